This is an optimization exercise on Yosys and OpenROAD, whose aim is small area, not a production implementation. RTL that was checked went through simulation tests only; none was proved equivalent to the original. The runs stand in the order in which they began. Some may have run side by side, so a run need not build on the results above it, and the first need not be the original design. Not every run is shown, and edits may drop behaviour that the tests do not exercise. No functional check of the RTL was part of runs 5 to 7. The clock cells of runs 9 to 15 come from the design's own scripts or RTL, not from TritonCTS. The flow treats the clock pin as an ideal source. Dropping or thinning the clock tree relies on that and would not hold on a real chip.

==> flow/design.v <==
module CRC_chk (
    input wire reset
    ,input wire clk
    ,input wire [7:0] CRC_data_in
    ,input wire CRC_init
    ,input wire CRC_en
    ,output reg [31:0] CRC_data_out
    ,output wire CRC_ok
);
function[31:0]  NextCRC;
    input[7:0]      D;
    input[31:0]     C;
    reg[31:0]       NewCRC;
    begin
    NewCRC[0]=C[24]^C[30]^D[1]^D[7];
    NewCRC[1]=C[25]^C[31]^D[0]^D[6]^C[24]^C[30]^D[1]^D[7];
    NewCRC[2]=C[26]^D[5]^C[25]^C[31]^D[0]^D[6]^C[24]^C[30]^D[1]^D[7];
    NewCRC[3]=C[27]^D[4]^C[26]^D[5]^C[25]^C[31]^D[0]^D[6];
    NewCRC[4]=C[28]^D[3]^C[27]^D[4]^C[26]^D[5]^C[24]^C[30]^D[1]^D[7];
    NewCRC[5]=C[29]^D[2]^C[28]^D[3]^C[27]^D[4]^C[25]^C[31]^D[0]^D[6]^C[24]^C[30]^D[1]^D[7];
    NewCRC[6]=C[30]^D[1]^C[29]^D[2]^C[28]^D[3]^C[26]^D[5]^C[25]^C[31]^D[0]^D[6];
    NewCRC[7]=C[31]^D[0]^C[29]^D[2]^C[27]^D[4]^C[26]^D[5]^C[24]^D[7];
    NewCRC[8]=C[0]^C[28]^D[3]^C[27]^D[4]^C[25]^D[6]^C[24]^D[7];
    NewCRC[9]=C[1]^C[29]^D[2]^C[28]^D[3]^C[26]^D[5]^C[25]^D[6];
    NewCRC[10]=C[2]^C[29]^D[2]^C[27]^D[4]^C[26]^D[5]^C[24]^D[7];
    NewCRC[11]=C[3]^C[28]^D[3]^C[27]^D[4]^C[25]^D[6]^C[24]^D[7];
    NewCRC[12]=C[4]^C[29]^D[2]^C[28]^D[3]^C[26]^D[5]^C[25]^D[6]^C[24]^C[30]^D[1]^D[7];
    NewCRC[13]=C[5]^C[30]^D[1]^C[29]^D[2]^C[27]^D[4]^C[26]^D[5]^C[25]^C[31]^D[0]^D[6];
    NewCRC[14]=C[6]^C[31]^D[0]^C[30]^D[1]^C[28]^D[3]^C[27]^D[4]^C[26]^D[5];
    NewCRC[15]=C[7]^C[31]^D[0]^C[29]^D[2]^C[28]^D[3]^C[27]^D[4];
    NewCRC[16]=C[8]^C[29]^D[2]^C[28]^D[3]^C[24]^D[7];
    NewCRC[17]=C[9]^C[30]^D[1]^C[29]^D[2]^C[25]^D[6];
    NewCRC[18]=C[10]^C[31]^D[0]^C[30]^D[1]^C[26]^D[5];
    NewCRC[19]=C[11]^C[31]^D[0]^C[27]^D[4];
    NewCRC[20]=C[12]^C[28]^D[3];
    NewCRC[21]=C[13]^C[29]^D[2];
    NewCRC[22]=C[14]^C[24]^D[7];
    NewCRC[23]=C[15]^C[25]^D[6]^C[24]^C[30]^D[1]^D[7];
    NewCRC[24]=C[16]^C[26]^D[5]^C[25]^C[31]^D[0]^D[6];
    NewCRC[25]=C[17]^C[27]^D[4]^C[26]^D[5];
    NewCRC[26]=C[18]^C[28]^D[3]^C[27]^D[4]^C[24]^C[30]^D[1]^D[7];
    NewCRC[27]=C[19]^C[29]^D[2]^C[28]^D[3]^C[25]^C[31]^D[0]^D[6];
    NewCRC[28]=C[20]^C[30]^D[1]^C[29]^D[2]^C[26]^D[5];
    NewCRC[29]=C[21]^C[31]^D[0]^C[30]^D[1]^C[27]^D[4];
    NewCRC[30]=C[22]^C[31]^D[0]^C[28]^D[3];
    NewCRC[31]=C[23]^C[29]^D[2];
    NextCRC=NewCRC;
    end
endfunction
always @ (posedge clk)
    if (reset)
        CRC_data_out <=32'hffffffff;
    else if (CRC_init)
        CRC_data_out <=32'hffffffff;
    else if (CRC_en)
        CRC_data_out <=NextCRC(CRC_data_in, CRC_data_out);
assign CRC_ok = &(CRC_data_out[31:0] == 32'hc704dd7b);
endmodule
module GMII_MAC_RX #
(    
    parameter [31:0] ip1 = {8'd192, 8'd168, 8'd0, 8'd1},
    parameter [31:0] ip2 = {8'd192, 8'd168, 8'd0, 8'd2},
    parameter [31:0] ip3 = {8'd192, 8'd168, 8'd0, 8'd3},
    parameter [31:0] ip4 = {8'd192, 8'd168, 8'd1, 8'd102},
    parameter [31:0] ip5 = {8'd192, 8'd168, 8'd0, 8'd5}
) (
    input wire reset
    ,input wire rx_clk          
    ,input wire [7:0] rxd      
    ,input wire rxdv           
    ,input wire rxer           
    ,output wire [7:0] data_out
    ,output wire IP_is_matched
    ,output reg error
    ,output reg CRC_ok
);
localparam [47:0] MAC_DST = 48'h38_6b_1c_1d_f5_65;
localparam [47:0] MAC_SRC = 48'hFF_FF_FF_11_11_11;
localparam [3:0]   
    SM_IDLE      = 4'd0,
    SM_PRMBL_RDY = 4'd1,
    SM_SFD       = 4'd2,
    SM_HEAD_MAC  = 4'd3,
    SM_FR_TYPE   = 4'd4,
    SM_PAYLOAD   = 4'd5,
    SM_CRC       = 4'd6,
    SM_IPG       = 4'd7,
    SM_ERROR     = 4'd8,
    SM_FR_VLAN   = 4'd9,
    SM_IP_DEST   = 4'd10
;
localparam [7:0]
    PREAMBLE = 8'h55,
    START_FRAME_DELIMITER = 8'h5d
;
localparam [15:0]
    IPV4 = 16'h08_00,
    VLAN_TAG = 16'h81_00
;
assign data_out = rxd;
reg [3:0] fsm_rcvr, fsm_rcvr_next;
reg [3:0] preamble_cntr;     
reg [3:0] header_cntr;       
reg [3:0] vlan_tags_cntr;    
reg [10:0] payload_cntr;
reg [95:0] mac_src_dst;      
reg [15:0] frame_type;
reg frame_start, frame_end;
reg [63:0] ip_src_dst_r;     
wire MAC_is_correct;
wire [47:0] MAC_src_w, MAC_dst_w;
assign MAC_src_w = mac_src_dst[95:48];
assign MAC_dst_w = mac_src_dst[47:0];
assign MAC_is_correct = (MAC_DST == MAC_dst_w) ? 1'b1 : 1'b0;
wire [31:0] ip_dest, ip_src;
assign ip_src = ip_src_dst_r[63:32];
assign ip_dest = ip_src_dst_r[31:0];
wire ip1_match, ip2_match, ip3_match, ip4_match, ip5_match;
assign ip1_match = (ip1 == ip_dest) ? 1'b1: 1'b0;
assign ip2_match = (ip2 == ip_dest) ? 1'b1: 1'b0;
assign ip3_match = (ip3 == ip_dest) ? 1'b1: 1'b0;
assign ip4_match = (ip4 == ip_dest) ? 1'b1: 1'b0;
assign ip5_match = (ip5 == ip_dest) ? 1'b1: 1'b0;
assign IP_is_matched = ip1_match || ip2_match || ip3_match || ip4_match || ip5_match;
localparam PAYLOAD_MAX = 1500;
wire [5:0] Payload_min;
assign Payload_min = (vlan_tags_cntr == 0) ? 46 :
                     (vlan_tags_cntr == 1) ? 42 :
                     (vlan_tags_cntr == 2) ? 38 :
                     34;        
reg [31:0] CRC_received_r;
reg rCRC_init, rCRC_en;
wire [31:0] wCRC_32;
wire wCRC_ok;
wire wCRC_shift_ok;
reg [2:0] wCRC_ok_shift;
always @(posedge rx_clk) begin
    if (reset)
        wCRC_ok_shift <= 0;
    else begin
        wCRC_ok_shift[0] <= wCRC_ok;
        wCRC_ok_shift[1] <= wCRC_ok_shift[0];
        wCRC_ok_shift[2] <= wCRC_ok_shift[1];
    end
end
assign  wCRC_shift_ok = |wCRC_ok_shift;
always @(posedge rx_clk) begin : Reseiver_FSM_first
    if (reset)
        fsm_rcvr <= SM_IDLE;
    else
        fsm_rcvr <= fsm_rcvr_next;
end  
always @(*) begin : Reseiver_FSM_second
    fsm_rcvr_next = SM_IDLE;
    case (fsm_rcvr)
        SM_IDLE :
            if (rxer) fsm_rcvr_next = SM_ERROR;
            else if (preamble_cntr >= 7) fsm_rcvr_next = SM_PRMBL_RDY;
            else fsm_rcvr_next = SM_IDLE;
        SM_PRMBL_RDY :
            if (rxer) fsm_rcvr_next = SM_ERROR;
            else if (rxd != PREAMBLE) fsm_rcvr_next = SM_IDLE;
            else if (rxdv) fsm_rcvr_next = SM_SFD;
            else fsm_rcvr_next = SM_PRMBL_RDY;
        SM_SFD :
            if (rxer) fsm_rcvr_next = SM_ERROR;
            else if (!rxdv) fsm_rcvr_next = SM_ERROR;
            else if (rxd == PREAMBLE) fsm_rcvr_next = SM_SFD;
            else if (rxd == START_FRAME_DELIMITER) fsm_rcvr_next = SM_HEAD_MAC;
            else fsm_rcvr_next = SM_IDLE;
        SM_HEAD_MAC :
            if (rxer) fsm_rcvr_next = SM_ERROR;
            else if (!rxdv) fsm_rcvr_next = SM_ERROR;
            else if (header_cntr >= 13) fsm_rcvr_next = SM_FR_TYPE;
            else fsm_rcvr_next = SM_HEAD_MAC;
        SM_FR_TYPE :
            if (rxer) fsm_rcvr_next = SM_ERROR;
            else if (!rxdv) fsm_rcvr_next = SM_ERROR;
            else if (preamble_cntr >= 2)  begin
                if (frame_type == VLAN_TAG) fsm_rcvr_next = SM_FR_VLAN;
                else fsm_rcvr_next = SM_PAYLOAD;  
            end
            else fsm_rcvr_next = SM_FR_TYPE;
        SM_FR_VLAN :
            if (rxer) fsm_rcvr_next = SM_ERROR;
            else if (!rxdv) fsm_rcvr_next = SM_ERROR;
            else if (header_cntr >= 2) fsm_rcvr_next = SM_FR_TYPE;
            else fsm_rcvr_next = SM_FR_VLAN;
        SM_PAYLOAD :
            if (rxer) fsm_rcvr_next = SM_ERROR;
            else if (payload_cntr == 12) fsm_rcvr_next = SM_IP_DEST;
            else if (payload_cntr >= PAYLOAD_MAX) fsm_rcvr_next = SM_ERROR;
            else if (!rxdv)
                if (payload_cntr <= Payload_min)
                    fsm_rcvr_next = SM_ERROR;
                else fsm_rcvr_next = SM_CRC;
            else fsm_rcvr_next = SM_PAYLOAD;
        SM_IP_DEST :
            if (rxer) fsm_rcvr_next = SM_ERROR;
            else if (!rxdv) fsm_rcvr_next = SM_ERROR;
            else if (payload_cntr == 20) fsm_rcvr_next = SM_PAYLOAD;
            else fsm_rcvr_next = SM_IP_DEST;
        SM_CRC :
            if (rxer) fsm_rcvr_next = SM_ERROR;
            else if (!wCRC_shift_ok) fsm_rcvr_next = SM_ERROR;
            else fsm_rcvr_next = SM_IPG;
        SM_ERROR :
            fsm_rcvr_next = SM_IPG;
        SM_IPG :
            fsm_rcvr_next = SM_IDLE;
        default :
            fsm_rcvr_next = SM_IDLE;
    endcase
end  
always @(posedge rx_clk) begin : Reseiver_FSM_third
    if (reset) begin
        CRC_received_r <= 32'hFFFFFFFF;
        preamble_cntr <= 4'h0;
        payload_cntr <= 11'b0;
        header_cntr <= 4'h0;
        frame_start <= 1'b0;
        frame_end <= 1'b0;
        frame_type <= 16'h0;
        mac_src_dst <= 96'h0;
        ip_src_dst_r <= 64'b0;
        vlan_tags_cntr <= 4'b0;
        error <= 1'b0;
        rCRC_init <= 1'b1;
        rCRC_en <= 1'b0;
        CRC_ok <= 1'b0;
    end
    else begin
        CRC_received_r <= { CRC_received_r[23:0], rxd };
        preamble_cntr <= 4'h0;
        payload_cntr <= 11'b0;
        header_cntr <= 4'h0;
        frame_start <= 1'b0;
        frame_end <= 1'b0;
        rCRC_init <= 1'b0;
        rCRC_en <= 1'b0;
        case (fsm_rcvr_next)     
            SM_IDLE : begin
                rCRC_init <= 1'b1;
                vlan_tags_cntr <= 4'b0;
                if (rxd == PREAMBLE) preamble_cntr <= preamble_cntr + 1'b1;
                else preamble_cntr <= 4'b0;
            end
            SM_PRMBL_RDY : begin
                CRC_ok <= 1'b0;
                error <= 0;
                if (rxd == PREAMBLE) preamble_cntr <= preamble_cntr;
                else preamble_cntr <= 4'b0;
            end
            SM_SFD : begin
                if (rxd == START_FRAME_DELIMITER) begin
                    frame_start <= 1'b1;
                    rCRC_en <= 1'b1;
                end
            end
            SM_HEAD_MAC : begin
                rCRC_en <= 1'b1;
                header_cntr <= header_cntr + 1'b1;
                mac_src_dst <= {mac_src_dst[88:0], rxd};
            end
            SM_FR_TYPE : begin
                rCRC_en <= 1'b1;
                preamble_cntr <= preamble_cntr + 1'b1;
                frame_type <= {frame_type[7:0], rxd};
            end
            SM_FR_VLAN : begin
                rCRC_en <= 1'b1;
                header_cntr <= header_cntr + 1'b1;
                if (header_cntr == 1)
                    vlan_tags_cntr <= vlan_tags_cntr +1'b1;
            end
            SM_PAYLOAD : begin
                rCRC_en <= 1'b1;
                payload_cntr <= payload_cntr + 1'b1;
            end
            SM_IP_DEST : begin
                rCRC_en <= 1'b1;
                payload_cntr <= payload_cntr + 1'b1;
                ip_src_dst_r <= {ip_src_dst_r[55:0], rxd};
            end
            SM_CRC : begin
                rCRC_en <= 1'b0;
                frame_end <= 1'b1;
            end
            SM_IPG : begin
                if (wCRC_shift_ok == 1'b1) CRC_ok <= 1'b1;
            end
            SM_ERROR : begin
                frame_end <= 1'b1;
                error <= 1'b1;
            end
        endcase
    end
end  
CRC_chk CRC_chk_inst (
    .reset          (reset),
    .clk            (rx_clk),
    .CRC_data_in    (rxd),
    .CRC_init       (rCRC_init),
    .CRC_en         (rCRC_en),
    .CRC_data_out   (wCRC_32),
    .CRC_ok        (wCRC_ok)
);
endmodule
==> flow/run.sh <==
#!/bin/bash
# synth_recipe.tcl (not shown) runs the flow's synth.tcl, then flattens the netlist and writes it again
# the make line also repeats each setting of config.mk as NAME=value (left out here)
make -C /OpenROAD-flow-scripts/flow DESIGN_CONFIG=/design/flow/config.mk WORK_HOME=/design/flow/orfs CLKGATE_MAP_FILE= SYNTH_SCRIPT=/design/flow/synth_recipe.tcl finish
==> flow/config.mk <==
export PLATFORM = sky130hd
export DESIGN_NAME = GMII_MAC_RX
export DESIGN_NICKNAME = GMII_MAC_RX
export VERILOG_FILES = /design/flow/design.v
export SDC_FILE = /design/flow/constraint.sdc
export NUM_CORES = 4
export LEC_CHECK = 0
export CAP_MARGIN = 20
export CORE_MARGIN = 2
export CORE_UTILIZATION = 40
export SLEW_MARGIN = 20
==> flow/constraint.sdc <==
create_clock -name core_clock -period 8.0 [get_ports {rx_clk}]
set_input_delay 1.6000 -clock core_clock [delete_from_list [all_inputs] [get_ports {rx_clk}]]
set_output_delay 1.6000 -clock core_clock [all_outputs]
set_load 0.01 [all_outputs]
==> flow_summary.json, run 1 <==
{
  "cp_data_required_time_ps": 8260,
  "clock_path_buffers": 2,
  "core_area_sq_um": 14400,
  "path_clk_slew_ps": 50,
  "fillCellCount": 1401,
  "vias_per_cell": 5.31,
  "final-setup-viol-count": 0,
  "synthToLayoutAreaGrowth_pct": 14.9,
  "cts_root_buf": "clkbuf_16",
  "grt_max_degree": 83,
  "tns_ps": 0,
  "grt_use_total": 0.176,
  "slew_headroom": 0.330,
  "die_area_sq_um": 15700,
  "setup_ws_ps": 3430,
  "grt_pass1_wl_mm": 22.4,
  "r2r-start": "payload_cntr[0]",
  "start_util": 0.407,
  "rsz0062_at_grt": "false",
  "async_reset_ff_frac": 0,
  "wl_mm": 13.3,
  "ctsHoldBuffers": 0,
  "fmax_mhz": 219,
  "status": "complete, no violations",
  "drtPass1Iterations": 5,
  "worstSetupPathType": "input port to flop",
  "wire_per_inst_microns": 15.3,
  "final-hold-violation-count": 0,
  "drv_cap": 0,
  "synth_cell_types": 61,
  "hold_class": "flop to flop",
  "drt_iter0_drc": 365,
  "antenna_found_initial": 0,
  "post-place-ws_ps": 3010,
  "fp.dieH_microns": 125,
  "hp-start": "error",
  "final_common_cell": "dfxtp_1",
  "synth_flop_cell": "dfxtp_1",
  "period_share": 0.571,
  "cts_resized": 0,
  "synth_edf_count": 0,
  "synth_warnings": 2,
  "dp_cells": 838,
  "die_w_microns": 125,
  "gp_congestion": 0.919,
  "syn_area_per_cell_sq_um": 8.84,
  "vias": 4621,
  "tritoncts": "built",
  "io_buffers": 22,
  "whs_ps": 457,
  "cts_setup_buffers": 0,
  "skew_ps": 11.1,
  "ys_seq_elements": 114,
  "path_max_fanout": 33,
  "cts_buffers": 17,
  "worstSetupEndpointType": "flop",
  "ys_seq_area_frac": 0.388,
  "nets": 699,
  "syn_area_sq_um": 5880,
  "drive_gt1_frac": 0.0700,
  "startpoint_type": "input port",
  "final_cells": 870,
  "most-common-layout-cells": "dfxtp_1, nand2_1, nor2_1, xnor2_1, mux2i_1",
  "synth_nets": 691,
  "synthCells": 665,
  "postRouteAntennaNets": 0,
  "fp-row-count": 44,
  "report.final.slew_viol_count": 0,
  "min_period_ps": 4570,
  "overflow": 0,
  "arrival_ps": 4830,
  "tightest_slew_ps": 998,
  "dp_hpwl_mm": 9.20,
  "numClockSinks": 114,
  "antenna_cells": 0,
  "io_pins": 23,
  "worstSetupStartpoint": "rxer",
  "drc_errors": 0,
  "grt_pass1_vias": 4387,
  "clk-insertion-delay-late_ps": 420,
  "cts_max_level": 4
}
==> critical path: stages <==
cell             delay, ps
clkdlybuf4s50_1        680
nand2b_1               280
nor3_1                 110
a222oi_1               450
o211a_1                260
a21o_1                 100
buf_4                  450
a21boi_1               770
nor3_1                 120
==> cell type report <==
type	count	area [sq um]	share of cell area
clock buffers	20	467	0.0692
clock inverters	12	108	0.0159
inverters	11	41.3	0.00612
multi-input cells	503	3370	0.500
well taps	184	230	0.0341
repair buffers	26	245	0.0363
flip-flops and latches	114	2280	0.338
==> routing by layer <==
metal	global-route usage	wire length, microns
met1	0.238	6460
met2	0.275	6150
met3	0.0479	545
met4	0.0588	177
met5	0	0
==> cell families after synthesis <==
family / after synthesis / synth area share
and+or+nand+nor: 258 / 0.221
DFF: 114 / 0.388
AOI/OAI and AO/OA: 92 / 0.105
xor gates and xnor gates: 87 / 0.130
muxes: 52 / 0.0886
buffers and inverters: 48 / 0.0377
adders and majority gates: 14 / 0.0298
==> synthesized netlist by cell type (11+ instances only) <==
master    instances  area [sq um]
dfxtp_1         114          2280
nand2_1          74           278
nor2_1           70           263
xnor2_1          63           552
mux2i_1          52           521
nor3_1           24           120
xor2_1           24           210
o21ai_0          23           115
clkbuf_1         19          71.3
nand3_1          17          85.1
a21oi_1          15          75.1
ha_1             14           175
o21ai_1          14          70.1
inv_1            11          41.3
nor2b_1          11          68.8
==> registers in the layout, indices dropped and copies added (netlist names) <==
signal and cells:
CRC_ok 1, frame_type 16, wCRC_ok_shift 3, rCRC_init 1, rCRC_en 1, fsm_rcvr 4
CRC_chk_inst.CRC_data_out 32, vlan_tags_cntr 4, preamble_cntr 4, header_cntr 4, error 1, ip_src_dst_r 32
payload_cntr 11
==> final timing paths <==
check	to	slack (ps)	cells past startpoint
max	payload_cntr[2]	3430	9
min	error	460	2
max reg2reg	payload_cntr[2]	4370	10
min reg2reg	error	460	2
==> metrics by stage <==
step | utilization | instance area (sq um)
after floorplan | - | 5880
after detailed placement | 0.428 | 6170
final | 0.468 | 6750
after global routing | 0.468 | 6750
after CTS | 0.468 | 6750
after global placement | 0.428 | 6170
Power of run 1 is not shown: the default activity estimate is doubtful for this run.
==> run 2, diff against run 1 <==
==> flow/design.v (replaced) <==
module CRC_chk (
    input wire clk
    ,input wire [7:0] CRC_data_in
    ,input wire CRC_en           
    ,output wire CRC_match       
);
reg [31:0] F;
wire [7:0] D = CRC_data_in;
wire [7:0] nb;
assign nb[0] = F[1] ^ F[2] ^ F[4] ^ F[7] ^ F[12] ^ F[13] ^ F[16] ^ F[17] ^ F[18] ^ F[24] ^ F[25] ^ F[26] ^ F[28] ^ F[29] ^ F[30] ^ D[1] ^ D[7];
assign nb[1] = F[2] ^ F[3] ^ F[5] ^ F[8] ^ F[13] ^ F[14] ^ F[17] ^ F[18] ^ F[19] ^ F[25] ^ F[26] ^ F[27] ^ F[29] ^ F[30] ^ F[31] ^ D[0] ^ D[6];
assign nb[2] = F[0] ^ F[3] ^ F[4] ^ F[10] ^ F[14] ^ F[15] ^ F[16] ^ F[18] ^ F[19] ^ F[21] ^ F[22] ^ F[24] ^ F[25] ^ F[26] ^ D[5];
assign nb[3] = F[1] ^ F[4] ^ F[5] ^ F[11] ^ F[15] ^ F[16] ^ F[17] ^ F[19] ^ F[20] ^ F[22] ^ F[23] ^ F[25] ^ F[26] ^ F[27] ^ D[4];
assign nb[4] = F[2] ^ F[5] ^ F[6] ^ F[12] ^ F[16] ^ F[17] ^ F[18] ^ F[20] ^ F[21] ^ F[23] ^ F[24] ^ F[26] ^ F[27] ^ F[28] ^ D[3];
assign nb[5] = F[3] ^ F[6] ^ F[7] ^ F[13] ^ F[17] ^ F[18] ^ F[19] ^ F[21] ^ F[22] ^ F[24] ^ F[25] ^ F[27] ^ F[28] ^ F[29] ^ D[2];
assign nb[6] = F[4] ^ F[7] ^ F[8] ^ F[14] ^ F[18] ^ F[19] ^ F[20] ^ F[22] ^ F[23] ^ F[25] ^ F[26] ^ F[28] ^ F[29] ^ F[30] ^ D[1];
assign nb[7] = F[5] ^ F[8] ^ F[9] ^ F[15] ^ F[19] ^ F[20] ^ F[21] ^ F[23] ^ F[24] ^ F[26] ^ F[27] ^ F[29] ^ F[30] ^ F[31] ^ D[0];
wire [31:0] Fn = {F[23:0], nb};
always @(posedge clk)
    F <= CRC_en ? Fn : 32'h47830999;
assign CRC_match = CRC_en & (Fn == 32'hfc4f00b5);
endmodule
module GMII_MAC_RX #
(    
    parameter [31:0] ip1 = {8'd192, 8'd168, 8'd0, 8'd1},
    parameter [31:0] ip2 = {8'd192, 8'd168, 8'd0, 8'd2},
    parameter [31:0] ip3 = {8'd192, 8'd168, 8'd0, 8'd3},
    parameter [31:0] ip4 = {8'd192, 8'd168, 8'd1, 8'd102},
    parameter [31:0] ip5 = {8'd192, 8'd168, 8'd0, 8'd5}
) (
    input wire reset
    ,input wire rx_clk
    ,input wire [7:0] rxd
    ,input wire rxdv
    ,input wire rxer
    ,output wire [7:0] data_out
    ,output wire IP_is_matched
    ,output reg error
    ,output reg CRC_ok
);
localparam [3:0]
    SM_IDLE      = 4'd0,
    SM_PRMBL_RDY = 4'd1,
    SM_SFD       = 4'd2,
    SM_HEAD_MAC  = 4'd3,
    SM_FR_TYPE   = 4'd4,
    SM_PAYLOAD   = 4'd5,
    SM_CRC       = 4'd6,
    SM_IPG       = 4'd7,
    SM_ERROR     = 4'd8,
    SM_FR_VLAN   = 4'd9,
    SM_IP_DEST   = 4'd10;
localparam [7:0]
    PREAMBLE = 8'h55,
    START_FRAME_DELIMITER = 8'h5d;
assign data_out = rxd;
reg [3:0] st, nx;
reg [10:0] cnt;
reg [3:0] vlan_tags_cntr;
reg type_vlan;               
reg [2:0] ip_st;             
reg crc_ok_r;                
reg [2:0] crc_ok_shift;
wire crc_shift_ok = |crc_ok_shift;
wire rx55 = (rxd == PREAMBLE);
wire cnt_idle_full = cnt[2] & cnt[1] & cnt[0];               
wire cnt_head_full = cnt[3] & cnt[2] & cnt[0];               
wire cnt_two       = cnt[1];                                 
wire cnt_low       = (cnt[10:6] == 5'd0);
wire cnt_is12      = cnt_low & (cnt[5:0] == 6'd12);
wire cnt_is20      = cnt[4] & cnt[2];                        
wire cnt_max       = cnt[10] & cnt[8] & cnt[7] & cnt[6] & cnt[4] & cnt[3] & cnt[2];  
wire [5:0] payload_min = (vlan_tags_cntr == 4'd0) ? 6'd46 :
                         (vlan_tags_cntr == 4'd1) ? 6'd42 :
                         (vlan_tags_cntr == 4'd2) ? 6'd38 : 6'd34;
wire cnt_le_min = cnt_low & (cnt[5:0] <= payload_min);
always @(*) begin
    nx = SM_IDLE;
    case (st)
        SM_IDLE :
            if (rxer) nx = SM_ERROR;
            else if (cnt_idle_full) nx = SM_PRMBL_RDY;
            else nx = SM_IDLE;
        SM_PRMBL_RDY :
            if (rxer) nx = SM_ERROR;
            else if (!rx55) nx = SM_IDLE;
            else if (rxdv) nx = SM_SFD;
            else nx = SM_PRMBL_RDY;
        SM_SFD :
            if (rxer || !rxdv) nx = SM_ERROR;
            else if (rx55) nx = SM_SFD;
            else if (rxd == START_FRAME_DELIMITER) nx = SM_HEAD_MAC;
            else nx = SM_IDLE;
        SM_HEAD_MAC :
            if (rxer || !rxdv) nx = SM_ERROR;
            else if (cnt_head_full) nx = SM_FR_TYPE;
            else nx = SM_HEAD_MAC;
        SM_FR_TYPE :
            if (rxer || !rxdv) nx = SM_ERROR;
            else if (cnt_two) nx = type_vlan ? SM_FR_VLAN : SM_PAYLOAD;
            else nx = SM_FR_TYPE;
        SM_FR_VLAN :
            if (rxer || !rxdv) nx = SM_ERROR;
            else if (cnt_two) nx = SM_FR_TYPE;
            else nx = SM_FR_VLAN;
        SM_PAYLOAD :
            if (rxer) nx = SM_ERROR;
            else if (cnt_is12) nx = SM_IP_DEST;
            else if (cnt_max) nx = SM_ERROR;
            else if (!rxdv) nx = cnt_le_min ? SM_ERROR : SM_CRC;
            else nx = SM_PAYLOAD;
        SM_IP_DEST :
            if (rxer || !rxdv) nx = SM_ERROR;
            else if (cnt_is20) nx = SM_PAYLOAD;
            else nx = SM_IP_DEST;
        SM_CRC :
            if (rxer || !crc_shift_ok) nx = SM_ERROR;
            else nx = SM_IPG;
        SM_ERROR :
            nx = SM_IPG;
        default :
            nx = SM_IDLE;
    endcase
end
wire crc_en = (st == SM_HEAD_MAC) || (st == SM_FR_TYPE) || (st == SM_FR_VLAN) ||
              (st == SM_PAYLOAD) || (st == SM_IP_DEST);
wire crc_match;
CRC_chk CRC_chk_inst (
    .clk         (rx_clk),
    .CRC_data_in (rxd),
    .CRC_en      (crc_en),
    .CRC_match   (crc_match)
);
wire cnt_inc = (nx == SM_HEAD_MAC) || (nx == SM_FR_TYPE) || (nx == SM_FR_VLAN) ||
               (nx == SM_PAYLOAD) || (nx == SM_IP_DEST) || ((nx == SM_IDLE) && rx55);
wire cnt_restart = ((st == SM_HEAD_MAC) && cnt_head_full) ||
                   (((st == SM_FR_TYPE) || (st == SM_FR_VLAN)) && cnt_two);
always @(posedge rx_clk) begin
    if (reset) begin
        st <= SM_IDLE;
        cnt <= 11'd0;
        ip_st <= 3'd0;
        error <= 1'b0;
        CRC_ok <= 1'b0;
        crc_ok_r <= 1'b0;
        crc_ok_shift <= 3'd0;
    end else begin
        st <= nx;
        cnt <= cnt_inc ? (cnt_restart ? 11'd1 : cnt + 11'd1) : 11'd0;
        crc_ok_shift <= {crc_ok_shift[1:0], crc_ok_r};
        if (crc_en) crc_ok_r <= crc_match;
        else if (st == SM_IDLE) crc_ok_r <= 1'b0;
        if (nx == SM_IP_DEST) begin
            if (rxd == ip1[31:24]) ip_st <= 3'd1;
            else case (ip_st)
                3'd1: ip_st <= (rxd == ip1[23:16]) ? 3'd2 : 3'd0;
                3'd2: ip_st <= (rxd == 8'd0) ? 3'd3 : (rxd == 8'd1) ? 3'd6 : 3'd0;
                3'd3: ip_st <= (rxd == 8'd1 || rxd == 8'd2 || rxd == 8'd3 || rxd == 8'd5) ? 3'd4 : 3'd0;
                3'd6: ip_st <= (rxd == 8'd102) ? 3'd4 : 3'd0;
                default: ip_st <= 3'd0;
            endcase
        end
        if (nx == SM_PRMBL_RDY) begin
            CRC_ok <= 1'b0;
            error <= 1'b0;
        end
        if (nx == SM_IPG && crc_shift_ok) CRC_ok <= 1'b1;
        if (nx == SM_ERROR) error <= 1'b1;
    end
end
assign IP_is_matched = (ip_st == 3'd4);
always @(posedge rx_clk) begin
    if (nx == SM_IDLE) vlan_tags_cntr <= 4'd0;
    else if ((st == SM_FR_VLAN) && (nx == SM_FR_VLAN) && cnt[0])
        vlan_tags_cntr <= vlan_tags_cntr + 1'b1;
    if (nx == SM_FR_TYPE)
        type_vlan <= (st == SM_FR_TYPE) ? (type_vlan & (rxd == 8'h00)) : (rxd == 8'h81);
end
endmodule
==> run 2 against run 1 <==
Against the previous run: still clean on timing, DRC and antenna; worst setup slack improved by 100 ps; final area fell by 37%; synthesized area fell by 34%; die area fell by 33%; utilization fell by 0.89 points; hold slack got worse by 3.3 ps; clock-buffer cell count fell by 11; largest cell class unchanged.
==> flow_summary.json, run 2 <==
{
  "fp-row-count": 35,
  "tritoncts": "built",
  "synth_area_leader_cell": "dfxtp_1",
  "hold_class": "flop to flop",
  "cts_root_buf": "clkbuf_8",
  "crit_path_cell_trace": "clkdlybuf4s50_1 > clkdlybuf4s50_1",
  "ctsHoldBuffers": 0,
  "critical-path-max-stage-delay_ps": 660,
  "worstSetupPathType": "input port to primary output",
  "critPathSlowestCell": "clkdlybuf4s50_1",
  "synth_top_area_share": 0.309,
  "drv_cap": 0,
  "die_area_sq_um": 10500,
  "stdcell_area_sq_um": 4280,
  "synthToLayoutAreaGrowth_pct": 10.1,
  "synthTopCellsByArea": "dfxtp_1, xnor2_1, nor2_1",
  "syn_area_per_cell_sq_um": 8.96,
  "ys_seq_area_frac": 0.317,
  "report.final.slew_viol_count": 0,
  "cts_max_level": 3,
  "status": "complete, no violations",
  "largest_reg_flops": 32,
  "cp_data_required_time_ps": 6400,
  "nets": 463,
  "worstSetupEndpointType": "primary output",
  "min_period_ps": 4470,
  "overflow": 0,
  "rsz0062_at_grt": "false",
  "most-common-layout-cells": "xnor2_1, dfxtp_1, nor2_1, clkdlybuf4s50_1, nand2_1",
  "cts_buffers": 9,
  "drt_iter0_drc": 129,
  "path_max_fanout": 8,
  "die_w_microns": 103,
  "clock_path_buffers": 2,
  "drive_gt1_frac": 0.112,
  "cts_resized": 0,
  "synth_flop_cell": "dfxtp_1",
  "final-setup-viol-count": 0,
  "cp.depth": 2,
  "final-hold-violation-count": 0,
  "postRouteAntennaNets": 0,
  "wire_per_inst_microns": 15.0,
  "reg_top3": "CRC_chk_inst.F (32), cnt (11)",
  "synth_nets": 456,
  "vias": 2971,
  "grt_pass1_vias": 2884,
  "regArea_sq_um": 1230,
  "fp.dieH_microns": 103,
  "fillCellCount": 904,
  "grt_use_total": 0.174,
  "fmax_mhz": 224,
  "startpoint_type": "input port",
  "hold_depth": 1,
  "setup_ws_ps": 3530,
  "synth.most_common_cell": "xnor2_1",
  "grt_max_degree": 34,
  "placed_area_sq_um": 4080,
  "synth_top_cells_by_count": "xnor2_1, dfxtp_1, nor2_1",
  "slew_headroom": 0.357,
  "skew_ps": 16.7,
  "io_pins": 23,
  "numClockSinks": 61,
  "post-place-ws_ps": 3530,
  "synth_cell_types": 71,
  "tns_ps": 0,
  "path_clk_slew_ps": 80,
  "async_reset_ff_frac": 0,
  "core_area_sq_um": 9330,
  "tightest_slew_ps": 956,
  "worstRegToRegCells": 11,
  "cts_setup_buffers": 0,
  "period_share": 0.558,
  "vias_per_cell": 5.17,
  "grt_pass1_wl_mm": 14.3,
  "wl_mm": 8.61,
  "final_common_cell": "xnor2_1",
  "multi_input_area_sq_um": 2410,
  "antenna_found_initial": 0,
  "drc_errors": 0,
  "syn_area_sq_um": 3890,
  "whs_ps": 453,
  "crit_top_cell": "clkdlybuf4s50_1",
  "synth_edf_count": 1,
  "critPathBufInv": 2,
  "synthCells": 434,
  "critPathTopFamily": "buffers and inverters",
  "drtPass1Iterations": 4,
  "antenna_cells": 0,
  "clk-insertion-delay-late_ps": 350,
  "io_buffers": 22,
  "regMostFlops": "CRC_chk_inst.F",
  "start_util": 0.417,
  "gp_congestion": 0.907,
  "synth_warnings": 2,
  "arrival_ps": 2870,
  "dp_hpwl_mm": 6.44,
  "ys_seq_elements": 61
}
-- run 2: cell types whose count changed after synthesis, sizes merged, moves of 7 or more --
cell	previous run	this run
dfxtp	114	60
nand2	74	20
mux2i	52	4
nor2	70	35
o21ai	37	12
nor3	24	10
xor2	24	12
or2	1	10
nor2b	11	19
xnor2	63	70
-- run 2: cell type report --
type	instances	area share
Clock buffer	9	0.0289
Multi-Input combinational cell	332	0.563
Tap cell	129	0.0377
Clock inverter	7	0.0172
Timing Repair Buffer	23	0.0532
Sequential cell	61	0.288
Inverter	14	0.0123
-- run 2: cell families (layout without fill, tap and decap cells) --
logic type      count (synthesis)  in the layout  synth area share
mux                             5              5            0.0132
fa+ha+maj                      10             10            0.0322
compound gates                 67             67             0.127
flops                          61             61             0.317
buf+inv                        41             53            0.0646
xor+xnor                       84             84             0.198
simple gates                  166            166             0.248
-- run 2: final timing paths --
check,from,endpoint,slack (ps)
setup / recovery,rxd[6],data_out[6],3530
hold reg to reg,crc_ok_shift[0],crc_ok_shift[1],450
setup reg to reg,vlan_tags_cntr[0],cnt[1],4670
hold / removal,crc_ok_shift[0],crc_ok_shift[1],450
-- run 2: worst register-to-register path: stages, from the launching register on --
cell	delay (ps)
dfxtp_1	430
inv_1	90
ha_1	210
o21ai_0	190
ha_1	270
a211o_1	300
a22oi_1	230
o21ai_1	150
a211oi_2	500
a21oi_4	100
o21ai_2	560
a2111oi_2	150
-- run 2: per-layer routing --
layer  part of all wire  global-route usage
met1               0.47               0.232
met2               0.46               0.282
met3              0.044              0.0332
met4              0.017              0.0595
met5                  0                   0
-- run 2: stage by stage --
| stage | util | instances |
|---|---|---|
| floorplan | - | 434 |
| global placement | 0.438 | 559 |
| global route | 0.459 | 575 |
| detailed placement | 0.438 | 559 |
| finish | 0.459 | 575 |
| CTS | 0.459 | 575 |
Power of run 2 is not shown: the default activity estimate is doubtful for this run.
==> run 3, diff against run 2 <==
--- a/flow/config.mk
+++ b/flow/config.mk
@@ -7,5 +7,7 @@
 export LEC_CHECK = 0
 export CAP_MARGIN = 20
 export CORE_MARGIN = 2
-export CORE_UTILIZATION = 40
+export CORE_UTILIZATION = 65
+export CTS_CLUSTER_DIAMETER = 100
+export CTS_CLUSTER_SIZE = 30
 export SLEW_MARGIN = 20
==> run 3 against run 2 <==
Against the previous run: clock-buffer cell count is 1 higher; final cell count is 9.6% lower; hold slack better by 16 ps; routed wire length grew 4.3%; still clean on timing, DRC and antenna; clock skew is 6.4 ps lower; synthesized cell count is the same; synthesized area stayed put; sequential share of layout area increased by 0.38 points; worst setup slack better by 6.2 ps; sequential cell count did not move.
==> flow_summary.json, run 3 <==
{
  "synthTopCellsByArea": "dfxtp_1, xnor2_1, nor2_1",
  "postRouteAntennaNets": 0,
  "cts_setup_buffers": 0,
  "die_area_sq_um": 6620,
  "drt_iter0_drc": 246,
  "fp.dieH_microns": 81.4,
  "final_common_cell": "xnor2_1",
  "synth_compound_area_frac": 0.127,
  "synth_cell_types": 71,
  "critPathTopFamily": "buffers and inverters",
  "grt_pass1_wl_mm": 14.3,
  "worstSetupPathType": "input port to primary output",
  "final-hold-violation-count": 0,
  "wl_mm": 8.98,
  "async_reset_ff_frac": 0,
  "tritoncts": "built",
  "tightest_slew_ps": 998,
  "period_share": 0.558,
  "critPathBufInv": 2,
  "synthCells": 434,
  "slew_headroom": 0.335,
  "synth.most_common_cell": "xnor2_1",
  "clk-insertion-delay-late_ps": 350,
  "arrival_ps": 2860,
  "rsz0062_at_grt": "false",
  "fmax_mhz": 224,
  "crit_top_cell": "clkdlybuf4s50_1",
  "reg_top3": "CRC_chk_inst.F (32), cnt (11)",
  "largest_reg_flops": 32,
  "die_w_microns": 81.4,
  "crit_path_cell_trace": "clkdlybuf4s50_1 > clkdlybuf4s50_1",
  "gp_congestion": 0.898,
  "tns_ps": 0,
  "cp.depth": 2,
  "ys_seq_elements": 61,
  "worstRegToRegCells": 11,
  "synth_edf_count": 1,
  "drv_cap": 0,
  "path_max_fanout": 9,
  "synth_flop_cell": "dfxtp_1",
  "fp-row-count": 28,
  "synth_simple_gate_area_share": 0.248,
  "cts_root_buf": "clkbuf_8",
  "antenna_cells": 0,
  "vias": 3083,
  "drc_errors": 0,
  "final-setup-viol-count": 0,
  "synth_mux_area_frac": 0.0132,
  "worstSetupEndpointType": "primary output",
  "hold_depth": 1,
  "report.final.slew_viol_count": 0,
  "synth_nets": 456,
  "cts_resized": 0,
  "synth_top_family_by_area": "simple AND/OR/NAND/NOR gates",
  "drive_gt1_frac": 0.110,
  "min_period_ps": 4460,
  "clock_path_buffers": 2,
  "status": "complete, no violations",
  "cts_buffers": 9,
  "core_area_sq_um": 5850,
  "cp_data_required_time_ps": 6400,
  "regMostFlops": "CRC_chk_inst.F",
  "dp_hpwl_mm": 6.45,
  "synth_top_cells_by_count": "xnor2_1, dfxtp_1, nor2_1",
  "cts_max_level": 3,
  "startpoint_type": "input port",
  "io_pins": 23,
  "syn_area_per_cell_sq_um": 8.96,
  "synth_warnings": 2,
  "synth_top_area_share": 0.309,
  "most-common-layout-cells": "xnor2_1, dfxtp_1, nor2_1, clkdlybuf4s50_1, nand2_1",
  "overflow": 0,
  "antenna_found_initial": 0,
  "hold_class": "flop to flop",
  "ctsHoldBuffers": 0,
  "grt_max_degree": 34,
  "start_util": 0.665,
  "synth_xor_area_frac": 0.198,
  "drtPass1Iterations": 6,
  "grt_pass1_vias": 2928,
  "synth_fa_ha_area_frac": 0.0322,
  "synthToLayoutAreaGrowth_pct": 8.62,
  "skew_ps": 10.4,
  "path_clk_slew_ps": 80,
  "synth_area_leader_cell": "dfxtp_1",
  "wire_per_inst_microns": 17.3,
  "critical-path-max-stage-delay_ps": 660,
  "syn_area_sq_um": 3890,
  "nets": 462,
  "numClockSinks": 61,
  "ys_seq_area_frac": 0.317,
  "vias_per_cell": 5.93,
  "io_buffers": 22,
  "critPathSlowestCell": "clkdlybuf4s50_1",
  "grt_use_total": 0.291
}
## run 3: cell counts after synthesis
Identical to the previous run, type by type.
## run 3: through the flow
stage               instances  utilization  area [sq um]  setup slack (ps)  hold WS (ps)
finish                    520        0.722          4230              3540           469
global route              520        0.722          4230              3510           479
CTS                       520        0.722          4230              3550           475
detailed placement        504        0.686          4020              3560           461
global placement          504        0.685          4010              3570           452
floorplan                 434            -          3890              4670           439
## run 3: layout make-up
type,instances,area [sq um]
inverters,14,52.6
multi-input cells,332,2420
fillers,461,1630
well taps,75,93.8
clock buffers,10,138
clock inverters,6,71.3
repair buffers,22,220
flip-flops and latches,61,1230
## run 3: routing by layer
layer  global-route usage  vias to the layer above  routed length, microns
met3               0.0756                       24                     396
met5                    0                        -                       0
li1                     -                     1514                       -
met2                0.489                       82                    4420
met1                0.356                     1463                    3940
met4                0.108                        0                     216
## run 3: logic make-up after synthesis
logic type,count (synthesis)
DFF,61
and+or+nand+nor,166
buffers and inverters,41
adders and majority gates,10
xor gates and xnor gates,84
AOI/OAI and AO/OA,67
muxes,5
## run 3: path summary, 6_finish.rpt
path	start	slack [ps]	endpoint
worst max-delay path	rxd[7]	3540	data_out[7]
worst min-delay path	crc_ok_shift[0]	470	crc_ok_shift[1]
worst max register to register	vlan_tags_cntr[0]	4640	cnt[1]
worst min register to register	crc_ok_shift[0]	470	crc_ok_shift[1]
Power of run 3 is not shown: the default activity estimate is doubtful for this run.
==> run 4, diff against run 3 <==
--- a/flow/config.mk
+++ b/flow/config.mk
@@ -7,7 +7,8 @@
 export LEC_CHECK = 0
 export CAP_MARGIN = 20
 export CORE_MARGIN = 2
-export CORE_UTILIZATION = 65
-export CTS_CLUSTER_DIAMETER = 100
-export CTS_CLUSTER_SIZE = 30
+export CORE_UTILIZATION = 40
+export CTS_BUF_LIST = sky130_fd_sc_hd__clkbuf_8
+export CTS_CLUSTER_DIAMETER = 500
+export CTS_CLUSTER_SIZE = 100
 export SLEW_MARGIN = 20
==> run 4 against run 3 <==
Against the previous run: worst setup slack lost 6.2 ps; synthesized cell count is the same; final cell count grew 11%; via count shrank 3.6%; maximum frequency shrank 0.14%; utilization shrank 26 points; sequential share of layout area shrank 0.38 points; critical path depth is the same; clock-buffer cell count shrank 1; routed wire length shrank 4.1%; final area grew 1.3%.
==> flow_summary.json, run 4 <==
{
  "status": "complete, no violations",
  "grt_use_total": 0.174,
  "largest_reg_flops": 32,
  "wire_per_inst_microns": 15.0,
  "die_area_sq_um": 10500,
  "final-hold-violation-count": 0,
  "crit_top_cell": "clkdlybuf4s50_1",
  "rsz0062_at_grt": "false",
  "dp_hpwl_mm": 6.44,
  "synth_top_cells_by_count": "xnor2_1, dfxtp_1, nor2_1",
  "path_max_fanout": 8,
  "startpoint_type": "input port",
  "synth_warnings": 2,
  "async_reset_ff_frac": 0,
  "syn_area_per_cell_sq_um": 8.96,
  "clk-insertion-delay-late_ps": 350,
  "drv_cap": 0,
  "synth_area_leader_cell": "dfxtp_1",
  "worstSetupPathType": "input port to primary output",
  "reg_top3": "CRC_chk_inst.F (32), cnt (11)",
  "period_share": 0.558,
  "wl_mm": 8.61,
  "cp_data_required_time_ps": 6400,
  "clock_path_buffers": 2,
  "tightest_slew_ps": 956,
  "most-common-layout-cells": "xnor2_1, dfxtp_1, nor2_1, clkdlybuf4s50_1, nand2_1",
  "vias_per_cell": 5.17,
  "crit_path_cell_trace": "clkdlybuf4s50_1 > clkdlybuf4s50_1",
  "synth_edf_count": 1,
  "slew_headroom": 0.357,
  "grt_pass1_vias": 2884,
  "placed_area_sq_um": 4080,
  "ctsHoldBuffers": 0,
  "antenna_found_initial": 0,
  "final-setup-viol-count": 0,
  "postRouteAntennaNets": 0,
  "skew_ps": 16.7,
  "antenna_cells": 0,
  "cts_resized": 0,
  "drc_errors": 0,
  "regArea_sq_um": 1230,
  "core_area_sq_um": 9330,
  "io_pins": 23,
  "final_common_cell": "xnor2_1",
  "syn_area_sq_um": 3890,
  "cts_setup_buffers": 0,
  "critical-path-max-stage-delay_ps": 660,
  "start_util": 0.417,
  "critPathSlowestCell": "clkdlybuf4s50_1",
  "ys_seq_area_frac": 0.317,
  "vias": 2971,
  "r2r_slack_ps": 4670,
  "die_w_microns": 103,
  "grt_max_degree": 34,
  "cts_root_buf": "clkbuf_8",
  "drtPass1Iterations": 4,
  "drt_iter0_drc": 129,
  "tns_ps": 0,
  "synth_top_area_share": 0.309,
  "overflow": 0,
  "report.final.slew_viol_count": 0,
  "regMostFlops": "CRC_chk_inst.F",
  "cts_buffers": 9,
  "synth_flop_cell": "dfxtp_1",
  "synthToLayoutAreaGrowth_pct": 10.1,
  "fmax_mhz": 224,
  "nets": 463,
  "critPathTopFamily": "buffers and inverters",
  "synth_cell_types": 71,
  "tritoncts": "built",
  "fp.dieH_microns": 103,
  "arrival_ps": 2870,
  "ys_seq_elements": 61,
  "numClockSinks": 61,
  "synthTopCellsByArea": "dfxtp_1, xnor2_1, nor2_1",
  "drive_gt1_frac": 0.112,
  "multi_input_area_sq_um": 2410,
  "critPathBufInv": 2,
  "stdcell_area_sq_um": 4280,
  "grt_pass1_wl_mm": 14.3,
  "synthCells": 434,
  "hold_class": "flop to flop",
  "cts_max_level": 3,
  "fillCellCount": 904,
  "io_buffers": 22,
  "synth_nets": 456,
  "fin_util": 0.459,
  "gp_congestion": 0.907,
  "fp-row-count": 35,
  "worstSetupEndpointType": "primary output",
  "min_period_ps": 4470,
  "synth.most_common_cell": "xnor2_1",
  "path_clk_slew_ps": 80
}
run 4: cell counts after synthesis:
No cell type changed its count.
run 4: final timing paths:
check             depth (start not counted)               from              end
setup / recovery                          2             rxd[6]      data_out[6]
hold reg to reg                           1    crc_ok_shift[0]  crc_ok_shift[1]
setup reg to reg                         11  vlan_tags_cntr[0]           cnt[1]
hold / removal                            1    crc_ok_shift[0]  crc_ok_shift[1]
run 4: cells by family (layout without fill, tap and decap cells):
kind of cell	after synthesis	in the layout	synth area share
AND/OR/NAND/NOR	166	166	0.248
XOR/XNOR	84	84	0.198
buffers and inverters	41	53	0.0646
AO/OA/AOI/OAI	67	67	0.127
flip-flops	61	61	0.317
multiplexers	5	5	0.0132
adder cells (fa/ha/maj)	10	10	0.0322
run 4: final cells by class:
class / count / share of cell area
multi-input cells: 332 / 0.563
flip-flops and latches: 61 / 0.288
repair buffers: 23 / 0.0532
well taps: 129 / 0.0377
clock buffers: 9 / 0.0289
clock inverters: 7 / 0.0172
inverters: 14 / 0.0123
run 4: stage by stage:
step | instances | hold slack [ps] | setup slack [ps]
2_1_floorplan | 434 | 439 | 4670
3_3_place_gp | 559 | 455 | 3560
3_5_place_dp | 559 | 458 | 3530
4_1_cts | 575 | 458 | 3530
5_1_grt | 575 | 461 | 3490
6_report | 575 | 453 | 3530
run 4: per-layer routing:
metal / track usage / wire [microns] / up-vias
met1: 0.232 / 4080 / 1384
met5: 0 / 0 / -
met2: 0.282 / 4000 / 68
met4: 0.0595 / 149 / 0
met3: 0.0332 / 375 / 13
li1: - / - / 1506
Power of run 4 is not shown: the default activity estimate is doubtful for this run.
==> run 5, diff against run 4 <==
--- a/flow/design.v
+++ b/flow/design.v
@@ -2,23 +2,25 @@
     input wire clk
     ,input wire [7:0] CRC_data_in
     ,input wire CRC_en           
+    ,input wire CRC_first        
     ,output wire CRC_match       
 );
 reg [31:0] F;
 wire [7:0] D = CRC_data_in;
+wire first = CRC_first;
 wire [7:0] nb;
 assign nb[0] = F[1] ^ F[2] ^ F[4] ^ F[7] ^ F[12] ^ F[13] ^ F[16] ^ F[17] ^ F[18] ^ F[24] ^ F[25] ^ F[26] ^ F[28] ^ F[29] ^ F[30] ^ D[1] ^ D[7];
 assign nb[1] = F[2] ^ F[3] ^ F[5] ^ F[8] ^ F[13] ^ F[14] ^ F[17] ^ F[18] ^ F[19] ^ F[25] ^ F[26] ^ F[27] ^ F[29] ^ F[30] ^ F[31] ^ D[0] ^ D[6];
-assign nb[2] = F[0] ^ F[3] ^ F[4] ^ F[10] ^ F[14] ^ F[15] ^ F[16] ^ F[18] ^ F[19] ^ F[21] ^ F[22] ^ F[24] ^ F[25] ^ F[26] ^ D[5];
-assign nb[3] = F[1] ^ F[4] ^ F[5] ^ F[11] ^ F[15] ^ F[16] ^ F[17] ^ F[19] ^ F[20] ^ F[22] ^ F[23] ^ F[25] ^ F[26] ^ F[27] ^ D[4];
-assign nb[4] = F[2] ^ F[5] ^ F[6] ^ F[12] ^ F[16] ^ F[17] ^ F[18] ^ F[20] ^ F[21] ^ F[23] ^ F[24] ^ F[26] ^ F[27] ^ F[28] ^ D[3];
-assign nb[5] = F[3] ^ F[6] ^ F[7] ^ F[13] ^ F[17] ^ F[18] ^ F[19] ^ F[21] ^ F[22] ^ F[24] ^ F[25] ^ F[27] ^ F[28] ^ F[29] ^ D[2];
-assign nb[6] = F[4] ^ F[7] ^ F[8] ^ F[14] ^ F[18] ^ F[19] ^ F[20] ^ F[22] ^ F[23] ^ F[25] ^ F[26] ^ F[28] ^ F[29] ^ F[30] ^ D[1];
-assign nb[7] = F[5] ^ F[8] ^ F[9] ^ F[15] ^ F[19] ^ F[20] ^ F[21] ^ F[23] ^ F[24] ^ F[26] ^ F[27] ^ F[29] ^ F[30] ^ F[31] ^ D[0];
+assign nb[2] = F[0] ^ F[3] ^ F[4] ^ F[10] ^ F[14] ^ F[15] ^ F[16] ^ F[18] ^ F[19] ^ F[21] ^ F[22] ^ F[24] ^ F[25] ^ F[26] ^ D[5] ^ first;
+assign nb[3] = F[1] ^ F[4] ^ F[5] ^ F[11] ^ F[15] ^ F[16] ^ F[17] ^ F[19] ^ F[20] ^ F[22] ^ F[23] ^ F[25] ^ F[26] ^ F[27] ^ D[4] ^ first;
+assign nb[4] = F[2] ^ F[5] ^ F[6] ^ F[12] ^ F[16] ^ F[17] ^ F[18] ^ F[20] ^ F[21] ^ F[23] ^ F[24] ^ F[26] ^ F[27] ^ F[28] ^ D[3] ^ first;
+assign nb[5] = F[3] ^ F[6] ^ F[7] ^ F[13] ^ F[17] ^ F[18] ^ F[19] ^ F[21] ^ F[22] ^ F[24] ^ F[25] ^ F[27] ^ F[28] ^ F[29] ^ D[2] ^ first;
+assign nb[6] = F[4] ^ F[7] ^ F[8] ^ F[14] ^ F[18] ^ F[19] ^ F[20] ^ F[22] ^ F[23] ^ F[25] ^ F[26] ^ F[28] ^ F[29] ^ F[30] ^ D[1] ^ first;
+assign nb[7] = F[5] ^ F[8] ^ F[9] ^ F[15] ^ F[19] ^ F[20] ^ F[21] ^ F[23] ^ F[24] ^ F[26] ^ F[27] ^ F[29] ^ F[30] ^ F[31] ^ D[0] ^ first;
 wire [31:0] Fn = {F[23:0], nb};
 always @(posedge clk)
-    F <= CRC_en ? Fn : 32'h47830999;
-assign CRC_match = CRC_en & (Fn == 32'hfc4f00b5);
+    F <= {F[23:0], CRC_en ? nb : 8'h00};
+assign CRC_match = (Fn == 32'hfc4f00b5);
 endmodule
 module GMII_MAC_RX #
 (    
@@ -129,6 +131,7 @@
     .clk         (rx_clk),
     .CRC_data_in (rxd),
     .CRC_en      (crc_en),
+    .CRC_first   ((st == SM_HEAD_MAC) && !cnt[3] && !(cnt[2] && (cnt[1] || cnt[0]))),
     .CRC_match   (crc_match)
 );
 wire cnt_inc = (nx == SM_HEAD_MAC) || (nx == SM_FR_TYPE) || (nx == SM_FR_VLAN) ||
==> flow/flow/run.sh (new file) <==
#!/bin/bash
# Standard layout, unchanged (used to look at the flow's inputs).
set -e
bash standard.sh > standard.log 2>&1
==> flow/standard.sh (new file) <==
#!/bin/bash
# synth_recipe.tcl (not shown) runs the flow's synth.tcl, then flattens the netlist and writes it again
# the make line also repeats each setting of config.mk as NAME=value (left out here)
make -C /OpenROAD-flow-scripts/flow DESIGN_CONFIG=/design/flow/config.mk WORK_HOME=/design/flow/orfs CLKGATE_MAP_FILE= SYNTH_SCRIPT=/design/flow/synth_recipe.tcl "${@:-finish}"
--- a/flow/config.mk
+++ b/flow/config.mk
@@ -8,7 +8,4 @@
 export CAP_MARGIN = 20
 export CORE_MARGIN = 2
 export CORE_UTILIZATION = 40
-export CTS_BUF_LIST = sky130_fd_sc_hd__clkbuf_8
-export CTS_CLUSTER_DIAMETER = 500
-export CTS_CLUSTER_SIZE = 100
 export SLEW_MARGIN = 20
removed: flow/run.sh
==> run 5 against run 4 <==
Against the previous run: still clean on timing, DRC and antenna; utilization increased by 0.46 points; final cell count decreased by 5.7%; maximum frequency decreased by 0.42%; worst setup slack got worse by 19 ps; die area decreased by 5.4%; first-iteration DRC count increased by 29%; non-clock buffer count unchanged; register-to-register slack got worse by 100 ps; via count decreased by 2.3%; sequential cell count unchanged; highest routed layer unchanged.
==> flow_summary.json, run 5 <==
{
  "synth_top_area_share": 0.327,
  "grt_pass1_wl_mm": 14.5,
  "grt_use_total": 0.185,
  "synth_mux_area_frac": 0.0112,
  "io_buffers": 22,
  "grt_max_degree": 26,
  "min_period_ps": 4490,
  "crit_path_cell_trace": "clkdlybuf4s50_1 > clkdlybuf4s50_1",
  "arrival_ps": 2890,
  "core_area_sq_um": 8810,
  "clock_path_buffers": 2,
  "clk-insertion-delay-late_ps": 340,
  "r2r-start": "vlan_tags_cntr[0]",
  "reg_top3": "CRC_chk_inst.F (32), cnt (11)",
  "cts_buffers": 9,
  "startpoint_type": "input port",
  "skew_ps": 10.2,
  "synthToLayoutAreaGrowth_pct": 11.1,
  "synth_flop_cell": "dfxtp_1",
  "synth_edf_count": 1,
  "numClockSinks": 61,
  "path_clk_slew_ps": 80,
  "tritoncts": "built",
  "critPathBufInv": 2,
  "final-hold-violation-count": 0,
  "synth_cell_types": 58,
  "worstSetupStartpoint": "rxd[6]",
  "syn_area_sq_um": 3670,
  "period_share": 0.561,
  "synthTopCellsByArea": "dfxtp_1, xnor2_1, nor2_1",
  "ys_seq_area_frac": 0.335,
  "vias_per_cell": 5.36,
  "fp-row-count": 34,
  "synth_compound_area_frac": 0.113,
  "critical-path-max-stage-delay_ps": 680,
  "worstSetupEndpointType": "primary output",
  "wire_per_inst_microns": 15.9,
  "critPathTopFamily": "buffers and inverters",
  "critPathSlowestCell": "clkdlybuf4s50_1",
  "rsz0062_at_grt": "false",
  "cts_max_level": 3,
  "die_w_microns": 99.8,
  "drv_cap": 0,
  "drc_errors": 0,
  "synth_fa_ha_area_frac": 0.0341,
  "synth_top_cells_by_count": "xnor2_1, dfxtp_1, nor2_1",
  "start_util": 0.417,
  "hp-start": "CRC_chk_inst.F[12]",
  "synth_area_leader_cell": "dfxtp_1",
  "slew_headroom": 0.372,
  "crit_top_cell": "clkdlybuf4s50_1",
  "fillCellCount": 855,
  "tns_ps": 0,
  "synth_top_family_by_area": "simple AND/OR/NAND/NOR gates",
  "die_area_sq_um": 9970,
  "wl_mm": 8.61,
  "drtPass1Iterations": 4,
  "dp_hpwl_mm": 6.49,
  "cp_data_required_time_ps": 6400,
  "io_pins": 23,
  "cts_root_buf": "clkbuf_8",
  "synth_nets": 442,
  "vias": 2903,
  "synth_simple_gate_area_share": 0.257,
  "grt_pass1_vias": 2850,
  "regMostFlops": "CRC_chk_inst.F",
  "cts_resized": 0,
  "drive_gt1_frac": 0.0876,
  "largest_reg_flops": 32,
  "ys_seq_elements": 61,
  "fp.dieH_microns": 99.8,
  "synthCells": 420,
  "path_max_fanout": 9,
  "nets": 451,
  "syn_area_per_cell_sq_um": 8.75,
  "gp_congestion": 0.871,
  "synth.most_common_cell": "xnor2_1",
  "report.final.slew_viol_count": 0,
  "worstSetupPathType": "input port to primary output",
  "antenna_found_initial": 0,
  "synth_xor_area_frac": 0.202,
  "final-setup-viol-count": 0,
  "postRouteAntennaNets": 0,
  "async_reset_ff_frac": 0,
  "status": "complete, no violations",
  "tightest_slew_ps": 940,
  "ctsHoldBuffers": 0,
  "drt_iter0_drc": 167,
  "antenna_cells": 0,
  "final_common_cell": "xnor2_1",
  "hold_class": "flop to flop",
  "overflow": 0,
  "cts_setup_buffers": 0,
  "fmax_mhz": 223,
  "most-common-layout-cells": "xnor2_1, dfxtp_1, nor2_1, clkdlybuf4s50_1, o21ai_0",
  "synth_warnings": 2
}
## run 5: logic make-up after synthesis
logic type | count (synthesis)
simple gates | 166
buf+inv | 37
fa+ha+maj | 10
mux | 4
compound gates | 62
xor+xnor | 80
flops | 61
## run 5: worst paths after layout
path                        endpoint  slack (ps)  cells after the start
setup / recovery         data_out[6]        3510                      2
hold / removal    CRC_chk_inst.F[20]         380                      0
setup reg to reg              cnt[0]        4570                     11
hold reg to reg   CRC_chk_inst.F[20]         380                      0
## run 5: area by class of cell
class	instances	area, sq um	share of cell area
clock buffers	9	124	0.0303
clock inverters	7	51.3	0.0126
inverters	12	45.0	0.0110
multi-input cells	322	2270	0.556
flip-flops and latches	61	1230	0.302
well taps	108	135	0.0331
repair buffers	23	228	0.0558
## run 5: through the flow
| step | std cells | setup WS (ps) | hold slack, ps | util | instance area (sq um) |
|---|---|---|---|---|---|
| after floorplan | 420 | 4460 | 351 | - | 3670 |
| after global placement | 526 | 3520 | 370 | 0.444 | 3910 |
| after detailed placement | 526 | 3480 | 370 | 0.444 | 3910 |
| after CTS | 542 | 3510 | 382 | 0.464 | 4080 |
| after global routing | 542 | 3480 | 394 | 0.464 | 4080 |
| final | 542 | 3510 | 380 | 0.464 | 4080 |
## run 5: metal layers
metal  up-vias  share of wire  global-route usage
li1       1474              -                   -
met1      1366           0.50               0.260
met2        46           0.45               0.285
met3        17          0.029              0.0299
met4         0          0.021              0.0717
met5         -              0                   0
Power of run 5 is not shown: the default activity estimate is doubtful for this run.
==> run 6, diff against run 5 <==
--- a/flow/design.v
+++ b/flow/design.v
@@ -9,18 +9,18 @@
 wire [7:0] D = CRC_data_in;
 wire first = CRC_first;
 wire [7:0] nb;
-assign nb[0] = F[1] ^ F[2] ^ F[4] ^ F[7] ^ F[12] ^ F[13] ^ F[16] ^ F[17] ^ F[18] ^ F[24] ^ F[25] ^ F[26] ^ F[28] ^ F[29] ^ F[30] ^ D[1] ^ D[7];
-assign nb[1] = F[2] ^ F[3] ^ F[5] ^ F[8] ^ F[13] ^ F[14] ^ F[17] ^ F[18] ^ F[19] ^ F[25] ^ F[26] ^ F[27] ^ F[29] ^ F[30] ^ F[31] ^ D[0] ^ D[6];
-assign nb[2] = F[0] ^ F[3] ^ F[4] ^ F[10] ^ F[14] ^ F[15] ^ F[16] ^ F[18] ^ F[19] ^ F[21] ^ F[22] ^ F[24] ^ F[25] ^ F[26] ^ D[5] ^ first;
-assign nb[3] = F[1] ^ F[4] ^ F[5] ^ F[11] ^ F[15] ^ F[16] ^ F[17] ^ F[19] ^ F[20] ^ F[22] ^ F[23] ^ F[25] ^ F[26] ^ F[27] ^ D[4] ^ first;
-assign nb[4] = F[2] ^ F[5] ^ F[6] ^ F[12] ^ F[16] ^ F[17] ^ F[18] ^ F[20] ^ F[21] ^ F[23] ^ F[24] ^ F[26] ^ F[27] ^ F[28] ^ D[3] ^ first;
-assign nb[5] = F[3] ^ F[6] ^ F[7] ^ F[13] ^ F[17] ^ F[18] ^ F[19] ^ F[21] ^ F[22] ^ F[24] ^ F[25] ^ F[27] ^ F[28] ^ F[29] ^ D[2] ^ first;
-assign nb[6] = F[4] ^ F[7] ^ F[8] ^ F[14] ^ F[18] ^ F[19] ^ F[20] ^ F[22] ^ F[23] ^ F[25] ^ F[26] ^ F[28] ^ F[29] ^ F[30] ^ D[1] ^ first;
-assign nb[7] = F[5] ^ F[8] ^ F[9] ^ F[15] ^ F[19] ^ F[20] ^ F[21] ^ F[23] ^ F[24] ^ F[26] ^ F[27] ^ F[29] ^ F[30] ^ F[31] ^ D[0] ^ first;
+assign nb[0] = F[0] ^ F[7] ^ F[12] ^ F[14] ^ F[17] ^ F[21] ^ F[26] ^ F[28] ^ F[29] ^ F[31] ^ D[2] ^ D[4] ^ D[5] ^ D[7];
+assign nb[1] = F[0] ^ F[2] ^ F[7] ^ F[11] ^ F[12] ^ F[15] ^ F[16] ^ F[17] ^ F[18] ^ F[19] ^ F[21] ^ F[23] ^ F[25] ^ F[28] ^ F[30] ^ D[0] ^ D[1] ^ D[4] ^ D[7];
+assign nb[2] = F[1] ^ F[2] ^ F[3] ^ F[6] ^ F[7] ^ F[9] ^ F[12] ^ F[15] ^ F[16] ^ F[20] ^ F[23] ^ F[25] ^ F[27] ^ F[28] ^ D[2] ^ D[7];
+assign nb[3] = F[0] ^ F[1] ^ F[3] ^ F[6] ^ F[7] ^ F[11] ^ F[12] ^ F[17] ^ F[21] ^ F[27] ^ F[28] ^ F[29] ^ D[2] ^ D[6] ^ D[7] ^ first;
+assign nb[4] = F[2] ^ F[4] ^ F[6] ^ F[7] ^ F[9] ^ F[12] ^ F[15] ^ F[19] ^ F[23] ^ F[27] ^ F[31] ^ D[1] ^ D[3];
+assign nb[5] = F[0] ^ F[1] ^ F[4] ^ F[5] ^ F[9] ^ F[11] ^ F[16] ^ F[24] ^ F[25] ^ F[26] ^ F[31] ^ D[4] ^ D[6];
+assign nb[6] = F[1] ^ F[2] ^ F[6] ^ F[7] ^ F[8] ^ F[12] ^ F[16] ^ F[26] ^ F[27] ^ F[29] ^ D[4] ^ D[5] ^ D[7] ^ first;
+assign nb[7] = F[0] ^ F[1] ^ F[2] ^ F[4] ^ F[5] ^ F[6] ^ F[9] ^ F[10] ^ F[11] ^ F[18] ^ F[21] ^ F[23] ^ F[27] ^ D[0] ^ D[4];
 wire [31:0] Fn = {F[23:0], nb};
 always @(posedge clk)
     F <= {F[23:0], CRC_en ? nb : 8'h00};
-assign CRC_match = (Fn == 32'hfc4f00b5);
+assign CRC_match = (Fn == 32'h489800b9);
 endmodule
 module GMII_MAC_RX #
 (    
==> flow/flow/run.sh (replaced) <==
#!/bin/bash
# The standard layout, with two changes: the port buffers are the
# smallest buffer cell, and the clock tree is built from few clock buffers
# without dummy loads.
set -euo pipefail
bash standard.sh \
  BUFFER_PORTS_ARGS="-buffer_cell sky130_fd_sc_hd__buf_1" \
  CTS_ARGS="-sink_clustering_enable -repair_clock_nets -sink_clustering_size 40 -sink_clustering_max_diameter 500 -buf_list sky130_fd_sc_hd__clkbuf_8 -dont_use_dummy_load" \
  finish > standard.log 2>&1
==> run 6 against run 5 <==
Against the previous run: critical path depth rose by 7; clock skew grew 18 ps; via count decreased by 7.5%; synthesized cell count shrank 6.4%; routed wire length shrank 9.7%; critical endpoint is now cnt[7].
==> flow_summary.json, run 6 <==
{
  "critPathBufInv": 1,
  "most-common-layout-cells": "dfxtp_1, xnor2_1, nor2_1, buf_1, nand3_1",
  "largest_reg_flops": 32,
  "wire_per_inst_microns": 15.3,
  "antenna_cells": 0,
  "synth_area_leader_cell": "dfxtp_1",
  "clock_path_buffers": 2,
  "synth_top_family_by_area": "simple AND/OR/NAND/NOR gates",
  "synth_top_area_share": 0.340,
  "min_period_ps": 4040,
  "die_w_microns": 98.0,
  "status": "complete, no violations",
  "hold_class": "flop to flop",
  "fmax_mhz": 247,
  "worstSetupPathType": "input port to flop",
  "synth_top_cells_by_count": "dfxtp_1, xnor2_1, nor2_1",
  "fp.dieH_microns": 98.0,
  "vias": 2684,
  "synth_simple_gate_area_share": 0.257,
  "reg_top3": "CRC_chk_inst.F (32), cnt (11)",
  "synth_compound_area_frac": 0.0989,
  "cts_resized": 0,
  "wl_mm": 7.78,
  "core_area_sq_um": 8640,
  "cts_buffers": 9,
  "synth_fa_ha_area_frac": 0.0354,
  "drive_gt1_frac": 0.0627,
  "regMostFlops": "CRC_chk_inst.F",
  "grt_pass1_vias": 2665,
  "io_pins": 23,
  "cts_setup_buffers": 0,
  "syn_area_sq_um": 3530,
  "ctsHoldBuffers": 0,
  "period_share": 0.505,
  "synth_flop_cell": "dfxtp_1",
  "syn_area_per_cell_sq_um": 8.98,
  "tightest_slew_ps": 847,
  "ys_seq_elements": 61,
  "synth_cell_types": 67,
  "cp_data_required_time_ps": 8190,
  "synth_mux_area_frac": 0.00850,
  "path_clk_slew_ps": 80,
  "tns_ps": 0,
  "report.final.slew_viol_count": 0,
  "rsz0062_at_grt": "false",
  "tritoncts": "built",
  "synth_nets": 415,
  "clk-insertion-delay-late_ps": 350,
  "arrival_ps": 4230,
  "drt_iter0_drc": 104,
  "overflow": 0,
  "drtPass1Iterations": 4,
  "route.met2.wl_mm": 3.43,
  "fillCellCount": 877,
  "dp_hpwl_mm": 5.90,
  "cts_max_level": 3,
  "drc_errors": 0,
  "wl_met3_microns": 327,
  "grt_pass1_wl_mm": 13.1,
  "synth.most_common_cell": "dfxtp_1",
  "crit_path_cell_trace": "buf_1 > nor4bb_1 > and4_1 > nand3_1 > o211a_1 > and2_1 > nor2b_1 > a2111oi_4 > nor3_1",
  "fp-row-count": 34,
  "synthCells": 393,
  "synth_xor_area_frac": 0.197,
  "critical-path-max-stage-delay_ps": 790,
  "vias_per_cell": 5.29,
  "drv_cap": 0,
  "postRouteAntennaNets": 0,
  "numClockSinks": 61,
  "io_buffers": 22,
  "worstSetupEndpointType": "flop",
  "final_common_cell": "dfxtp_1",
  "grt_use_total": 0.172,
  "wl_met1_mm": 3.83,
  "critPathSlowestCell": "a2111oi_4",
  "antenna_found_initial": 0,
  "skew_ps": 27.9,
  "grt_max_degree": 22,
  "gp_congestion": 0.940,
  "final-hold-violation-count": 0,
  "die_area_sq_um": 9600,
  "synth_edf_count": 1,
  "final-setup-viol-count": 0,
  "path_max_fanout": 11,
  "start_util": 0.409,
  "synth_warnings": 2,
  "async_reset_ff_frac": 0,
  "ys_seq_area_frac": 0.349,
  "nets": 423,
  "synthToLayoutAreaGrowth_pct": 5.81,
  "cts_root_buf": "clkbuf_8",
  "slew_headroom": 0.435,
  "routed.top_layer": "met4",
  "critPathTopFamily": "simple AND/OR/NAND/NOR gates",
  "synthTopCellsByArea": "dfxtp_1, xnor2_1, nor2_1",
  "startpoint_type": "input port"
}
run 6: metrics by stage:
stage	util	cell area, sq um	std cells	hold slack (ps)	setup slack, ps
finish	0.433	3740	507	353	3960
detailed placement	0.418	3610	498	337	3610
floorplan	-	3530	393	331	4380
global route	0.433	3740	507	361	3770
global placement	0.418	3610	498	335	3760
CTS	0.433	3740	507	354	3980
run 6: path summary, 6_finish.rpt:
kind	from	to	slack, ps	cells after the start
worst min register to register	CRC_chk_inst.F[22]	CRC_chk_inst.F[30]	350	0
worst max-delay path	rxd[6]	cnt[7]	3960	9
worst min-delay path	CRC_chk_inst.F[22]	CRC_chk_inst.F[30]	350	0
worst max register to register	vlan_tags_cntr[0]	cnt[7]	4470	12
run 6: area by class of cell:
cell class | instances | area, sq um | area share
Inverter | 13 | 48.8 | 0.0131
Timing Repair Buffer | 23 | 90.1 | 0.0241
Sequential cell | 61 | 1230 | 0.330
Tap cell | 108 | 135 | 0.0362
Clock buffer | 9 | 124 | 0.0332
Multi-Input combinational cell | 293 | 2110 | 0.564
run 6: per-layer routing:
metal | up-vias | GRT usage
li1 | 1368 | -
met1 | 1246 | 0.230
met2 | 52 | 0.258
met3 | 18 | 0.0508
met4 | 0 | 0.0705
met5 | - | 0
run 6: worst reg2reg max path, delay by kind of cell, from the launching register on:
kind | cells | cell delay (ps)
buf+inv | 1 | 100
simple gates | 1 | 140
flops | 1 | 380
compound gates | 8 | 2300
fa+ha+maj | 2 | 480
run 6: kinds of logic after synthesis:
logic type	Yosys count
adders and majority gates	10
xor gates and xnor gates	78
and+or+nand+nor	157
DFF	61
AOI/OAI and AO/OA	45
buffers and inverters	39
muxes	3
Power of run 6 is not shown: the default activity estimate is doubtful for this run.
==> run 7, diff against run 6 <==
==> flow/run.sh (new file) <==
#!/bin/bash
# synth_recipe.tcl (not shown) runs the flow's synth.tcl, then flattens the netlist and writes it again
# the make line also repeats each setting of config.mk as NAME=value (left out here)
make -C /OpenROAD-flow-scripts/flow DESIGN_CONFIG=/design/flow/config.mk WORK_HOME=/design/flow/orfs CLKGATE_MAP_FILE= SYNTH_SCRIPT=/design/flow/synth_recipe.tcl finish
removed: flow/flow/run.sh
removed: flow/standard.sh
==> run 7 against run 6 <==
Against the previous run: via count increased by 3.0%; synthesized cell count unchanged; clock skew decreased by 17 ps; utilization increased by 2.3 points; sequential cell count unchanged; first-iteration DRC count increased by 5.8%; maximum frequency decreased by 11%; sequential share of layout area decreased by 1.6 points; routed wire length increased by 4.3%; still clean; global-route usage increased by 0.23 points; largest cell class unchanged; final cell count increased by 1.2%; worst setup slack got worse by 520 ps.
==> flow_summary.json, run 7 <==
{
  "status": "complete, no violations",
  "dp_cells": 497,
  "clock_path_buffers": 2,
  "post-place-ws_ps": 3260,
  "startpoint_type": "input port",
  "critical-path-max-stage-delay_ps": 730,
  "drtPass1Iterations": 4,
  "overflow": 0,
  "io_pins": 23,
  "cp.depth": 2,
  "worstSetupPathType": "input port to primary output",
  "grt_use_total": 0.174,
  "fp.dieH_microns": 98.0,
  "worstSetupEndpointType": "primary output",
  "final_cells": 513,
  "die_w_microns": 98.0,
  "drc_errors": 0,
  "core_area_sq_um": 8640,
  "cts_resized": 0,
  "final_common_cell": "dfxtp_1",
  "cts_buffers": 9,
  "reg2reg_to": "cnt[9]",
  "synth_top_cells_by_count": "dfxtp_1, xnor2_1, nor2_1",
  "tns_ps": 0,
  "drt_iter0_drc": 110,
  "final-setup-viol-count": 0,
  "tightest_slew_ps": 963,
  "vias": 2764,
  "nets": 422,
  "grt_max_degree": 22,
  "io_buffers": 22,
  "synth_nets": 415,
  "r2r-start": "vlan_tags_cntr[0]",
  "wl_mm": 8.11,
  "synthCells": 393,
  "period_share": 0.570,
  "tritoncts": "built",
  "gr-usage-met3": 0.0394,
  "grt_pass1_wl_mm": 13.5,
  "fillCellCount": 847,
  "ctsHoldBuffers": 0,
  "met1_usage": 0.239,
  "synth_top_area_share": 0.340,
  "drive_gt1_frac": 0.0765,
  "setup.worst_path.end": "data_out[3]",
  "hp-start": "CRC_chk_inst.F[22]",
  "synth.most_common_cell": "dfxtp_1",
  "use_met2": 0.266,
  "fin_util": 0.455,
  "crit_top_cell": "clkdlybuf4s50_1",
  "synth_area_leader_cell": "dfxtp_1",
  "die_area_sq_um": 9600,
  "slew_headroom": 0.356,
  "cts_max_level": 3,
  "busiest_layer": "met2",
  "synth_edf_count": 1,
  "most-common-layout-cells": "dfxtp_1, xnor2_1, nor2_1, clkdlybuf4s50_1, nand3_1",
  "grt_pass1_vias": 2737,
  "ys_seq_elements": 61,
  "synth_flop_cell": "dfxtp_1",
  "regMostFlops": "CRC_chk_inst.F",
  "setup_ws_ps": 3440,
  "cp_data_required_time_ps": 6400,
  "critPathTopFamily": "buffers and inverters",
  "r2r_slack_ps": 4440,
  "syn_area_sq_um": 3530,
  "synthTopCellsByArea": "dfxtp_1, xnor2_1, nor2_1",
  "path_clk_slew_ps": 90,
  "synth_warnings": 2,
  "cts_setup_buffers": 0,
  "rsz0062_at_grt": "false",
  "reg_top3": "CRC_chk_inst.F (32), cnt (11)",
  "arrival_ps": 2960,
  "numClockSinks": 61,
  "ys_seq_area_frac": 0.349,
  "critPathSlowestCell": "clkdlybuf4s50_1",
  "postRouteAntennaNets": 0,
  "min_period_ps": 4560,
  "cts_root_buf": "clkbuf_8",
  "worstSetupStartpoint": "rxd[3]",
  "worstRegToRegCells": 12,
  "path_max_fanout": 10,
  "start_util": 0.409,
  "hold_class": "flop to flop",
  "async_reset_ff_frac": 0,
  "final-hold-violation-count": 0,
  "largest_reg_flops": 32,
  "clk-insertion-delay-late_ps": 350,
  "dp_hpwl_mm": 6.03,
  "antenna_found_initial": 0,
  "gp_congestion": 0.895,
  "critPathBufInv": 2,
  "fmax_mhz": 219,
  "wire_per_inst_microns": 15.8,
  "syn_area_per_cell_sq_um": 8.98,
  "antenna_cells": 0,
  "crit_path_cell_trace": "clkdlybuf4s50_1 > clkdlybuf4s50_1",
  "synth_cell_types": 67,
  "fp-row-count": 34,
  "drv_cap": 0,
  "skew_ps": 11.1,
  "vias_per_cell": 5.39,
  "synthToLayoutAreaGrowth_pct": 11.3,
  "report.final.slew_viol_count": 0
}
==> run 7: area by class of cell <==
class | instances | area [sq um] | share of cell area
Tap cell | 108 | 135 | 0.0344
Clock buffer | 9 | 124 | 0.0315
Timing Repair Buffer | 22 | 220 | 0.0560
Multi-Input combinational cell | 293 | 2110 | 0.536
Sequential cell | 61 | 1230 | 0.313
Inverter | 13 | 48.8 | 0.0124
Clock inverter | 7 | 65.1 | 0.0165
==> run 7: stage by stage <==
step | area, sq um | hold WS [ps]
CTS | 3930 | 355
global route | 3930 | 358
global placement | 3740 | 334
floorplan | 3530 | 331
detailed placement | 3740 | 337
finish | 3930 | 355
==> run 7: how the worst min path moves through the flow <==
stage                                     to  slack [ps]  cells past startpoint
after detailed placement  CRC_chk_inst.F[30]         340                      0
final                     CRC_chk_inst.F[30]         350                      0
after floorplan           CRC_chk_inst.F[30]         330                      0
after CTS                 CRC_chk_inst.F[30]         360                      0
after global routing      CRC_chk_inst.F[30]         360                      0
after global placement    CRC_chk_inst.F[21]         330                      0
==> run 7: kinds of logic after synthesis <==
group | synth area share
buffers and inverters | 0.0546
flip-flops | 0.349
adder cells (fa/ha/maj) | 0.0354
AO/OA/AOI/OAI | 0.0989
XOR/XNOR | 0.197
AND/OR/NAND/NOR | 0.257
multiplexers | 0.00850
==> run 7: routing by layer <==
layer / wire, microns / vias up
met1: 3930 / 1300
met2: 3600 / 72
met4: 219 / 0
li1: - / 1374
met3: 362 / 18
met5: 0 / -
==> run 7: worst reg2reg max path, cell delays in order, from the launching register on <==
cell       delay [ps]
dfxtp_1           380
inv_1             100
ha_1              210
o21ai_0           170
ha_1              260
a211o_1           320
a22oi_1           250
o21ai_0           140
o211ai_1          310
a22o_4            250
o21ai_2            80
a2111oi_4         820
nor3_1            140
Power of run 7 is not shown: the default activity estimate is doubtful for this run.
==> run 8, diff against run 7 <==
--- a/flow/design.v
+++ b/flow/design.v
@@ -44,17 +44,14 @@
     SM_IDLE      = 4'd0,
     SM_PRMBL_RDY = 4'd1,
     SM_SFD       = 4'd2,
-    SM_HEAD_MAC  = 4'd3,
-    SM_FR_TYPE   = 4'd4,
-    SM_PAYLOAD   = 4'd5,
-    SM_CRC       = 4'd6,
-    SM_IPG       = 4'd7,
-    SM_ERROR     = 4'd8,
-    SM_FR_VLAN   = 4'd9,
-    SM_IP_DEST   = 4'd10;
-localparam [7:0]
-    PREAMBLE = 8'h55,
-    START_FRAME_DELIMITER = 8'h5d;
+    SM_CRC       = 4'd3,
+    SM_ERROR     = 4'd4,
+    SM_IPG       = 4'd5,
+    SM_HEAD_MAC  = 4'd8,
+    SM_FR_TYPE   = 4'd9,
+    SM_FR_VLAN   = 4'd10,
+    SM_PAYLOAD   = 4'd11,
+    SM_IP_DEST   = 4'd12;
 assign data_out = rxd;
 reg [3:0] st, nx;
 reg [10:0] cnt;
@@ -64,18 +61,33 @@
 reg crc_ok_r;                
 reg [2:0] crc_ok_shift;
 wire crc_shift_ok = |crc_ok_shift;
-wire rx55 = (rxd == PREAMBLE);
+wire s_idle  = (st == SM_IDLE);
+wire s_prmbl = (st == SM_PRMBL_RDY);
+wire s_sfd   = (st == SM_SFD);
+wire s_head  = (st == SM_HEAD_MAC);
+wire s_type  = (st == SM_FR_TYPE);
+wire s_vlan  = (st == SM_FR_VLAN);
+wire s_pay   = (st == SM_PAYLOAD);
+wire s_ipd   = (st == SM_IP_DEST);
+wire s_crc   = (st == SM_CRC);
+wire s_err   = (st == SM_ERROR);
+wire s_ipg   = (st == SM_IPG);
+wire crc_en  = st[3];
+wire rx55 = (rxd == 8'h55);
+wire rx5d = (rxd == 8'h5d);
+wire dv_ok = rxdv & !rxer;
 wire cnt_idle_full = cnt[2] & cnt[1] & cnt[0];               
 wire cnt_head_full = cnt[3] & cnt[2] & cnt[0];               
 wire cnt_two       = cnt[1];                                 
 wire cnt_low       = (cnt[10:6] == 5'd0);
-wire cnt_is12      = cnt_low & (cnt[5:0] == 6'd12);
+wire cnt_is12      = cnt_low & !cnt[5] & !cnt[4] & cnt[3] & cnt[2] & !cnt[1] & !cnt[0];
 wire cnt_is20      = cnt[4] & cnt[2];                        
 wire cnt_max       = cnt[10] & cnt[8] & cnt[7] & cnt[6] & cnt[4] & cnt[3] & cnt[2];  
-wire [5:0] payload_min = (vlan_tags_cntr == 4'd0) ? 6'd46 :
-                         (vlan_tags_cntr == 4'd1) ? 6'd42 :
-                         (vlan_tags_cntr == 4'd2) ? 6'd38 : 6'd34;
-wire cnt_le_min = cnt_low & (cnt[5:0] <= payload_min);
+wire x1 = (vlan_tags_cntr[3:1] == 3'd0);
+wire x0 = (vlan_tags_cntr[3:2] == 2'd0) & !vlan_tags_cntr[0];
+wire c_lt = (!cnt[3] & (x1 | (!cnt[2] & x0))) | (!cnt[2] & x1 & x0);
+wire c_eq = (cnt[3] == x1) & (cnt[2] == x0);
+wire cnt_le_min = cnt_low & (!cnt[5] | (!cnt[4] & (c_lt | (c_eq & !(cnt[1] & cnt[0])))));
 always @(*) begin
     nx = SM_IDLE;
     case (st)
@@ -89,20 +101,20 @@
             else if (rxdv) nx = SM_SFD;
             else nx = SM_PRMBL_RDY;
         SM_SFD :
-            if (rxer || !rxdv) nx = SM_ERROR;
+            if (!dv_ok) nx = SM_ERROR;
             else if (rx55) nx = SM_SFD;
-            else if (rxd == START_FRAME_DELIMITER) nx = SM_HEAD_MAC;
+            else if (rx5d) nx = SM_HEAD_MAC;
             else nx = SM_IDLE;
         SM_HEAD_MAC :
-            if (rxer || !rxdv) nx = SM_ERROR;
+            if (!dv_ok) nx = SM_ERROR;
             else if (cnt_head_full) nx = SM_FR_TYPE;
             else nx = SM_HEAD_MAC;
         SM_FR_TYPE :
-            if (rxer || !rxdv) nx = SM_ERROR;
+            if (!dv_ok) nx = SM_ERROR;
             else if (cnt_two) nx = type_vlan ? SM_FR_VLAN : SM_PAYLOAD;
             else nx = SM_FR_TYPE;
         SM_FR_VLAN :
-            if (rxer || !rxdv) nx = SM_ERROR;
+            if (!dv_ok) nx = SM_ERROR;
             else if (cnt_two) nx = SM_FR_TYPE;
             else nx = SM_FR_VLAN;
         SM_PAYLOAD :
@@ -112,7 +124,7 @@
             else if (!rxdv) nx = cnt_le_min ? SM_ERROR : SM_CRC;
             else nx = SM_PAYLOAD;
         SM_IP_DEST :
-            if (rxer || !rxdv) nx = SM_ERROR;
+            if (!dv_ok) nx = SM_ERROR;
             else if (cnt_is20) nx = SM_PAYLOAD;
             else nx = SM_IP_DEST;
         SM_CRC :
@@ -124,20 +136,27 @@
             nx = SM_IDLE;
     endcase
 end
-wire crc_en = (st == SM_HEAD_MAC) || (st == SM_FR_TYPE) || (st == SM_FR_VLAN) ||
-              (st == SM_PAYLOAD) || (st == SM_IP_DEST);
 wire crc_match;
 CRC_chk CRC_chk_inst (
     .clk         (rx_clk),
     .CRC_data_in (rxd),
     .CRC_en      (crc_en),
-    .CRC_first   ((st == SM_HEAD_MAC) && !cnt[3] && !(cnt[2] && (cnt[1] || cnt[0]))),
+    .CRC_first   (s_head && !cnt[3] && !(cnt[2] && (cnt[1] || cnt[0]))),
     .CRC_match   (crc_match)
 );
-wire cnt_inc = (nx == SM_HEAD_MAC) || (nx == SM_FR_TYPE) || (nx == SM_FR_VLAN) ||
-               (nx == SM_PAYLOAD) || (nx == SM_IP_DEST) || ((nx == SM_IDLE) && rx55);
-wire cnt_restart = ((st == SM_HEAD_MAC) && cnt_head_full) ||
-                   (((st == SM_FR_TYPE) || (st == SM_FR_VLAN)) && cnt_two);
+wire cnt_inc = (s_idle & !rxer & !cnt_idle_full & rx55) |
+               (s_sfd & dv_ok & rx5d) |
+               ((s_head | s_type | s_vlan | s_ipd) & dv_ok) |
+               (s_pay & !rxer & (cnt_is12 | (!cnt_max & rxdv))) |
+               (s_ipg & rx55);
+wire cnt_restart = (s_head & cnt_head_full) | ((s_type | s_vlan) & cnt_two);
+wire ip_shift = (s_pay & !rxer & cnt_is12) | (s_ipd & dv_ok & !cnt_is20);
+wire to_prmbl = s_idle & !rxer & cnt_idle_full;
+wire to_error = (rxer & !s_ipg) |
+                ((s_sfd | s_head | s_type | s_vlan | s_ipd) & !rxdv) |
+                (s_pay & !cnt_is12 & (cnt_max | (!rxdv & cnt_le_min))) |
+                (s_crc & !crc_shift_ok);
+wire set_ok = (s_crc & !rxer | s_err) & crc_shift_ok;
 always @(posedge rx_clk) begin
     if (reset) begin
         st <= SM_IDLE;
@@ -152,8 +171,8 @@
         cnt <= cnt_inc ? (cnt_restart ? 11'd1 : cnt + 11'd1) : 11'd0;
         crc_ok_shift <= {crc_ok_shift[1:0], crc_ok_r};
         if (crc_en) crc_ok_r <= crc_match;
-        else if (st == SM_IDLE) crc_ok_r <= 1'b0;
-        if (nx == SM_IP_DEST) begin
+        else if (s_idle) crc_ok_r <= 1'b0;
+        if (ip_shift) begin
             if (rxd == ip1[31:24]) ip_st <= 3'd1;
             else case (ip_st)
                 3'd1: ip_st <= (rxd == ip1[23:16]) ? 3'd2 : 3'd0;
@@ -163,20 +182,17 @@
                 default: ip_st <= 3'd0;
             endcase
         end
-        if (nx == SM_PRMBL_RDY) begin
-            CRC_ok <= 1'b0;
-            error <= 1'b0;
-        end
-        if (nx == SM_IPG && crc_shift_ok) CRC_ok <= 1'b1;
-        if (nx == SM_ERROR) error <= 1'b1;
+        if (to_prmbl) error <= 1'b0;
+        else if (to_error) error <= 1'b1;
+        if (to_prmbl) CRC_ok <= 1'b0;
+        else if (set_ok) CRC_ok <= 1'b1;
     end
 end
 assign IP_is_matched = (ip_st == 3'd4);
 always @(posedge rx_clk) begin
-    if (nx == SM_IDLE) vlan_tags_cntr <= 4'd0;
-    else if ((st == SM_FR_VLAN) && (nx == SM_FR_VLAN) && cnt[0])
+    if (!crc_en) vlan_tags_cntr <= 4'd0;
+    else if (s_vlan & dv_ok & cnt[0])
         vlan_tags_cntr <= vlan_tags_cntr + 1'b1;
-    if (nx == SM_FR_TYPE)
-        type_vlan <= (st == SM_FR_TYPE) ? (type_vlan & (rxd == 8'h00)) : (rxd == 8'h81);
+    type_vlan <= s_type ? (type_vlan & (rxd == 8'h00)) : (rxd == 8'h81);
 end
 endmodule
==> flow/flow/run.sh (new file) <==
#!/bin/bash
# The standard layout (standard.sh) with three changes:
#  - synthesis maps the logic with an area-oriented ABC script (synth.tcl);
#  - the port buffers are the smallest buffer cell;
#  - the clock tree has no dummy loads.
set -euo pipefail
FD=$(cd "$(dirname "$0")" && pwd)
bash standard.sh \
  SYNTH_SCRIPT="$FD/synth.tcl" \
  BUFFER_PORTS_ARGS="-buffer_cell sky130_fd_sc_hd__buf_1" \
  CTS_ARGS="-sink_clustering_enable -repair_clock_nets -buf_list sky130_fd_sc_hd__clkbuf_8 -dont_use_dummy_load" \
  finish > standard.log 2>&1
==> flow/flow/abc_area.script (new file) <==
strash
&get -n
&st
&syn2
&if -g -K 6
&synch2
&st
&syn2
&if -g -K 6
&synch2
&put
strash
dch -f
amap
==> flow/flow/synth.tcl (new file) <==
# The standard flow's synthesis script (synth_recipe.tcl) with one change: ABC maps the
# logic with an area-oriented script (abc_area.script beside this file)
# instead of ORFS's speed script. Registers are mapped before ABC runs, so
# they are the same as in the standard synthesis.
set my_abc_script [file join [file dirname [file normalize [info script]]] abc_area.script]
proc synth {args} { yosys synth -nofsm -noshare {*}$args }
proc abc {args} {
  set i [lsearch $args -script]
  if {$i >= 0} { lset args [expr {$i+1}] $::my_abc_script }
  yosys abc {*}$args
}
source $::env(SCRIPTS_DIR)/synth.tcl
# left out here: clear keep_hierarchy, flatten, clean up, hide names made inside functions, write 1_2_yosys.v
==> flow/standard.sh (new file) <==
#!/bin/bash
# synth_recipe.tcl (not shown) runs the flow's synth.tcl, then flattens the netlist and writes it again
# the make line also repeats each setting of config.mk as NAME=value (left out here)
make -C /OpenROAD-flow-scripts/flow DESIGN_CONFIG=/design/flow/config.mk WORK_HOME=/design/flow/orfs CLKGATE_MAP_FILE= SYNTH_SCRIPT=/design/flow/synth_recipe.tcl "${@:-finish}"
removed: flow/run.sh
==> run 8 against run 7 <==
Against the previous run: final cell count grew 11%; first-iteration DRC count is 31% higher; clock skew up 20 ps; synthesized area fell by 12%; clock-buffer cell count unchanged; sequential cell count did not move; die area fell by 11%; global-route usage up 2.9 points; critical path depth up 8; maximum frequency grew 16%; worst setup slack improved by 630 ps; critical endpoint is now cnt[2].
==> flow_summary.json, run 8 <==
{
  "antenna_cells": 0,
  "cts_root_buf": "clkbuf_8",
  "path_clk_slew_ps": 70,
  "nets": 485,
  "regMostFlops": "CRC_chk_inst.F",
  "wire_per_inst_microns": 14.1,
  "final-setup-viol-count": 0,
  "gp_congestion": 0.926,
  "startpoint_type": "input port",
  "tns_ps": 0,
  "rsz0062_at_grt": "false",
  "final-hold-violation-count": 0,
  "grt_max_degree": 20,
  "postRouteAntennaNets": 0,
  "worstSetupEndpointType": "flop",
  "synth.most_common_cell": "nor2_1",
  "cts_setup_buffers": 0,
  "start_util": 0.408,
  "clock_path_buffers": 2,
  "report.final.slew_viol_count": 0,
  "reg_top3": "CRC_chk_inst.F (32), cnt (11)",
  "path_max_fanout": 10,
  "clk-insertion-delay-late_ps": 340,
  "synth_fa_ha_area_frac": 0.0200,
  "use_met2": 0.308,
  "drtPass1Iterations": 4,
  "arrival_ps": 4160,
  "largest_reg_flops": 32,
  "gr-usage-met3": 0.0391,
  "min_period_ps": 3920,
  "synth_compound_area_frac": 0.220,
  "fin_util": 0.444,
  "period_share": 0.491,
  "synth_nets": 460,
  "cts_resized": 0,
  "synth_simple_gate_area_share": 0.263,
  "vias_per_cell": 5.27,
  "tritoncts": "built",
  "synth_top_area_share": 0.391,
  "worstSetupPathType": "input port to flop",
  "synth_edf_count": 0,
  "slew_headroom": 0.546,
  "fp-row-count": 32,
  "crit_path_cell_trace": "buf_1 > nand2_1 > or4_1 > or4_1 > o21ai_0 > nor3_1 > clkinv_1 > o21ai_0 > or2_0 > a221oi_1",
  "synthCells": 443,
  "fp.dieH_microns": 92.3,
  "hold_class": "flop to flop",
  "critical-path-max-stage-delay_ps": 580,
  "synth_top_cells_by_count": "nor2_1, dfxtp_1, clkinv_1",
  "synth_xor_area_frac": 0.0140,
  "cts_max_level": 3,
  "async_reset_ff_frac": 0,
  "synth_cell_types": 35,
  "final_common_cell": "nor2_1",
  "core_area_sq_um": 7650,
  "status": "complete, no violations",
  "ctsHoldBuffers": 0,
  "synth_warnings": 2,
  "met1_usage": 0.281,
  "drc_errors": 0,
  "antenna_found_initial": 0,
  "synthToLayoutAreaGrowth_pct": 8.78,
  "synthTopCellsByArea": "dfxtp_1, nor2_1, clkinv_1",
  "ys_seq_elements": 61,
  "cp_data_required_time_ps": 8230,
  "r2r_slack_ps": 4910,
  "ys_seq_area_frac": 0.391,
  "skew_ps": 31.3,
  "overflow": 0,
  "dp_hpwl_mm": 6.32,
  "grt_pass1_vias": 2835,
  "syn_area_sq_um": 3120,
  "io_buffers": 22,
  "grt_pass1_wl_mm": 13.5,
  "synth_area_leader_cell": "dfxtp_1",
  "grt_use_total": 0.202,
  "syn_area_per_cell_sq_um": 7.04,
  "fillCellCount": 798,
  "synth_top_family_by_area": "simple AND/OR/NAND/NOR gates",
  "synth_mux_area_frac": 0,
  "critPathSlowestCell": "or4_1",
  "vias": 2992,
  "drv_cap": 0,
  "busiest_layer": "met2",
  "synth_flop_cell": "dfxtp_1",
  "drt_iter0_drc": 144,
  "tightest_slew_ps": 674,
  "wl_mm": 8.03,
  "die_area_sq_um": 8520,
  "most-common-layout-cells": "nor2_1, dfxtp_1, clkinv_1, a21oi_1, nand2_1",
  "numClockSinks": 61,
  "cts_buffers": 9,
  "io_pins": 23,
  "fmax_mhz": 255,
  "drive_gt1_frac": 0.0193,
  "die_w_microns": 92.3
}
==> run 8: cell count changes in the layout (fill, tap and decap cells not counted), moves of 7 or more <==
cell             delta
clkinv_1           +60
nand3_1            -11
inv_1              -12
o22ai_1            +17
nand2_1            +23
nor4b_1             -8
xor2_1             -13
nor2_1             +56
o21ai_0            +23
clkdlybuf4s50_1    -22
buf_1              +22
nand2b_1            -7
a21oi_1            +29
xnor2_1            -59
==> run 8: cells by family (layout without fill, tap and decap cells) <==
family	count (synthesis)	count (layout)
buffers and inverters	68	91
DFF	61	61
xor gates and xnor gates	5	5
AOI/OAI and AO/OA	116	116
and+or+nand+nor	188	188
adders and majority gates	5	5
==> run 8: layout make-up <==
cell class              count  area (sq um)  share of cell area
multi-input cells         314          1610               0.475
well taps                 102           128              0.0376
clock buffers               9           124              0.0365
flip-flops and latches     61          1220               0.360
repair buffers             22          82.6              0.0243
inverters                  60           225              0.0663
==> run 8: worst paths after layout <==
check             cells after the start          startpoint                 end
setup / recovery                     10              rxd[2]              cnt[2]
hold / removal                        0  CRC_chk_inst.F[13]  CRC_chk_inst.F[21]
setup reg to reg                     10               st[3]            crc_ok_r
hold reg to reg                       0  CRC_chk_inst.F[13]  CRC_chk_inst.F[21]
==> run 8: worst max-delay path, delay by kind of cell <==
kind / cells / cell delay (ps)
AND/OR/NAND/NOR: 5 / 1650
AO/OA/AOI/OAI: 3 / 580
buffers and inverters: 2 / 330
==> run 8: routing by layer <==
metal	vias to the layer above	part of all wire	wire, microns
met5	-	0	0
met4	0	0.020	157
met3	10	0.054	433
met2	78	0.42	3400
met1	1319	0.50	4040
li1	1585	-	-
==> run 8: through the flow <==
| stage | worst slack (ps) | hold slack (ps) | instances | cell area (sq um) |
|---|---|---|---|---|
| 6_report | 4080 | 351 | 568 | 3390 |
| 5_1_grt | 3880 | 362 | 568 | 3390 |
| 4_1_cts | 4090 | 351 | 568 | 3390 |
| 3_5_place_dp | 3740 | 338 | 559 | 3270 |
| 3_3_place_gp | 3840 | 336 | 559 | 3270 |
| 2_1_floorplan | 4340 | 326 | 443 | 3120 |
Power of run 8 is not shown: the default activity estimate is doubtful for this run.
==> run 9, diff against run 8 <==
--- a/flow/design.v
+++ b/flow/design.v
@@ -78,7 +78,7 @@
 wire dv_ok = rxdv & !rxer;
 wire cnt_idle_full = cnt[2] & cnt[1] & cnt[0];               
 wire cnt_head_full = cnt[3] & cnt[2] & cnt[0];               
-wire cnt_two       = cnt[1];                                 
+wire cnt_two       = cnt[0];    
 wire cnt_low       = (cnt[10:6] == 5'd0);
 wire cnt_is12      = cnt_low & !cnt[5] & !cnt[4] & cnt[3] & cnt[2] & !cnt[1] & !cnt[0];
 wire cnt_is20      = cnt[4] & cnt[2];                        
@@ -144,12 +144,8 @@
     .CRC_first   (s_head && !cnt[3] && !(cnt[2] && (cnt[1] || cnt[0]))),
     .CRC_match   (crc_match)
 );
-wire cnt_inc = (s_idle & !rxer & !cnt_idle_full & rx55) |
-               (s_sfd & dv_ok & rx5d) |
-               ((s_head | s_type | s_vlan | s_ipd) & dv_ok) |
-               (s_pay & !rxer & (cnt_is12 | (!cnt_max & rxdv))) |
-               (s_ipg & rx55);
-wire cnt_restart = (s_head & cnt_head_full) | ((s_type | s_vlan) & cnt_two);
+wire cnt_inc = crc_en | ((s_idle | s_ipg) & rx55) | (s_sfd & rx5d);
+wire cnt_restart = s_type & cnt_two & !type_vlan;
 wire ip_shift = (s_pay & !rxer & cnt_is12) | (s_ipd & dv_ok & !cnt_is20);
 wire to_prmbl = s_idle & !rxer & cnt_idle_full;
 wire to_error = (rxer & !s_ipg) |
@@ -191,7 +187,7 @@
 assign IP_is_matched = (ip_st == 3'd4);
 always @(posedge rx_clk) begin
     if (!crc_en) vlan_tags_cntr <= 4'd0;
-    else if (s_vlan & dv_ok & cnt[0])
+    else if (s_vlan & dv_ok & !cnt[0])
         vlan_tags_cntr <= vlan_tags_cntr + 1'b1;
     type_vlan <= s_type ? (type_vlan & (rxd == 8'h00)) : (rxd == 8'h81);
 end
==> flow/flow/run.sh (replaced) <==
#!/bin/bash
# The standard layout (standard.sh) with these changes:
#  - synthesis maps the logic with an area-oriented ABC script (synth.tcl,
#    abc_area.script); the registers are the standard synthesis's;
#  - the port buffers are the smallest buffer cell;
#  - the clock reaches the registers through three clkbuf_16 cells, each
#    driving a group of nearby registers (post_cts.tcl, clock_tree.tcl).
set -euo pipefail
FD=$(cd "$(dirname "$0")" && pwd)
bash standard.sh \
  SYNTH_SCRIPT="$FD/synth.tcl" \
  BUFFER_PORTS_ARGS="-buffer_cell sky130_fd_sc_hd__buf_1" \
  CTS_ARGS="-sink_clustering_enable -repair_clock_nets -buf_list sky130_fd_sc_hd__clkbuf_8 -dont_use_dummy_load" \
  POST_CTS_TCL="$FD/post_cts.tcl" \
  finish > standard.log 2>&1
==> flow/flow/abc_area.script (replaced) <==
strash
&get -n
&st
&syn2
&if -g -K 6
&synch2
&st
&syn2
&if -g -K 6
&synch2
&deepsyn -T 60
&put
strash
dch -f
amap
==> flow/flow/clock_tree.tcl (new file) <==
# Drive the register clock pins from a few clock buffers, one per group of
# nearby sinks (k-means on the sink positions), each placed at its group's centre.
proc insert_clock_buffers {clkname nbuf cell} {
  set block [ord::get_db_block]
  set clknet [$block findNet $clkname]
  set master [[ord::get_db] findMaster $cell]
  set pts {}
  foreach it [$clknet getITerms] {
    if {![$it isInputSignal]} { continue }
    set bb [[$it getInst] getBBox]
    lappend pts [list [expr {([$bb xMin]+[$bb xMax])/2.0}] [expr {([$bb yMin]+[$bb yMax])/2.0}] $it]
  }
  set pts [lsort -real -index 0 $pts]
  set n [llength $pts]
  # initial centres: x-sorted equal groups
  set cent {}
  for {set g 0} {$g < $nbuf} {incr g} {
    set grp [lrange $pts [expr {$g*$n/$nbuf}] [expr {($g+1)*$n/$nbuf - 1}]]
    set sx 0; set sy 0
    foreach p $grp { set sx [expr {$sx+[lindex $p 0]}]; set sy [expr {$sy+[lindex $p 1]}] }
    lappend cent [list [expr {$sx/[llength $grp]}] [expr {$sy/[llength $grp]}]]
  }
  for {set iter 0} {$iter < 30} {incr iter} {
    set asg {}
    foreach p $pts {
      set best 0; set bd 1e30
      for {set g 0} {$g < $nbuf} {incr g} {
        set c [lindex $cent $g]
        set d [expr {abs([lindex $p 0]-[lindex $c 0]) + abs([lindex $p 1]-[lindex $c 1])}]
        if {$d < $bd} { set bd $d; set best $g }
      }
      lappend asg $best
    }
    set new {}
    for {set g 0} {$g < $nbuf} {incr g} {
      set sx 0; set sy 0; set k 0
      foreach p $pts a $asg { if {$a == $g} { set sx [expr {$sx+[lindex $p 0]}]; set sy [expr {$sy+[lindex $p 1]}]; incr k } }
      if {$k == 0} { lappend new [lindex $cent $g] } else { lappend new [list [expr {$sx/$k}] [expr {$sy/$k}]] }
    }
    set cent $new
  }
  for {set g 0} {$g < $nbuf} {incr g} {
    set inst [odb::dbInst_create $block $master "clkbuf_manual_$g"]
    set net [odb::dbNet_create $block "clknet_manual_$g"]
    $net setSigType CLOCK
    [$inst findITerm A] connect $clknet
    [$inst findITerm X] connect $net
    foreach p $pts a $asg { if {$a == $g} { set it [lindex $p 2]; $it disconnect; $it connect $net } }
    set c [lindex $cent $g]
    $inst setLocation [expr {int([lindex $c 0])}] [expr {int([lindex $c 1])}]
    $inst setPlacementStatus PLACED
  }
}
# Replace the clock tree that CTS built with a few large clock buffers, each
# driving a group of nearby registers (see insert_clock_buffers).
proc replace_clock_tree {clkname nbuf cell} {
  set block [ord::get_db_block]
  set root [$block findNet $clkname]
  # every register clock pin goes back onto the root net
  set bufs {}
  foreach inst [$block getInsts] {
    set m [[$inst getMaster] getName]
    if {[string match "sky130_fd_sc_hd__clkbuf_*" $m] && [string match "clkbuf_*" [$inst getName]]} {
      lappend bufs $inst
    }
  }
  foreach inst $bufs {
    set out [[$inst findITerm X] getNet]
    foreach it [$out getITerms] {
      if {[$it isInputSignal] && [lsearch -exact $bufs [$it getInst]] < 0} {
        $it disconnect
        $it connect $root
      }
    }
  }
  foreach inst $bufs {
    set out [[$inst findITerm X] getNet]
    odb::dbInst_destroy $inst
    if {[llength [$out getITerms]] == 0 && [llength [$out getBTerms]] == 0} { odb::dbNet_destroy $out }
  }
  insert_clock_buffers $clkname $nbuf $cell
}
==> flow/flow/post_cts.tcl (new file) <==
# ORFS hook run at the end of the CTS step (POST_CTS_TCL): replace the
# clock tree by three clkbuf_16 cells, then legalize their placement.
source [file join [file dirname [file normalize [info script]]] clock_tree.tcl]
replace_clock_tree rx_clk 3 sky130_fd_sc_hd__clkbuf_16
detailed_placement
check_placement -verbose
estimate_parasitics -placement
report_clock_skew
==> run 9 against run 8 <==
Against the previous run: still clean on timing, DRC and antenna; final cell count fell by 7.6%; worst setup slack improved by 68 ps; synthesized cell count fell by 7.7%; via count fell by 6.5%; die area fell by 3.8%; routed wire length fell by 8.4%; global-route usage fell by 1.8 points; highest routed layer unchanged.
==> flow_summary.json, run 9 <==
{
  "status": "complete, no violations",
  "final-hold-violation-count": 0,
  "wl_mm": 7.36,
  "ys_seq_area_frac": 0.408,
  "synth_flop_cell": "dfxtp_1",
  "drv_cap": 0,
  "tightest_slew_ps": 631,
  "ys_seq_elements": 61,
  "critPathSlowestCell": "o21ai_0",
  "period_share": 0.482,
  "start_util": 0.413,
  "synth_edf_count": 0,
  "largest_reg_flops": 32,
  "die_area_sq_um": 8200,
  "nets": 446,
  "worstSetupEndpointType": "flop",
  "critPathBufInv": 2,
  "synthTopCellsByArea": "dfxtp_1, nor2_1, clkinv_1",
  "antenna_cells": 0,
  "startpoint_type": "input port",
  "synth_top_area_share": 0.408,
  "skew_ps": 35.1,
  "path_clk_slew_ps": 110,
  "regMostFlops": "CRC_chk_inst.F",
  "critical-path-max-stage-delay_ps": 400,
  "worstSetupPathType": "input port to flop",
  "min_period_ps": 3860,
  "grt_max_degree": 31,
  "wire_per_inst_microns": 14.0,
  "crit_path_cell_trace": "buf_1 > o21ai_0 > o21ai_0 > clkinv_1 > a21oi_1 > a21oi_1 > o21ai_0 > nand4_1 > nor3_1 > nand2_1 > nor2_1 > a31o_1",
  "rsz0062_at_grt": "false",
  "drtPass1Iterations": 4,
  "synth.most_common_cell": "nor2_1",
  "synth_nets": 426,
  "most-common-layout-cells": "nor2_1, dfxtp_1, clkinv_1, nand2_1, o21ai_0",
  "synth_top_cells_by_count": "nor2_1, dfxtp_1, clkinv_1",
  "cp_data_required_time_ps": 8090,
  "grt_pass1_wl_mm": 12.2,
  "crit_top_cell": "o21ai_0",
  "synthToLayoutAreaGrowth_pct": 7.39,
  "reg_top3": "CRC_chk_inst.F (32), cnt (11)",
  "io_buffers": 22,
  "clk-insertion-delay-late_ps": 170,
  "arrival_ps": 3940,
  "gp_congestion": 0.897,
  "final-setup-viol-count": 0,
  "slew_headroom": 0.579,
  "fin_util": 0.444,
  "grt_pass1_vias": 2566,
  "vias": 2797,
  "synth_warnings": 2,
  "synth_area_leader_cell": "dfxtp_1",
  "hold_class": "flop to flop",
  "vias_per_cell": 5.33,
  "final_common_cell": "nor2_1",
  "syn_area_sq_um": 3000,
  "drive_gt1_frac": 0.00704,
  "core_area_sq_um": 7250,
  "syn_area_per_cell_sq_um": 7.33,
  "overflow": 0,
  "io_pins": 23,
  "critPathTopFamily": "compound AO/OA/AOI/OAI gates",
  "path_max_fanout": 8,
  "synth_cell_types": 36,
  "drt_iter0_drc": 123,
  "fp.dieH_microns": 90.6,
  "postRouteAntennaNets": 0,
  "report.final.slew_viol_count": 0,
  "die_w_microns": 90.6,
  "async_reset_ff_frac": 0,
  "fmax_mhz": 259,
  "fp-row-count": 31,
  "synthCells": 409,
  "drc_errors": 0,
  "tns_ps": 0,
  "numClockSinks": 61,
  "dp_hpwl_mm": 5.81,
  "antenna_found_initial": 0,
  "grt_use_total": 0.184
}
[run 9: changes by cell type after synthesis, sizes merged, moves of 5 or more]
cell    before  now
clkinv      60   54
nand3        8   13
nor2        98   62
a21oi       39   32
[run 9: final cells by class]
| cell class | count | area [sq um] |
|---|---|---|
| repair buffers | 22 | 82.6 |
| flip-flops and latches | 61 | 1220 |
| multi-input cells | 286 | 1510 |
| inverters | 54 | 203 |
| plain buffers | 3 | 75.1 |
| fillers | 732 | 4040 |
| well taps | 99 | 124 |
[run 9: logic make-up after synthesis]
group | Yosys count | synth area share
simple gates | 163 | 0.246
compound gates | 115 | 0.229
buf+inv | 62 | 0.0877
flops | 61 | 0.408
fa+ha+maj | 5 | 0.0209
xor+xnor | 3 | 0.00877
[run 9: worst paths after layout]
kind / end / from / cells after the start / slack, ps
worst min-delay path: CRC_chk_inst.F[12] / CRC_chk_inst.F[4] / 0 / 360
worst max-delay path: crc_ok_r / rxd[7] / 12 / 4140
worst min register to register: CRC_chk_inst.F[12] / CRC_chk_inst.F[4] / 0 / 360
worst max register to register: crc_ok_r / CRC_chk_inst.F[7] / 13 / 4990
[run 9: per-stage QoR]
step	setup WS, ps	cell area [sq um]	cells	hold WS, ps
detailed placement	4030	3140	522	349
finish	4140	3220	525	363
global placement	4060	3140	522	340
floorplan	4530	3000	409	331
global route	3810	3220	525	371
[run 9: layer usage]
layer  vias to the layer above  GRT usage  routed length [microns]
met1                      1254      0.269                     3850
met5                         -          0                        0
met3                         6     0.0376                      381
li1                       1476          -                        -
met4                         0     0.0500                      105
met2                        61      0.276                     3020
Power of run 9 is not shown: the default activity estimate is doubtful for this run.
==> run 10, diff against run 9 <==
--- a/flow/config.mk
+++ b/flow/config.mk
@@ -7,5 +7,5 @@
 export LEC_CHECK = 0
 export CAP_MARGIN = 20
 export CORE_MARGIN = 2
-export CORE_UTILIZATION = 40
+export CORE_UTILIZATION = 60
 export SLEW_MARGIN = 20
==> run 10 against run 9 <==
Against the previous run: synthesized cell count is the same; global-route usage is 8.9 points higher; utilization rose by 22 points; critical path type unchanged; critical endpoint unchanged; via count up 1.6%.
==> flow_summary.json, run 10 <==
{
  "arrival_ps": 4070,
  "dp_cells": 490,
  "final-setup-viol-count": 0,
  "startpoint_type": "input port",
  "nets": 446,
  "antenna_found_initial": 0,
  "syn_area_per_cell_sq_um": 7.33,
  "report.final.slew_viol_count": 0,
  "fmax_mhz": 251,
  "grt_use_total": 0.273,
  "worstSetupEndpointType": "flop",
  "postRouteAntennaNets": 0,
  "synth.most_common_cell": "nor2_1",
  "largest_reg_flops": 32,
  "drive_gt1_frac": 0.00704,
  "gp_congestion": 0.963,
  "skew_ps": 21.9,
  "io_buffers": 22,
  "placed_area_sq_um": 3100,
  "fp.dieH_microns": 74.7,
  "synth_cell_types": 36,
  "hold_end": "CRC_chk_inst.F[25]",
  "grt_pass1_wl_mm": 11.9,
  "crit_path_cell_trace": "buf_1 > clkinv_1 > o22ai_1 > o21ai_0 > xnor2_1 > nor2_1 > a21oi_1 > o21ai_0 > a21oi_1 > nand4_1 > nor3_1 > nand2_1 > nor2_1 > a31o_1",
  "tightest_slew_ps": 600,
  "synth_area_leader_cell": "dfxtp_1",
  "die_area_sq_um": 5580,
  "final_cells": 493,
  "regMostFlops": "CRC_chk_inst.F",
  "r2r_slack_ps": 4920,
  "synthCells": 409,
  "r2r-start": "CRC_chk_inst.F[7]",
  "hp-start": "CRC_chk_inst.F[17]",
  "synth_top_cells_by_count": "nor2_1, dfxtp_1, clkinv_1",
  "drv_cap": 0,
  "antenna_cells": 0,
  "synthToLayoutAreaGrowth_pct": 6.05,
  "synth_top_area_share": 0.408,
  "fp-row-count": 25,
  "path_max_fanout": 7,
  "path_clk_slew_ps": 80,
  "period_share": 0.497,
  "grt_max_degree": 29,
  "synth_nets": 426,
  "critical-path-max-stage-delay_ps": 330,
  "hold_depth": 0,
  "vias_per_cell": 5.76,
  "stdcell_area_sq_um": 3180,
  "hold_class": "flop to flop",
  "synthTopCellsByArea": "dfxtp_1, nor2_1, clkinv_1",
  "reg2reg_to": "crc_ok_r",
  "min_period_ps": 3980,
  "wl_mm": 7.02,
  "io_pins": 23,
  "synth_warnings": 2,
  "critPathTopFamily": "compound AO/OA/AOI/OAI gates",
  "rsz0062_at_grt": "false",
  "start_util": 0.630,
  "overflow": 0,
  "reg_top3": "CRC_chk_inst.F (32), cnt (11)",
  "async_reset_ff_frac": 0,
  "numClockSinks": 61,
  "worstSetupPathType": "input port to flop",
  "drc_errors": 0,
  "critPathBufInv": 2,
  "final-hold-violation-count": 0,
  "worstRegToRegCells": 13,
  "dp_hpwl_mm": 5.44,
  "die_w_microns": 74.7,
  "core_area_sq_um": 4750,
  "ys_seq_elements": 61,
  "synth_flop_cell": "dfxtp_1",
  "syn_area_sq_um": 3000,
  "vias": 2841,
  "status": "complete, no violations",
  "synth_edf_count": 0,
  "cp_data_required_time_ps": 8090,
  "clk-insertion-delay-late_ps": 160,
  "drt_iter0_drc": 180,
  "slew_headroom": 0.599,
  "wire_per_inst_microns": 14.2,
  "critPathSlowestCell": "o22ai_1",
  "tns_ps": 0,
  "final_common_cell": "nor2_1",
  "drtPass1Iterations": 6,
  "ys_seq_area_frac": 0.408,
  "most-common-layout-cells": "nor2_1, dfxtp_1, clkinv_1, nand2_1, o21ai_0",
  "grt_pass1_vias": 2467
}
## run 10: cells by family after synthesis
family,after synthesis,share of synthesized area
DFF,61,0.408
adders and majority gates,5,0.0209
buffers and inverters,62,0.0877
AOI/OAI and AO/OA,115,0.229
xor gates and xnor gates,3,0.00877
and+or+nand+nor,163,0.246
## run 10: area by class of cell
type | count | area (sq um)
buffer | 3 | 75.1
fill | 442 | 1580
inverter | 54 | 203
multi-input combinational | 286 | 1510
sequential | 61 | 1220
tap | 67 | 83.8
timing repair buffer | 22 | 82.6
## run 10: worst max path at each step
| stage | startpoint | endpoint | slack (ps) | depth (start not counted) |
|---|---|---|---|---|
| detailed placement | rxd[7] | CRC_chk_inst.F[3] | 4010 | 14 |
| global placement | rxd[4] | crc_ok_r | 4080 | 14 |
| finish | rxd[4] | crc_ok_r | 4020 | 14 |
| floorplan | rxd[7] | CRC_chk_inst.F[3] | 4530 | 14 |
| global route | rxd[4] | crc_ok_r | 3620 | 14 |
## run 10: stage by stage
| step | worst slack, ps | hold WS, ps | util |
|---|---|---|---|
| floorplan | 4530 | 331 | - |
| global placement | 4080 | 344 | 0.653 |
| detailed placement | 4010 | 349 | 0.653 |
| global route | 3620 | 375 | 0.668 |
| finish | 4020 | 363 | 0.668 |
## run 10: metal layers
layer | track usage | routed length [microns]
met2 | 0.405 | 2920
met4 | 0.0397 | 18
met5 | 0 | 0
met3 | 0.0442 | 471
met1 | 0.428 | 3610
## run 10: worst register-to-register path, stage by stage (launching register included)
cell and delay (ps):
dfxtp_1 360, clkinv_1 80, o21ai_0 430, o21ai_0 240, o21ai_0 280, clkinv_1 150
o22ai_1 280, clkinv_1 140, o22ai_1 230, xor2_1 200, nor2_1 60, a21oi_1 230
nor2_1 100, a31o_1 200
Power of run 10 is not shown: the default activity estimate is doubtful for this run.
==> run 11, diff against run 10 <==
--- a/flow/design.v
+++ b/flow/design.v
@@ -9,18 +9,18 @@
 wire [7:0] D = CRC_data_in;
 wire first = CRC_first;
 wire [7:0] nb;
-assign nb[0] = F[0] ^ F[7] ^ F[12] ^ F[14] ^ F[17] ^ F[21] ^ F[26] ^ F[28] ^ F[29] ^ F[31] ^ D[2] ^ D[4] ^ D[5] ^ D[7];
-assign nb[1] = F[0] ^ F[2] ^ F[7] ^ F[11] ^ F[12] ^ F[15] ^ F[16] ^ F[17] ^ F[18] ^ F[19] ^ F[21] ^ F[23] ^ F[25] ^ F[28] ^ F[30] ^ D[0] ^ D[1] ^ D[4] ^ D[7];
-assign nb[2] = F[1] ^ F[2] ^ F[3] ^ F[6] ^ F[7] ^ F[9] ^ F[12] ^ F[15] ^ F[16] ^ F[20] ^ F[23] ^ F[25] ^ F[27] ^ F[28] ^ D[2] ^ D[7];
-assign nb[3] = F[0] ^ F[1] ^ F[3] ^ F[6] ^ F[7] ^ F[11] ^ F[12] ^ F[17] ^ F[21] ^ F[27] ^ F[28] ^ F[29] ^ D[2] ^ D[6] ^ D[7] ^ first;
-assign nb[4] = F[2] ^ F[4] ^ F[6] ^ F[7] ^ F[9] ^ F[12] ^ F[15] ^ F[19] ^ F[23] ^ F[27] ^ F[31] ^ D[1] ^ D[3];
-assign nb[5] = F[0] ^ F[1] ^ F[4] ^ F[5] ^ F[9] ^ F[11] ^ F[16] ^ F[24] ^ F[25] ^ F[26] ^ F[31] ^ D[4] ^ D[6];
-assign nb[6] = F[1] ^ F[2] ^ F[6] ^ F[7] ^ F[8] ^ F[12] ^ F[16] ^ F[26] ^ F[27] ^ F[29] ^ D[4] ^ D[5] ^ D[7] ^ first;
-assign nb[7] = F[0] ^ F[1] ^ F[2] ^ F[4] ^ F[5] ^ F[6] ^ F[9] ^ F[10] ^ F[11] ^ F[18] ^ F[21] ^ F[23] ^ F[27] ^ D[0] ^ D[4];
+assign nb[0] = F[5] ^ F[6] ^ F[8] ^ F[21] ^ F[23] ^ F[31] ^ D[2] ^ D[3];
+assign nb[1] = F[0] ^ F[8] ^ F[11] ^ F[19] ^ F[20] ^ F[21] ^ F[30] ^ D[1] ^ D[2] ^ D[3] ^ D[6];
+assign nb[2] = F[0] ^ F[2] ^ F[7] ^ F[20] ^ F[22] ^ F[27] ^ D[0] ^ D[1] ^ D[2] ^ D[6];
+assign nb[3] = F[0] ^ F[2] ^ F[9] ^ F[16] ^ F[20] ^ F[24] ^ F[25] ^ F[26] ^ F[28] ^ D[1] ^ D[2] ^ D[6] ^ D[7];
+assign nb[4] = F[0] ^ F[5] ^ F[7] ^ F[13] ^ F[16] ^ F[19] ^ F[23] ^ F[24] ^ D[2] ^ D[4] ^ D[5] ^ D[6] ^ D[7] ^ first;
+assign nb[5] = F[2] ^ F[4] ^ F[12] ^ F[17] ^ F[19] ^ F[22] ^ F[24] ^ F[25] ^ F[28] ^ D[2] ^ D[3] ^ D[4] ^ D[5] ^ D[6] ^ D[7];
+assign nb[6] = F[1] ^ F[4] ^ F[6] ^ F[18] ^ F[25] ^ D[0] ^ D[3] ^ D[6] ^ D[7];
+assign nb[7] = F[1] ^ F[3] ^ F[5] ^ F[6] ^ F[11] ^ F[15] ^ F[17] ^ F[21] ^ F[24] ^ F[25] ^ F[28] ^ F[29] ^ D[0] ^ D[2] ^ D[5] ^ D[6];
 wire [31:0] Fn = {F[23:0], nb};
 always @(posedge clk)
     F <= {F[23:0], CRC_en ? nb : 8'h00};
-assign CRC_match = (Fn == 32'h489800b9);
+assign CRC_match = (Fn == 32'h1070002e);
 endmodule
 module GMII_MAC_RX #
 (    
@@ -59,8 +59,8 @@
 reg type_vlan;               
 reg [2:0] ip_st;             
 reg crc_ok_r;                
-reg [2:0] crc_ok_shift;
-wire crc_shift_ok = |crc_ok_shift;
+reg [1:0] crc_ok_age;        
+wire crc_shift_ok = (crc_ok_age != 2'd3);
 wire s_idle  = (st == SM_IDLE);
 wire s_prmbl = (st == SM_PRMBL_RDY);
 wire s_sfd   = (st == SM_SFD);
@@ -161,11 +161,12 @@
         error <= 1'b0;
         CRC_ok <= 1'b0;
         crc_ok_r <= 1'b0;
-        crc_ok_shift <= 3'd0;
+        crc_ok_age <= 2'd3;
     end else begin
         st <= nx;
         cnt <= cnt_inc ? (cnt_restart ? 11'd1 : cnt + 11'd1) : 11'd0;
-        crc_ok_shift <= {crc_ok_shift[1:0], crc_ok_r};
+        if (crc_ok_r) crc_ok_age <= 2'd0;
+        else if (crc_shift_ok) crc_ok_age <= crc_ok_age + 2'd1;
         if (crc_en) crc_ok_r <= crc_match;
         else if (s_idle) crc_ok_r <= 1'b0;
         if (ip_shift) begin
==> run 11 against run 10 <==
Against the previous run: maximum frequency grew 4.3%; die area fell by 3.2%; final area is 3.7% lower; via count down 4.5%; sequential cell count shrank 1.
==> flow_summary.json, run 11 <==
{
  "status": "complete, no violations",
  "wire_per_inst_microns": 14.4,
  "critical-path-max-stage-delay_ps": 330,
  "io_pins": 23,
  "slew_headroom": 0.623,
  "gp_congestion": 0.912,
  "die_w_microns": 73.5,
  "vias_per_cell": 5.79,
  "path_clk_slew_ps": 90,
  "min_period_ps": 3820,
  "synth_warnings": 2,
  "fp-row-count": 25,
  "final-hold-violation-count": 0,
  "synth.most_common_cell": "nor2_1",
  "synth_cell_types": 38,
  "tightest_slew_ps": 559,
  "numClockSinks": 60,
  "syn_area_sq_um": 2890,
  "synthCells": 398,
  "critPathSlowestCell": "nor4b_1",
  "tns_ps": 0,
  "critPathBufInv": 2,
  "synth_top_cells_by_count": "nor2_1, dfxtp_1, a21oi_1",
  "crit_top_cell": "nor2_1",
  "io_buffers": 22,
  "multi_input_area_sq_um": 1470,
  "startpoint_type": "input port",
  "drtPass1Iterations": 4,
  "skew_ps": 19.4,
  "final_common_cell": "nor2_1",
  "grt_pass1_vias": 2456,
  "synth_flop_cell": "dfxtp_1",
  "arrival_ps": 3880,
  "crit_path_cell_trace": "buf_1 > clkinv_1 > o22ai_1 > xor2_1 > nor2_1 > a21oi_1 > nor2_1 > a211oi_1 > nand4_1 > nor4b_1 > nand3_1 > o41ai_1",
  "synth_nets": 415,
  "regMostFlops": "CRC_chk_inst.F",
  "path_max_fanout": 6,
  "core_area_sq_um": 4690,
  "fp.dieH_microns": 73.5,
  "dp_hpwl_mm": 5.29,
  "postRouteAntennaNets": 0,
  "fillCellCount": 427,
  "overflow": 0,
  "syn_area_per_cell_sq_um": 7.27,
  "ys_seq_area_frac": 0.415,
  "grt_pass1_wl_mm": 11.1,
  "antenna_cells": 0,
  "wl_mm": 6.74,
  "antenna_found_initial": 0,
  "route.met2.wl_mm": 3.37,
  "worstSetupPathType": "input port to flop",
  "drive_gt1_frac": 0.00723,
  "rsz0062_at_grt": "false",
  "synthTopCellsByArea": "dfxtp_1, nor2_1, a21oi_1",
  "routed.top_layer": "met4",
  "wl_met3_microns": 245,
  "regArea_sq_um": 1200,
  "grt_max_degree": 26,
  "vias": 2714,
  "synthToLayoutAreaGrowth_pct": 5.71,
  "synth_area_leader_cell": "dfxtp_1",
  "most-common-layout-cells": "nor2_1, dfxtp_1, a21oi_1, clkinv_1, nand2_1",
  "die_area_sq_um": 5390,
  "synth_edf_count": 0,
  "largest_reg_flops": 32,
  "cp_data_required_time_ps": 8060,
  "wl_met1_mm": 3.02,
  "start_util": 0.617,
  "drc_errors": 0,
  "clk-insertion-delay-late_ps": 150,
  "ys_seq_elements": 60,
  "reg_top3": "CRC_chk_inst.F (32), cnt (11)",
  "hold_class": "flop to flop",
  "period_share": 0.477,
  "final-setup-viol-count": 0,
  "drt_iter0_drc": 122,
  "r2r_slack_ps": 5440,
  "grt_use_total": 0.266,
  "fmax_mhz": 262,
  "async_reset_ff_frac": 0,
  "worstSetupEndpointType": "flop",
  "synth_top_area_share": 0.415,
  "report.final.slew_viol_count": 0,
  "drv_cap": 0,
  "critPathTopFamily": "compound AO/OA/AOI/OAI gates",
  "nets": 435
}
==> run 11: per-layer routing <==
layer | global-route usage | up-vias
met4 | 0.0485 | 0
met1 | 0.319 | 1206
met2 | 0.493 | 68
li1 | - | 1431
met5 | 0 | -
met3 | 0.0494 | 9
==> run 11: cell type report <==
class | instances | share of cell area
Buffer | 3 | 0.0245
Inverter | 44 | 0.0540
Multi-Input combinational cell | 286 | 0.480
Sequential cell | 60 | 0.393
Tap cell | 54 | 0.0221
Timing Repair Buffer | 22 | 0.0270
==> run 11: stage by stage <==
stage	setup slack (ps)	hold slack (ps)	utilization	std cells	cell area [sq um]
2_1_floorplan	4680	331	-	398	2890
3_3_place_gp	4050	340	0.636	466	2980
3_5_place_dp	4010	347	0.636	466	2980
5_1_grt	3940	350	0.652	469	3060
6_report	4180	348	0.652	469	3060
==> run 11: cell families after synthesis <==
family | share of synthesized area
AOI/OAI and AO/OA | 0.226
DFF | 0.415
buffers and inverters | 0.0778
adders and majority gates | 0.0216
xor gates and xnor gates | 0.00908
and+or+nand+nor | 0.250
==> run 11: worst reg2reg max path, cell delays in order, from the launching register on <==
cell and delay, ps:
dfxtp_1 380, clkinv_1 150, o22ai_1 200, o21ai_0 180, o21ai_0 500, nor2_1 110
a211oi_1 310, nand4_1 140, nor4b_1 330, nand3_1 120, o41ai_1 70
==> run 11: worst paths after layout <==
kind / start / endpoint / cells past startpoint
worst max-delay path: rxd[0] / crc_ok_r / 12
worst min-delay path: CRC_chk_inst.F[22] / CRC_chk_inst.F[30] / 0
worst max register to register: CRC_chk_inst.F[0] / crc_ok_r / 10
worst min register to register: CRC_chk_inst.F[22] / CRC_chk_inst.F[30] / 0
Power of run 11 is not shown: the default activity estimate is doubtful for this run.
==> run 12, diff against run 11 <==
--- a/flow/flow/run.sh
+++ b/flow/flow/run.sh
@@ -1,7 +1,8 @@
 #!/bin/bash
 # The standard layout (standard.sh) with these changes:
-#  - synthesis maps the logic with an area-oriented ABC script (synth.tcl,
-#    abc_area.script); the registers are the standard synthesis's;
+#  - synthesis maps the logic with area-oriented ABC scripts (synth.tcl,
+#    abc_*.script) and keeps the smallest result; the registers are the
+#    standard synthesis's;
 #  - the port buffers are the smallest buffer cell;
 #  - the clock reaches the registers through three clkbuf_16 cells, each
 #    driving a group of nearby registers (post_cts.tcl, clock_tree.tcl).
==> flow/flow/abc_a.script (new file) <==
strash
&get -n
&st
&syn2
&if -g -K 6
&synch2
&st
&syn2
&if -g -K 6
&synch2
&deepsyn -T 60
&put
strash
dch -f
amap
==> flow/flow/abc_b.script (new file) <==
strash
&get -n
&st
&syn2
&if -g -K 6
&synch2
&st
&syn2
&if -g -K 6
&synch2
&deepsyn -T 60
&put
strash
dch -f
amap -m
==> flow/flow/abc_c.script (new file) <==
strash
&get -n
&st
&syn2
&if -g -K 6
&synch2
&st
&syn2
&if -g -K 6
&synch2
&deepsyn -T 60
&put
strash
dch -f
&get -n
&nf -p -R 1000
&put
==> flow/flow/synth.tcl (replaced) <==
# The standard flow's synthesis script (synth_recipe.tcl) with one change: ABC maps the
# logic with area-oriented scripts (abc_*.script beside this file) instead of
# ORFS's speed script; each is tried and the smallest result is kept.
# Registers are mapped before ABC runs, so they are the standard synthesis's.
set my_dir [file dirname [file normalize [info script]]]
proc synth {args} { yosys synth -nofsm -noshare {*}$args }
proc abc {args} {
  set i [lsearch $args -script]
  set j [lsearch $args -liberty]
  if {$i < 0 || $j < 0} { yosys abc {*}$args; return }
  set lib [lindex $args [expr {$j+1}]]
  set scripts [lsort [glob -directory $::my_dir abc_*.script]]
  yosys design -save pre_abc
  set best_area -1
  set best_script ""
  foreach s $scripts {
    yosys design -load pre_abc
    lset args [expr {$i+1}] $s
    yosys abc {*}$args
    set f [file join $::env(OBJECTS_DIR) abc_area.txt]
    yosys tee -q -o $f stat -liberty $lib
    set fh [open $f]; set txt [read $fh]; close $fh
    regexp {Chip area for module [^:]*:\s*([0-9.]+)} $txt -> area
    puts "ABC script $s: area $area"
    if {$best_area < 0 || $area < $best_area} {
      set best_area $area
      set best_script $s
      yosys design -save best_abc
    }
  }
  puts "ABC script kept: $best_script (area $best_area)"
  yosys design -load best_abc
}
source $::env(SCRIPTS_DIR)/synth.tcl
# left out here: clear keep_hierarchy, flatten, clean up, hide names made inside functions, write 1_2_yosys.v
removed: flow/flow/abc_area.script
==> run 12 against run 11 <==
Against the previous run: still clean; sequential share of layout area up 0.15 points; clock skew down 11 ps; synthesized area down 0.39%; hold slack better by 4.9 ps; final cell count down 0.64%; worst setup slack better by 25 ps; register-to-register slack worse by 20 ps; via count down 1.4%; synthesized cell count down 0.75%; routed wire length down 2.1%; die area down 0.37%; critical endpoint unchanged.
==> flow_summary.json, run 12 <==
{
  "vias": 2675,
  "synth_cell_types": 39,
  "fmax_mhz": 264,
  "io_pins": 23,
  "multi_input_area_sq_um": 1460,
  "fin_util": 0.650,
  "tightest_slew_ps": 603,
  "grt_pass1_wl_mm": 10.9,
  "synth_top_cells_by_count": "nor2_1, dfxtp_1, a21oi_1",
  "fillCellCount": 401,
  "clk-insertion-delay-late_ps": 150,
  "synth_area_leader_cell": "dfxtp_1",
  "antenna_cells": 0,
  "ys_seq_elements": 60,
  "start_util": 0.614,
  "critical-path-max-stage-delay_ps": 330,
  "final-hold-violation-count": 0,
  "synthTopCellsByArea": "dfxtp_1, nor2_1, a21oi_1",
  "final_cells": 466,
  "syn_area_per_cell_sq_um": 7.30,
  "drt_iter0_drc": 205,
  "drive_gt1_frac": 0.00728,
  "slew_headroom": 0.594,
  "drc_errors": 0,
  "fp-row-count": 25,
  "synth_warnings": 2,
  "reg_top3": "CRC_chk_inst.F (32), cnt (11)",
  "worstSetupPathType": "input port to flop",
  "vias_per_cell": 5.74,
  "dp_cells": 463,
  "report.final.slew_viol_count": 0,
  "grt_pass1_vias": 2355,
  "drtPass1Iterations": 8,
  "antenna_found_initial": 0,
  "hold_end": "CRC_chk_inst.F[30]",
  "die_area_sq_um": 5380,
  "crit_path_cell_trace": "buf_1 > clkinv_1 > o22ai_1 > xor2_1 > nor2_1 > a21oi_1 > nor2_1 > a211oi_1 > nand4_1 > nor4b_1 > nand3_1 > o41ai_1",
  "wl_mm": 6.60,
  "synth_flop_cell": "dfxtp_1",
  "arrival_ps": 3840,
  "skew_ps": 8.88,
  "gp_congestion": 0.911,
  "syn_area_sq_um": 2880,
  "synth_xor_area_frac": 0.00911,
  "critPathSlowestCell": "nor4b_1",
  "fp.dieH_microns": 73.3,
  "postRouteAntennaNets": 0,
  "final_common_cell": "nor2_1",
  "synth_mux_area_frac": 0,
  "synth_compound_area_frac": 0.230,
  "hold_depth": 0,
  "min_period_ps": 3790,
  "nets": 432,
  "most-common-layout-cells": "nor2_1, dfxtp_1, a21oi_1, clkinv_1, nand2_1",
  "cp_data_required_time_ps": 8050,
  "path_clk_slew_ps": 80,
  "async_reset_ff_frac": 0,
  "synth_fa_ha_area_frac": 0.0217,
  "path_max_fanout": 6,
  "io_buffers": 22,
  "final-setup-viol-count": 0,
  "largest_reg_flops": 32,
  "synthCells": 395,
  "regMostFlops": "CRC_chk_inst.F",
  "reg2reg_to": "crc_ok_r",
  "ys_seq_area_frac": 0.417,
  "synthToLayoutAreaGrowth_pct": 5.73,
  "worstRegToRegCells": 10,
  "overflow": 0,
  "die_w_microns": 73.3,
  "grt_max_degree": 22,
  "status": "complete, no violations",
  "drv_cap": 0,
  "hp-start": "CRC_chk_inst.F[22]",
  "hold_class": "flop to flop",
  "core_area_sq_um": 4690,
  "critPathTopFamily": "compound AO/OA/AOI/OAI gates",
  "regArea_sq_um": 1200,
  "rsz0062_at_grt": "false",
  "synth_top_family_by_area": "simple AND/OR/NAND/NOR gates",
  "r2r-start": "CRC_chk_inst.F[0]",
  "synth_nets": 412,
  "synth.most_common_cell": "nor2_1",
  "critPathBufInv": 2,
  "synth_top_area_share": 0.417,
  "wire_per_inst_microns": 14.2,
  "worstSetupEndpointType": "flop",
  "period_share": 0.474,
  "r2r_slack_ps": 5420,
  "crit_top_cell": "nor2_1",
  "synth_simple_gate_area_share": 0.244,
  "synth_edf_count": 0,
  "numClockSinks": 60,
  "tns_ps": 0,
  "startpoint_type": "input port",
  "grt_use_total": 0.262,
  "cp.depth": 12,
  "dp_hpwl_mm": 5.16
}
-- run 12: how the worst max path moves through the flow --
stage,start,to,slack [ps]
floorplan,rxd[0],data_out[0],4680
global placement,rxd[0],crc_ok_r,4100
detailed placement,rxd[0],crc_ok_r,4130
global route,rxd[0],crc_ok_r,3920
finish,rxd[0],crc_ok_r,4210
-- run 12: logic make-up (layout without fill, tap and decap cells) --
group,Yosys count,after routing
simple gates,162,162
compound gates,113,113
flops,60,60
buf+inv,52,69
fa+ha+maj,5,5
xor+xnor,3,3
-- run 12: area by class of cell --
cell class                      count  area share
Multi-Input combinational cell    283       0.478
Sequential cell                    60       0.394
Inverter                           44      0.0542
Timing Repair Buffer               22      0.0271
Buffer                              3      0.0246
Tap cell                           54      0.0222
-- run 12: per-stage QoR --
stage | cell area [sq um] | hold slack (ps) | setup WS [ps]
final | 3050 | 353 | 4210
after global routing | 3050 | 366 | 3920
after detailed placement | 2970 | 346 | 4130
after global placement | 2970 | 341 | 4100
after floorplan | 2880 | 331 | 4680
-- run 12: layer usage --
metal / share of wire / track usage / up-vias
li1: - / - / 1417
met1: 0.44 / 0.323 / 1171
met2: 0.50 / 0.464 / 73
met3: 0.043 / 0.0343 / 14
met4: 0.018 / 0.101 / 0
met5: 0 / 0 / -
Power of run 12 is not shown: the default activity estimate is doubtful for this run.
==> run 13, diff against run 12 <==
--- a/flow/design.v
+++ b/flow/design.v
@@ -55,7 +55,7 @@
 assign data_out = rxd;
 reg [3:0] st, nx;
 reg [10:0] cnt;
-reg [3:0] vlan_tags_cntr;
+reg tags_le1, tags_even;
 reg type_vlan;               
 reg [2:0] ip_st;             
 reg crc_ok_r;                
@@ -83,8 +83,8 @@
 wire cnt_is12      = cnt_low & !cnt[5] & !cnt[4] & cnt[3] & cnt[2] & !cnt[1] & !cnt[0];
 wire cnt_is20      = cnt[4] & cnt[2];                        
 wire cnt_max       = cnt[10] & cnt[8] & cnt[7] & cnt[6] & cnt[4] & cnt[3] & cnt[2];  
-wire x1 = (vlan_tags_cntr[3:1] == 3'd0);
-wire x0 = (vlan_tags_cntr[3:2] == 2'd0) & !vlan_tags_cntr[0];
+wire x1 = tags_le1;
+wire x0 = tags_even;
 wire c_lt = (!cnt[3] & (x1 | (!cnt[2] & x0))) | (!cnt[2] & x1 & x0);
 wire c_eq = (cnt[3] == x1) & (cnt[2] == x0);
 wire cnt_le_min = cnt_low & (!cnt[5] | (!cnt[4] & (c_lt | (c_eq & !(cnt[1] & cnt[0])))));
@@ -187,9 +187,10 @@
 end
 assign IP_is_matched = (ip_st == 3'd4);
 always @(posedge rx_clk) begin
-    if (!crc_en) vlan_tags_cntr <= 4'd0;
-    else if (s_vlan & dv_ok & !cnt[0])
-        vlan_tags_cntr <= vlan_tags_cntr + 1'b1;
+    if (s_type) begin
+        tags_le1  <= (cnt[5:2] == 4'd3) | (cnt[5:2] == 4'd4);
+        tags_even <= (cnt[5:2] == 4'd3) | (cnt[5:2] == 4'd5);
+    end
     type_vlan <= s_type ? (type_vlan & (rxd == 8'h00)) : (rxd == 8'h81);
 end
 endmodule
==> flow/flow/abc_s1b.script (new file) <==
strash
&get -n
&st
&syn2
&if -g -K 6
&synch2
&st
&syn2
&if -g -K 6
&synch2
&deepsyn -T 60 -S 1
&put
strash
dch -f
amap -m
==> flow/flow/abc_s1c.script (new file) <==
strash
&get -n
&st
&syn2
&if -g -K 6
&synch2
&st
&syn2
&if -g -K 6
&synch2
&deepsyn -T 60 -S 1
&put
strash
dch -f
&get -n
&nf -p -R 1000
&put
==> flow/flow/abc_s2b.script (new file) <==
strash
&get -n
&st
&syn2
&if -g -K 6
&synch2
&st
&syn2
&if -g -K 6
&synch2
&deepsyn -T 60 -S 2
&put
strash
dch -f
amap -m
==> flow/flow/abc_s2c.script (new file) <==
strash
&get -n
&st
&syn2
&if -g -K 6
&synch2
&st
&syn2
&if -g -K 6
&synch2
&deepsyn -T 60 -S 2
&put
strash
dch -f
&get -n
&nf -p -R 1000
&put
==> run 13 against run 12 <==
Against the previous run: still clean; routed wire length decreased by 5.2%; maximum frequency rose by 4.1%; global-route usage is 0.083 points higher; die area decreased by 3.3%; final area down 3.4%; critical path depth decreased by 1; clock skew grew 21 ps; utilization grew 1.8 points; first-iteration DRC count is 0.49% higher; register-to-register slack got worse by 360 ps; worst setup slack gained 150 ps; critical path type unchanged; critical endpoint is now ip_st[2]; highest routed layer unchanged.
==> flow_summary.json, run 13 <==
{
  "final-hold-violation-count": 0,
  "tightest_slew_ps": 690,
  "dp_cells": 449,
  "antenna_cells": 0,
  "synthCells": 383,
  "fp.dieH_microns": 72.1,
  "numClockSinks": 58,
  "slew_headroom": 0.536,
  "drt_iter0_drc": 206,
  "wire_per_inst_microns": 13.8,
  "synth_area_leader_cell": "dfxtp_1",
  "syn_area_per_cell_sq_um": 7.27,
  "vias": 2543,
  "io_pins": 23,
  "synth_warnings": 2,
  "drv_cap": 0,
  "fp-row-count": 24,
  "skew_ps": 29.5,
  "ys_seq_area_frac": 0.424,
  "worstSetupPathType": "input port to flop",
  "reg_top3": "CRC_chk_inst.F (32), cnt (11), st (4)",
  "antenna_found_initial": 0,
  "fmax_mhz": 275,
  "hold_end": "CRC_chk_inst.F[23]",
  "rsz0062_at_grt": "false",
  "overflow": 0,
  "nets": 419,
  "worstSetupEndpointType": "flop",
  "async_reset_ff_frac": 0,
  "period_share": 0.455,
  "vias_per_cell": 5.63,
  "ys_seq_elements": 58,
  "wl_mm": 6.26,
  "min_period_ps": 3640,
  "synth_edf_count": 2,
  "die_w_microns": 72.1,
  "path_max_fanout": 5,
  "largest_reg_flops": 32,
  "path_clk_slew_ps": 100,
  "synthToLayoutAreaGrowth_pct": 5.85,
  "hold_class": "flop to flop",
  "synth.most_common_cell": "nor2_1",
  "grt_max_degree": 30,
  "grt_use_total": 0.263,
  "final-setup-viol-count": 0,
  "grt_pass1_wl_mm": 10.8,
  "hp-start": "CRC_chk_inst.F[15]",
  "synth_top_cells_by_count": "nor2_1, dfxtp_1, a21oi_1, clkinv_1, nand2_1",
  "report.final.slew_viol_count": 0,
  "most-common-layout-cells": "nor2_1, dfxtp_1, a21oi_1, clkinv_1, nand2_1",
  "postRouteAntennaNets": 0,
  "die_area_sq_um": 5200,
  "synthTopCellsByArea": "dfxtp_1, nor2_1, a21oi_1",
  "final_common_cell": "nor2_1",
  "cp_data_required_time_ps": 8070,
  "startpoint_type": "input port",
  "r2r-start": "cnt[2]",
  "synth_cell_types": 30,
  "synth_top_area_share": 0.403,
  "io_buffers": 22,
  "gp_congestion": 0.982,
  "drive_gt1_frac": 0.00750,
  "r2r_slack_ps": 5060,
  "synth_flop_cell": "dfxtp_1",
  "worstRegToRegCells": 13,
  "syn_area_sq_um": 2780,
  "grt_pass1_vias": 2323,
  "hold_depth": 0,
  "start_util": 0.630,
  "arrival_ps": 3710,
  "drc_errors": 0,
  "status": "complete, no violations",
  "reg2reg_to": "ip_st[2]",
  "final_cells": 452,
  "synth_nets": 399,
  "regMostFlops": "CRC_chk_inst.F",
  "dp_hpwl_mm": 4.92,
  "tns_ps": 0,
  "drtPass1Iterations": 4,
  "core_area_sq_um": 4410,
  "clk-insertion-delay-late_ps": 160
}
-- run 13: worst max-delay path: stages --
cell      delay (ps)
buf_1            180
nor2_1            90
or3_1            360
or3_1            380
a21oi_1          360
clkinv_1         210
nor2_1           130
a21oi_1           50
a211oi_1         200
a21oi_1           70
nor2_1            80
-- run 13: final cells by class --
cell class / instances / area [sq um]
fill: 406 / 1470
multi-input combinational: 273 / 1380
sequential: 58 / 1180
inverter: 44 / 165
timing repair buffer: 22 / 82.6
buffer: 3 / 75.1
tap: 52 / 65.1
-- run 13: cell families after synthesis --
group,share of synthesized area
and+or+nand+nor,0.245
AOI/OAI and AO/OA,0.226
DFF,0.424
buffers and inverters,0.0809
adders and majority gates,0.0180
xor gates and xnor gates,0.00630
-- run 13: per-layer routing --
| metal | routed length, microns | share of wire | track usage |
|---|---|---|---|
| met1 | 3220 | 0.51 | 0.402 |
| met2 | 2520 | 0.40 | 0.384 |
| met3 | 421 | 0.067 | 0.0333 |
| met4 | 91 | 0.015 | 0.0860 |
| met5 | 0 | 0 | 0 |
-- run 13: worst max-delay path by stage --
stage            from           to  slack (ps)
5_1_grt        rxd[2]     crc_ok_r        4080
3_3_place_gp     rxdv     ip_st[2]        4290
2_1_floorplan  rxd[0]  data_out[0]        4680
6_report         rxdv     ip_st[2]        4360
3_5_place_dp     rxdv     ip_st[2]        4260
-- run 13: stage by stage --
stage | utilization | hold slack [ps] | area [sq um] | setup slack [ps]
after floorplan | - | 330 | 2780 | 4680
after detailed placement | 0.650 | 343 | 2870 | 4260
after global routing | 0.667 | 369 | 2950 | 4080
after global placement | 0.650 | 338 | 2870 | 4290
final | 0.667 | 360 | 2950 | 4360
Power of run 13 is not shown: the default activity estimate is doubtful for this run.
==> run 14, diff against run 13 <==
==> flow/flow/post_cts.tcl (replaced) <==
# ORFS hook run at the end of the CTS step (POST_CTS_TCL): replace the
# clock tree by three clkbuf_16 cells, then legalize their placement.
source [file join [file dirname [file normalize [info script]]] clock_tree.tcl]
replace_clock_tree rx_clk 2 sky130_fd_sc_hd__clkbuf_16
detailed_placement
check_placement -verbose
estimate_parasitics -placement
report_clock_skew
--- a/flow/config.mk
+++ b/flow/config.mk
@@ -7,5 +7,5 @@
 export LEC_CHECK = 0
 export CAP_MARGIN = 20
 export CORE_MARGIN = 2
-export CORE_UTILIZATION = 60
+export CORE_UTILIZATION = 75
 export SLEW_MARGIN = 20
==> run 14 against run 13 <==
Against the previous run: still clean on timing, DRC and antenna; register-to-register slack lost 250 ps; final cell count down 1.1%; die area shrank 19%; final area is 1.0% lower; critical path depth stayed put; maximum frequency is 3.6% lower; via count rose by 10%; first-iteration DRC count rose by 65%; sequential share of layout area grew 0.41 points; worst setup slack got worse by 140 ps; critical path type unchanged; critical endpoint unchanged; largest cell class unchanged; highest routed layer unchanged.
==> flow_summary.json, run 14 <==
{
  "status": "complete, no violations",
  "syn_area_per_cell_sq_um": 7.27,
  "gp_congestion": 0.890,
  "drt_iter0_drc": 340,
  "vias_per_cell": 6.26,
  "period_share": 0.472,
  "synth.most_common_cell": "nor2_1",
  "critPathTopFamily": "simple AND/OR/NAND/NOR gates",
  "nets": 418,
  "final_common_cell": "nor2_1",
  "synth_area_leader_cell": "dfxtp_1",
  "worstSetupEndpointType": "flop",
  "reg_top3": "CRC_chk_inst.F (32), cnt (11), st (4)",
  "synthTopCellsByArea": "dfxtp_1, nor2_1, a21oi_1",
  "ys_seq_area_frac": 0.424,
  "synthToLayoutAreaGrowth_pct": 4.77,
  "skew_ps": 13.9,
  "synth_simple_gate_area_share": 0.245,
  "critPathSlowestCell": "a21oi_1",
  "syn_area_sq_um": 2780,
  "vias": 2797,
  "hold_depth": 0,
  "synthCells": 383,
  "wire_per_inst_microns": 15.8,
  "async_reset_ff_frac": 0,
  "critical-path-max-stage-delay_ps": 400,
  "slew_headroom": 0.535,
  "synth_cell_types": 30,
  "antenna_found_initial": 0,
  "crit_path_cell_trace": "buf_1 > nor2_1 > or3_1 > or3_1 > a21oi_1 > clkinv_1 > nor2_1 > a21oi_1 > a211oi_1 > a21oi_1 > nor2_1",
  "drtPass1Iterations": 6,
  "grt_pass1_vias": 2540,
  "drc_errors": 0,
  "report.final.slew_viol_count": 0,
  "synth_mux_area_frac": 0,
  "dp_hpwl_mm": 5.40,
  "synth_top_area_share": 0.403,
  "drive_gt1_frac": 0.00501,
  "startpoint_type": "input port",
  "wl_mm": 7.07,
  "clk-insertion-delay-late_ps": 170,
  "stdcell_area_sq_um": 2920,
  "synth_top_family_by_area": "simple AND/OR/NAND/NOR gates",
  "worstRegToRegCells": 13,
  "whs_ps": 360,
  "start_util": 0.772,
  "io_pins": 23,
  "min_period_ps": 3780,
  "overflow": 0,
  "placed_area_sq_um": 2870,
  "synth_compound_area_frac": 0.226,
  "drv_cap": 0,
  "rsz0062_at_grt": "false",
  "most-common-layout-cells": "nor2_1, dfxtp_1, a21oi_1, clkinv_1, nand2_1",
  "synth_nets": 399,
  "fmax_mhz": 265,
  "grt_use_total": 0.364,
  "arrival_ps": 3890,
  "synth_xor_area_frac": 0.00629,
  "io_buffers": 22,
  "hold_class": "flop to flop",
  "die_w_microns": 64.9,
  "regMostFlops": "CRC_chk_inst.F",
  "cp.depth": 11,
  "path_max_fanout": 5,
  "synth_edf_count": 2,
  "cp_data_required_time_ps": 8110,
  "antenna_cells": 0,
  "tns_ps": 0,
  "largest_reg_flops": 32,
  "path_clk_slew_ps": 110,
  "grt_max_degree": 30,
  "final-hold-violation-count": 0,
  "worstSetupPathType": "input port to flop",
  "critPathBufInv": 2,
  "fp-row-count": 22,
  "die_area_sq_um": 4210,
  "postRouteAntennaNets": 0,
  "grt_pass1_wl_mm": 12.0,
  "numClockSinks": 58,
  "tightest_slew_ps": 693,
  "synth_warnings": 2,
  "fp.dieH_microns": 64.9,
  "synth_fa_ha_area_frac": 0.0180,
  "final-setup-viol-count": 0,
  "ys_seq_elements": 58,
  "synth_flop_cell": "dfxtp_1",
  "core_area_sq_um": 3610,
  "synth_top_cells_by_count": "nor2_1, dfxtp_1, a21oi_1, clkinv_1, nand2_1"
}
run 14: cell families after synthesis:
logic type                 count (synthesis)
buffers and inverters                     52
adders and majority gates                  4
DFF                                       58
and+or+nand+nor                          157
xor gates and xnor gates                   2
AOI/OAI and AO/OA                        110
run 14: routing by layer:
layer / track usage / vias up / share of wire
met4: 0.0798 / 0 / 0.016
met3: 0.0417 / 15 / 0.087
li1: - / 1375 / -
met1: 0.525 / 1250 / 0.44
met5: 0 / - / 0
met2: 0.589 / 157 / 0.46
run 14: through the flow:
stage / setup WS, ps / std cells / utilization
2_1_floorplan: 4680 / 383 / -
3_3_place_gp: 4290 / 445 / 0.795
3_5_place_dp: 4170 / 445 / 0.795
5_1_grt: 4160 / 447 / 0.808
6_report: 4220 / 447 / 0.808
run 14: path summary, 6_finish.rpt:
path | start | end | slack, ps
max | rxdv | ip_st[2] | 4220
min | CRC_chk_inst.F[12] | CRC_chk_inst.F[20] | 360
max reg2reg | cnt[2] | ip_st[2] | 4810
min reg2reg | CRC_chk_inst.F[12] | CRC_chk_inst.F[20] | 360
run 14: final cells by class:
| cell class | instances | area, sq um |
|---|---|---|
| Tap cell | 48 | 60.1 |
| Timing Repair Buffer | 22 | 82.6 |
| Sequential cell | 58 | 1180 |
| Inverter | 44 | 165 |
| Fill cell | 266 | 691 |
| Buffer | 2 | 50.0 |
| Multi-Input combinational cell | 273 | 1380 |
run 14: worst reg2reg max path, stage by stage (launching register included):
cell      delay, ps
dfxtp_1         440
clkinv_1        200
nor2_1          310
nand3_1         200
nor4_1          320
nor3_1           80
or3_1           330
a21oi_1         400
clkinv_1        240
nor2_1          150
a21oi_1          50
a211oi_1        250
a21oi_1          70
nor2_1           90
Power of run 14 is not shown: the default activity estimate is doubtful for this run.
==> run 15, diff against run 14 <==
--- a/flow/flow/run.sh
+++ b/flow/flow/run.sh
@@ -4,7 +4,7 @@
 #    abc_*.script) and keeps the smallest result; the registers are the
 #    standard synthesis's;
 #  - the port buffers are the smallest buffer cell;
-#  - the clock reaches the registers through three clkbuf_16 cells, each
+#  - the clock reaches the registers through two clkbuf_16 cells, each
 #    driving a group of nearby registers (post_cts.tcl, clock_tree.tcl).
 set -euo pipefail
 FD=$(cd "$(dirname "$0")" && pwd)
==> flow/flow/post_cts.tcl (replaced) <==
# ORFS hook run at the end of the CTS step (POST_CTS_TCL): replace the
# clock tree by two clkbuf_16 cells, then legalize their placement.
source [file join [file dirname [file normalize [info script]]] clock_tree.tcl]
replace_clock_tree rx_clk 2 sky130_fd_sc_hd__clkbuf_16
detailed_placement
check_placement -verbose
estimate_parasitics -placement
report_clock_skew
==> run 15 against run 14 <==
Against the previous run: largest cell class unchanged; sequential share of layout area did not move; highest routed layer unchanged; maximum frequency is 2.1% higher; die area unchanged; final cell count unchanged; synthesized cell count unchanged; sequential cell count is the same.
==> flow_summary.json, run 15 <==
{
  "status": "complete, no violations",
  "min_period_ps": 3700,
  "drive_gt1_frac": 0.00501,
  "syn_area_per_cell_sq_um": 7.27,
  "worstSetupPathType": "input port to flop",
  "reg_top3": "CRC_chk_inst.F (32), cnt (11), st (4)",
  "arrival_ps": 3820,
  "die_w_microns": 64.9,
  "gp_congestion": 0.921,
  "ys_seq_area_frac": 0.424,
  "wl_mm": 6.84,
  "synth.most_common_cell": "nor2_1",
  "io_buffers": 22,
  "cp_data_required_time_ps": 8120,
  "hold_depth": 0,
  "postRouteAntennaNets": 0,
  "synth_top_area_share": 0.403,
  "core_area_sq_um": 3610,
  "async_reset_ff_frac": 0,
  "final-hold-violation-count": 0,
  "path_clk_slew_ps": 110,
  "synth_edf_count": 2,
  "die_area_sq_um": 4210,
  "final-setup-viol-count": 0,
  "path_max_fanout": 5,
  "synth_cell_types": 30,
  "synth_warnings": 2,
  "grt_max_degree": 30,
  "drtPass1Iterations": 5,
  "grt_pass1_vias": 2568,
  "synthCells": 383,
  "wire_per_inst_microns": 15.3,
  "fp.dieH_microns": 64.9,
  "nets": 418,
  "final_cells": 447,
  "regMostFlops": "CRC_chk_inst.F",
  "drt_iter0_drc": 310,
  "synth_top_cells_by_count": "nor2_1, dfxtp_1, a21oi_1, clkinv_1, nand2_1",
  "grt_pass1_wl_mm": 11.7,
  "dp_hpwl_mm": 5.11,
  "report.final.slew_viol_count": 0,
  "fp-row-count": 22,
  "setup_ws_ps": 4300,
  "io_pins": 23,
  "antenna_cells": 0,
  "r2r_slack_ps": 4890,
  "antenna_found_initial": 0,
  "clk-insertion-delay-late_ps": 170,
  "worstSetupEndpointType": "flop",
  "tightest_slew_ps": 680,
  "final_common_cell": "nor2_1",
  "hold_class": "flop to flop",
  "grt_use_total": 0.351,
  "numClockSinks": 58,
  "start_util": 0.772,
  "dp_cells": 445,
  "fmax_mhz": 270,
  "overflow": 0,
  "tns_ps": 0,
  "slew_headroom": 0.543,
  "worstRegToRegCells": 13,
  "synth_flop_cell": "dfxtp_1",
  "syn_area_sq_um": 2780,
  "synth_nets": 399,
  "most-common-layout-cells": "nor2_1, dfxtp_1, a21oi_1, clkinv_1, nand2_1",
  "vias": 2828,
  "post-place-ws_ps": 4180,
  "synthToLayoutAreaGrowth_pct": 4.77,
  "ys_seq_elements": 58,
  "drc_errors": 0,
  "drv_cap": 0,
  "skew_ps": 14.2,
  "synth_area_leader_cell": "dfxtp_1",
  "startpoint_type": "input port",
  "rsz0062_at_grt": "false",
  "period_share": 0.463,
  "synthTopCellsByArea": "dfxtp_1, nor2_1, a21oi_1",
  "vias_per_cell": 6.33,
  "largest_reg_flops": 32
}
## run 15: per-layer routing
metal	global-route usage	share of wire	vias to the layer above
met5	0	0	-
met4	0.0559	0.0096	0
met3	0.0434	0.091	11
met2	0.572	0.46	155
met1	0.507	0.44	1301
li1	-	-	1361
## run 15: worst paths after layout
path | from | to
max | rxdv | ip_st[2]
min reg2reg | CRC_chk_inst.F[22] | CRC_chk_inst.F[30]
min | CRC_chk_inst.F[22] | CRC_chk_inst.F[30]
max reg2reg | cnt[2] | ip_st[2]
## run 15: critical path, cell delays in order
cell	delay [ps]
buf_1	190
nor2_1	90
or3_1	370
or3_1	390
a21oi_1	360
clkinv_1	240
nor2_1	150
a21oi_1	50
a211oi_1	210
a21oi_1	70
nor2_1	90
## run 15: kinds of logic after synthesis
kind of cell	share of synthesized area
flops	0.424
compound gates	0.226
simple gates	0.245
buf+inv	0.0809
fa+ha+maj	0.0180
xor+xnor	0.00630
## run 15: cell type report
class	count	area, sq um
Buffer	2	50.0
Inverter	44	165
Tap cell	48	60.1
Timing Repair Buffer	22	82.6
Multi-Input combinational cell	273	1380
Sequential cell	58	1180
Fill cell	250	691
## run 15: stage by stage
step,area (sq um),utilization,hold WS (ps)
global placement,2870,0.795,335
finish,2920,0.808,365
detailed placement,2870,0.795,340
floorplan,2780,-,330
global route,2920,0.808,373
Power of run 15 is not shown: the default activity estimate is doubtful for this run.
==> run 16, diff against run 15 <==
--- a/flow/config.mk
+++ b/flow/config.mk
@@ -7,5 +7,5 @@
 export LEC_CHECK = 0
 export CAP_MARGIN = 20
 export CORE_MARGIN = 2
-export CORE_UTILIZATION = 75
+export CORE_UTILIZATION = 85
 export SLEW_MARGIN = 20
==> run 16 against run 15 <==
Against the previous run: the flow now stops in 3_1_place_gp_skip_io; synthesized cell count is the same; synthesized area is the same.
==> flow_summary.json, run 16 <==
{
  "ys_seq_elements": 58,
  "lastStage": "3_1_place_gp_skip_io",
  "synth_top_area_share": 0.403,
  "synth.most_common_cell": "nor2_1",
  "status": "stopped before the end",
  "synth_edf_count": 2,
  "start_util": 0.904,
  "async_reset_ff_frac": 0,
  "syn_area_per_cell_sq_um": 7.27,
  "synth_flop_cell": "dfxtp_1",
  "synth_warnings": 2,
  "synth_cell_types": 30,
  "synthTopCellsByArea": "dfxtp_1, nor2_1, a21oi_1",
  "fp.dieH_microns": 61.2,
  "synthCells": 383,
  "synth_area_leader_cell": "dfxtp_1",
  "synth_nets": 399,
  "synth_top_cells_by_count": "nor2_1, dfxtp_1, a21oi_1, clkinv_1, nand2_1",
  "die_w_microns": 61.2,
  "error": "[ERROR GPL-0301] Utilization 106.420 % exceeds 100%.",
  "ys_seq_area_frac": 0.424,
  "fp-row-count": 20,
  "syn_area_sq_um": 2780
}
## run 16: cell counts after synthesis
Identical to the previous run, type by type.
## run 16: logic make-up after synthesis
kind of cell / synth area share
simple gates: 0.245
compound gates: 0.226
fa+ha+maj: 0.0180
buf+inv: 0.0809
flops: 0.424
xor+xnor: 0.00630

==> what the ideal ports hide <==
The results above use ideal ports. As a check the final layouts listed here were re-extracted and re-timed, cells and wires unchanged.
Step 1: set_driving_cell puts a clkbuf_16 on rx_clk and a buf_2 on each other input, an assumption about the parent block.
Step 2 times the ports against the registers' clock, not the clock port: input delays grow and output delays shrink by t, the midpoint of the rising clock arrivals with the driver on.
Slacks: ideal ports / drivers / drivers and shift; pairs: ideal ports / drivers.
run | shift t [ns] | slack for setup (ns) | hold WS [ns]
run 1 | 0.459 | 3.429 / 3.409 / 2.988 | 0.457 / 0.457 / 0.457
run 2 | 0.374 | 3.534 / 3.509 / 3.509 | 0.453 / 0.453 / 0.453
run 3 | 0.376 | 3.540 / 3.515 / 3.515 | 0.469 / 0.469 / 0.469
run 4 | 0.374 | 3.534 / 3.509 / 3.509 | 0.453 / 0.453 / 0.453
run 5 | 0.371 | 3.515 / 3.492 / 3.461 | 0.380 / 0.380 / 0.380
run 6 | 0.364 | 3.958 / 3.967 / 3.603 | 0.353 / 0.353 / 0.353
run 7 | 0.373 | 3.441 / 3.407 / 3.244 | 0.355 / 0.355 / 0.355
run 8 | 0.352 | 4.075 / 4.082 / 3.731 | 0.351 / 0.351 / 0.351
run 9 | 0.220 | 4.143 / 4.191 / 3.971 | 0.363 / 0.363 / 0.363
run 10 | 0.202 | 4.020 / 4.050 / 3.848 | 0.363 / 0.363 / 0.363
run 11 | 0.212 | 4.183 / 4.226 / 4.014 | 0.348 / 0.348 / 0.348
run 12 | 0.208 | 4.208 / 4.251 / 4.043 | 0.353 / 0.353 / 0.353
run 13 | 0.210 | 4.359 / 4.349 / 4.193 | 0.360 / 0.360 / 0.360
run 14 | 0.210 | 4.221 / 4.248 / 4.038 | 0.360 / 0.360 / 0.360
run 15 | 0.213 | 4.299 / 4.324 / 4.111 | 0.365 / 0.365 / 0.365
After both steps every run listed still meets setup and hold. For run 1, which loses most, drivers alone change the setup slack by -0.020 ns; drivers and shift together by -0.441 ns.
